Context: an optimization exercise on an open-source flow, tuned for small area and a short achievable clock period. The choices shown serve that exercise and are no tape-out recipe.
Where RTL was checked, it was by simulation tests only, not by an equivalence proof against the original.
The runs stand in the order in which they began. Some may have run side by side, so a run need not build on the results above it, and the first need not be the original design.
The series may have gaps, and a smaller design here may also do less where the tests do not look.
The RTL of runs 2 to 8 and 24 to 29 was laid out without a check of its function.
In runs 9 to 39 the design's own scripts or RTL, not TritonCTS, make the clock network.
The flow treats the clock pin as an ideal source. Dropping or thinning the clock tree relies on that and would not hold on a real chip.

`config.mk`:
```
export PLATFORM = sky130hd
export DESIGN_NAME = fifo_top
export DESIGN_NICKNAME = fifo_top
export VERILOG_FILES = /design/flow/design.v
export SDC_FILE = /design/flow/constraint.sdc
export NUM_CORES = 4
export LEC_CHECK = 0
export CAP_MARGIN = 20
export CORE_MARGIN = 2
export CORE_UTILIZATION = 40
export SLEW_MARGIN = 20
```
`constraint.sdc`:
```
create_clock -name core_clock -period 4.5 [get_ports {clk}]
set_input_delay 0.9000 -clock core_clock [delete_from_list [all_inputs] [get_ports {clk}]]
set_output_delay 0.9000 -clock core_clock [all_outputs]
set_load 0.01 [all_outputs]
```
`design.v`:
```
module fifo_top (
    input         clk,
    input         rst,         
    input  [63:0] inputs,
    input         in_vld,
    output        fifo_rdy,
    output [63:0] outputs,
    output        fifo_vld,
    input         mac_rdy
  );
  fifo #(.WORD_L(8), .DEPTH(8), .PORT_L(8)) u_fifo (
    .clk      (clk),
    .rst      (rst),
    .inputs   (inputs),
    .in_vld   (in_vld),
    .fifo_rdy (fifo_rdy),
    .outputs  (outputs),
    .fifo_vld (fifo_vld),
    .mac_rdy  (mac_rdy)
  );
endmodule

module fifo #(parameter WORD_L= 8, DEPTH= 8, PORT_L= 8) (
    input                                   clk,
    input                                   rst,
    input [PORT_L - 1 : 0] [WORD_L -1 : 0]  inputs,
    input                                   in_vld,
    output                                  fifo_rdy,
    output [PORT_L - 1 : 0] [WORD_L -1 : 0] outputs,
    output                                  fifo_vld,
    input                                   mac_rdy
  ); 
  localparam ADR_L = $clog2(DEPTH);
  logic [DEPTH - 1 : 0] [PORT_L - 1 : 0] [WORD_L - 1 : 0] fifo_reg;
  logic [ADR_L : 0]                                       wr_adr;
  logic [ADR_L : 0]                                       rd_adr;
  logic                                                   full;
  logic                                                   empty;
  logic                                                   wr_en;
  logic                                                   rd_en;
  always_comb begin
    if ((wr_adr [ADR_L - 1 : 0] == rd_adr[ADR_L - 1 : 0]) && (wr_adr[ADR_L] != rd_adr[ADR_L])) begin
      full = 1;
    end else begin
      full = 0;
    end
    if (wr_adr == rd_adr) begin
      empty = 1;
    end else begin
      empty = 0;
    end
  end
  assign fifo_rdy = ~full;
  assign fifo_vld = ~empty;
  assign wr_en    = fifo_rdy && in_vld;
  assign rd_en    = fifo_vld && mac_rdy;
  always_ff @(posedge clk) begin
    if (rst== 0) begin
      wr_adr <= '0;
      rd_adr <= '0;
    end else begin
      if (wr_en) begin
        wr_adr <= wr_adr + 1;
      end
      if (rd_en) begin
        rd_adr <= rd_adr + 1;
      end      
    end
  end
  always_ff @(posedge clk) begin
    if (rst== 0) begin
      fifo_reg <= '0;
    end else begin
      if (wr_en) begin
        fifo_reg[wr_adr[ADR_L-1 : 0]] <= inputs;
      end
    end
  end
  assign outputs = fifo_reg[rd_adr[ADR_L-1 : 0]];
endmodule
```
`run.sh`:
```
#!/bin/bash
# synth_recipe.tcl (not shown) runs the flow's synth.tcl, then flattens the netlist and writes it again
# the make line also repeats each setting of config.mk as NAME=value (left out here)
make -C /OpenROAD-flow-scripts/flow DESIGN_CONFIG=/design/flow/config.mk WORK_HOME=/design/flow/orfs CLKGATE_MAP_FILE= SYNTH_SCRIPT=/design/flow/synth_recipe.tcl finish
```
==> results of run 1 <==
-- area by class of cell --
type | instances | share of cell area
repair buffers | 180 | 0.0805
multi-input cells | 899 | 0.401
clock buffers | 82 | 0.0615
well taps | 696 | 0.0349
flip-flops and latches | 520 | 0.417
inverters | 8 | 0.00120
clock inverters | 10 | 0.00431
-- per-stage QoR --
stage               utilization  instance area (µm²)  setup slack [ns]  instances
global route              0.462                25000             0.308       2395
finish                    0.462                25000             0.479       2395
detailed placement        0.430                23300              1.07       2300
floorplan                     -                21900              1.88       1696
global placement          0.430                23300              1.09       2300
CTS                       0.461                24900             0.405       2392
-- worst register-to-register path, cell delays in order, from the launching register on --
cell,delay (ns)
dfxtp_4,0.82
xnor2_2,0.21
nand4_2,0.33
buf_4,0.30
a41oi_4,0.79
buf_4,0.44
a32o_1,0.19
-- Yosys cell counts (5+ instances only) --
cell type / instances / area share
buf_6: 58 / 0.030
nand3b_1: 63 / 0.022
buf_1: 69 / 0.012
and3_1: 9 / 0.0026
nand3_1: 5 / 0.0011
ha_1: 6 / 0.0034
nand2_1: 70 / 0.012
mux4_2: 128 / 0.13
mux2_2: 64 / 0.033
inv_1: 8 / 0.0014
a22o_1: 64 / 0.026
clkbuf_1: 90 / 0.015
mux2i_1: 65 / 0.030
buf_2: 49 / 0.011
a32o_1: 384 / 0.18
dfxtp_1: 520 / 0.47
-- path summary, 6_finish.rpt --
kind	to	slack (ns)
min reg2reg	u_fifo.fifo_reg[50]	0.46
max reg2reg	u_fifo.fifo_reg[234]	1.33
max	outputs[22]	0.48
min	u_fifo.fifo_reg[50]	0.46
-- layer usage --
layer / part of all wire / vias up / global-route usage
met2: 0.48 / 556 / 0.368
li1: - / 6774 / -
met3: 0.068 / 104 / 0.0436
met4: 0.017 / 4 / 0.0489
met5: 0.00047 / - / 0
met1: 0.43 / 8216 / 0.296
-- layout by cell type (no fill, tap or decap), types with 3 or more instances in the layout --
cell / synthesis / layout
dfxtp_1: 520 / 517
mux2_2: 64 / 64
nand3_1: 5 / 5
a21oi_1: 3 / 3
clkbuf_1: 90 / 19
clkdlybuf4s50_1: 0 / 132
nand3b_1: 63 / 63
nand2_1: 70 / 70
a32o_1: 384 / 384
xnor2_2: 3 / 3
buf_12: 0 / 21
and3_2: 0 / 6
a41oi_4: 4 / 4
buf_16: 0 / 3
ha_1: 6 / 5
clkinv_2: 0 / 4
mux2i_1: 65 / 65
dfxtp_4: 0 / 3
inv_1: 8 / 8
mux4_2: 128 / 128
o21ai_0: 4 / 4
clkbuf_16: 0 / 53
clkbuf_8: 0 / 10
and3_1: 9 / 3
a22o_1: 64 / 64
a31oi_4: 3 / 3
buf_4: 2 / 23
-- cell families (layout without fill, tap and decap cells) --
kind of cell,Yosys count,in the layout,synth area share
buf+inv,277,280,0.0704
simple gates,164,164,0.0425
flops,520,520,0.474
fa+ha+maj,6,6,0.00342
mux,257,257,0.194
compound gates,466,466,0.212
xor+xnor,6,6,0.00342
==> results.json, run 1 <==
{
  "routed_via_density": 6.54,
  "outcome": "timing/DRC/antenna clean",
  "ys_ff_latch": 520,
  "cts_tree": "done",
  "port_buffers": 133,
  "relSlewSlack": 0.280,
  "multi_input_area_mm2": 0.0100,
  "drt-total-wl_um": 64100,
  "std_cell_rows": 85,
  "fillers": 4820,
  "cts_setup_buffers": 0,
  "rsz0062_at_grt": "no",
  "period_share": 0.894,
  "cp-start-kind": "register",
  "grt_max_degree": 224,
  "endpoint_kind": "primary output",
  "start_util": 0.406,
  "wire_per_inst_um": 26.7,
  "fp.coreArea_mm2": 0.0540,
  "yosysWarnings": 1,
  "synth_nets": 1770,
  "crit_buf_inv": 2,
  "syn_inst": 1696,
  "min_path_cells": 2,
  "synth.avg_cell_area_um2": 12.9,
  "die_y_um": 238,
  "regArea_mm2": 0.0104,
  "hp-class": "register to register",
  "cap_violations": 0,
  "rr_worst_depth": 6,
  "finalHoldViolCount": 0,
  "max_freq_mhz": 249,
  "grt_pass1_wl_um": 96800,
  "r2r-start": "u_fifo.rd_adr[1]",
  "maxSlewViolCount": 0,
  "skew_ns": 0.0252,
  "nNetsFinal": 1736,
  "cp_cell_sequence": "buf_4 > mux4_2 > mux2_2 > clkdlybuf4s50_1",
  "synth_cell_types": 39,
  "cp.depth": 4,
  "worst_ep_arrival_time_ns": 3.12,
  "die_w_um": 238,
  "setup_viol": 0,
  "drive_gt1_frac": 0.199,
  "setup.worst_path.start": "u_fifo.rd_adr[0]",
  "cts-root-buf": "clkbuf_16",
  "cts_sinks": 520,
  "cts_hold_buf": 0,
  "drtIter0Drc": 1471,
  "path_delay_family": "buffers and inverters",
  "path_class": "register to primary output",
  "cp_max_fo": 22,
  "synth_ff_type": "dfxtp_1",
  "cts_made_buffers": 53,
  "fin_hold_ws_ns": 0.457,
  "tns_ns": 0,
  "critPathSlowestCell": "dfxtp_4",
  "synth_edf_count": 0,
  "async_flop_share": 0,
  "num_vias": 15700,
  "diodes": 0,
  "drc_errors": 0,
  "post-route-min-period_ns": 4.02,
  "largest_reg_flops": 512,
  "gr-total-overflow": 0,
  "clk_pin_slew_ns": 0.06,
  "grt_pass1_vias": 15700,
  "dr.pass1.iters": 7,
  "grt.total_usage": 0.221,
  "yosysSeqAreaShare": 0.474,
  "hpwl_um": 33500,
  "io_pins": 134,
  "clkLatencyLatePin_ns": 0.61,
  "worstHoldStart": "u_fifo.fifo_reg[50]",
  "antenna_found_initial": 2,
  "synthToLayoutAreaGrowth_pct": 13.9,
  "h-tree-depth": 2,
  "netlist_area_mm2": 0.0219,
  "max_stage_delay_ns": 0.62,
  "die-area_mm2": 0.0567,
  "cts_buffer_depth": 3,
  "crit_required_ns": 3.60,
  "globalplace.congestion": 0.745,
  "worst_pin_slew_ns": 1.08,
  "cts_resized": 0,
  "final_antenna_net_count": 0
}
Power of run 1 is not shown: the default activity estimate is doubtful for this run.
==> run 2: changes to the inputs <==
==> design.v (replaced) <==
module fifo_top (
    input         clk,
    input         rst,         
    input  [63:0] inputs,
    input         in_vld,
    output        fifo_rdy,
    output [63:0] outputs,
    output        fifo_vld,
    input         mac_rdy
  );
  fifo #(.WORD_L(8), .DEPTH(8), .PORT_L(8)) u_fifo (
    .clk      (clk),
    .rst      (rst),
    .inputs   (inputs),
    .in_vld   (in_vld),
    .fifo_rdy (fifo_rdy),
    .outputs  (outputs),
    .fifo_vld (fifo_vld),
    .mac_rdy  (mac_rdy)
  );
endmodule

module fifo #(parameter WORD_L= 8, DEPTH= 8, PORT_L= 8) (
    input                                   clk,
    input                                   rst,
    input [PORT_L - 1 : 0] [WORD_L -1 : 0]  inputs,
    input                                   in_vld,
    output                                  fifo_rdy,
    output [PORT_L - 1 : 0] [WORD_L -1 : 0] outputs,
    output                                  fifo_vld,
    input                                   mac_rdy
  );
  localparam W   = PORT_L * WORD_L;
  localparam M   = DEPTH - 1;               
  localparam CNT = $clog2(DEPTH + 1);
  logic [M-1:0][W-1:0] mem;
  logic [W-1:0]        out_q;
  logic [M-1:0]        wr_oh;               
  logic [M-1:0]        rd_oh;               
  logic [M-1:0]        we_q;                
  logic [CNT-1:0]      count;
  logic                vld_q;               
  logic                rdy_q;               
  logic                two_q;               
  logic                wr_en, rd_en, load, to_mem, from_mem;
  logic [CNT-1:0]      count_n;
  logic [M-1:0]        wr_oh_n, rd_oh_n;
  logic [W-1:0]        head;
  assign fifo_rdy = rdy_q;
  assign fifo_vld = vld_q;
  assign outputs  = out_q;
  assign wr_en    = in_vld  & rdy_q;
  assign rd_en    = mac_rdy & vld_q;
  assign load     = mac_rdy | ~vld_q;
  assign from_mem = load & two_q;           
  assign to_mem   = wr_en & (two_q | (vld_q & ~mac_rdy));
  assign count_n  = count + CNT'(wr_en) - CNT'(rd_en);
  assign wr_oh_n  = to_mem   ? {wr_oh[M-2:0], wr_oh[M-1]} : wr_oh;
  assign rd_oh_n  = from_mem ? {rd_oh[M-2:0], rd_oh[M-1]} : rd_oh;
  always_ff @(posedge clk) begin
    if (!rst) begin
      count <= '0;
      vld_q <= 1'b0;
      rdy_q <= 1'b1;
      two_q <= 1'b0;
      wr_oh <= M'(1);
      rd_oh <= M'(1);
      we_q  <= M'(1);
    end else begin
      count <= count_n;
      vld_q <= count_n != 0;
      rdy_q <= count_n != CNT'(DEPTH);
      two_q <= count_n > 1;
      wr_oh <= wr_oh_n;
      rd_oh <= rd_oh_n;
      we_q  <= (count_n != CNT'(DEPTH)) ? wr_oh_n : '0;
    end
  end
  always_comb begin
    head = '0;
    for (int k = 0; k < M; k++)
      head = head | (mem[k] & {W{rd_oh[k]}});
  end
  always_ff @(posedge clk) begin
    for (int k = 0; k < M; k++)
      if (we_q[k]) mem[k] <= inputs;
    if (load) out_q <= two_q ? head : inputs;
  end
endmodule
==> results.json, run 2 <==
{
  "drtIter0Drc": 984,
  "design_area_mm2": 0.0230,
  "die_w_um": 223,
  "cts_hold_buf": 0,
  "grt_pass1_vias": 10400,
  "drive_gt1_frac": 0.0998,
  "clkLatencyLatePin_ns": 0.59,
  "pre_cts_slack_ns": 1.01,
  "hp-class": "register to register",
  "std_cell_rows": 80,
  "dpl_cell_area_mm2": 0.0211,
  "max_freq_mhz": 346,
  "cp_max_fo": 8,
  "grt_max_degree": 88,
  "routed_via_density": 5.67,
  "ys_top_cells_by_count": "edfxtp_1, a22oi_1, nor2_1",
  "die-area_mm2": 0.0497,
  "hpwl_um": 20800,
  "syn_inst": 1001,
  "synth_compound_area_frac": 0.117,
  "cts_tree": "done",
  "grt.total_usage": 0.177,
  "cts_resized": 0,
  "async_flop_share": 0,
  "fin_hold_ws_ns": 0.529,
  "crit_required_ns": 4.93,
  "drt-total-wl_um": 44000,
  "worst_pin_slew_ns": 1.08,
  "synthToLayoutAreaGrowth_pct": 20.0,
  "synth_edf_count": 512,
  "outcome": "timing/DRC/antenna clean",
  "final_cell_mix": "edfxtp_1, clkdlybuf4s50_1, a22oi_1",
  "cts_buffer_depth": 3,
  "tns_ns": 0,
  "synth_top_area_share": 0.801,
  "relSlewSlack": 0.278,
  "ys_ff_latch": 540,
  "start_util": 0.403,
  "h-tree-depth": 2,
  "synth-simple-area-share": 0.0264,
  "path_class": "input pin to register",
  "maxSlewViolCount": 0,
  "grt_pass1_wl_um": 66000,
  "endpoint_kind": "register",
  "io_pins": 134,
  "final_common_cell": "edfxtp_1",
  "post-route-min-period_ns": 2.89,
  "drc_errors": 0,
  "num_vias": 10200,
  "final_antenna_net_count": 0,
  "setup_viol": 0,
  "synth_fa_ha_area_frac": 0.00365,
  "synth_ff_type": "edfxtp_1",
  "netlist.top_cell.by_area": "edfxtp_1",
  "synth-xor-area-share": 0.000913,
  "finalHoldViolCount": 0,
  "antenna_found_initial": 6,
  "yosysSeqAreaShare": 0.831,
  "globalplace.congestion": 0.694,
  "synth_area_leaders": "edfxtp_1, a22oi_1, a222oi_1",
  "yosys.cell_count.top_type": "edfxtp_1",
  "cts_made_buffers": 54,
  "skew_ns": 0.0147,
  "die_y_um": 223,
  "synth.avg_cell_area_um2": 19.2,
  "port_buffers": 133,
  "cap_violations": 0,
  "yosysWarnings": 1,
  "cp-start-kind": "input pin",
  "fp.coreArea_mm2": 0.0475,
  "cts_setup_buffers": 0,
  "largest_reg_flops": 448,
  "worst_slack_ns": 1.61,
  "rsz0062_at_grt": "no",
  "worst_ep_arrival_time_ns": 3.32,
  "nNetsFinal": 1210,
  "synth_nets": 1074,
  "cts-root-buf": "clkbuf_16",
  "clk_pin_slew_ns": 0.06,
  "synth_cell_types": 32,
  "fillers": 3883,
  "gr-total-overflow": 0,
  "period_share": 0.642,
  "cts_sinks": 540,
  "netlist_area_mm2": 0.0192,
  "muxShareOfSynthArea": 0.00365,
  "synth_top_family_by_area": "compound AO/OA/AOI/OAI gates",
  "dr.pass1.iters": 5,
  "wire_per_inst_um": 24.4
}
==> run 2: changes by cell type after synthesis, moves of 68 or more <==
cell      before  now
buf_1         69    1
a22oi_1        0  128
dfxtp_1      520   28
clkbuf_1      90   16
a32o_1       384    0
mux4_2       128    0
edfxtp_1       0  512
==> run 2: final timing paths <==
path                                 startpoint               to  slack, ns  cells past startpoint
worst min register to register  u_fifo.wr_oh[6]  u_fifo.wr_oh[0]       0.53                      2
worst max register to register     u_fifo.vld_q   u_fifo.we_q[0]       2.11                      9
worst min-delay path            u_fifo.wr_oh[6]  u_fifo.wr_oh[0]       0.53                      2
worst max-delay path                    mac_rdy   u_fifo.we_q[0]       1.61                     10
==> run 2: layer usage <==
layer | track usage | share of wire | vias up | wire length (µm)
met5 | 0 | 0.0011 | - | 49
met4 | 0.0478 | 0.017 | 8 | 726
met2 | 0.280 | 0.46 | 439 | 20400
met1 | 0.252 | 0.43 | 5165 | 18800
met3 | 0.0356 | 0.089 | 55 | 3920
li1 | - | - | 4541 | -
==> run 2: worst max-delay path: stages <==
cell	delay [ns]
clkdlybuf4s50_1	0.46
and2_2	0.22
ha_1	0.28
inv_1	0.04
ha_1	0.20
fa_1	0.40
xor2_1	0.18
nor3_2	0.15
nor3b_4	0.39
o21ai_1	0.11
==> run 2: layout make-up <==
cell class / instances / area (µm²) / share of cell area
diodes: 2 / 5.00 / 0.000217
clock buffers: 68 / 1480 / 0.0642
inverters: 6 / 25.0 / 0.00109
well taps: 615 / 769 / 0.0334
multi-input cells: 389 / 2920 / 0.127
repair buffers: 146 / 1440 / 0.0626
flip-flops and latches: 540 / 16000 / 0.695
clock inverters: 33 / 389 / 0.0169
==> run 2: stage by stage <==
stage	instances	util
6_report	1799	0.484
5_1_grt	1797	0.484
4_1_cts	1796	0.484
3_5_place_dp	1695	0.444
3_3_place_gp	1695	0.444
2_1_floorplan	1001	-
==> run 2: kinds of logic after synthesis <==
kind of cell / count (synthesis)
flops: 540
compound gates: 268
simple gates: 107
buf+inv: 72
mux: 7
fa+ha+maj: 5
xor+xnor: 2
Power of run 2 is not shown: the default activity estimate is doubtful for this run.
==> run 3: changes to the inputs <==
==> design.v (replaced) <==
module fifo_top (
    input         clk,
    input         rst,         
    input  [63:0] inputs,
    input         in_vld,
    output        fifo_rdy,
    output [63:0] outputs,
    output        fifo_vld,
    input         mac_rdy
  );
  fifo #(.WORD_L(8), .DEPTH(8), .PORT_L(8)) u_fifo (
    .clk      (clk),
    .rst      (rst),
    .inputs   (inputs),
    .in_vld   (in_vld),
    .fifo_rdy (fifo_rdy),
    .outputs  (outputs),
    .fifo_vld (fifo_vld),
    .mac_rdy  (mac_rdy)
  );
endmodule

module fifo #(parameter WORD_L= 8, DEPTH= 8, PORT_L= 8) (
    input                                   clk,
    input                                   rst,
    input [PORT_L - 1 : 0] [WORD_L -1 : 0]  inputs,
    input                                   in_vld,
    output                                  fifo_rdy,
    output [PORT_L - 1 : 0] [WORD_L -1 : 0] outputs,
    output                                  fifo_vld,
    input                                   mac_rdy
  );
  localparam W = PORT_L * WORD_L;
  localparam M = DEPTH - 1;                 
  logic [M-1:0][W-1:0] mem;
  logic [W-1:0]        out_q;
  logic [M-1:0]        wr_oh;               
  logic [M-1:0]        rd_oh;               
  logic [DEPTH-1:0]    lvl;                 
  logic                rdy_q;               
  logic                wr_en, rd_en, inc, dec, load, to_mem, from_mem;
  logic [DEPTH-1:0]    lvl_n;
  logic [W-1:0]        head;
  assign fifo_rdy = rdy_q;
  assign fifo_vld = lvl[0];
  assign outputs  = out_q;
  assign wr_en    = in_vld  & rdy_q;
  assign rd_en    = mac_rdy & lvl[0];
  assign inc      = wr_en & ~rd_en;
  assign dec      = rd_en & ~wr_en;
  assign load     = mac_rdy | ~lvl[0];
  assign from_mem = mac_rdy & lvl[1];       
  assign to_mem   = wr_en & (lvl[1] | (lvl[0] & ~mac_rdy));
  always_comb begin
    for (int i = 0; i < DEPTH; i++) begin
      if (inc)      lvl_n[i] = (i == 0) ? 1'b1 : lvl[i-1];
      else if (dec) lvl_n[i] = (i == DEPTH-1) ? 1'b0 : lvl[i+1];
      else          lvl_n[i] = lvl[i];
    end
  end
  always_ff @(posedge clk) begin
    if (!rst) begin
      lvl   <= '0;
      rdy_q <= 1'b1;
      wr_oh <= M'(1);
      rd_oh <= M'(1);
    end else begin
      lvl   <= lvl_n;
      rdy_q <= ~lvl_n[DEPTH-1];
      if (to_mem)   wr_oh <= {wr_oh[M-2:0], wr_oh[M-1]};
      if (from_mem) rd_oh <= {rd_oh[M-2:0], rd_oh[M-1]};
    end
  end
  always_comb begin
    head = '0;
    for (int k = 0; k < M; k++)
      head = head | (mem[k] & {W{rd_oh[k]}});
  end
  always_ff @(posedge clk) begin
    for (int k = 0; k < M; k++)
      if (wr_oh[k] & rdy_q) mem[k] <= inputs;
    if (load) out_q <= lvl[1] ? head : inputs;
  end
endmodule
--- a/config.mk
+++ b/config.mk
@@ -7,5 +7,7 @@
 export LEC_CHECK = 0
 export CAP_MARGIN = 20
 export CORE_MARGIN = 2
-export CORE_UTILIZATION = 40
+export CORE_UTILIZATION = 60
+export CTS_BUF_LIST = sky130_fd_sc_hd__clkbuf_8
+export SETUP_SLACK_MARGIN = 2.8
 export SLEW_MARGIN = 20
==> results.json, run 3 <==
{
  "outcome": "timing/DRC/antenna clean",
  "antenna_found_initial": 2,
  "worst_ep_arrival_time_ns": 1.19,
  "num_vias": 11200,
  "cts_sinks": 535,
  "io_pins": 134,
  "grt_pass1_wl_um": 71900,
  "multi_input_area_mm2": 0.00332,
  "yosysWarnings": 1,
  "drt-total-wl_um": 51000,
  "cp_max_fo": 1,
  "fillers": 2027,
  "min_path_cells": 3,
  "regArea_mm2": 0.0159,
  "synth_area_leaders": "edfxtp_1, a222oi_1, a221oi_2",
  "drtIter0Drc": 1554,
  "clkLatencyLatePin_ns": 0.60,
  "h-tree-depth": 3,
  "worst_pin_slew_ns": 0.887,
  "setup_viol": 0,
  "worstReg2RegEnd": "u_fifo.mem[198]",
  "routed_via_density": 6.66,
  "cts_tree": "done",
  "path_delay_family": "flip-flops",
  "relSlewSlack": 0.409,
  "final_antenna_net_count": 0,
  "crit_required_ns": 3.60,
  "final_common_cell": "edfxtp_1",
  "netlist_area_mm2": 0.0194,
  "r2r_slack_ns": 2.70,
  "cp_cell_sequence": "buf_2",
  "die-area_mm2": 0.0338,
  "port_buffers": 133,
  "utilization": 0.717,
  "ys_top_cells_by_count": "edfxtp_1, a222oi_1, a22o_1, a31oi_1, nor2_1",
  "gr-total-overflow": 0,
  "fp.coreArea_mm2": 0.0317,
  "synth.avg_cell_area_um2": 19.2,
  "tns_ns": 0,
  "cap_violations": 0,
  "cts_buffer_depth": 3,
  "drive_gt1_frac": 0.224,
  "max_freq_mhz": 478,
  "largest_reg_flops": 448,
  "ys_ff_latch": 535,
  "grt_pass1_vias": 11100,
  "skew_ns": 0.0212,
  "diodes": 0,
  "std_cell_rows": 65,
  "synth_cell_types": 26,
  "finalHoldViolCount": 0,
  "yosysSeqAreaShare": 0.816,
  "start_util": 0.612,
  "synth_edf_count": 512,
  "die_w_um": 184,
  "worst_slack_ns": 2.41,
  "r2r-start": "u_fifo.rdy_q",
  "path_class": "register to primary output",
  "synth_nets": 1080,
  "die_y_um": 184,
  "max_stage_delay_ns": 0.43,
  "endpoint_kind": "primary output",
  "cts_hold_buf": 0,
  "synthToLayoutAreaGrowth_pct": 17.2,
  "final_cell_mix": "edfxtp_1, clkbuf_8",
  "syn_inst": 1010,
  "synth_ff_type": "edfxtp_1",
  "async_flop_share": 0,
  "dr.pass1.iters": 6,
  "worstHoldStart": "u_fifo.lvl[7]",
  "hp-class": "register to register",
  "yosys.cell_count.top_type": "edfxtp_1",
  "post-route-min-period_ns": 2.09,
  "crit_buf_inv": 1,
  "wire_per_inst_um": 30.4,
  "cts-root-buf": "clkbuf_8",
  "nNetsFinal": 1285,
  "hold_path_end": "u_fifo.rdy_q",
  "period_share": 0.465,
  "cp-start-kind": "register",
  "hpwl_um": 19500,
  "grt.total_usage": 0.298,
  "synth_top_area_share": 0.792,
  "cts_made_buffers": 83,
  "netlist.top_cell.by_area": "edfxtp_1",
  "clk_pin_slew_ns": 0.06,
  "pre_cts_slack_ns": 1.50,
  "drc_errors": 0,
  "maxSlewViolCount": 0,
  "globalplace.congestion": 0.699,
  "grt_max_degree": 43,
  "rsz0062_at_grt": "yes",
  "rr_worst_depth": 3,
  "critPathSlowestCell": "edfxtp_1"
}
-- run 3: cell count changes in the layout (fill, tap and decap cells not counted), moves of 14 or more --
cell / delta
a22oi_1: -128
inv_1: +33
a22o_1: +64
a221oi_2: +38
buf_2: +61
clkbuf_16: -56
clkbuf_8: +83
a41oi_1: -64
buf_6: +14
clkdlybuf4s50_1: -69
a221oi_1: +26
a31oi_1: +64
-- run 3: timing repair --
| item | CTS | global route |
|---|---|---|
| buffers inserted | 21 | 9 |
| setup endpoints to repair | 566 | 175 |
| gates cloned | 11 | 3 |
| gates resized for setup | 290 | 9 |
| pin swaps | 1 | 2 |
-- run 3: final cells by class --
cell class / count / area share
Sequential cell: 535 / 0.698
Multi-Input combinational cell: 416 / 0.146
Timing Repair Buffer: 176 / 0.0704
Clock buffer: 86 / 0.0520
Tap cell: 402 / 0.0221
Clock inverter: 62 / 0.0114
Inverter: 3 / 0.000495
-- run 3: worst max-delay path by stage --
stage                     cells after the start          endpoint  slack [ns]             from
after detailed placement                      3  u_fifo.out_q[53]        1.50          mac_rdy
after global routing                          1        outputs[2]        2.38  u_fifo.out_q[2]
after CTS                                     1        outputs[2]        2.38  u_fifo.out_q[2]
after floorplan                               5   u_fifo.wr_oh[4]        2.41          mac_rdy
final                                         1        outputs[2]        2.41  u_fifo.out_q[2]
after global placement                        3  u_fifo.out_q[52]        1.55          mac_rdy
-- run 3: kinds of logic (layout without fill, tap and decap cells) --
kind of cell,after synthesis,after routing,synth area share
flops,535,535,0.816
compound gates,271,271,0.129
simple gates,116,130,0.0258
buf+inv,73,327,0.0214
mux,13,13,0.00671
fa+ha+maj,2,2,0.00129
-- run 3: layer usage --
layer,part of all wire,track usage,vias to the layer above
met5,0.00051,0,-
met2,0.47,0.474,690
met3,0.11,0.0531,77
met4,0.019,0.0797,4
li1,-,-,4751
met1,0.40,0.436,5660
-- run 3: stage by stage --
step           hold slack [ns]  instance area (µm²)  std cells
2_1_floorplan            0.449                19500       1010
3_3_place_gp             0.463                21000       1488
3_5_place_dp             0.468                21000       1488
4_1_cts                  0.530                22600       1668
5_1_grt                  0.583                22800       1680
6_report                 0.532                22800       1680
Power of run 3 is not shown: the default activity estimate is doubtful for this run.
==> run 4: changes to the inputs <==
--- a/config.mk
+++ b/config.mk
@@ -7,7 +7,5 @@
 export LEC_CHECK = 0
 export CAP_MARGIN = 20
 export CORE_MARGIN = 2
-export CORE_UTILIZATION = 60
-export CTS_BUF_LIST = sky130_fd_sc_hd__clkbuf_8
-export SETUP_SLACK_MARGIN = 2.8
+export CORE_UTILIZATION = 40
 export SLEW_MARGIN = 20
==> results.json, run 4 <==
{
  "outcome": "timing/DRC/antenna clean",
  "crit_required_ns": 3.60,
  "cts_sinks": 535,
  "synth_cell_types": 26,
  "synth_ff_type": "edfxtp_1",
  "muxShareOfSynthArea": 0.00671,
  "rsz0062_at_grt": "no",
  "final_common_cell": "edfxtp_1",
  "cts_buffer_depth": 3,
  "synth.avg_cell_area_um2": 19.2,
  "io_pins": 134,
  "cts_hold_buf": 0,
  "cts_made_buffers": 52,
  "max_stage_delay_ns": 0.63,
  "diodes": 0,
  "relSlewSlack": 0.250,
  "std_cell_rows": 80,
  "cts_resized": 0,
  "period_share": 0.579,
  "final_antenna_net_count": 0,
  "die-area_mm2": 0.0503,
  "post-route-min-period_ns": 2.61,
  "worst_ep_arrival_time_ns": 1.71,
  "synth_edf_count": 512,
  "cts-root-buf": "clkbuf_16",
  "synth_fa_ha_area_frac": 0.00129,
  "ys_ff_latch": 535,
  "synth_area_leaders": "edfxtp_1, a222oi_1, a221oi_2",
  "drive_gt1_frac": 0.113,
  "port_buffers": 133,
  "h-tree-depth": 2,
  "synth_top_area_share": 0.792,
  "tns_ns": 0,
  "worst_pin_slew_ns": 1.12,
  "endpoint_kind": "primary output",
  "yosysWarnings": 1,
  "yosys.cell_count.top_type": "edfxtp_1",
  "cap_violations": 0,
  "nNetsFinal": 1208,
  "die_y_um": 224,
  "clkLatencyLatePin_ns": 0.57,
  "setup_viol": 0,
  "max_freq_mhz": 384,
  "synth-xor-area-share": 0,
  "start_util": 0.406,
  "antenna_found_initial": 7,
  "fp.coreArea_mm2": 0.0478,
  "cp_cell_sequence": "clkdlybuf4s50_1",
  "largest_reg_flops": 448,
  "yosysSeqAreaShare": 0.816,
  "path_class": "register to primary output",
  "grt_pass1_vias": 10300,
  "cts_tree": "done",
  "hpwl_um": 21300,
  "cp_max_fo": 9,
  "grt_pass1_wl_um": 64700,
  "die_w_um": 224,
  "netlist.top_cell.by_area": "edfxtp_1",
  "hp-class": "register to register",
  "cp-start-kind": "register",
  "critPathSlowestCell": "clkdlybuf4s50_1",
  "gr-total-overflow": 0,
  "path_delay_family": "buffers and inverters",
  "wire_per_inst_um": 24.5,
  "synthToLayoutAreaGrowth_pct": 17.7,
  "drc_errors": 0,
  "routed_via_density": 5.66,
  "netlist_area_mm2": 0.0194,
  "fillers": 3932,
  "maxSlewViolCount": 0,
  "crit_buf_inv": 1,
  "dr.pass1.iters": 6,
  "syn_inst": 1010,
  "ys_top_cells_by_count": "edfxtp_1, a222oi_1, a22o_1, a31oi_1, nor2_1",
  "num_vias": 10100,
  "synth_top_family_by_area": "compound AO/OA/AOI/OAI gates",
  "async_flop_share": 0,
  "synth_nets": 1080,
  "skew_ns": 0.0138,
  "synth-simple-area-share": 0.0258,
  "drtIter0Drc": 1064,
  "finalHoldViolCount": 0,
  "globalplace.congestion": 0.702,
  "grt.total_usage": 0.173,
  "clk_pin_slew_ns": 0.06,
  "final_cell_mix": "edfxtp_1, clkdlybuf4s50_1",
  "synth_compound_area_frac": 0.129,
  "drt-total-wl_um": 44000,
  "grt_max_degree": 75,
  "cts_setup_buffers": 0
}
==> run 4: layout make-up <==
| type | count | area (µm²) | share of cell area |
|---|---|---|---|
| well taps | 615 | 769 | 0.0337 |
| flip-flops and latches | 535 | 15900 | 0.694 |
| repair buffers | 144 | 1440 | 0.0630 |
| clock buffers | 68 | 1380 | 0.0605 |
| clock inverters | 26 | 208 | 0.00909 |
| inverters | 3 | 11.3 | 0.000493 |
| multi-input cells | 402 | 3170 | 0.139 |
==> run 4: per-layer routing <==
metal	vias to the layer above	track usage	part of all wire
met5	-	0	0.0023
met4	14	0.0442	0.018
met2	346	0.288	0.48
li1	4544	-	-
met1	5159	0.233	0.43
met3	79	0.0371	0.070
==> run 4: per-stage QoR <==
step / cell area [µm²] / utilization / hold slack [ns] / worst slack, ns / cells
detailed placement: 21300 / 0.444 / 0.469 / 1.75 / 1699
finish: 22800 / 0.477 / 0.476 / 1.89 / 1793
global route: 22800 / 0.477 / 0.512 / 1.82 / 1793
floorplan: 19400 / - / 0.444 / 2.08 / 1010
CTS: 22800 / 0.477 / 0.478 / 1.85 / 1793
global placement: 21300 / 0.444 / 0.460 / 1.81 / 1699
==> run 4: worst paths after layout <==
check | start | to | slack [ns] | cells past startpoint
worst max-delay path | u_fifo.rdy_q | fifo_rdy | 1.89 | 1
worst min-delay path | u_fifo.wr_oh[0] | u_fifo.wr_oh[1] | 0.48 | 2
worst max register to register | u_fifo.rdy_q | u_fifo.mem[105] | 2.36 | 2
worst min register to register | u_fifo.wr_oh[0] | u_fifo.wr_oh[1] | 0.48 | 2
==> run 4: logic make-up (layout without fill, tap and decap cells) <==
logic type,Yosys count,count (layout)
and+or+nand+nor,116,116
adders and majority gates,2,2
muxes,13,13
AOI/OAI and AO/OA,271,271
buffers and inverters,73,241
DFF,535,535
Power of run 4 is not shown: the default activity estimate is doubtful for this run.
==> run 5: changes to the inputs <==
==> flow/run.sh (new file) <==
#!/bin/bash
# Standard layout with two changes: port buffers are buf_2 cells (not the
# slow clkdlybuf4s50_1 buffer_ports picks by default) and the clock tree is
# built from fewer, larger sink clusters without dummy loads.
set -euo pipefail
bash standard.sh \
  "BUFFER_PORTS_ARGS=-buffer_cell sky130_fd_sc_hd__buf_2" \
  "CTS_ARGS=-sink_clustering_enable -repair_clock_nets -buf_list sky130_fd_sc_hd__clkbuf_16 -sink_clustering_size 20 -sink_clustering_max_diameter 50 -dont_use_dummy_load" \
  finish > standard.log 2>&1
==> standard.sh (new file) <==
#!/bin/bash
# synth_recipe.tcl (not shown) runs the flow's synth.tcl, then flattens the netlist and writes it again
# the make line also repeats each setting of config.mk as NAME=value (left out here)
make -C /OpenROAD-flow-scripts/flow DESIGN_CONFIG=/design/flow/config.mk WORK_HOME=/design/flow/orfs CLKGATE_MAP_FILE= SYNTH_SCRIPT=/design/flow/synth_recipe.tcl "${@:-finish}"
--- a/config.mk
+++ b/config.mk
@@ -7,5 +7,6 @@
 export LEC_CHECK = 0
 export CAP_MARGIN = 20
 export CORE_MARGIN = 2
-export CORE_UTILIZATION = 40
+export CORE_UTILIZATION = 60
+export SETUP_SLACK_MARGIN = 2.8
 export SLEW_MARGIN = 20
removed: run.sh
==> results.json, run 5 <==
{
  "max_freq_mhz": 480,
  "grt_pass1_wl_um": 68200,
  "r2r-start": "u_fifo.rdy_q",
  "cts_tree": "done",
  "final_cells": 1576,
  "grt_pass1_vias": 10200,
  "antenna_found_initial": 3,
  "cts_made_buffers": 41,
  "tns_ns": 0,
  "hpwl_um": 19100,
  "ys_top_cells_by_count": "edfxtp_1, a222oi_1, a22o_1, a31oi_1, nor2_1",
  "synth_area_leaders": "edfxtp_1, a222oi_1, a221oi_2",
  "port_buffers": 133,
  "synth.avg_cell_area_um2": 19.2,
  "cp-start-kind": "register",
  "grt_use_met1": 0.412,
  "dp.cells": 1486,
  "synthToLayoutAreaGrowth_pct": 13.4,
  "worstHoldStart": "u_fifo.wr_oh[6]",
  "async_flop_share": 0,
  "dr.pass1.iters": 7,
  "yosys.cell_count.top_type": "edfxtp_1",
  "r2r_slack_ns": 2.72,
  "synth_edf_count": 512,
  "period_share": 0.463,
  "setup_viol": 0,
  "yosysSeqAreaShare": 0.816,
  "cap_violations": 0,
  "synth_ff_type": "edfxtp_1",
  "final_antenna_net_count": 0,
  "h-tree-depth": 2,
  "synth_top_family_by_area": "compound AO/OA/AOI/OAI gates",
  "cts_hold_buf": 0,
  "globalplace.congestion": 0.700,
  "largest_reg_flops": 448,
  "setup.worst_path.start": "u_fifo.out_q[5]",
  "hp-class": "register to register",
  "netlist.top_cell.by_area": "edfxtp_1",
  "outcome": "timing/DRC/antenna clean",
  "cp_max_fo": 1,
  "crit_buf_inv": 1,
  "synth_cell_types": 26,
  "routed_via_density": 6.74,
  "utilization": 0.694,
  "finalHoldViolCount": 0,
  "ys_ff_latch": 535,
  "skew_ns": 0.0442,
  "path_class": "register to primary output",
  "cts_buffer_depth": 3,
  "synth-xor-area-share": 0,
  "worst_ep_arrival_time_ns": 1.18,
  "max_stage_delay_ns": 0.46,
  "drive_gt1_frac": 0.250,
  "cts_sinks": 535,
  "drt-total-wl_um": 48200,
  "post-route-min-period_ns": 2.08,
  "cp_cell_sequence": "buf_2",
  "drtIter0Drc": 1500,
  "num_vias": 10600,
  "die_w_um": 184,
  "die_y_um": 184,
  "synth_top_area_share": 0.792,
  "die-area_mm2": 0.0338,
  "relSlewSlack": 0.497,
  "worst_pin_slew_ns": 0.754,
  "fp.coreArea_mm2": 0.0317,
  "start_util": 0.612,
  "drc_errors": 0,
  "grt_max_degree": 93,
  "rsz0062_at_grt": "yes",
  "muxShareOfSynthArea": 0.00671,
  "critPathSlowestCell": "edfxtp_1",
  "yosysWarnings": 1,
  "endpoint_kind": "primary output",
  "syn_inst": 1010,
  "grt_busiest_layer": "met2",
  "clk_pin_slew_ns": 0.08,
  "synth_nets": 1080,
  "grt_use_met3": 0.0497,
  "use_met2": 0.450,
  "synth_fa_ha_area_frac": 0.00129,
  "gr-total-overflow": 0,
  "netlist_area_mm2": 0.0194,
  "wire_per_inst_um": 30.6,
  "synth_compound_area_frac": 0.129,
  "cts-root-buf": "clkbuf_16",
  "io_pins": 134,
  "maxSlewViolCount": 0,
  "path_delay_family": "flip-flops",
  "crit_required_ns": 3.60,
  "clkLatencyLatePin_ns": 0.54,
  "nNetsFinal": 1243,
  "final_common_cell": "edfxtp_1",
  "std_cell_rows": 65,
  "grt.total_usage": 0.282,
  "synth-simple-area-share": 0.0258,
  "final_cell_mix": "edfxtp_1, buf_2"
}
-- run 5: cell types whose count changed in the layout (fill, tap and decap cells not counted), moves of 12 or more --
cell | previous run | this run
clkdlybuf4s50_1 | 133 | 0
buf_2 | 0 | 127
clkbuf_1 | 15 | 0
buf_6 | 0 | 13
clkbuf_16 | 53 | 41
-- run 5: path summary, 6_finish.rpt --
check / cells after the start / endpoint
min reg2reg: 2 / u_fifo.wr_oh[6]
min: 2 / u_fifo.wr_oh[6]
max reg2reg: 3 / u_fifo.mem[205]
max: 1 / outputs[5]
-- run 5: layer usage --
| metal | share of wire | routed length, µm |
|---|---|---|
| met2 | 0.48 | 23200 |
| met3 | 0.093 | 4470 |
| met4 | 0.017 | 838 |
| met5 | 0.00023 | 11 |
| met1 | 0.41 | 19700 |
-- run 5: per-stage QoR --
stage	hold WS, ns	worst slack, ns	area [µm²]
after floorplan	0.449	2.41	19500
after global placement	0.462	1.84	20300
after detailed placement	0.466	1.81	20300
after CTS	0.541	2.42	21700
after global routing	0.583	2.39	22000
final	0.535	2.42	22000
-- run 5: kinds of logic (layout without fill, tap and decap cells) --
logic type / count (synthesis) / after routing
compound gates: 271 / 271
fa+ha+maj: 2 / 2
buf+inv: 73 / 221
flops: 535 / 535
mux: 13 / 13
other cells: 0 / 3
simple gates: 116 / 129
-- run 5: final cells by class --
| type | count | area (µm²) |
|---|---|---|
| fill | 2066 | 9720 |
| timing repair buffer | 177 | 1270 |
| tap | 402 | 503 |
| sequential | 535 | 15900 |
| clock buffer | 41 | 1030 |
| multi-input combinational | 415 | 3310 |
| antenna | 3 | 7.51 |
| inverter | 3 | 11.3 |
-- run 5: what timing repair did --
action                                 CTS  global route
pin swaps                                7             1
gates resized for setup                 16            13
gates cloned                            11             2
endpoints found under the hold margin    0             0
setup endpoints to repair              384           208
buffers inserted                        13            20
-- run 5: worst min-delay path: stages (launching register included) --
cell and delay [ns]:
dfxtp_1 0.35, nand2_1 0.07, mux2i_1 0.06
Power of run 5 is not shown: the default activity estimate is doubtful for this run.
==> run 6: changes to the inputs <==
==> flow/run.sh (replaced) <==
#!/bin/bash
# Standard layout with two changes: port buffers are buf_2 cells (not the
# slow clkdlybuf4s50_1 buffer_ports picks by default) and the clock tree is
# built from fewer, larger sink clusters without dummy loads.
set -euo pipefail
bash standard.sh \
  "BUFFER_PORTS_ARGS=-buffer_cell sky130_fd_sc_hd__buf_2" \
  "CTS_ARGS=-sink_clustering_enable -repair_clock_nets -buf_list {sky130_fd_sc_hd__clkbuf_8 sky130_fd_sc_hd__clkbuf_16} -sink_clustering_size 12 -sink_clustering_max_diameter 40 -dont_use_dummy_load" \
  finish > standard.log 2>&1
==> results.json, run 6 <==
{
  "cts-root-buf": "clkbuf_16",
  "endpoint_kind": "primary output",
  "outcome": "timing/DRC/antenna clean",
  "diodes": 0,
  "clk_pin_slew_ns": 0.05,
  "nNetsFinal": 1254,
  "netlist_area_mm2": 0.0194,
  "grt_max_degree": 93,
  "synth.avg_cell_area_um2": 19.2,
  "start_util": 0.612,
  "design_area_mm2": 0.0224,
  "die-area_mm2": 0.0338,
  "netlist.top_cell.by_area": "edfxtp_1",
  "wire_per_inst_um": 30.7,
  "num_vias": 10800,
  "largest_reg_flops": 448,
  "regArea_mm2": 0.0159,
  "cap_violations": 0,
  "fillers": 2020,
  "worst_ep_arrival_time_ns": 1.17,
  "multi_input_area_mm2": 0.00332,
  "tns_ns": 0,
  "utilization": 0.705,
  "max_stage_delay_ns": 0.45,
  "fp.coreArea_mm2": 0.0317,
  "clkLatencyLatePin_ns": 0.58,
  "path_class": "register to primary output",
  "rsz0062_at_grt": "yes",
  "path_delay_family": "flip-flops",
  "drive_gt1_frac": 0.257,
  "dr.pass1.iters": 7,
  "globalplace.congestion": 0.700,
  "synth_cell_types": 26,
  "fin_hold_ws_ns": 0.517,
  "yosys.cell_count.top_type": "edfxtp_1",
  "drc_errors": 0,
  "synthToLayoutAreaGrowth_pct": 15.3,
  "synth_ff_type": "edfxtp_1",
  "synth_nets": 1080,
  "h-tree-depth": 2,
  "critPathSlowestCell": "edfxtp_1",
  "gr-total-overflow": 0,
  "async_flop_share": 0,
  "grt.total_usage": 0.275,
  "final_antenna_net_count": 0,
  "dpl_cell_area_mm2": 0.0203,
  "post-route-min-period_ns": 2.07,
  "synth_edf_count": 512,
  "cp_cell_sequence": "buf_2",
  "synth_area_leaders": "edfxtp_1, a222oi_1, a221oi_2",
  "synth_top_area_share": 0.792,
  "ys_top_cells_by_count": "edfxtp_1, a222oi_1, a22o_1, a31oi_1, nor2_1",
  "cts_sinks": 535,
  "max_freq_mhz": 483,
  "cp_max_fo": 1,
  "yosysWarnings": 1,
  "routed_via_density": 6.80,
  "crit_required_ns": 3.60,
  "final_common_cell": "edfxtp_1",
  "worst_pin_slew_ns": 0.790,
  "cts_tree": "done",
  "die_y_um": 184,
  "drt-total-wl_um": 48600,
  "hpwl_um": 19100,
  "setup_viol": 0,
  "finalHoldViolCount": 0,
  "hp-class": "register to register",
  "std_cell_rows": 65,
  "crit_buf_inv": 1,
  "drtIter0Drc": 1374,
  "yosysSeqAreaShare": 0.816,
  "grt_pass1_vias": 10300,
  "port_buffers": 133,
  "skew_ns": 0.0503,
  "cts_buffer_depth": 3,
  "cts_made_buffers": 58,
  "cts_hold_buf": 0,
  "ys_ff_latch": 535,
  "maxSlewViolCount": 0,
  "antenna_found_initial": 2,
  "syn_inst": 1010,
  "die_w_um": 184,
  "relSlewSlack": 0.473,
  "grt_pass1_wl_um": 67200,
  "io_pins": 134,
  "final_cell_mix": "edfxtp_1, buf_2",
  "period_share": 0.460,
  "cp-start-kind": "register"
}
[run 6: cell counts after synthesis]
No cell type changed its count.
[run 6: stage by stage]
step	setup WS [ns]	std cells
after floorplan	2.41	1010
after global placement	1.84	1486
after detailed placement	1.81	1486
after CTS	2.42	1568
after global routing	2.38	1584
final	2.43	1584
[run 6: cell type report]
class	count	share of cell area
timing repair buffer	170	0.0545
clock buffer	58	0.0649
sequential	535	0.709
inverter	3	0.000503
tap	402	0.0225
multi-input combinational	416	0.148
[run 6: what timing repair did]
action / 4_1_cts / 5_1_grt
resized for setup: 16 / 20
pin swaps: 7 / 0
setup buffers: 12 / 14
cloned: 12 / 2
endpoints found under the setup margin: 406 / 278
[run 6: final timing paths]
| kind | start | depth (start not counted) | endpoint | slack (ns) |
|---|---|---|---|---|
| worst min register to register | u_fifo.wr_oh[3] | 2 | u_fifo.wr_oh[4] | 0.52 |
| worst max-delay path | u_fifo.out_q[5] | 1 | outputs[5] | 2.43 |
| worst max register to register | u_fifo.rdy_q | 3 | u_fifo.mem[220] | 2.73 |
| worst min-delay path | u_fifo.wr_oh[3] | 2 | u_fifo.wr_oh[4] | 0.52 |
[run 6: layer usage]
metal | track usage | vias to the layer above | wire (µm)
met3 | 0.0489 | 77 | 4600
met1 | 0.406 | 5469 | 20000
li1 | - | 4639 | -
met5 | 0 | - | 28
met2 | 0.437 | 586 | 23000
met4 | 0.0653 | 4 | 847
[run 6: cell families (layout without fill, tap and decap cells)]
group	after synthesis	after routing	synth area share
flip-flops	535	535	0.816
AND/OR/NAND/NOR	116	130	0.0258
multiplexers	13	13	0.00671
AO/OA/AOI/OAI	271	271	0.129
adder cells (fa/ha/maj)	2	2	0.00129
buffers and inverters	73	231	0.0214
Power of run 6 is not shown: the default activity estimate is doubtful for this run.
==> run 7: changes to the inputs <==
--- a/design.v
+++ b/design.v
@@ -74,11 +74,14 @@
   always_comb begin
     head = '0;
     for (int k = 0; k < M; k++)
-      head = head | (mem[k] & {W{rd_oh[k]}});
+      head = head | (mem[k] & {W{from_mem & rd_oh[k]}});
   end
   always_ff @(posedge clk) begin
     for (int k = 0; k < M; k++)
       if (wr_oh[k] & rdy_q) mem[k] <= inputs;
-    if (load) out_q <= lvl[1] ? head : inputs;
   end
+  always_ff @(posedge clk)
+    out_q <= (out_q  & {W{~load}})
+           | (inputs & {W{load & ~lvl[1]}})
+           | head;
 endmodule
==> flow/run.sh (replaced) <==
#!/bin/bash
# Standard layout with two changes: port buffers are buf_2 cells (not the
# slow clkdlybuf4s50_1 buffer_ports picks by default) and the clock tree is
# built from fewer, larger sink clusters without dummy loads.
set -euo pipefail
bash standard.sh \
  "BUFFER_PORTS_ARGS=-buffer_cell sky130_fd_sc_hd__buf_2" \
  "CTS_ARGS=-sink_clustering_enable -repair_clock_nets -buf_list sky130_fd_sc_hd__clkbuf_16 -sink_clustering_size 20 -sink_clustering_max_diameter 50 -dont_use_dummy_load" \
  finish > standard.log 2>&1
==> results.json, run 7 <==
{
  "period_share": 0.426,
  "synth_nets": 1218,
  "largest_reg_flops": 448,
  "netlist_area_mm2": 0.0197,
  "antenna_found_initial": 4,
  "synthToLayoutAreaGrowth_pct": 17.5,
  "syn_inst": 1148,
  "synth-simple-area-share": 0.0507,
  "skew_ns": 0.0338,
  "grt.total_usage": 0.272,
  "globalplace.congestion": 0.707,
  "synth.avg_cell_area_um2": 17.1,
  "synth_edf_count": 448,
  "async_flop_share": 0,
  "hold_path_end": "u_fifo.out_q[1]",
  "synth_area_leaders": "edfxtp_1, dfxtp_1, a22oi_1",
  "io_pins": 134,
  "hpwl_um": 22100,
  "cts_hold_buf": 0,
  "final_antenna_net_count": 0,
  "yosysSeqAreaShare": 0.773,
  "yosysWarnings": 1,
  "nNetsFinal": 1413,
  "min_path_cells": 2,
  "rr_worst_depth": 2,
  "ys_top_cells_by_count": "edfxtp_1, a22oi_1, dfxtp_1",
  "dr.pass1.iters": 5,
  "start_util": 0.608,
  "cts_tree": "done",
  "outcome": "timing/DRC/antenna clean",
  "die_y_um": 185,
  "setup_viol": 0,
  "hp-class": "register to register",
  "drt-total-wl_um": 48200,
  "crit_buf_inv": 1,
  "synth_compound_area_frac": 0.146,
  "synth_top_family_by_area": "compound AO/OA/AOI/OAI gates",
  "cp_max_fo": 2,
  "yosys.cell_count.top_type": "edfxtp_1",
  "synth_ff_type": "edfxtp_1",
  "routed_via_density": 6.39,
  "cp_cell_sequence": "buf_6",
  "crit_required_ns": 3.60,
  "netlist.top_cell.by_area": "edfxtp_1",
  "synth_fa_ha_area_frac": 0.00127,
  "final_common_cell": "edfxtp_1",
  "std_cell_rows": 66,
  "r2r-start": "u_fifo.wr_oh[4]",
  "wire_per_inst_um": 27.0,
  "die-area_mm2": 0.0342,
  "synth-xor-area-share": 0,
  "max_freq_mhz": 522,
  "grt_pass1_vias": 11200,
  "synth_top_area_share": 0.684,
  "worstReg2RegEnd": "u_fifo.mem[285]",
  "maxSlewViolCount": 0,
  "worstHoldStart": "u_fifo.mem[385]",
  "rsz0062_at_grt": "yes",
  "worst_pin_slew_ns": 0.689,
  "cts_buffer_depth": 3,
  "clkLatencyLatePin_ns": 0.53,
  "muxShareOfSynthArea": 0.00662,
  "h-tree-depth": 2,
  "cts_sinks": 535,
  "worst_ep_arrival_time_ns": 1.02,
  "port_buffers": 133,
  "grt_pass1_wl_um": 68300,
  "cap_violations": 0,
  "critPathSlowestCell": "dfxtp_4",
  "die_w_um": 185,
  "cts_made_buffers": 40,
  "drive_gt1_frac": 0.324,
  "relSlewSlack": 0.541,
  "drtIter0Drc": 1070,
  "path_class": "register to primary output",
  "tns_ns": 0,
  "num_vias": 11400,
  "cp-start-kind": "register",
  "fp.coreArea_mm2": 0.0324,
  "post-route-min-period_ns": 1.92,
  "r2r_slack_ns": 2.82,
  "gr-total-overflow": 0,
  "final_cell_mix": "edfxtp_1, a22oi_1, nand2_1",
  "finalHoldViolCount": 0,
  "path_delay_family": "flip-flops",
  "grt_max_degree": 47,
  "clk_pin_slew_ns": 0.07,
  "synth_cell_types": 27,
  "max_stage_delay_ns": 0.36,
  "endpoint_kind": "primary output",
  "ys_ff_latch": 535,
  "drc_errors": 0,
  "cts-root-buf": "clkbuf_16"
}
run 7: metrics by stage:
step | area (µm²) | setup WS [ns] | hold slack (ns) | std cells | util
after floorplan | 19800 | 2.71 | 0.453 | 1148 | -
after global placement | 20700 | 1.81 | 0.461 | 1661 | 0.641
after detailed placement | 20800 | 1.81 | 0.478 | 1662 | 0.642
after CTS | 22900 | 2.56 | 0.463 | 1770 | 0.707
after global routing | 23100 | 2.55 | 0.482 | 1784 | 0.714
final | 23100 | 2.58 | 0.470 | 1786 | 0.714
run 7: cell families (layout without fill, tap and decap cells):
| kind of cell | after synthesis | after routing |
|---|---|---|
| multiplexers | 13 | 13 |
| other | 0 | 3 |
| flip-flops | 535 | 535 |
| adder cells (fa/ha/maj) | 2 | 2 |
| AND/OR/NAND/NOR | 177 | 189 |
| AO/OA/AOI/OAI | 336 | 336 |
| buffers and inverters | 85 | 266 |
run 7: worst register-to-register path, cell delays in order (launching register included):
cell and delay (ns):
dfxtp_1 0.45, and2_4 0.49, buf_6 0.37
run 7: cell type report:
class                           count  area, µm²
Clock buffer                       40       1000
Tap cell                          442        553
Fill cell                        2183       9250
Inverter                            3       11.3
Antenna cell                        3       7.51
Sequential cell                   535      15300
Timing Repair Buffer              223       2000
Multi-Input combinational cell    540       4240
run 7: timing repair:
item	4_1_cts	5_1_grt
gates resized for setup	165	14
pin swaps	8	1
endpoints found under the setup margin	436	246
setup buffers	60	7
gates cloned	8	6
endpoints found under the hold margin	0	0
run 7: routing by layer:
metal | wire (µm) | part of all wire | GRT usage
met5 | 13 | 0.00027 | 0
met3 | 2880 | 0.060 | 0.0409
met2 | 24200 | 0.50 | 0.474
met1 | 19900 | 0.41 | 0.361
met4 | 1210 | 0.025 | 0.0695
run 7: worst max path at each step:
stage	to	slack [ns]	cells past startpoint	from
2_1_floorplan	u_fifo.lvl[1]	2.71	5	in_vld
3_3_place_gp	u_fifo.out_q[44]	1.81	6	mac_rdy
3_5_place_dp	u_fifo.out_q[44]	1.81	6	mac_rdy
4_1_cts	outputs[43]	2.56	1	u_fifo.out_q[43]
5_1_grt	outputs[43]	2.55	1	u_fifo.out_q[43]
6_report	outputs[43]	2.58	1	u_fifo.out_q[43]
Power of run 7 is not shown: the default activity estimate is doubtful for this run.
==> run 8: changes to the inputs <==
--- a/design.v
+++ b/design.v
@@ -74,14 +74,11 @@
   always_comb begin
     head = '0;
     for (int k = 0; k < M; k++)
-      head = head | (mem[k] & {W{from_mem & rd_oh[k]}});
+      head = head | (mem[k] & {W{rd_oh[k]}});
   end
   always_ff @(posedge clk) begin
     for (int k = 0; k < M; k++)
       if (wr_oh[k] & rdy_q) mem[k] <= inputs;
+    if (load) out_q <= lvl[1] ? head : inputs;
   end
-  always_ff @(posedge clk)
-    out_q <= (out_q  & {W{~load}})
-           | (inputs & {W{load & ~lvl[1]}})
-           | head;
 endmodule
==> flow/run.sh (replaced) <==
#!/bin/bash
# Standard layout with two changes: port buffers are buf_2 cells (not the
# slow clkdlybuf4s50_1 buffer_ports picks by default) and the clock tree is
# built from fewer, larger sink clusters without dummy loads.
set -euo pipefail
bash standard.sh \
  "BUFFER_PORTS_ARGS=-buffer_cell sky130_fd_sc_hd__buf_2" \
  "CTS_ARGS=-sink_clustering_enable -repair_clock_nets -buf_list sky130_fd_sc_hd__clkbuf_16 -sink_clustering_size 30 -sink_clustering_max_diameter 60 -dont_use_dummy_load" \
  finish > standard.log 2>&1
==> results.json, run 8 <==
{
  "hpwl_um": 19100,
  "synth_edf_count": 512,
  "gr-total-overflow": 0,
  "skew_ns": 0.0437,
  "antenna_found_initial": 4,
  "fp.coreArea_mm2": 0.0317,
  "crit_path_end": "outputs[5]",
  "r2r_slack_ns": 2.72,
  "cp.depth": 1,
  "drt-total-wl_um": 49200,
  "grt_pass1_vias": 10200,
  "clkLatencyLatePin_ns": 0.55,
  "path_delay_family": "flip-flops",
  "worst_pin_slew_ns": 0.781,
  "max_freq_mhz": 481,
  "drc_errors": 0,
  "cp-start-kind": "register",
  "grt.total_usage": 0.281,
  "num_vias": 10600,
  "finalHoldViolCount": 0,
  "yosysWarnings": 1,
  "grt_pass1_wl_um": 67600,
  "die_w_um": 184,
  "yosysSeqAreaShare": 0.816,
  "dr.pass1.iters": 6,
  "io_pins": 134,
  "worstHoldStart": "u_fifo.wr_oh[0]",
  "ys_top_cells_by_count": "edfxtp_1, a222oi_1, a22o_1, a31oi_1, nor2_1",
  "h-tree-depth": 2,
  "start_util": 0.612,
  "post-route-min-period_ns": 2.08,
  "synth.avg_cell_area_um2": 19.2,
  "yosys.cell_count.top_type": "edfxtp_1",
  "grt_max_degree": 93,
  "die-area_mm2": 0.0338,
  "critPathSlowestCell": "edfxtp_1",
  "pre_cts_slack_ns": 1.81,
  "synth_area_leaders": "edfxtp_1, a222oi_1, a221oi_2",
  "worst_slack_ns": 2.42,
  "syn_inst": 1010,
  "netlist_area_mm2": 0.0194,
  "drive_gt1_frac": 0.245,
  "max_stage_delay_ns": 0.48,
  "period_share": 0.462,
  "async_flop_share": 0,
  "wire_per_inst_um": 31.4,
  "synthToLayoutAreaGrowth_pct": 12.9,
  "nNetsFinal": 1237,
  "grt_busiest_layer": "met2",
  "tns_ns": 0,
  "cp_cell_sequence": "buf_2",
  "die_y_um": 184,
  "setup_viol": 0,
  "cts_buffer_depth": 3,
  "hp-class": "register to register",
  "r2r-start": "u_fifo.rdy_q",
  "grt_use_met3": 0.0440,
  "cts_sinks": 535,
  "largest_reg_flops": 448,
  "cts-root-buf": "clkbuf_16",
  "synth_ff_type": "edfxtp_1",
  "worstReg2RegEnd": "u_fifo.mem[200]",
  "use_met2": 0.442,
  "endpoint_kind": "primary output",
  "synth_cell_types": 26,
  "grt_use_met1": 0.419,
  "path_class": "register to primary output",
  "fin_hold_ws_ns": 0.486,
  "synth_nets": 1080,
  "maxSlewViolCount": 0,
  "synth_top_area_share": 0.792,
  "cp_max_fo": 1,
  "dp.cells": 1486,
  "final_antenna_net_count": 0,
  "setup.worst_path.start": "u_fifo.out_q[5]",
  "cap_violations": 0,
  "clk_pin_slew_ns": 0.08,
  "outcome": "timing/DRC/antenna clean",
  "final_common_cell": "edfxtp_1",
  "worst_ep_arrival_time_ns": 1.18,
  "port_buffers": 133,
  "cts_tree": "done",
  "final_cell_mix": "edfxtp_1, buf_2",
  "drtIter0Drc": 1498,
  "rr_worst_depth": 3,
  "relSlewSlack": 0.479,
  "cts_made_buffers": 36,
  "globalplace.congestion": 0.700,
  "crit_required_ns": 3.60,
  "std_cell_rows": 65,
  "crit_buf_inv": 1,
  "ys_ff_latch": 535,
  "netlist.top_cell.by_area": "edfxtp_1",
  "rsz0062_at_grt": "yes",
  "routed_via_density": 6.77,
  "final_cells": 1569
}
-- run 8: logic make-up (layout without fill, tap and decap cells) --
| logic type | Yosys count | after routing | share of synthesized area |
|---|---|---|---|
| AOI/OAI and AO/OA | 271 | 271 | 0.129 |
| adders and majority gates | 2 | 2 | 0.00129 |
| buffers and inverters | 73 | 215 | 0.0214 |
| DFF | 535 | 535 | 0.816 |
| muxes | 13 | 13 | 0.00671 |
| other | 0 | 2 | 0 |
| and+or+nand+nor | 116 | 129 | 0.0258 |
-- run 8: timing repair --
item                       CTS  global route
pin swaps                    7             0
setup buffers               14            18
gates resized for setup     15            12
cloned                      10             3
hold buffers                 0             0
setup endpoints to repair  411           259
-- run 8: worst min-delay path by stage --
stage / end / slack, ns / cells past startpoint
2_1_floorplan: u_fifo.wr_oh[1] / 0.45 / 2
3_3_place_gp: u_fifo.wr_oh[1] / 0.46 / 2
3_5_place_dp: u_fifo.wr_oh[1] / 0.47 / 2
4_1_cts: u_fifo.wr_oh[1] / 0.48 / 2
5_1_grt: u_fifo.wr_oh[1] / 0.50 / 2
6_report: u_fifo.wr_oh[1] / 0.49 / 2
-- run 8: metal layers --
metal	routed length, µm	part of all wire	vias up
met5	23	0.00047	-
li1	-	-	4589
met1	20700	0.42	5413
met2	23200	0.47	563
met4	818	0.017	4
met3	4390	0.089	60
-- run 8: area by class of cell --
type,instances,area (µm²)
fillers,2063,9810
clock buffers,36,901
multi-input cells,415,3310
repair buffers,176,1300
flip-flops and latches,535,15900
inverters,3,11.3
diodes,2,5.00
well taps,402,503
-- run 8: metrics by stage --
step,cell area (µm²),utilization
3_3_place_gp,20300,0.641
5_1_grt,21900,0.691
6_report,21900,0.691
2_1_floorplan,19500,-
4_1_cts,21600,0.681
3_5_place_dp,20300,0.641
Power of run 8 is not shown: the default activity estimate is doubtful for this run.
==> run 9: changes to the inputs <==
--- a/design.v
+++ b/design.v
@@ -38,8 +38,10 @@
   logic [M-1:0]        rd_oh;               
   logic [DEPTH-1:0]    lvl;                 
   logic                rdy_q;               
+  logic [M-1:0]        we_q;                
   logic                wr_en, rd_en, inc, dec, load, to_mem, from_mem;
   logic [DEPTH-1:0]    lvl_n;
+  logic [M-1:0]        wr_oh_n;
   logic [W-1:0]        head;
   assign fifo_rdy = rdy_q;
   assign fifo_vld = lvl[0];
@@ -58,27 +60,33 @@
       else          lvl_n[i] = lvl[i];
     end
   end
+  assign wr_oh_n = to_mem ? {wr_oh[M-2:0], wr_oh[M-1]} : wr_oh;
   always_ff @(posedge clk) begin
     if (!rst) begin
       lvl   <= '0;
       rdy_q <= 1'b1;
       wr_oh <= M'(1);
+      we_q  <= M'(1);
       rd_oh <= M'(1);
     end else begin
       lvl   <= lvl_n;
       rdy_q <= ~lvl_n[DEPTH-1];
-      if (to_mem)   wr_oh <= {wr_oh[M-2:0], wr_oh[M-1]};
+      wr_oh <= wr_oh_n;
+      we_q  <= lvl_n[DEPTH-1] ? '0 : wr_oh_n;
       if (from_mem) rd_oh <= {rd_oh[M-2:0], rd_oh[M-1]};
     end
   end
   always_comb begin
     head = '0;
     for (int k = 0; k < M; k++)
-      head = head | (mem[k] & {W{rd_oh[k]}});
+      head = head | (mem[k] & {W{from_mem & rd_oh[k]}});
   end
   always_ff @(posedge clk) begin
     for (int k = 0; k < M; k++)
-      if (wr_oh[k] & rdy_q) mem[k] <= inputs;
-    if (load) out_q <= lvl[1] ? head : inputs;
+      if (we_q[k]) mem[k] <= inputs;
   end
+  always_ff @(posedge clk)
+    out_q <= (out_q  & {W{~load}})
+           | (inputs & {W{load & ~lvl[1]}})
+           | head;
 endmodule
==> flow/run.sh (replaced) <==
#!/bin/bash
# Standard layout (standard.sh, standard synthesis unchanged) with two
# changes: port buffers are buf_2 cells instead of the slow clkdlybuf4s50_1
# that buffer_ports picks by default, and the clock tree is a balanced
# two-level tree built by flow/mycts.tcl in place of clock_tree_synthesis.
set -euo pipefail
export MYCTS_LEAF_SIZE=20
export MYCTS_MID=4
bash standard.sh \
  "BUFFER_PORTS_ARGS=-buffer_cell sky130_fd_sc_hd__buf_2" \
  "PRE_CTS_TCL=$PWD/flow/mycts.tcl" \
  finish > standard.log 2>&1
==> flow/mycts.tcl (new file) <==
# Two-level clock tree built by hand, used in place of clock_tree_synthesis.
# The clock port drives a few mid buffers; each drives leaf buffers placed at
# the centroids of k-means clusters of the flip-flops; every flip-flop is
# driven by a leaf buffer. All clock buffers are sky130_fd_sc_hd__clkbuf_16.

proc kmeans {pts k iters} {
  # pts: list of {x y}; returns list of cluster index per point
  set n [llength $pts]
  set cent {}
  # seed: points spread along sorted order
  set sorted [lsort -real -index 0 $pts]
  for {set i 0} {$i < $k} {incr i} {
    lappend cent [lindex $sorted [expr {int(($i + 0.5) * $n / $k)}]]
  }
  set asg [lrepeat $n 0]
  for {set it 0} {$it < $iters} {incr it} {
    set asg {}
    foreach p $pts {
      lassign $p x y
      set best 0; set bd 1e30
      set c 0
      foreach q $cent {
        lassign $q cx cy
        set d [expr {($x-$cx)*($x-$cx) + ($y-$cy)*($y-$cy)}]
        if {$d < $bd} { set bd $d; set best $c }
        incr c
      }
      lappend asg $best
    }
    set sx [lrepeat $k 0.0]; set sy [lrepeat $k 0.0]; set sn [lrepeat $k 0]
    foreach p $pts a $asg {
      lassign $p x y
      lset sx $a [expr {[lindex $sx $a] + $x}]
      lset sy $a [expr {[lindex $sy $a] + $y}]
      lset sn $a [expr {[lindex $sn $a] + 1}]
    }
    set new {}
    for {set c 0} {$c < $k} {incr c} {
      if {[lindex $sn $c] > 0} {
        lappend new [list [expr {[lindex $sx $c] / [lindex $sn $c]}] [expr {[lindex $sy $c] / [lindex $sn $c]}]]
      } else {
        lappend new [lindex $cent $c]
      }
    }
    set cent $new
  }
  return [list $asg $cent]
}

proc balance {pts cent cap} {
  # Assign each point to a cluster with room left, nearest pairs first.
  set pairs {}
  set i 0
  foreach p $pts {
    lassign $p x y
    set c 0
    foreach q $cent {
      lassign $q cx cy
      lappend pairs [list [expr {abs($x-$cx) + abs($y-$cy)}] $i $c]
      incr c
    }
    incr i
  }
  set asg [lrepeat [llength $pts] -1]
  set room [lrepeat [llength $cent] $cap]
  foreach pr [lsort -real -index 0 $pairs] {
    lassign $pr d i c
    if {[lindex $asg $i] >= 0 || [lindex $room $c] <= 0} continue
    lset asg $i $c
    lset room $c [expr {[lindex $room $c] - 1}]
  }
  return $asg
}

proc centroids {pts asg k} {
  set sx [lrepeat $k 0.0]; set sy [lrepeat $k 0.0]; set sn [lrepeat $k 0]
  foreach p $pts a $asg {
    lassign $p x y
    lset sx $a [expr {[lindex $sx $a] + $x}]
    lset sy $a [expr {[lindex $sy $a] + $y}]
    lset sn $a [expr {[lindex $sn $a] + 1}]
  }
  set cent {}
  for {set c 0} {$c < $k} {incr c} {
    set m [expr {max(1, [lindex $sn $c])}]
    lappend cent [list [expr {[lindex $sx $c] / $m}] [expr {[lindex $sy $c] / $m}]]
  }
  return $cent
}

proc inst_center {inst} {
  set b [$inst getBBox]
  return [list [expr {([$b xMin] + [$b xMax]) / 2.0}] [expr {([$b yMin] + [$b yMax]) / 2.0}]]
}

proc my_clock_tree {} {
  set leaf_size [expr {[info exists ::env(MYCTS_LEAF_SIZE)] ? $::env(MYCTS_LEAF_SIZE) : 32}]
  set nmid [expr {[info exists ::env(MYCTS_MID)] ? $::env(MYCTS_MID) : 4}]
  set bufname [expr {[info exists ::env(MYCTS_BUF)] ? $::env(MYCTS_BUF) : "sky130_fd_sc_hd__clkbuf_16"}]
  set block [ord::get_db_block]
  set master [[ord::get_db] findMaster $bufname]
  set clk [$block findNet clk]
  set sinks {}
  set pts {}
  foreach it [$clk getITerms] {
    lappend sinks $it
    lappend pts [inst_center [$it getInst]]
  }
  set n [llength $sinks]
  set k [expr {int(ceil(double($n) / $leaf_size))}]
  puts "mycts: $n sinks, $k leaf buffers, $nmid mid buffers"
  lassign [kmeans $pts $k 30] asg cent
  set cap [expr {int(ceil(double($n) / $k))}]
  for {set r 0} {$r < 8} {incr r} {
    set asg [balance $pts $cent $cap]
    set cent [centroids $pts $asg $k]
  }
  # leaves
  set leaves {}
  for {set c 0} {$c < $k} {incr c} {
    set inst [odb::dbInst_create $block $master "clkbuf_leaf_${c}_clk"]
    set net [odb::dbNet_create $block "clknet_leaf_${c}_clk"]
    $net setSigType CLOCK
    [$inst findITerm X] connect $net
    lassign [lindex $cent $c] x y
    $inst setLocation [expr {int($x)}] [expr {int($y)}]
    $inst setPlacementStatus PLACED
    lappend leaves $inst
  }
  foreach it $sinks a $asg {
    $it disconnect
    $it connect [$block findNet "clknet_leaf_${a}_clk"]
  }
  # mids
  lassign [kmeans $cent $nmid 30] masg mcent
  for {set m 0} {$m < $nmid} {incr m} {
    set inst [odb::dbInst_create $block $master "clkbuf_mid_${m}_clk"]
    set net [odb::dbNet_create $block "clknet_mid_${m}_clk"]
    $net setSigType CLOCK
    [$inst findITerm X] connect $net
    [$inst findITerm A] connect $clk
    lassign [lindex $mcent $m] x y
    $inst setLocation [expr {int($x)}] [expr {int($y)}]
    $inst setPlacementStatus PLACED
  }
  foreach leaf $leaves a $masg {
    [$leaf findITerm A] connect [$block findNet "clknet_mid_${a}_clk"]
  }
  $clk setSigType CLOCK
  catch {global_connect}
  set_propagated_clock [all_clocks]
  puts "mycts: done"
}

rename clock_tree_synthesis orig_clock_tree_synthesis
proc clock_tree_synthesis {args} { my_clock_tree }
==> results.json, run 9 <==
{
  "antenna_found_initial": 6,
  "synth_cell_types": 28,
  "setup_viol": 0,
  "die_y_um": 186,
  "final_antenna_net_count": 0,
  "yosys.cell_count.top_type": "edfxtp_1",
  "worst_ep_arrival_time_ns": 2.01,
  "grt.total_usage": 0.295,
  "fp.coreArea_mm2": 0.0325,
  "post-route-min-period_ns": 1.78,
  "regArea_mm2": 0.0155,
  "hpwl_um": 22400,
  "grt_max_degree": 72,
  "yosysWarnings": 1,
  "final_cell_mix": "edfxtp_1, a22oi_1, nand2_1",
  "finalHoldViolCount": 0,
  "fillers": 2075,
  "synth_edf_count": 448,
  "syn_inst": 1156,
  "outcome": "timing/DRC/antenna clean",
  "drc_errors": 0,
  "grt_pass1_vias": 11500,
  "synth_top_area_share": 0.680,
  "path_delay_family": "buffers and inverters",
  "path_class": "input pin to register",
  "rsz0062_at_grt": "yes",
  "routed_via_density": 6.53,
  "max_freq_mhz": 562,
  "dr.pass1.iters": 5,
  "cpMostUsedCell": "buf_12",
  "drtIter0Drc": 1451,
  "die_w_um": 186,
  "crit_required_ns": 4.73,
  "netlist_area_mm2": 0.0198,
  "hp-class": "register to register",
  "multi_input_area_mm2": 0.00441,
  "synth_nets": 1226,
  "relSlewSlack": 0.543,
  "gr-total-overflow": 0,
  "cts_hold_buf": 0,
  "ys_top_cells_by_count": "edfxtp_1, a22oi_1, dfxtp_1",
  "largest_reg_flops": 448,
  "clkLatencyLatePin_ns": 0.38,
  "worst_pin_slew_ns": 0.686,
  "synth.avg_cell_area_um2": 17.1,
  "cp_max_fo": 7,
  "die-area_mm2": 0.0344,
  "num_vias": 11800,
  "final_common_cell": "edfxtp_1",
  "critPathSlowestCell": "nor2b_4",
  "period_share": 0.396,
  "drive_gt1_frac": 0.354,
  "cp-start-kind": "input pin",
  "port_buffers": 133,
  "maxSlewViolCount": 0,
  "synthToLayoutAreaGrowth_pct": 20.8,
  "start_util": 0.608,
  "netlist.top_cell.by_area": "edfxtp_1",
  "dp.cells": 1672,
  "grt_pass1_wl_um": 73200,
  "utilization": 0.734,
  "crit_buf_inv": 5,
  "globalplace.congestion": 0.688,
  "clk_pin_slew_ns": 0.08,
  "async_flop_share": 0,
  "final_cells": 1812,
  "synth_ff_type": "edfxtp_1",
  "cp_cell_sequence": "buf_12 > nor2b_4 > buf_12 > buf_8 > buf_16 > buf_12 > nor3b_4 > a221oi_2 > o21ai_1",
  "wire_per_inst_um": 29.3,
  "drt-total-wl_um": 53100,
  "io_pins": 134,
  "synth_area_leaders": "edfxtp_1, dfxtp_1, a22oi_1",
  "cap_violations": 0,
  "yosysSeqAreaShare": 0.775,
  "nNetsFinal": 1438,
  "tns_ns": 0,
  "ys_ff_latch": 542,
  "endpoint_kind": "register",
  "skew_ns": 0.0596,
  "std_cell_rows": 66,
  "max_stage_delay_ns": 0.16
}
run 9: changes by cell type in the layout (fill, tap and decap cells not counted), sizes merged, moves of 64 or more:
cell,previous run,this run
a22oi,0,128
buf,175,252
dfxtp,23,94
o21ai,7,73
a221oi,64,128
a222oi,64,0
a22o,64,0
a31oi,64,0
edfxtp,512,448
nor3b,0,64
run 9: cells by family (layout without fill, tap and decap cells):
logic type,after synthesis,in the layout,share of synthesized area
flip-flops,542,542,0.775
AO/OA/AOI/OAI,338,338,0.145
AND/OR/NAND/NOR,176,181,0.0483
buffers and inverters,85,290,0.0231
multiplexers,13,13,0.00658
adder cells (fa/ha/maj),2,2,0.00127
other,0,4,0
run 9: worst paths after layout:
check | slack [ns] | endpoint | depth (start not counted) | start
setup / recovery | 2.72 | u_fifo.out_q[35] | 9 | mac_rdy
hold / removal | 0.48 | u_fifo.out_q[24] | 2 | u_fifo.mem[280]
setup reg to reg | 2.80 | u_fifo.we_q[0] | 8 | u_fifo.lvl[0]
hold reg to reg | 0.48 | u_fifo.out_q[24] | 2 | u_fifo.mem[280]
run 9: worst min-delay path: stages, from the launching register on:
cell and delay, ns:
edfxtp_1 0.35, a221oi_2 0.06, o21ai_1 0.07
run 9: repair_timing:
action | CTS | global route
setup buffers | 67 | 18
endpoints found under the setup margin | 293 | 154
gates resized for setup | 183 | 49
gates cloned | 14 | 5
pin swaps | 7 | 8
run 9: layout make-up:
type	instances	area share
diodes	4	0.000419
plain buffers	32	0.0335
inverters	3	0.000681
multi-input cells	534	0.185
flip-flops and latches	542	0.648
well taps	442	0.0231
repair buffers	255	0.110
run 9: routing by layer:
layer	share of wire	wire length, µm	track usage	up-vias
li1	-	-	-	5129
met1	0.40	21200	0.411	6085
met2	0.50	26400	0.498	542
met3	0.085	4500	0.0417	72
met4	0.018	968	0.0743	4
met5	0.00051	27	0	-
run 9: per-stage QoR:
step                hold slack (ns)  instance area, µm²  setup WS (ns)
floorplan                     0.453               20000           2.72
CTS                           0.480               23300           2.73
global route                  0.502               23900           2.69
detailed placement            0.474               21000           1.97
global placement              0.459               21000           1.99
finish                        0.483               23900           2.72
Power of run 9 is not shown: the default activity estimate is doubtful for this run.
==> run 10: changes to the inputs <==
--- a/design.v
+++ b/design.v
@@ -79,14 +79,12 @@
   always_comb begin
     head = '0;
     for (int k = 0; k < M; k++)
-      head = head | (mem[k] & {W{from_mem & rd_oh[k]}});
+      head = head | (mem[k] & {W{rd_oh[k]}});
   end
   always_ff @(posedge clk) begin
     for (int k = 0; k < M; k++)
       if (we_q[k]) mem[k] <= inputs;
   end
   always_ff @(posedge clk)
-    out_q <= (out_q  & {W{~load}})
-           | (inputs & {W{load & ~lvl[1]}})
-           | head;
+    if (load) out_q <= lvl[1] ? head : inputs;
 endmodule
--- a/config.mk
+++ b/config.mk
@@ -8,5 +8,5 @@
 export CAP_MARGIN = 20
 export CORE_MARGIN = 2
 export CORE_UTILIZATION = 60
-export SETUP_SLACK_MARGIN = 2.8
+export SETUP_SLACK_MARGIN = 2.65
 export SLEW_MARGIN = 20
==> results.json, run 10 <==
{
  "hpwl_um": 18800,
  "clk_pin_slew_ns": 0.08,
  "netlist.top_cell.by_area": "edfxtp_1",
  "cap_violations": 0,
  "tns_ns": 0,
  "crit_buf_inv": 1,
  "crit_required_ns": 3.60,
  "num_vias": 10400,
  "synth.avg_cell_area_um2": 19.0,
  "std_cell_rows": 65,
  "worst_slack_ns": 2.60,
  "synth_nets": 1086,
  "period_share": 0.421,
  "cp-start-kind": "register",
  "die_w_um": 183,
  "dp.cells": 1490,
  "synthToLayoutAreaGrowth_pct": 10.6,
  "endpoint_kind": "primary output",
  "relSlewSlack": 0.275,
  "cts_hold_buf": 0,
  "final_cell_mix": "edfxtp_1, buf_2, a22oi_1",
  "ys_top_cells_by_count": "edfxtp_1, a22oi_1, nor2_1",
  "yosysSeqAreaShare": 0.829,
  "synth_ff_type": "edfxtp_1",
  "max_freq_mhz": 528,
  "post-route-min-period_ns": 1.90,
  "fp.coreArea_mm2": 0.0316,
  "drc_errors": 0,
  "io_pins": 134,
  "critPathSlowestCell": "edfxtp_1",
  "synth_edf_count": 512,
  "synth_cell_types": 26,
  "syn_inst": 1016,
  "start_util": 0.611,
  "drt-total-wl_um": 44500,
  "rsz0062_at_grt": "yes",
  "cp_max_fo": 1,
  "final_antenna_net_count": 0,
  "yosysWarnings": 1,
  "async_flop_share": 0,
  "finalHoldViolCount": 0,
  "pre_cts_slack_ns": 1.99,
  "drive_gt1_frac": 0.182,
  "grt_pass1_vias": 10100,
  "grt.total_usage": 0.246,
  "ys_ff_latch": 542,
  "synth_area_leaders": "edfxtp_1, a22oi_1, a222oi_1",
  "gr-total-overflow": 0,
  "fillers": 2111,
  "nNetsFinal": 1203,
  "worst_ep_arrival_time_ns": 1.00,
  "path_class": "register to primary output",
  "yosys.cell_count.top_type": "edfxtp_1",
  "grt_pass1_wl_um": 61900,
  "setup_viol": 0,
  "drtIter0Drc": 1337,
  "outcome": "timing/DRC/antenna clean",
  "final_common_cell": "edfxtp_1",
  "path_delay_family": "flip-flops",
  "clkLatencyLatePin_ns": 0.36,
  "skew_ns": 0.0423,
  "final_cells": 1536,
  "largest_reg_flops": 448,
  "die-area_mm2": 0.0336,
  "port_buffers": 133,
  "wire_per_inst_um": 29.0,
  "netlist_area_mm2": 0.0193,
  "worst_pin_slew_ns": 1.09,
  "globalplace.congestion": 0.718,
  "max_stage_delay_ns": 0.46,
  "maxSlewViolCount": 0,
  "dr.pass1.iters": 8,
  "fin_hold_ws_ns": 0.518,
  "antenna_found_initial": 5,
  "synth_top_area_share": 0.798,
  "r2r_slack_ns": 2.71,
  "grt_max_degree": 80,
  "routed_via_density": 6.77,
  "cp_cell_sequence": "buf_2",
  "die_y_um": 183,
  "hp-class": "register to register"
}
-- run 10: path summary, 6_finish.rpt --
check / cells after the start / startpoint / to
worst min-delay path: 2 / u_fifo.wr_oh[0] / u_fifo.we_q[1]
worst max register to register: 1 / u_fifo.we_q[3] / u_fifo.mem[232]
worst min register to register: 2 / u_fifo.wr_oh[0] / u_fifo.we_q[1]
worst max-delay path: 1 / u_fifo.out_q[2] / outputs[2]
-- run 10: final cells by class --
cell class | instances | area [µm²] | share of cell area
inverter | 4 | 18.8 | 0.000881
antenna | 3 | 7.51 | 0.000352
sequential | 542 | 16000 | 0.753
buffer | 32 | 801 | 0.0376
tap | 402 | 503 | 0.0236
timing repair buffer | 153 | 1010 | 0.0476
multi-input combinational | 400 | 2930 | 0.137
-- run 10: cell families after synthesis --
kind of cell / Yosys count / share of synthesized area
buf+inv: 74 / 0.0197
mux: 13 / 0.00675
compound gates: 273 / 0.118
simple gates: 112 / 0.0247
fa+ha+maj: 2 / 0.00130
flops: 542 / 0.829
-- run 10: what timing repair did --
item,4_1_cts,5_1_grt
pin swaps,1,0
endpoints found under the setup margin,94,91
gates resized for setup,3,3
hold endpoints to repair,0,0
setup buffers,3,8
gates cloned,0,0
-- run 10: per-stage QoR --
stage          area [µm²]  utilization
5_1_grt             21300        0.675
4_1_cts             21100        0.668
6_report            21300        0.675
3_5_place_dp        20200        0.641
3_3_place_gp        20200        0.641
2_1_floorplan       19300            -
-- run 10: worst min-delay path: stages, from the launching register on --
cell and delay, ns:
dfxtp_1 0.33, mux2i_1 0.08, nor2_1 0.08
-- run 10: routing by layer --
layer / GRT usage / vias up / share of wire
li1: - / 4497 / -
met1: 0.357 / 5330 / 0.41
met2: 0.411 / 503 / 0.48
met3: 0.0316 / 58 / 0.092
met4: 0.0493 / 6 / 0.017
met5: 0 / - / 0.00085
Power of run 10 is not shown: the default activity estimate is doubtful for this run.
==> run 11: changes to the inputs <==
--- a/design.v
+++ b/design.v
@@ -79,12 +79,14 @@
   always_comb begin
     head = '0;
     for (int k = 0; k < M; k++)
-      head = head | (mem[k] & {W{rd_oh[k]}});
+      head = head | (mem[k] & {W{from_mem & rd_oh[k]}});
   end
   always_ff @(posedge clk) begin
     for (int k = 0; k < M; k++)
       if (we_q[k]) mem[k] <= inputs;
   end
   always_ff @(posedge clk)
-    if (load) out_q <= lvl[1] ? head : inputs;
+    out_q <= (out_q  & {W{~load}})
+           | (inputs & {W{load & ~lvl[1]}})
+           | head;
 endmodule
--- a/flow/run.sh
+++ b/flow/run.sh
@@ -4,7 +4,7 @@
 # that buffer_ports picks by default, and the clock tree is a balanced
 # two-level tree built by flow/mycts.tcl in place of clock_tree_synthesis.
 set -euo pipefail
-export MYCTS_LEAF_SIZE=20
+export MYCTS_LEAF_SIZE=24
 export MYCTS_MID=4
 bash standard.sh \
   "BUFFER_PORTS_ARGS=-buffer_cell sky130_fd_sc_hd__buf_2" \
--- a/config.mk
+++ b/config.mk
@@ -7,6 +7,6 @@
 export LEC_CHECK = 0
 export CAP_MARGIN = 20
 export CORE_MARGIN = 2
-export CORE_UTILIZATION = 60
+export CORE_UTILIZATION = 70
 export SETUP_SLACK_MARGIN = 2.65
 export SLEW_MARGIN = 20
==> results.json, run 11 <==
{
  "outcome": "timing/DRC/antenna clean",
  "die_y_um": 172,
  "netlist.top_cell.by_area": "edfxtp_1",
  "tns_ns": 0,
  "max_stage_delay_ns": 0.25,
  "synth_nets": 1226,
  "crit_required_ns": 4.71,
  "yosys.cell_count.top_type": "edfxtp_1",
  "cp-start-kind": "input pin",
  "grt_max_degree": 65,
  "cts_hold_buf": 0,
  "synth_edf_count": 448,
  "synth_area_leaders": "edfxtp_1, dfxtp_1, a22oi_1",
  "die-area_mm2": 0.0296,
  "drive_gt1_frac": 0.223,
  "fp.coreArea_mm2": 0.0278,
  "antenna_found_initial": 5,
  "endpoint_kind": "register",
  "io_pins": 134,
  "design_area_mm2": 0.0218,
  "drt-total-wl_um": 45400,
  "syn_inst": 1156,
  "num_vias": 11400,
  "synth_top_area_share": 0.680,
  "maxSlewViolCount": 0,
  "skew_ns": 0.0382,
  "cp_max_fo": 8,
  "yosysSeqAreaShare": 0.775,
  "netlist_area_mm2": 0.0198,
  "finalHoldViolCount": 0,
  "synth_ff_type": "edfxtp_1",
  "yosysWarnings": 1,
  "path_class": "input pin to register",
  "crit_buf_inv": 4,
  "drtIter0Drc": 1500,
  "start_util": 0.712,
  "critPathSlowestCell": "mux2i_1",
  "largest_reg_flops": 448,
  "cap_violations": 0,
  "path_delay_family": "buffers and inverters",
  "worst_pin_slew_ns": 1.11,
  "final_antenna_net_count": 0,
  "drc_errors": 0,
  "relSlewSlack": 0.260,
  "grt.total_usage": 0.301,
  "wire_per_inst_um": 27.5,
  "max_freq_mhz": 544,
  "nNetsFinal": 1343,
  "hp-class": "register to register",
  "dpl_cell_area_mm2": 0.0207,
  "synth.avg_cell_area_um2": 17.1,
  "grt_pass1_wl_um": 66100,
  "ys_ff_latch": 542,
  "clk_pin_slew_ns": 0.09,
  "rsz0062_at_grt": "yes",
  "ys_top_cells_by_count": "edfxtp_1, a22oi_1, dfxtp_1",
  "worst_ep_arrival_time_ns": 2.05,
  "async_flop_share": 0,
  "routed_via_density": 6.89,
  "dr.pass1.iters": 5,
  "gr-total-overflow": 0,
  "final_cell_mix": "edfxtp_1, buf_2, a22oi_1",
  "final_common_cell": "edfxtp_1",
  "die_w_um": 172,
  "hpwl_um": 22600,
  "std_cell_rows": 61,
  "synth_cell_types": 28,
  "cp_cell_sequence": "buf_12 > nor2b_4 > buf_12 > buf_16 > o21ai_4 > buf_6 > mux2i_1 > nor2b_1",
  "cpMostUsedCell": "buf_12",
  "synthToLayoutAreaGrowth_pct": 10.1,
  "period_share": 0.409,
  "setup_viol": 0,
  "port_buffers": 133,
  "grt_pass1_vias": 11100,
  "globalplace.congestion": 0.729,
  "post-route-min-period_ns": 1.84,
  "clkLatencyLatePin_ns": 0.36
}
[run 11: through the flow]
stage               utilization  worst slack, ns  hold WS, ns  instances
finish                    0.784             2.66        0.491       1651
global route              0.784             2.62        0.511       1649
CTS                       0.777             2.60        0.488       1641
detailed placement        0.745             1.80        0.477       1608
global placement          0.745             1.86        0.458       1608
floorplan                     -             2.67        0.453       1156
[run 11: timing repair]
action	4_1_cts	5_1_grt
buffers inserted	1	7
endpoints found under the setup margin	195	57
pin swaps	3	2
gates cloned	5	1
resized for setup	25	20
[run 11: final timing paths]
path	from	to	slack (ns)	depth (start not counted)
max	mac_rdy	u_fifo.wr_oh[6]	2.66	8
min	u_fifo.mem[398]	u_fifo.out_q[14]	0.49	2
max reg2reg	u_fifo.we_q[2]	u_fifo.mem[169]	2.74	1
min reg2reg	u_fifo.mem[398]	u_fifo.out_q[14]	0.49	2
[run 11: cell families (layout without fill, tap and decap cells)]
family / count (synthesis) / after routing / synth area share
fa+ha+maj: 2 / 2 / 0.00127
other cells: 0 / 2 / 0
buf+inv: 85 / 198 / 0.0231
flops: 542 / 542 / 0.775
compound gates: 338 / 338 / 0.145
simple gates: 176 / 178 / 0.0483
mux: 13 / 13 / 0.00658
[run 11: routing by layer]
layer / global-route usage / vias to the layer above / wire length [µm]
met3: 0.0426 / 71 / 4070
met5: 0 / - / 49
met2: 0.517 / 572 / 22200
met4: 0.0526 / 8 / 733
met1: 0.424 / 5802 / 18300
li1: - / 4921 / -
[run 11: layout make-up]
type	instances	area, µm²
inverter	3	11.3
sequential	542	15400
buffer	27	676
tap	378	473
multi-input combinational	531	4080
timing repair buffer	168	1150
antenna	2	5.00
fill	1615	6000
Power of run 11 is not shown: the default activity estimate is doubtful for this run.
==> run 12: changes to the inputs <==
--- a/flow/run.sh
+++ b/flow/run.sh
@@ -4,7 +4,7 @@
 # that buffer_ports picks by default, and the clock tree is a balanced
 # two-level tree built by flow/mycts.tcl in place of clock_tree_synthesis.
 set -euo pipefail
-export MYCTS_LEAF_SIZE=24
+export MYCTS_LEAF_SIZE=20
 export MYCTS_MID=4
 bash standard.sh \
   "BUFFER_PORTS_ARGS=-buffer_cell sky130_fd_sc_hd__buf_2" \
--- a/config.mk
+++ b/config.mk
@@ -7,6 +7,6 @@
 export LEC_CHECK = 0
 export CAP_MARGIN = 20
 export CORE_MARGIN = 2
-export CORE_UTILIZATION = 70
+export CORE_UTILIZATION = 60
 export SETUP_SLACK_MARGIN = 2.65
 export SLEW_MARGIN = 20
==> results.json, run 12 <==
{
  "gr-total-overflow": 0,
  "netlist_area_mm2": 0.0198,
  "num_vias": 11200,
  "antenna_found_initial": 5,
  "setup_viol": 0,
  "maxSlewViolCount": 0,
  "worst_ep_arrival_time_ns": 0.93,
  "grt.total_usage": 0.263,
  "finalHoldViolCount": 0,
  "worst_pin_slew_ns": 0.723,
  "final_cell_mix": "edfxtp_1, buf_2, a22oi_1",
  "yosys.cell_count.top_type": "edfxtp_1",
  "rsz0062_at_grt": "no",
  "rr_worst_depth": 3,
  "final_common_cell": "edfxtp_1",
  "routed_via_density": 6.50,
  "max_stage_delay_ns": 0.41,
  "die_y_um": 186,
  "post-route-min-period_ns": 1.83,
  "drt-total-wl_um": 46900,
  "crit_buf_inv": 1,
  "nNetsFinal": 1349,
  "globalplace.congestion": 0.718,
  "relSlewSlack": 0.518,
  "hpwl_um": 23300,
  "wire_per_inst_um": 27.2,
  "async_flop_share": 0,
  "crit_required_ns": 3.60,
  "io_pins": 134,
  "max_freq_mhz": 548,
  "synth_edf_count": 448,
  "path_class": "register to primary output",
  "std_cell_rows": 66,
  "largest_reg_flops": 448,
  "synth_top_area_share": 0.680,
  "grt_pass1_vias": 11000,
  "start_util": 0.608,
  "dr.pass1.iters": 5,
  "endpoint_kind": "primary output",
  "port_buffers": 133,
  "synthToLayoutAreaGrowth_pct": 11.0,
  "synth.avg_cell_area_um2": 17.1,
  "grt_max_degree": 72,
  "ys_top_cells_by_count": "edfxtp_1, a22oi_1, dfxtp_1",
  "synth_area_leaders": "edfxtp_1, dfxtp_1, a22oi_1",
  "cp.depth": 1,
  "final_antenna_net_count": 0,
  "yosysSeqAreaShare": 0.775,
  "path_delay_family": "flip-flops",
  "period_share": 0.406,
  "dp.cells": 1673,
  "clkLatencyLatePin_ns": 0.37,
  "final_cells": 1723,
  "fillers": 2282,
  "outcome": "timing/DRC/antenna clean",
  "die-area_mm2": 0.0344,
  "grt_pass1_wl_um": 68000,
  "cap_violations": 0,
  "dpl_cell_area_mm2": 0.0208,
  "syn_inst": 1156,
  "skew_ns": 0.0378,
  "drive_gt1_frac": 0.226,
  "tns_ns": 0,
  "die_w_um": 186,
  "utilization": 0.675,
  "synth_ff_type": "edfxtp_1",
  "drtIter0Drc": 1066,
  "synth_cell_types": 28,
  "design_area_mm2": 0.0220,
  "clk_pin_slew_ns": 0.08,
  "fp.coreArea_mm2": 0.0325,
  "cp_cell_sequence": "buf_2",
  "synth_nets": 1226,
  "netlist.top_cell.by_area": "edfxtp_1",
  "ys_ff_latch": 542,
  "cp-start-kind": "register",
  "cp_max_fo": 2,
  "cts_hold_buf": 0,
  "min_path_cells": 2,
  "drc_errors": 0,
  "critPathSlowestCell": "dfxtp_1",
  "yosysWarnings": 1,
  "hp-class": "register to register"
}
## run 12: logic make-up (layout without fill, tap and decap cells)
| logic type | Yosys count | in the layout | share of synthesized area |
|---|---|---|---|
| multiplexers | 13 | 13 | 0.00658 |
| AND/OR/NAND/NOR | 176 | 177 | 0.0483 |
| buffers and inverters | 85 | 205 | 0.0231 |
| AO/OA/AOI/OAI | 338 | 338 | 0.145 |
| adder cells (fa/ha/maj) | 2 | 2 | 0.00127 |
| flip-flops | 542 | 542 | 0.775 |
| other | 0 | 4 | 0 |
## run 12: stage by stage
| stage | hold WS [ns] | setup WS (ns) |
|---|---|---|
| after detailed placement | 0.472 | 1.84 |
| final | 0.468 | 2.67 |
| after global routing | 0.506 | 2.65 |
| after floorplan | 0.453 | 2.67 |
| after CTS | 0.472 | 2.62 |
| after global placement | 0.460 | 1.86 |
## run 12: worst paths after layout
kind                                  startpoint                to  slack, ns
worst max-delay path            u_fifo.out_q[60]       outputs[60]       2.67
worst min-delay path             u_fifo.mem[430]  u_fifo.out_q[46]       0.47
worst max register to register   u_fifo.rd_oh[3]  u_fifo.out_q[63]       2.73
worst min register to register   u_fifo.mem[430]  u_fifo.out_q[46]       0.47
## run 12: repair_timing
| action | 4_1_cts | 5_1_grt |
|---|---|---|
| hold endpoints to repair | 0 | 0 |
| cloned | 2 | 3 |
| setup buffers | 5 | 4 |
| pin swaps | 2 | 2 |
| endpoints found under the setup margin | 174 | 83 |
| gates resized for setup | 24 | 13 |
## run 12: area by class of cell
type,instances,area [µm²],area share
Antenna cell,4,10.0,0.000456
Tap cell,442,553,0.0252
Multi-Input combinational cell,530,4050,0.184
Buffer,32,801,0.0365
Inverter,3,11.3,0.000513
Sequential cell,542,15400,0.700
Timing Repair Buffer,170,1160,0.0526
## run 12: routing by layer
metal | GRT usage | part of all wire | up-vias
met5 | 0 | 0.00045 | -
met1 | 0.401 | 0.45 | 5852
li1 | - | - | 4930
met4 | 0.0435 | 0.014 | 4
met3 | 0.0303 | 0.067 | 47
met2 | 0.422 | 0.47 | 369
Power of run 12 is not shown: the default activity estimate is doubtful for this run.
==> run 13: changes to the inputs <==
--- a/design.v
+++ b/design.v
@@ -79,14 +79,12 @@
   always_comb begin
     head = '0;
     for (int k = 0; k < M; k++)
-      head = head | (mem[k] & {W{from_mem & rd_oh[k]}});
+      head = head | (mem[k] & {W{rd_oh[k]}});
   end
   always_ff @(posedge clk) begin
     for (int k = 0; k < M; k++)
       if (we_q[k]) mem[k] <= inputs;
   end
   always_ff @(posedge clk)
-    out_q <= (out_q  & {W{~load}})
-           | (inputs & {W{load & ~lvl[1]}})
-           | head;
+    if (load) out_q <= lvl[1] ? head : inputs;
 endmodule
==> flow/run.sh (replaced) <==
#!/bin/bash
# Standard layout (standard.sh, standard synthesis unchanged) with
# three changes:
#  - port buffers are buf_2 cells instead of the slow clkdlybuf4s50_1 that
#    buffer_ports picks by default;
#  - after global placement, flow/outff.tcl moves each flip-flop that drives
#    an output port buffer next to that buffer (detailed placement legalizes);
#  - the clock tree is a balanced two-level inverter tree built by
#    flow/mycts.tcl in place of clock_tree_synthesis.
set -euo pipefail
export MYCTS_LEAF_SIZE=20
export MYCTS_MID=4
export MYCTS_BUF=sky130_fd_sc_hd__clkinv_8
export MYCTS_MIDBUF=sky130_fd_sc_hd__clkinv_16
bash standard.sh \
  "BUFFER_PORTS_ARGS=-buffer_cell sky130_fd_sc_hd__buf_2" \
  "POST_GLOBAL_PLACE_TCL=$PWD/flow/outff.tcl" \
  "PRE_CTS_TCL=$PWD/flow/mycts.tcl" \
  finish > standard.log 2>&1
--- a/flow/mycts.tcl
+++ b/flow/mycts.tcl
@@ -99,6 +99,8 @@
   set bufname [expr {[info exists ::env(MYCTS_BUF)] ? $::env(MYCTS_BUF) : "sky130_fd_sc_hd__clkbuf_16"}]
   set block [ord::get_db_block]
   set master [[ord::get_db] findMaster $bufname]
+  set midname [expr {[info exists ::env(MYCTS_MIDBUF)] ? $::env(MYCTS_MIDBUF) : $bufname}]
+  set mmaster [[ord::get_db] findMaster $midname]
   set clk [$block findNet clk]
   set sinks {}
   set pts {}
@@ -121,7 +123,7 @@
     set inst [odb::dbInst_create $block $master "clkbuf_leaf_${c}_clk"]
     set net [odb::dbNet_create $block "clknet_leaf_${c}_clk"]
     $net setSigType CLOCK
-    [$inst findITerm X] connect $net
+    [$inst getFirstOutput] connect $net
     lassign [lindex $cent $c] x y
     $inst setLocation [expr {int($x)}] [expr {int($y)}]
     $inst setPlacementStatus PLACED
@@ -134,10 +136,10 @@
   # mids
   lassign [kmeans $cent $nmid 30] masg mcent
   for {set m 0} {$m < $nmid} {incr m} {
-    set inst [odb::dbInst_create $block $master "clkbuf_mid_${m}_clk"]
+    set inst [odb::dbInst_create $block $mmaster "clkbuf_mid_${m}_clk"]
     set net [odb::dbNet_create $block "clknet_mid_${m}_clk"]
     $net setSigType CLOCK
-    [$inst findITerm X] connect $net
+    [$inst getFirstOutput] connect $net
     [$inst findITerm A] connect $clk
     lassign [lindex $mcent $m] x y
     $inst setLocation [expr {int($x)}] [expr {int($y)}]
==> flow/outff.tcl (new file) <==
# After global placement: move each flip-flop that drives an output port's
# buffer next to that buffer, so the flop's output wire is short. Detailed
# placement legalizes the moved cells afterwards.
proc move_output_flops {} {
  set block [ord::get_db_block]
  set die [$block getDieArea]
  set cx [expr {([$die xMin] + [$die xMax]) / 2.0}]
  set cy [expr {([$die yMin] + [$die yMax]) / 2.0}]
  set step [expr {[info exists ::env(OUTFF_STEP_UM)] ? $::env(OUTFF_STEP_UM) : 6.0}]
  set step [expr {$step * [$block getDbUnitsPerMicron]}]
  set moved 0
  foreach bt [$block getBTerms] {
    if {[$bt getIoType] != "OUTPUT"} continue
    set net [$bt getNet]
    if {$net == "NULL"} continue
    set buf ""
    foreach it [$net getITerms] {
      if {[$it isOutputSignal]} { set buf [$it getInst] }
    }
    if {$buf == ""} continue
    set ff ""
    foreach it [$buf getITerms] {
      if {[$it isInputSignal]} {
        set n [$it getNet]
        if {$n == "NULL"} continue
        foreach j [$n getITerms] {
          if {[$j isOutputSignal] && [[[$j getInst] getMaster] isSequential]} { set ff [$j getInst] }
        }
      }
    }
    if {$ff == ""} continue
    lassign [$buf getLocation] bx by
    set dx [expr {$cx - $bx}]; set dy [expr {$cy - $by}]
    set d [expr {hypot($dx, $dy)}]
    if {$d < 1} continue
    set x [expr {int($bx + $step * $dx / $d)}]
    set y [expr {int($by + $step * $dy / $d)}]
    $ff setLocation $x $y
    incr moved
  }
  puts "outff: moved $moved output flip-flops next to their port buffers"
}
move_output_flops
--- a/config.mk
+++ b/config.mk
@@ -8,5 +8,5 @@
 export CAP_MARGIN = 20
 export CORE_MARGIN = 2
 export CORE_UTILIZATION = 60
-export SETUP_SLACK_MARGIN = 2.65
+export SETUP_SLACK_MARGIN = 2.8
 export SLEW_MARGIN = 20
==> results.json, run 13 <==
{
  "worst_slack_ns": 2.80,
  "yosysSeqAreaShare": 0.829,
  "rsz0062_at_grt": "yes",
  "async_flop_share": 0,
  "hpwl_um": 21000,
  "ys_top_cells_by_count": "edfxtp_1, a22oi_1, nor2_1",
  "clkLatencyLatePin_ns": 0.25,
  "grt.total_usage": 0.256,
  "synthToLayoutAreaGrowth_pct": 11.6,
  "max_stage_delay_ns": 0.41,
  "cp-start-kind": "register",
  "crit_buf_inv": 1,
  "wire_per_inst_um": 27.7,
  "crit_required_ns": 3.60,
  "netlist.top_cell.by_area": "edfxtp_1",
  "cap_violations": 0,
  "worstReg2RegEnd": "u_fifo.out_q[20]",
  "final_common_cell": "edfxtp_1",
  "pre_cts_slack_ns": 1.87,
  "outcome": "timing/DRC/antenna clean",
  "period_share": 0.379,
  "synth_compound_area_frac": 0.118,
  "die_y_um": 183,
  "cts_hold_buf": 0,
  "max_freq_mhz": 587,
  "dr.pass1.iters": 5,
  "worst_pin_slew_ns": 0.700,
  "drive_gt1_frac": 0.212,
  "fp.coreArea_mm2": 0.0316,
  "synth.avg_cell_area_um2": 19.0,
  "syn_inst": 1016,
  "final_cell_mix": "edfxtp_1, buf_2, a22oi_1",
  "drc_errors": 0,
  "synth_area_leaders": "edfxtp_1, a22oi_1, a222oi_1",
  "routed_via_density": 6.60,
  "r2r_slack_ns": 2.87,
  "finalHoldViolCount": 0,
  "path_class": "register to primary output",
  "cp.depth": 1,
  "die_w_um": 183,
  "synth_top_family_by_area": "compound AO/OA/AOI/OAI gates",
  "synth-simple-area-share": 0.0247,
  "maxSlewViolCount": 0,
  "final_antenna_net_count": 0,
  "r2r-start": "u_fifo.rd_oh[5]",
  "synth_cell_types": 26,
  "grt_pass1_wl_um": 63400,
  "hp-class": "register to register",
  "synth-xor-area-share": 0,
  "io_pins": 134,
  "gr-total-overflow": 0,
  "relSlewSlack": 0.533,
  "grt_pass1_vias": 10100,
  "worst_ep_arrival_time_ns": 0.80,
  "start_util": 0.611,
  "skew_ns": 0.0670,
  "synth_edf_count": 512,
  "port_buffers": 133,
  "ys_ff_latch": 542,
  "die-area_mm2": 0.0336,
  "worstHoldStart": "u_fifo.wr_oh[4]",
  "synth_top_area_share": 0.798,
  "std_cell_rows": 65,
  "antenna_found_initial": 5,
  "netlist_area_mm2": 0.0193,
  "setup_viol": 0,
  "path_delay_family": "flip-flops",
  "tns_ns": 0,
  "setup.worst_path.start": "u_fifo.out_q[1]",
  "min_path_cells": 2,
  "synth_fa_ha_area_frac": 0.00130,
  "largest_reg_flops": 448,
  "post-route-min-period_ns": 1.70,
  "synth_nets": 1086,
  "hold_path_end": "u_fifo.we_q[4]",
  "endpoint_kind": "primary output",
  "cp_cell_sequence": "buf_6",
  "drtIter0Drc": 1222,
  "muxShareOfSynthArea": 0.00675,
  "clk_pin_slew_ns": 0.08,
  "yosysWarnings": 1,
  "nNetsFinal": 1229,
  "num_vias": 10300,
  "drt-total-wl_um": 43200,
  "critPathSlowestCell": "edfxtp_1",
  "synth_ff_type": "edfxtp_1",
  "grt_max_degree": 67,
  "cp_max_fo": 1,
  "rr_worst_depth": 3,
  "yosys.cell_count.top_type": "edfxtp_1"
}
-- run 13: cell count changes after synthesis, moves of 12 or more --
cell,before,now
a221oi_1,72,0
nor2_1,6,70
a41oi_1,0,64
dfxtp_1,94,30
a222oi_1,0,64
o21ai_1,60,1
nor3b_1,64,0
a221oi_2,56,0
clkbuf_1,29,17
nand2_1,87,19
edfxtp_1,448,512
-- run 13: cell families (layout without fill, tap and decap cells) --
kind of cell / after synthesis / count (layout)
compound gates: 273 / 273
fa+ha+maj: 2 / 2
buf+inv: 74 / 215
flops: 542 / 542
mux: 13 / 13
other cells: 0 / 1
simple gates: 112 / 112
-- run 13: metrics by stage --
step | hold slack [ns] | utilization | instances | cell area (µm²)
after detailed placement | 0.485 | 0.643 | 1503 | 20300
after CTS | 0.491 | 0.677 | 1558 | 21400
after global placement | 0.475 | 0.643 | 1503 | 20300
after global routing | 0.511 | 0.681 | 1559 | 21500
final | 0.496 | 0.682 | 1560 | 21500
after floorplan | 0.454 | - | 1016 | 19300
-- run 13: worst max-delay path by stage --
stage,endpoint
6_report,outputs[1]
5_1_grt,u_fifo.we_q[6]
4_1_cts,fifo_vld
3_5_place_dp,u_fifo.out_q[25]
3_3_place_gp,u_fifo.out_q[30]
2_1_floorplan,u_fifo.out_q[0]
-- run 13: repair_timing --
action	in CTS	in global routing
buffers inserted	20	1
cloned	3	0
endpoints found under the setup margin	317	51
resized for setup	46	32
pin swaps	8	10
-- run 13: layout make-up --
type / count / area, µm²
Multi-Input combinational cell: 400 / 3010
Antenna cell: 1 / 2.50
Sequential cell: 542 / 16000
Inverter: 36 / 597
Tap cell: 402 / 503
Timing Repair Buffer: 179 / 1360
Fill cell: 2070 / 10000
-- run 13: per-layer routing --
layer,vias up,track usage,routed length [µm]
li1,4552,-,-
met1,5256,0.367,17800
met2,408,0.427,20900
met3,69,0.0423,3660
met4,8,0.0448,838
met5,-,0,46
Power of run 13 is not shown: the default activity estimate is doubtful for this run.
==> run 14: changes to the inputs <==
--- a/config.mk
+++ b/config.mk
@@ -8,5 +8,5 @@
 export CAP_MARGIN = 20
 export CORE_MARGIN = 2
 export CORE_UTILIZATION = 60
-export SETUP_SLACK_MARGIN = 2.8
+export SETUP_SLACK_MARGIN = 3.0
 export SLEW_MARGIN = 20
==> results.json, run 14 <==
{
  "gr-total-overflow": 0,
  "synth_compound_area_frac": 0.118,
  "worst_ep_arrival_time_ns": 1.79,
  "final_cells": 1635,
  "num_vias": 10900,
  "muxShareOfSynthArea": 0.00675,
  "yosysWarnings": 1,
  "std_cell_rows": 65,
  "async_flop_share": 0,
  "clk_pin_slew_ns": 0.08,
  "worst_pin_slew_ns": 0.511,
  "start_util": 0.611,
  "setup.worst_path.start": "mac_rdy",
  "synth_top_family_by_area": "compound AO/OA/AOI/OAI gates",
  "synth_cell_types": 26,
  "crit_required_ns": 4.53,
  "setup_viol": 0,
  "dp.cells": 1503,
  "synth_edf_count": 512,
  "hpwl_um": 21000,
  "skew_ns": 0.0685,
  "yosys.cell_count.top_type": "edfxtp_1",
  "wire_per_inst_um": 30.0,
  "maxSlewViolCount": 0,
  "synth-simple-area-share": 0.0247,
  "endpoint_kind": "register",
  "synth_nets": 1086,
  "relSlewSlack": 0.659,
  "post-route-min-period_ns": 1.76,
  "synth-xor-area-share": 0,
  "drc_errors": 0,
  "die_y_um": 183,
  "cp_max_fo": 9,
  "die-area_mm2": 0.0336,
  "drive_gt1_frac": 0.284,
  "rsz0062_at_grt": "yes",
  "ys_ff_latch": 542,
  "worstHoldStart": "u_fifo.rd_oh[3]",
  "drt-total-wl_um": 49100,
  "tns_ns": 0,
  "synth_fa_ha_area_frac": 0.00130,
  "grt_max_degree": 67,
  "die_w_um": 183,
  "port_buffers": 133,
  "drtIter0Drc": 1481,
  "nNetsFinal": 1304,
  "hp-class": "register to register",
  "path_class": "input pin to register",
  "outcome": "timing/DRC/antenna clean",
  "grt_pass1_vias": 10400,
  "io_pins": 134,
  "synth_area_leaders": "edfxtp_1, a22oi_1, a222oi_1",
  "grt.total_usage": 0.271,
  "largest_reg_flops": 448,
  "dr.pass1.iters": 6,
  "netlist.top_cell.by_area": "edfxtp_1",
  "synthToLayoutAreaGrowth_pct": 19.1,
  "routed_via_density": 6.66,
  "synth.avg_cell_area_um2": 19.0,
  "cp-start-kind": "input pin",
  "synth_ff_type": "edfxtp_1",
  "yosysSeqAreaShare": 0.829,
  "grt_pass1_wl_um": 66800,
  "antenna_found_initial": 4,
  "max_freq_mhz": 567,
  "final_antenna_net_count": 0,
  "synth_top_area_share": 0.798,
  "r2r-start": "u_fifo.rd_oh[0]",
  "fp.coreArea_mm2": 0.0316,
  "syn_inst": 1016,
  "cap_violations": 0,
  "ys_top_cells_by_count": "edfxtp_1, a22oi_1, nor2_1",
  "period_share": 0.392,
  "finalHoldViolCount": 0,
  "final_common_cell": "edfxtp_1",
  "final_cell_mix": "edfxtp_1, buf_2, a22oi_1",
  "netlist_area_mm2": 0.0193,
  "clkLatencyLatePin_ns": 0.25
}
## run 14: cell counts after synthesis
No cell type changed its count.
## run 14: final timing paths
check	to	slack, ns	cells past startpoint
worst max register to register	u_fifo.out_q[52]	2.89	4
worst max-delay path	u_fifo.out_q[60]	2.74	5
worst min register to register	u_fifo.rd_oh[4]	0.55	2
worst min-delay path	u_fifo.rd_oh[4]	0.55	2
## run 14: logic make-up (layout without fill, tap and decap cells)
family	after synthesis	count (layout)
other	0	1
AO/OA/AOI/OAI	273	273
flip-flops	542	542
AND/OR/NAND/NOR	112	112
multiplexers	13	13
buffers and inverters	74	290
adder cells (fa/ha/maj)	2	2
## run 14: per-stage QoR
stage	setup slack, ns	hold WS [ns]	utilization	instance area (µm²)
6_report	2.74	0.553	0.727	22900
5_1_grt	2.71	0.578	0.727	22900
4_1_cts	2.78	0.503	0.702	22200
3_5_place_dp	1.87	0.485	0.643	20300
3_3_place_gp	1.82	0.475	0.643	20300
2_1_floorplan	2.00	0.454	-	19300
## run 14: final cells by class
| type | instances | area, µm² |
|---|---|---|
| Timing Repair Buffer | 254 | 2600 |
| Antenna cell | 1 | 2.50 |
| Tap cell | 402 | 503 |
| Multi-Input combinational cell | 400 | 3210 |
| Inverter | 36 | 597 |
| Fill cell | 1888 | 8610 |
| Sequential cell | 542 | 16000 |
## run 14: worst max-delay path: stages
cell and delay [ns]:
buf_12 0.11, nor2b_4 0.15, clkinvlp_4 0.14, buf_12 0.20, bufbuf_16 0.29
## run 14: what timing repair did
item,in CTS,in global routing
pin swaps,41,70
cloned,12,10
hold buffers,0,0
buffers inserted,51,26
gates resized for setup,118,69
setup endpoints to repair,420,247
## run 14: per-layer routing
| layer | GRT usage | vias up | wire length (µm) |
|---|---|---|---|
| met3 | 0.0439 | 63 | 4420 |
| met2 | 0.463 | 502 | 24400 |
| met4 | 0.0397 | 6 | 784 |
| met1 | 0.384 | 5598 | 19400 |
| met5 | 0 | - | 41 |
| li1 | - | 4727 | - |
Power of run 14 is not shown: the default activity estimate is doubtful for this run.
==> run 15: changes to the inputs <==
--- a/design.v
+++ b/design.v
@@ -79,12 +79,14 @@
   always_comb begin
     head = '0;
     for (int k = 0; k < M; k++)
-      head = head | (mem[k] & {W{rd_oh[k]}});
+      head = head | (mem[k] & {W{from_mem & rd_oh[k]}});
   end
   always_ff @(posedge clk) begin
     for (int k = 0; k < M; k++)
       if (we_q[k]) mem[k] <= inputs;
   end
   always_ff @(posedge clk)
-    if (load) out_q <= lvl[1] ? head : inputs;
+    out_q <= (out_q  & {W{~load}})
+           | (inputs & {W{load & ~lvl[1]}})
+           | head;
 endmodule
--- a/config.mk
+++ b/config.mk
@@ -8,5 +8,5 @@
 export CAP_MARGIN = 20
 export CORE_MARGIN = 2
 export CORE_UTILIZATION = 60
-export SETUP_SLACK_MARGIN = 3.0
+export SETUP_SLACK_MARGIN = 2.8
 export SLEW_MARGIN = 20
==> results.json, run 15 <==
{
  "synth_area_leaders": "edfxtp_1, dfxtp_1, a22oi_1",
  "grt_pass1_wl_um": 71000,
  "utilization": 0.688,
  "outcome": "timing/DRC/antenna clean",
  "crit_buf_inv": 6,
  "hpwl_um": 22700,
  "cpMostUsedCell": "buf_12",
  "nNetsFinal": 1367,
  "drt-total-wl_um": 50200,
  "netlist.top_cell.by_area": "edfxtp_1",
  "cp-start-kind": "input pin",
  "dpl_cell_area_mm2": 0.0210,
  "drive_gt1_frac": 0.268,
  "num_vias": 11300,
  "ys_top_cells_by_count": "edfxtp_1, a22oi_1, dfxtp_1",
  "dr.pass1.iters": 5,
  "cp_max_fo": 5,
  "fin_hold_ws_ns": 0.483,
  "post-route-min-period_ns": 1.94,
  "gr-total-overflow": 0,
  "max_stage_delay_ns": 0.20,
  "grt.total_usage": 0.285,
  "yosys.cell_count.top_type": "edfxtp_1",
  "final_cell_mix": "edfxtp_1, buf_2, a22oi_1",
  "fp.coreArea_mm2": 0.0325,
  "fillers": 2229,
  "maxSlewViolCount": 0,
  "critPathSlowestCell": "a221oi_2",
  "tns_ns": 0,
  "synth_ff_type": "edfxtp_1",
  "ys_ff_latch": 542,
  "rsz0062_at_grt": "yes",
  "synth_top_area_share": 0.680,
  "endpoint_kind": "register",
  "grt_max_degree": 72,
  "synth_edf_count": 448,
  "cp_cell_sequence": "buf_12 > nor2b_4 > buf_12 > clkbuf_16 > buf_12 > buf_16 > buf_4 > a221oi_2 > o21ai_1",
  "syn_inst": 1156,
  "period_share": 0.432,
  "yosysSeqAreaShare": 0.775,
  "clk_pin_slew_ns": 0.09,
  "max_freq_mhz": 515,
  "port_buffers": 133,
  "final_common_cell": "edfxtp_1",
  "std_cell_rows": 66,
  "path_class": "input pin to register",
  "drtIter0Drc": 1014,
  "final_antenna_net_count": 0,
  "worst_ep_arrival_time_ns": 2.02,
  "async_flop_share": 0,
  "design_area_mm2": 0.0224,
  "setup_viol": 0,
  "largest_reg_flops": 448,
  "path_delay_family": "buffers and inverters",
  "cap_violations": 0,
  "relSlewSlack": 0.545,
  "wire_per_inst_um": 28.9,
  "crit_required_ns": 4.58,
  "die_w_um": 186,
  "yosysWarnings": 1,
  "die_y_um": 186,
  "synth_cell_types": 28,
  "start_util": 0.608,
  "io_pins": 134,
  "skew_ns": 0.0516,
  "antenna_found_initial": 6,
  "die-area_mm2": 0.0344,
  "synthToLayoutAreaGrowth_pct": 13.3,
  "routed_via_density": 6.52,
  "worst_pin_slew_ns": 0.683,
  "regArea_mm2": 0.0154,
  "cts_hold_buf": 0,
  "synth_nets": 1226,
  "multi_input_area_mm2": 0.00432,
  "hp-class": "register to register",
  "drc_errors": 0,
  "clkLatencyLatePin_ns": 0.24,
  "finalHoldViolCount": 0,
  "netlist_area_mm2": 0.0198,
  "synth.avg_cell_area_um2": 17.1,
  "grt_pass1_vias": 11000
}
run 15: changes by cell type after synthesis, moves of 59 or more:
cell	change
a221oi_1	+72
a222oi_1	-64
a41oi_1	-64
dfxtp_1	+64
edfxtp_1	-64
nand2_1	+68
nor2_1	-64
nor3b_1	+64
o21ai_1	+59
run 15: per-layer routing:
layer  wire (µm)  track usage  vias to the layer above
li1            -            -                     4974
met1       21600        0.407                     5840
met2       24300        0.472                      454
met3        3370       0.0423                       67
met4         975       0.0592                        6
met5          39            0                        -
run 15: worst paths after layout:
path	endpoint	from	cells past startpoint	slack, ns
max reg2reg	u_fifo.out_q[4]	u_fifo.rd_oh[0]	5	2.72
min	u_fifo.out_q[0]	u_fifo.mem[256]	2	0.48
max	u_fifo.out_q[16]	mac_rdy	9	2.56
min reg2reg	u_fifo.out_q[0]	u_fifo.mem[256]	2	0.48
run 15: final cells by class:
type / instances / area share
Antenna cell: 3 / 0.000335
Inverter: 35 / 0.0264
Multi-Input combinational cell: 531 / 0.193
Sequential cell: 542 / 0.687
Tap cell: 442 / 0.0247
Timing Repair Buffer: 187 / 0.0687
run 15: metrics by stage:
step           cells  setup slack, ns
6_report        1740             2.56
5_1_grt         1739             2.52
4_1_cts         1726             2.60
3_5_place_dp    1672             1.85
3_3_place_gp    1672             1.99
2_1_floorplan   1156             2.72
run 15: logic make-up (layout without fill, tap and decap cells):
group / count (synthesis) / after routing / synth area share
buffers and inverters: 85 / 222 / 0.0231
muxes: 13 / 13 / 0.00658
adders and majority gates: 2 / 2 / 0.00127
DFF: 542 / 542 / 0.775
other: 0 / 3 / 0
AOI/OAI and AO/OA: 338 / 338 / 0.145
and+or+nand+nor: 176 / 178 / 0.0483
run 15: repair_timing:
action,CTS,global route
hold endpoints to repair,0,0
endpoints found under the setup margin,235,86
cloned,10,4
pin swaps,6,6
buffers inserted,12,7
resized for setup,50,18
run 15: worst register-to-register path, stage by stage (launching register included):
cell and delay [ns]:
dfxtp_4 0.67, buf_6 0.41, a22oi_1 0.17, nand2_1 0.10
a221oi_1 0.05, o21ai_1 0.28
Power of run 15 is not shown: the default activity estimate is doubtful for this run.
==> run 16: changes to the inputs <==
--- a/design.v
+++ b/design.v
@@ -79,14 +79,12 @@
   always_comb begin
     head = '0;
     for (int k = 0; k < M; k++)
-      head = head | (mem[k] & {W{from_mem & rd_oh[k]}});
+      head = head | (mem[k] & {W{rd_oh[k]}});
   end
   always_ff @(posedge clk) begin
     for (int k = 0; k < M; k++)
       if (we_q[k]) mem[k] <= inputs;
   end
   always_ff @(posedge clk)
-    out_q <= (out_q  & {W{~load}})
-           | (inputs & {W{load & ~lvl[1]}})
-           | head;
+    if (load) out_q <= lvl[1] ? head : inputs;
 endmodule
--- a/config.mk
+++ b/config.mk
@@ -7,6 +7,6 @@
 export LEC_CHECK = 0
 export CAP_MARGIN = 20
 export CORE_MARGIN = 2
-export CORE_UTILIZATION = 60
+export CORE_UTILIZATION = 70
 export SETUP_SLACK_MARGIN = 2.8
 export SLEW_MARGIN = 20
==> results.json, run 16 <==
{
  "finalHoldViolCount": 0,
  "die_y_um": 170,
  "antenna_found_initial": 8,
  "nNetsFinal": 1221,
  "post-route-min-period_ns": 1.74,
  "final_cell_mix": "edfxtp_1, buf_2, a22oi_1",
  "path_class": "input pin to register",
  "die-area_mm2": 0.0289,
  "skew_ns": 0.0463,
  "synth_top_area_share": 0.798,
  "yosys.cell_count.top_type": "edfxtp_1",
  "period_share": 0.387,
  "yosysWarnings": 1,
  "largest_reg_flops": 448,
  "clk_pin_slew_ns": 0.08,
  "syn_inst": 1016,
  "fp.coreArea_mm2": 0.0270,
  "cp_cell_sequence": "buf_8 > nand2_4 > inv_4 > buf_12 > o21ai_4 > buf_12 > mux2i_1 > nor2b_1",
  "synth_cell_types": 26,
  "critPathSlowestCell": "mux2i_1",
  "max_stage_delay_ns": 0.30,
  "worst_pin_slew_ns": 1.10,
  "synth_top_family_by_area": "compound AO/OA/AOI/OAI gates",
  "setup_viol": 0,
  "dr.pass1.iters": 7,
  "hp-class": "register to register",
  "io_pins": 134,
  "synth.avg_cell_area_um2": 19.0,
  "cts_hold_buf": 0,
  "ys_ff_latch": 542,
  "synth_area_leaders": "edfxtp_1, a22oi_1, a222oi_1",
  "maxSlewViolCount": 0,
  "drtIter0Drc": 1606,
  "drt-total-wl_um": 42700,
  "worst_ep_arrival_time_ns": 1.83,
  "ys_top_cells_by_count": "edfxtp_1, a22oi_1, nor2_1",
  "outcome": "timing/DRC/antenna clean",
  "max_freq_mhz": 575,
  "die_w_um": 170,
  "muxShareOfSynthArea": 0.00675,
  "endpoint_kind": "register",
  "routed_via_density": 6.97,
  "synth_nets": 1086,
  "synth_compound_area_frac": 0.118,
  "crit_required_ns": 4.59,
  "synth_edf_count": 512,
  "wire_per_inst_um": 28.6,
  "crit_buf_inv": 4,
  "path_delay_family": "buffers and inverters",
  "tns_ns": 0,
  "netlist_area_mm2": 0.0193,
  "synth-simple-area-share": 0.0247,
  "synthToLayoutAreaGrowth_pct": 10.5,
  "start_util": 0.713,
  "rsz0062_at_grt": "yes",
  "cpMostUsedCell": "buf_12",
  "synth_fa_ha_area_frac": 0.00130,
  "netlist.top_cell.by_area": "edfxtp_1",
  "yosysSeqAreaShare": 0.829,
  "final_antenna_net_count": 0,
  "hpwl_um": 20500,
  "synth-xor-area-share": 0,
  "cap_violations": 0,
  "gr-total-overflow": 0,
  "clkLatencyLatePin_ns": 0.24,
  "async_flop_share": 0,
  "grt_pass1_vias": 10500,
  "cp-start-kind": "input pin",
  "drive_gt1_frac": 0.209,
  "synth_ff_type": "edfxtp_1",
  "port_buffers": 133,
  "cp_max_fo": 7,
  "drc_errors": 0,
  "grt_pass1_wl_um": 63400,
  "grt_max_degree": 65,
  "final_common_cell": "edfxtp_1",
  "relSlewSlack": 0.266,
  "num_vias": 10400,
  "grt.total_usage": 0.298,
  "std_cell_rows": 60
}
## run 16: cells by family after synthesis
| family | after synthesis |
|---|---|
| AOI/OAI and AO/OA | 273 |
| and+or+nand+nor | 112 |
| buffers and inverters | 74 |
| DFF | 542 |
| muxes | 13 |
| adders and majority gates | 2 |
## run 16: area by class of cell
class / count / area [µm²]
sequential: 542 / 16000
tap: 341 / 427
antenna: 4 / 10.0
inverter: 36 / 597
fill: 1440 / 5730
multi-input combinational: 400 / 3020
timing repair buffer: 171 / 1210
## run 16: repair_timing
item / 4_1_cts / 5_1_grt
setup buffers: 16 / 5
gates resized for setup: 43 / 23
gates cloned: 0 / 0
pin swaps: 4 / 10
endpoints found under the setup margin: 235 / 54
## run 16: worst paths after layout
| kind | from | endpoint | slack (ns) | cells after the start |
|---|---|---|---|---|
| min reg2reg | u_fifo.wr_oh[0] | u_fifo.wr_oh[0] | 0.53 | 2 |
| max | in_vld | u_fifo.wr_oh[1] | 2.76 | 8 |
| min | u_fifo.wr_oh[0] | u_fifo.wr_oh[0] | 0.53 | 2 |
| max reg2reg | u_fifo.rd_oh[2] | u_fifo.out_q[55] | 2.86 | 3 |
## run 16: metal layers
metal  part of all wire  wire length (µm)  GRT usage  vias up
met4              0.024              1030     0.0780        6
met5            0.00096                41          0        -
met3              0.098              4200     0.0414       78
li1                   -                 -          -     4549
met2               0.48             20600      0.481      579
met1               0.39             16800      0.443     5195
## run 16: through the flow
stage | cells | util | hold slack (ns) | setup slack, ns | cell area [µm²]
3_5_place_dp | 1437 | 0.747 | 0.476 | 2.16 | 20200
3_3_place_gp | 1437 | 0.747 | 0.472 | 2.30 | 20200
6_report | 1494 | 0.788 | 0.533 | 2.76 | 21300
5_1_grt | 1492 | 0.788 | 0.557 | 2.73 | 21300
2_1_floorplan | 1016 | - | 0.454 | 2.00 | 19300
4_1_cts | 1485 | 0.782 | 0.494 | 2.79 | 21100
## run 16: worst register-to-register path: stages (launching register included)
cell	delay (ns)
dfxtp_4	0.61
buf_12	0.32
a222oi_1	0.16
a41oi_1	0.34
Power of run 16 is not shown: the default activity estimate is doubtful for this run.
==> run 17: changes to the inputs <==
--- a/flow/run.sh
+++ b/flow/run.sh
@@ -16,4 +16,5 @@
   "BUFFER_PORTS_ARGS=-buffer_cell sky130_fd_sc_hd__buf_2" \
   "POST_GLOBAL_PLACE_TCL=$PWD/flow/outff.tcl" \
   "PRE_CTS_TCL=$PWD/flow/mycts.tcl" \
+  "IO_CONSTRAINTS=$PWD/flow/io.tcl" \
   finish > standard.log 2>&1
==> flow/io.tcl (new file) <==
# Pin sides: the producer side (data in, in_vld, rst) on the left edge and the
# consumer side (data out, fifo_vld, fifo_rdy, mac_rdy) on the right edge, so
# each bit's storage sits in a row between its input and output pins.
set_io_pin_constraint -pin_names {inputs[*] in_vld rst} -region left:*
set_io_pin_constraint -pin_names {outputs[*] fifo_vld fifo_rdy mac_rdy} -region right:*
--- a/config.mk
+++ b/config.mk
@@ -7,6 +7,6 @@
 export LEC_CHECK = 0
 export CAP_MARGIN = 20
 export CORE_MARGIN = 2
-export CORE_UTILIZATION = 70
+export CORE_UTILIZATION = 60
 export SETUP_SLACK_MARGIN = 2.8
 export SLEW_MARGIN = 20
==> results.json, run 17 <==
{
  "synth_edf_count": 512,
  "max_stage_delay_ns": 0.36,
  "grt.total_usage": 0.308,
  "hpwl_um": 29500,
  "grt_pass1_wl_um": 72900,
  "wire_per_inst_um": 33.5,
  "period_share": 0.393,
  "endpoint_kind": "register",
  "largest_reg_flops": 448,
  "synth_area_leaders": "edfxtp_1, a22oi_1, a222oi_1",
  "final_cell_mix": "edfxtp_1, a22oi_1, buf_2",
  "synth_nets": 1086,
  "cp.depth": 8,
  "num_vias": 11100,
  "setup_viol": 0,
  "fin_hold_ws_ns": 0.549,
  "fillers": 1990,
  "crit_required_ns": 4.64,
  "synth_cell_types": 26,
  "worst_pin_slew_ns": 0.565,
  "cp_cell_sequence": "buf_12 > nand2_4 > inv_4 > buf_4 > o21ai_4 > buf_12 > mux2i_1 > nor2b_1",
  "start_util": 0.611,
  "dr.pass1.iters": 6,
  "std_cell_rows": 65,
  "path_class": "input pin to register",
  "nNetsFinal": 1261,
  "antenna_found_initial": 45,
  "netlist.top_cell.by_area": "edfxtp_1",
  "ys_top_cells_by_count": "edfxtp_1, a22oi_1, nor2_1",
  "drt-total-wl_um": 53600,
  "relSlewSlack": 0.623,
  "tns_ns": 0,
  "grt_max_degree": 59,
  "drtIter0Drc": 1790,
  "worst_ep_arrival_time_ns": 1.90,
  "die_w_um": 183,
  "yosysWarnings": 1,
  "drive_gt1_frac": 0.254,
  "rsz0062_at_grt": "yes",
  "hp-class": "register to register",
  "post-route-min-period_ns": 1.77,
  "cp-start-kind": "input pin",
  "path_delay_family": "buffers and inverters",
  "netlist_area_mm2": 0.0193,
  "die_y_um": 183,
  "clk_pin_slew_ns": 0.09,
  "ys_ff_latch": 542,
  "final_common_cell": "edfxtp_1",
  "synth_ff_type": "edfxtp_1",
  "synthToLayoutAreaGrowth_pct": 14.5,
  "crit_buf_inv": 4,
  "grt_pass1_vias": 10100,
  "cp_max_fo": 7,
  "gr-total-overflow": 0,
  "async_flop_share": 0,
  "synth.avg_cell_area_um2": 19.0,
  "die-area_mm2": 0.0336,
  "drc_errors": 0,
  "cpMostUsedCell": "buf_12",
  "clkLatencyLatePin_ns": 0.25,
  "finalHoldViolCount": 0,
  "rr_worst_depth": 3,
  "maxSlewViolCount": 0,
  "max_freq_mhz": 566,
  "critPathSlowestCell": "mux2i_1",
  "port_buffers": 133,
  "io_pins": 134,
  "min_path_cells": 2,
  "final_antenna_net_count": 0,
  "syn_inst": 1016,
  "skew_ns": 0.0509,
  "yosys.cell_count.top_type": "edfxtp_1",
  "utilization": 0.699,
  "outcome": "timing/DRC/antenna clean",
  "fp.coreArea_mm2": 0.0316,
  "routed_via_density": 6.95,
  "synth_top_area_share": 0.798,
  "yosysSeqAreaShare": 0.829,
  "cap_violations": 0
}
==> run 17: cell counts after synthesis <==
No cell type changed its count.
==> run 17: logic make-up (layout without fill, tap and decap cells) <==
logic type | Yosys count | in the layout | synth area share
other | 0 | 10 | 0
muxes | 13 | 13 | 0.00675
DFF | 542 | 542 | 0.829
and+or+nand+nor | 112 | 112 | 0.0247
adders and majority gates | 2 | 2 | 0.00130
buffers and inverters | 74 | 247 | 0.0197
AOI/OAI and AO/OA | 273 | 273 | 0.118
==> run 17: path summary, 6_finish.rpt <==
kind,slack [ns],end,start
min reg2reg,0.55,u_fifo.wr_oh[0],u_fifo.wr_oh[6]
max,2.73,u_fifo.wr_oh[5],in_vld
max reg2reg,2.77,u_fifo.out_q[29],u_fifo.rd_oh[4]
min,0.55,u_fifo.wr_oh[0],u_fifo.wr_oh[6]
==> run 17: cell type report <==
cell class	instances	area (µm²)	area share
sequential	542	16000	0.727
multi-input combinational	400	3210	0.146
timing repair buffer	211	1680	0.0764
inverter	36	597	0.0271
tap	402	503	0.0228
antenna	10	25.0	0.00113
==> run 17: routing by layer <==
layer	GRT usage	vias up	wire length, µm
met5	0	-	349
met4	0.0451	56	869
met3	0.161	113	8850
met2	0.408	739	21600
met1	0.466	5602	21900
li1	-	4624	-
==> run 17: timing repair <==
item / 4_1_cts / 5_1_grt
setup endpoints to repair: 352 / 50
resized for setup: 71 / 28
pin swaps: 12 / 32
endpoints found under the hold margin: 0 / 0
hold buffers: 0 / 0
buffers inserted: 23 / 26
cloned: 0 / 3
==> run 17: worst register-to-register path: stages, from the launching register on <==
cell      delay (ns)
dfxtp_4         0.46
buf_8           0.24
a222oi_1        0.38
a41oi_2         0.30
==> run 17: stage by stage <==
| stage | cells | area [µm²] | worst slack (ns) |
|---|---|---|---|
| floorplan | 1016 | 19300 | 2.00 |
| global placement | 1507 | 20400 | 2.23 |
| detailed placement | 1507 | 20400 | 2.03 |
| CTS | 1562 | 21600 | 2.73 |
| global route | 1591 | 22000 | 2.72 |
| finish | 1601 | 22100 | 2.73 |
Power of run 17 is not shown: the default activity estimate is doubtful for this run.
==> run 18: changes to the inputs <==
--- a/flow/run.sh
+++ b/flow/run.sh
@@ -16,5 +16,4 @@
   "BUFFER_PORTS_ARGS=-buffer_cell sky130_fd_sc_hd__buf_2" \
   "POST_GLOBAL_PLACE_TCL=$PWD/flow/outff.tcl" \
   "PRE_CTS_TCL=$PWD/flow/mycts.tcl" \
-  "IO_CONSTRAINTS=$PWD/flow/io.tcl" \
   finish > standard.log 2>&1
--- a/config.mk
+++ b/config.mk
@@ -8,5 +8,5 @@
 export CAP_MARGIN = 20
 export CORE_MARGIN = 2
 export CORE_UTILIZATION = 60
-export SETUP_SLACK_MARGIN = 2.8
+export SETUP_SLACK_MARGIN = 2.9
 export SLEW_MARGIN = 20
removed: flow/io.tcl
==> results.json, run 18 <==
{
  "finalHoldViolCount": 0,
  "nNetsFinal": 1260,
  "critPathSlowestCell": "buf_12",
  "fp.coreArea_mm2": 0.0316,
  "path_class": "input pin to register",
  "io_pins": 134,
  "cpMostUsedCell": "buf_12",
  "cp-start-kind": "input pin",
  "largest_reg_flops": 448,
  "die-area_mm2": 0.0336,
  "rr_worst_depth": 3,
  "gr-total-overflow": 0,
  "routed_via_density": 6.61,
  "synth.avg_cell_area_um2": 19.0,
  "path_delay_family": "buffers and inverters",
  "clkLatencyLatePin_ns": 0.25,
  "multi_input_area_mm2": 0.00309,
  "grt_use_met1": 0.377,
  "grt_use_met3": 0.0437,
  "min_path_cells": 2,
  "synth_area_leaders": "edfxtp_1, a22oi_1, a222oi_1",
  "setup.worst_path.start": "mac_rdy",
  "worst_ep_arrival_time_ns": 1.77,
  "cp_max_fo": 9,
  "r2r_slack_ns": 2.92,
  "worstHoldStart": "u_fifo.rd_oh[4]",
  "worst_pin_slew_ns": 0.541,
  "outcome": "timing/DRC/antenna clean",
  "yosysWarnings": 1,
  "relSlewSlack": 0.639,
  "period_share": 0.400,
  "netlist.top_cell.by_area": "edfxtp_1",
  "endpoint_kind": "register",
  "hpwl_um": 21000,
  "r2r-start": "u_fifo.rd_oh[5]",
  "skew_ns": 0.0657,
  "port_buffers": 133,
  "yosysSeqAreaShare": 0.829,
  "std_cell_rows": 65,
  "hold_path_end": "u_fifo.rd_oh[5]",
  "drtIter0Drc": 1319,
  "ys_top_cells_by_count": "edfxtp_1, a22oi_1, nor2_1",
  "synth_cell_types": 26,
  "drive_gt1_frac": 0.242,
  "netlist_area_mm2": 0.0193,
  "max_freq_mhz": 556,
  "synth_ff_type": "edfxtp_1",
  "synthToLayoutAreaGrowth_pct": 14.7,
  "yosys.cell_count.top_type": "edfxtp_1",
  "wire_per_inst_um": 28.3,
  "setup_viol": 0,
  "grt_pass1_wl_um": 65100,
  "use_met2": 0.443,
  "regArea_mm2": 0.0160,
  "rsz0062_at_grt": "yes",
  "grt_busiest_layer": "met2",
  "die_w_um": 183,
  "cap_violations": 0,
  "clk_pin_slew_ns": 0.08,
  "grt_max_degree": 67,
  "cts_hold_buf": 0,
  "synth_nets": 1086,
  "crit_buf_inv": 5,
  "antenna_found_initial": 5,
  "hp-class": "register to register",
  "fillers": 2000,
  "maxSlewViolCount": 0,
  "grt.total_usage": 0.264,
  "final_antenna_net_count": 0,
  "final_common_cell": "edfxtp_1",
  "num_vias": 10500,
  "grt_pass1_vias": 10300,
  "ys_ff_latch": 542,
  "async_flop_share": 0,
  "synth_edf_count": 512,
  "cp_cell_sequence": "buf_12 > nor2b_4 > clkinvlp_4 > buf_12 > buf_4 > buf_16",
  "tns_ns": 0,
  "post-route-min-period_ns": 1.80,
  "final_cell_mix": "edfxtp_1, a22oi_1, buf_2",
  "syn_inst": 1016,
  "drc_errors": 0,
  "crit_required_ns": 4.47,
  "die_y_um": 183,
  "start_util": 0.611,
  "synth_top_area_share": 0.798,
  "drt-total-wl_um": 45000,
  "dr.pass1.iters": 7,
  "max_stage_delay_ns": 0.18,
  "worstReg2RegEnd": "u_fifo.out_q[23]"
}
==> run 18: cell types whose count changed in the layout (fill, tap and decap cells not counted), sizes merged <==
cell / previous run / this run
clkbuf: 6 / 2
buf: 205 / 206
diode: 10 / 1
bufbuf: 0 / 2
==> run 18: worst register-to-register path: stages, from the launching register on <==
cell and delay (ns):
dfxtp_4 0.42, buf_12 0.21, a222oi_1 0.44, a41oi_2 0.19
==> run 18: metrics by stage <==
step	setup WS, ns	hold slack [ns]	cells	utilization	cell area [µm²]
6_report	2.70	0.501	1591	0.700	22100
5_1_grt	2.68	0.520	1590	0.700	22100
4_1_cts	2.73	0.496	1577	0.689	21700
3_5_place_dp	1.87	0.485	1503	0.643	20300
3_3_place_gp	1.82	0.475	1503	0.643	20300
2_1_floorplan	2.00	0.454	1016	-	19300
==> run 18: cell families after synthesis <==
family	count (synthesis)	synth area share
DFF	542	0.829
buffers and inverters	74	0.0197
adders and majority gates	2	0.00130
muxes	13	0.00675
AOI/OAI and AO/OA	273	0.118
and+or+nand+nor	112	0.0247
==> run 18: worst max-delay path by stage <==
stage,slack (ns),to,cells past startpoint
3_5_place_dp,1.87,u_fifo.out_q[25],5
4_1_cts,2.73,u_fifo.out_q[31],6
2_1_floorplan,2.00,u_fifo.out_q[0],3
3_3_place_gp,1.82,u_fifo.out_q[30],5
6_report,2.70,u_fifo.out_q[31],6
5_1_grt,2.68,u_fifo.out_q[31],6
==> run 18: what timing repair did <==
action / 4_1_cts / 5_1_grt
endpoints found under the setup margin: 413 / 196
resized for setup: 82 / 41
cloned: 7 / 2
setup buffers: 35 / 11
pin swaps: 20 / 16
==> run 18: layout make-up <==
| cell class | count | share of cell area |
|---|---|---|
| Timing Repair Buffer | 210 | 0.0847 |
| Tap cell | 402 | 0.0228 |
| Sequential cell | 542 | 0.726 |
| Antenna cell | 1 | 0.000113 |
| Multi-Input combinational cell | 400 | 0.140 |
| Inverter | 36 | 0.0270 |
==> run 18: metal layers <==
metal | vias to the layer above | part of all wire | wire length (µm)
li1 | 4626 | - | -
met1 | 5348 | 0.40 | 18000
met2 | 479 | 0.49 | 22100
met3 | 61 | 0.092 | 4130
met4 | 8 | 0.016 | 711
met5 | - | 0.0011 | 48
Power of run 18 is not shown: the default activity estimate is doubtful for this run.
==> run 19: changes to the inputs <==
--- a/config.mk
+++ b/config.mk
@@ -8,5 +8,5 @@
 export CAP_MARGIN = 20
 export CORE_MARGIN = 2
 export CORE_UTILIZATION = 60
-export SETUP_SLACK_MARGIN = 2.9
+export SETUP_SLACK_MARGIN = 2.75
 export SLEW_MARGIN = 20
==> results.json, run 19 <==
{
  "fp.coreArea_mm2": 0.0316,
  "yosysWarnings": 1,
  "cap_violations": 0,
  "synth_edf_count": 512,
  "die_w_um": 183,
  "start_util": 0.611,
  "final_common_cell": "edfxtp_1",
  "synthToLayoutAreaGrowth_pct": 10.6,
  "relSlewSlack": 0.561,
  "utilization": 0.675,
  "gr-total-overflow": 0,
  "max_freq_mhz": 556,
  "worst_pin_slew_ns": 0.658,
  "dp.cells": 1503,
  "std_cell_rows": 65,
  "netlist.top_cell.by_area": "edfxtp_1",
  "netlist_area_mm2": 0.0193,
  "largest_reg_flops": 448,
  "clkLatencyLatePin_ns": 0.25,
  "grt.total_usage": 0.259,
  "hp-class": "register to register",
  "dr.pass1.iters": 7,
  "endpoint_kind": "register",
  "io_pins": 134,
  "grt_pass1_vias": 10200,
  "period_share": 0.400,
  "fillers": 2076,
  "rsz0062_at_grt": "yes",
  "grt_pass1_wl_um": 64000,
  "drive_gt1_frac": 0.198,
  "cts_hold_buf": 0,
  "synth_cell_types": 26,
  "final_antenna_net_count": 0,
  "async_flop_share": 0,
  "crit_required_ns": 4.46,
  "routed_via_density": 6.68,
  "drc_errors": 0,
  "die-area_mm2": 0.0336,
  "nNetsFinal": 1221,
  "pre_cts_slack_ns": 2.04,
  "ys_top_cells_by_count": "edfxtp_1, a22oi_1, nor2_1",
  "synth_area_leaders": "edfxtp_1, a22oi_1, a222oi_1",
  "worst_slack_ns": 2.70,
  "die_y_um": 183,
  "synth.avg_cell_area_um2": 19.0,
  "outcome": "timing/DRC/antenna clean",
  "finalHoldViolCount": 0,
  "grt_use_met1": 0.372,
  "drtIter0Drc": 1227,
  "post-route-min-period_ns": 1.80,
  "final_cell_mix": "edfxtp_1, buf_2, a22oi_1",
  "grt_busiest_layer": "met2",
  "tns_ns": 0,
  "clk_pin_slew_ns": 0.09,
  "setup_viol": 0,
  "worst_ep_arrival_time_ns": 1.76,
  "antenna_found_initial": 6,
  "skew_ns": 0.0599,
  "use_met2": 0.423,
  "grt_use_met3": 0.0439,
  "yosys.cell_count.top_type": "edfxtp_1",
  "synth_top_area_share": 0.798,
  "num_vias": 10400,
  "path_class": "input pin to register",
  "cp-start-kind": "input pin",
  "ys_ff_latch": 542,
  "synth_nets": 1086,
  "final_cells": 1554,
  "cp_max_fo": 8,
  "syn_inst": 1016,
  "wire_per_inst_um": 28.0,
  "synth_ff_type": "edfxtp_1",
  "maxSlewViolCount": 0,
  "drt-total-wl_um": 43500,
  "port_buffers": 133,
  "hpwl_um": 21200,
  "yosysSeqAreaShare": 0.829,
  "grt_max_degree": 57
}
[run 19: cell counts after synthesis]
Identical to the previous run, type by type.
[run 19: logic make-up (layout without fill, tap and decap cells)]
group,after synthesis,after routing,share of synthesized area
AO/OA/AOI/OAI,273,273,0.118
adder cells (fa/ha/maj),2,2,0.00130
buffers and inverters,74,207,0.0197
flip-flops,542,542,0.829
multiplexers,13,13,0.00675
other,0,3,0
AND/OR/NAND/NOR,112,112,0.0247
[run 19: worst paths after layout]
path | depth (start not counted) | from | endpoint | slack [ns]
worst min-delay path | 2 | u_fifo.wr_oh[6] | u_fifo.wr_oh[0] | 0.52
worst max-delay path | 6 | mac_rdy | u_fifo.out_q[16] | 2.70
worst max register to register | 3 | u_fifo.rd_oh[4] | u_fifo.out_q[50] | 2.79
worst min register to register | 2 | u_fifo.wr_oh[6] | u_fifo.wr_oh[0] | 0.52
[run 19: worst max-delay path, stage by stage]
cell and delay (ns):
buf_12 0.11, nor2b_4 0.13, clkinvlp_4 0.16, buf_12 0.18, buf_8 0.12, buf_16 0.15
[run 19: stage by stage]
| step | hold slack, ns | cell area, µm² |
|---|---|---|
| floorplan | 0.463 | 19300 |
| global placement | 0.499 | 20300 |
| detailed placement | 0.503 | 20300 |
| CTS | 0.530 | 21200 |
| global route | 0.564 | 21300 |
| finish | 0.523 | 21300 |
[run 19: cell type report]
cell class / count / area [µm²] / area share
well taps: 402 / 503 / 0.0236
diodes: 3 / 7.51 / 0.000352
repair buffers: 171 / 1230 / 0.0580
flip-flops and latches: 542 / 16000 / 0.752
multi-input cells: 400 / 2940 / 0.138
inverters: 36 / 597 / 0.0280
[run 19: layer usage]
metal  wire (µm)  vias up
met3        3790       78
li1            -     4539
met4        1170        6
met1       17700     5294
met5          41        -
met2       20800      460
[run 19: timing repair]
action / in CTS / in global routing
setup buffers: 10 / 3
endpoints found under the setup margin: 291 / 77
resized for setup: 30 / 20
gates cloned: 3 / 0
pin swaps: 1 / 4
Power of run 19 is not shown: the default activity estimate is doubtful for this run.
==> run 20: changes to the inputs <==
--- a/flow/run.sh
+++ b/flow/run.sh
@@ -12,6 +12,7 @@
 export MYCTS_MID=4
 export MYCTS_BUF=sky130_fd_sc_hd__clkinv_8
 export MYCTS_MIDBUF=sky130_fd_sc_hd__clkinv_16
+export OUTFF_MOVE_BUF=1
 bash standard.sh \
   "BUFFER_PORTS_ARGS=-buffer_cell sky130_fd_sc_hd__buf_2" \
   "POST_GLOBAL_PLACE_TCL=$PWD/flow/outff.tcl" \
--- a/flow/outff.tcl
+++ b/flow/outff.tcl
@@ -29,6 +29,13 @@
       }
     }
     if {$ff == ""} continue
+    if {[info exists ::env(OUTFF_MOVE_BUF)] && $::env(OUTFF_MOVE_BUF)} {
+      # keep the flip-flop, bring the port buffer to it
+      lassign [$ff getLocation] fx fy
+      $buf setLocation [expr {int($fx + $step)}] $fy
+      incr moved
+      continue
+    }
     lassign [$buf getLocation] bx by
     set dx [expr {$cx - $bx}]; set dy [expr {$cy - $by}]
     set d [expr {hypot($dx, $dy)}]
--- a/config.mk
+++ b/config.mk
@@ -8,5 +8,5 @@
 export CAP_MARGIN = 20
 export CORE_MARGIN = 2
 export CORE_UTILIZATION = 60
-export SETUP_SLACK_MARGIN = 2.75
+export SETUP_SLACK_MARGIN = 2.8
 export SLEW_MARGIN = 20
==> results.json, run 20 <==
{
  "synth_ff_type": "edfxtp_1",
  "synth_edf_count": 512,
  "netlist.top_cell.by_area": "edfxtp_1",
  "outcome": "timing/DRC/antenna clean",
  "grt_pass1_vias": 10300,
  "tns_ns": 0,
  "nNetsFinal": 1238,
  "drive_gt1_frac": 0.215,
  "worst_ep_arrival_time_ns": 1.73,
  "synth_nets": 1086,
  "critPathSlowestCell": "clkbuf_16",
  "cp-start-kind": "input pin",
  "final_common_cell": "edfxtp_1",
  "path_class": "input pin to register",
  "drtIter0Drc": 1204,
  "netlist_area_mm2": 0.0193,
  "rr_worst_depth": 1,
  "path_delay_family": "buffers and inverters",
  "synth_top_area_share": 0.798,
  "async_flop_share": 0,
  "num_vias": 10400,
  "relSlewSlack": 0.530,
  "period_share": 0.390,
  "fin_hold_ws_ns": 0.502,
  "skew_ns": 0.0446,
  "largest_reg_flops": 448,
  "grt_pass1_wl_um": 64100,
  "grt.total_usage": 0.257,
  "clk_pin_slew_ns": 0.07,
  "dr.pass1.iters": 6,
  "synthToLayoutAreaGrowth_pct": 12.3,
  "start_util": 0.611,
  "hp-class": "register to register",
  "min_path_cells": 2,
  "cp_max_fo": 5,
  "yosysSeqAreaShare": 0.829,
  "yosysWarnings": 1,
  "dp.cells": 1503,
  "synth.avg_cell_area_um2": 19.0,
  "syn_inst": 1016,
  "max_stage_delay_ns": 0.16,
  "die_y_um": 183,
  "crit_required_ns": 4.47,
  "max_freq_mhz": 570,
  "r2r_slack_ns": 2.85,
  "final_antenna_net_count": 0,
  "antenna_found_initial": 3,
  "maxSlewViolCount": 0,
  "regArea_mm2": 0.0160,
  "wire_per_inst_um": 28.1,
  "final_cell_mix": "edfxtp_1, buf_2, a22oi_1",
  "worstReg2RegEnd": "u_fifo.mem[421]",
  "endpoint_kind": "register",
  "rsz0062_at_grt": "yes",
  "hpwl_um": 21100,
  "gr-total-overflow": 0,
  "final_cells": 1569,
  "finalHoldViolCount": 0,
  "synth_area_leaders": "edfxtp_1, a22oi_1, a222oi_1",
  "fp.coreArea_mm2": 0.0316,
  "cap_violations": 0,
  "cp.depth": 6,
  "yosys.cell_count.top_type": "edfxtp_1",
  "r2r-start": "u_fifo.we_q[6]",
  "worst_pin_slew_ns": 0.705,
  "die_w_um": 183,
  "drt-total-wl_um": 44100,
  "cp_cell_sequence": "buf_12 > nor2b_4 > clkinvlp_4 > buf_12 > buf_12 > clkbuf_16",
  "worst_slack_ns": 2.74,
  "drc_errors": 0,
  "multi_input_area_mm2": 0.00299,
  "fillers": 2090,
  "grt_max_degree": 67,
  "crit_buf_inv": 5,
  "ys_top_cells_by_count": "edfxtp_1, a22oi_1, nor2_1",
  "port_buffers": 133,
  "hold_path_end": "u_fifo.rd_oh[3]",
  "die-area_mm2": 0.0336,
  "post-route-min-period_ns": 1.76,
  "cts_hold_buf": 0,
  "clkLatencyLatePin_ns": 0.24,
  "setup_viol": 0,
  "synth_cell_types": 26,
  "std_cell_rows": 65,
  "ys_ff_latch": 542,
  "worstHoldStart": "u_fifo.rd_oh[3]",
  "pre_cts_slack_ns": 1.81,
  "cpMostUsedCell": "buf_12",
  "io_pins": 134,
  "routed_via_density": 6.61
}
run 20: per-layer routing:
layer / vias up / wire length, µm / track usage
met1: 5353 / 17900 / 0.359
met4: 4 / 578 / 0.0362
li1: 4578 / - / -
met3: 48 / 3520 / 0.0455
met5: - / 24 / 0
met2: 387 / 22100 / 0.442
run 20: what timing repair did:
action / CTS / global route
pin swaps: 6 / 5
endpoints found under the hold margin: 0 / 0
gates cloned: 5 / 3
setup endpoints to repair: 329 / 133
resized for setup: 43 / 21
buffers inserted: 19 / 6
run 20: stage by stage:
stage          cell area (µm²)   util
6_report                 21600  0.686
5_1_grt                  21600  0.686
4_1_cts                  21400  0.679
3_5_place_dp             20300  0.643
3_3_place_gp             20300  0.643
2_1_floorplan            19300      -
run 20: final cells by class:
type                            count  share of cell area
Sequential cell                   542               0.741
Multi-Input combinational cell    400               0.138
Timing Repair Buffer              188              0.0699
Inverter                           36              0.0276
Tap cell                          402              0.0232
Antenna cell                        1            0.000116
run 20: kinds of logic (layout without fill, tap and decap cells):
family | count (synthesis) | after routing | share of synthesized area
adder cells (fa/ha/maj) | 2 | 2 | 0.00130
AO/OA/AOI/OAI | 273 | 273 | 0.118
other | 0 | 1 | 0
flip-flops | 542 | 542 | 0.829
AND/OR/NAND/NOR | 112 | 112 | 0.0247
buffers and inverters | 74 | 224 | 0.0197
multiplexers | 13 | 13 | 0.00675
run 20: how the worst max path moves through the flow:
stage,to,slack [ns],from
4_1_cts,fifo_vld,2.74,u_fifo.lvl[0]
3_5_place_dp,u_fifo.out_q[46],1.81,mac_rdy
6_report,u_fifo.out_q[37],2.74,mac_rdy
2_1_floorplan,u_fifo.out_q[0],2.00,mac_rdy
5_1_grt,u_fifo.out_q[37],2.72,mac_rdy
3_3_place_gp,u_fifo.out_q[30],1.82,mac_rdy
Power of run 20 is not shown: the default activity estimate is doubtful for this run.
==> run 21: changes to the inputs <==
--- a/design.v
+++ b/design.v
@@ -35,13 +35,13 @@
   logic [M-1:0][W-1:0] mem;
   logic [W-1:0]        out_q;
   logic [M-1:0]        wr_oh;               
-  logic [M-1:0]        rd_oh;               
+  logic [M-1:0]        rsel;                
   logic [DEPTH-1:0]    lvl;                 
   logic                rdy_q;               
   logic [M-1:0]        we_q;                
   logic                wr_en, rd_en, inc, dec, load, to_mem, from_mem;
   logic [DEPTH-1:0]    lvl_n;
-  logic [M-1:0]        wr_oh_n;
+  logic [M-1:0]        wr_oh_n, rd_oh, rd_oh_n;
   logic [W-1:0]        head;
   assign fifo_rdy = rdy_q;
   assign fifo_vld = lvl[0];
@@ -60,31 +60,33 @@
       else          lvl_n[i] = lvl[i];
     end
   end
-  assign wr_oh_n = to_mem ? {wr_oh[M-2:0], wr_oh[M-1]} : wr_oh;
+  assign rd_oh   = lvl[1] ? rsel : wr_oh;
+  assign wr_oh_n = to_mem   ? {wr_oh[M-2:0], wr_oh[M-1]} : wr_oh;
+  assign rd_oh_n = from_mem ? {rd_oh[M-2:0], rd_oh[M-1]} : rd_oh;
   always_ff @(posedge clk) begin
     if (!rst) begin
       lvl   <= '0;
       rdy_q <= 1'b1;
       wr_oh <= M'(1);
       we_q  <= M'(1);
-      rd_oh <= M'(1);
+      rsel  <= '0;
     end else begin
       lvl   <= lvl_n;
       rdy_q <= ~lvl_n[DEPTH-1];
       wr_oh <= wr_oh_n;
       we_q  <= lvl_n[DEPTH-1] ? '0 : wr_oh_n;
-      if (from_mem) rd_oh <= {rd_oh[M-2:0], rd_oh[M-1]};
+      rsel  <= lvl_n[1] ? rd_oh_n : '0;
     end
   end
   always_comb begin
-    head = '0;
+    head = inputs & {W{~lvl[1]}};
     for (int k = 0; k < M; k++)
-      head = head | (mem[k] & {W{rd_oh[k]}});
+      head = head | (mem[k] & {W{rsel[k]}});
   end
   always_ff @(posedge clk) begin
     for (int k = 0; k < M; k++)
       if (we_q[k]) mem[k] <= inputs;
   end
   always_ff @(posedge clk)
-    if (load) out_q <= lvl[1] ? head : inputs;
+    if (load) out_q <= head;
 endmodule
--- a/flow/run.sh
+++ b/flow/run.sh
@@ -12,7 +12,6 @@
 export MYCTS_MID=4
 export MYCTS_BUF=sky130_fd_sc_hd__clkinv_8
 export MYCTS_MIDBUF=sky130_fd_sc_hd__clkinv_16
-export OUTFF_MOVE_BUF=1
 bash standard.sh \
   "BUFFER_PORTS_ARGS=-buffer_cell sky130_fd_sc_hd__buf_2" \
   "POST_GLOBAL_PLACE_TCL=$PWD/flow/outff.tcl" \
--- a/flow/outff.tcl
+++ b/flow/outff.tcl
@@ -29,13 +29,6 @@
       }
     }
     if {$ff == ""} continue
-    if {[info exists ::env(OUTFF_MOVE_BUF)] && $::env(OUTFF_MOVE_BUF)} {
-      # keep the flip-flop, bring the port buffer to it
-      lassign [$ff getLocation] fx fy
-      $buf setLocation [expr {int($fx + $step)}] $fy
-      incr moved
-      continue
-    }
     lassign [$buf getLocation] bx by
     set dx [expr {$cx - $bx}]; set dy [expr {$cy - $by}]
     set d [expr {hypot($dx, $dy)}]
==> results.json, run 21 <==
{
  "netlist.top_cell.by_area": "edfxtp_1",
  "synth_area_leaders": "edfxtp_1, a22oi_1, dfxtp_1",
  "worstHoldStart": "u_fifo.mem[319]",
  "r2r_slack_ns": 2.87,
  "largest_reg_flops": 448,
  "cap_violations": 0,
  "skew_ns": 0.0436,
  "grt_pass1_vias": 10200,
  "wire_per_inst_um": 29.2,
  "grt_max_degree": 67,
  "path_class": "input pin to register",
  "drc_errors": 0,
  "die_w_um": 183,
  "yosysSeqAreaShare": 0.836,
  "synth_ff_type": "edfxtp_1",
  "finalHoldViolCount": 0,
  "die_y_um": 183,
  "regArea_mm2": 0.0160,
  "grt_busiest_layer": "met2",
  "io_pins": 134,
  "hp-class": "register to register",
  "netlist_area_mm2": 0.0191,
  "max_freq_mhz": 573,
  "worst_pin_slew_ns": 1.12,
  "synth_top_area_share": 0.804,
  "fillers": 2104,
  "post-route-min-period_ns": 1.74,
  "drtIter0Drc": 1009,
  "synth_nets": 1079,
  "utilization": 0.676,
  "grt_use_met3": 0.0281,
  "antenna_found_initial": 4,
  "crit_required_ns": 4.65,
  "dr.pass1.iters": 5,
  "final_cell_mix": "edfxtp_1, a22oi_1, buf_2",
  "ys_top_cells_by_count": "edfxtp_1, a22oi_1, nand4_1",
  "worstReg2RegEnd": "u_fifo.out_q[22]",
  "relSlewSlack": 0.254,
  "final_common_cell": "edfxtp_1",
  "cp_max_fo": 8,
  "synthToLayoutAreaGrowth_pct": 11.3,
  "syn_inst": 1009,
  "die-area_mm2": 0.0333,
  "num_vias": 10300,
  "yosysWarnings": 1,
  "routed_via_density": 6.70,
  "grt_pass1_wl_um": 64400,
  "clkLatencyLatePin_ns": 0.24,
  "min_path_cells": 2,
  "drt-total-wl_um": 45100,
  "std_cell_rows": 65,
  "hold_path_end": "u_fifo.out_q[63]",
  "endpoint_kind": "register",
  "maxSlewViolCount": 0,
  "synth_cell_types": 23,
  "port_buffers": 133,
  "grt_use_met1": 0.390,
  "multi_input_area_mm2": 0.00299,
  "setup_viol": 0,
  "clk_pin_slew_ns": 0.08,
  "grt.total_usage": 0.262,
  "ys_ff_latch": 542,
  "rsz0062_at_grt": "yes",
  "outcome": "timing/DRC/antenna clean",
  "cp-start-kind": "input pin",
  "synth_edf_count": 512,
  "start_util": 0.607,
  "tns_ns": 0,
  "gr-total-overflow": 0,
  "drive_gt1_frac": 0.204,
  "rr_worst_depth": 2,
  "nNetsFinal": 1212,
  "async_flop_share": 0,
  "synth.avg_cell_area_um2": 18.9,
  "fp.coreArea_mm2": 0.0315,
  "worst_ep_arrival_time_ns": 1.89,
  "use_met2": 0.425,
  "yosys.cell_count.top_type": "edfxtp_1",
  "period_share": 0.387,
  "r2r-start": "u_fifo.rsel[6]",
  "hpwl_um": 19100,
  "final_antenna_net_count": 0
}
-- run 21: cell types whose count changed in the layout (fill, tap and decap cells not counted), moves of 6 or more --
cell,delta
buf_4,-8
nor2_1,-60
a41oi_1,-64
nand2_1,-7
a222oi_1,-64
a21boi_0,-6
a22oi_1,+128
nand3_1,-8
a211oi_2,+7
buf_6,-9
nand4_1,+64
mux2i_1,+11
-- run 21: how the worst max path moves through the flow --
stage / end / slack, ns / depth (start not counted) / start
final: u_fifo.rsel[2] / 2.76 / 8 / in_vld
after global placement: u_fifo.out_q[55] / 1.78 / 3 / mac_rdy
after floorplan: u_fifo.we_q[0] / 2.22 / 6 / mac_rdy
after detailed placement: u_fifo.out_q[58] / 1.82 / 3 / mac_rdy
after global routing: u_fifo.we_q[2] / 2.71 / 8 / in_vld
after CTS: u_fifo.rsel[2] / 2.73 / 8 / mac_rdy
-- run 21: worst max-delay path, stage by stage --
cell and delay (ns):
buf_6 0.09, nand2_4 0.09, inv_4 0.04, ha_4 0.17, buf_6 0.13, o21ai_2 0.16, nand2_4 0.12, a211oi_2 0.18
-- run 21: logic make-up (layout without fill, tap and decap cells) --
kind of cell	after synthesis	count (layout)	synth area share
DFF	542	542	0.836
AOI/OAI and AO/OA	274	274	0.107
and+or+nand+nor	103	104	0.0308
buffers and inverters	68	198	0.0152
muxes	20	20	0.0105
adders and majority gates	2	2	0.00131
other	0	2	0
-- run 21: final cells by class --
class                   count  share of cell area
flip-flops and latches    542               0.753
inverters                  37              0.0284
diodes                      2            0.000235
repair buffers            161              0.0541
well taps                 402              0.0236
multi-input cells         400               0.140
-- run 21: through the flow --
step	hold WS (ns)	cells	instance area, µm²	setup slack, ns
floorplan	0.487	1009	19200	2.22
global placement	0.522	1489	20200	1.78
CTS	0.522	1535	21100	2.73
detailed placement	0.532	1489	20200	1.82
global route	0.568	1543	21300	2.71
finish	0.530	1544	21300	2.76
-- run 21: routing by layer --
metal	share of wire	wire length, µm
met1	0.42	19000
met2	0.48	21800
met3	0.073	3310
met4	0.023	1030
met5	0.00047	21
-- run 21: timing repair --
item / 4_1_cts / 5_1_grt
buffers inserted: 13 / 6
hold buffers: 0 / 0
pin swaps: 3 / 7
resized for setup: 20 / 28
setup endpoints to repair: 293 / 61
cloned: 1 / 1
Power of run 21 is not shown: the default activity estimate is doubtful for this run.
==> run 22: changes to the inputs <==
--- a/flow/run.sh
+++ b/flow/run.sh
@@ -12,6 +12,7 @@
 export MYCTS_MID=4
 export MYCTS_BUF=sky130_fd_sc_hd__clkinv_8
 export MYCTS_MIDBUF=sky130_fd_sc_hd__clkinv_16
+export OUTFF_MOVE_BUF=1
 bash standard.sh \
   "BUFFER_PORTS_ARGS=-buffer_cell sky130_fd_sc_hd__buf_2" \
   "POST_GLOBAL_PLACE_TCL=$PWD/flow/outff.tcl" \
--- a/flow/outff.tcl
+++ b/flow/outff.tcl
@@ -29,6 +29,13 @@
       }
     }
     if {$ff == ""} continue
+    if {[info exists ::env(OUTFF_MOVE_BUF)] && $::env(OUTFF_MOVE_BUF)} {
+      # keep the flip-flop, bring the port buffer to it
+      lassign [$ff getLocation] fx fy
+      $buf setLocation [expr {int($fx + $step)}] $fy
+      incr moved
+      continue
+    }
     lassign [$buf getLocation] bx by
     set dx [expr {$cx - $bx}]; set dy [expr {$cy - $by}]
     set d [expr {hypot($dx, $dy)}]
==> results.json, run 22 <==
{
  "antenna_found_initial": 6,
  "grt_pass1_vias": 10100,
  "skew_ns": 0.0650,
  "drive_gt1_frac": 0.211,
  "met3_length_um": 3170,
  "largest_reg_flops": 448,
  "finalHoldViolCount": 0,
  "crit_required_ns": 4.62,
  "routed_via_density": 6.59,
  "final_common_cell": "edfxtp_1",
  "ys_ff_latch": 542,
  "hpwl_um": 19000,
  "dr.max_layer_used": "met5",
  "dr.pass1.iters": 5,
  "yosysSeqAreaShare": 0.836,
  "relSlewSlack": 0.245,
  "grt_pass1_wl_um": 63100,
  "final_antenna_net_count": 0,
  "synth_top_area_share": 0.804,
  "hp-class": "register to register",
  "synth_cell_types": 23,
  "io_pins": 134,
  "worstHoldStart": "u_fifo.mem[383]",
  "outcome": "timing/DRC/antenna clean",
  "worst_ep_arrival_time_ns": 1.90,
  "endpoint_kind": "register",
  "gr-total-overflow": 0,
  "drt-met1-wl_um": 18400,
  "syn_inst": 1009,
  "post-route-min-period_ns": 1.78,
  "yosysWarnings": 1,
  "num_vias": 10200,
  "cp_max_fo": 8,
  "synth_area_leaders": "edfxtp_1, a22oi_1, dfxtp_1",
  "clkLatencyLatePin_ns": 0.25,
  "clk_pin_slew_ns": 0.08,
  "wl_met2_um": 21000,
  "cp_cell_sequence": "buf_12 > nand2_8 > inv_4 > ha_4 > mux2i_2 > o21ai_4 > nand2_4 > a211oi_2",
  "worstReg2RegEnd": "u_fifo.out_q[14]",
  "die-area_mm2": 0.0333,
  "synth_ff_type": "edfxtp_1",
  "die_w_um": 183,
  "netlist.top_cell.by_area": "edfxtp_1",
  "grt.total_usage": 0.255,
  "tns_ns": 0,
  "std_cell_rows": 65,
  "worst_pin_slew_ns": 1.13,
  "synth_edf_count": 512,
  "port_buffers": 133,
  "max_freq_mhz": 561,
  "cap_violations": 0,
  "grt_max_degree": 67,
  "drt-total-wl_um": 43300,
  "rr_worst_depth": 2,
  "min_path_cells": 2,
  "hold_path_end": "u_fifo.out_q[63]",
  "critPathSlowestCell": "a211oi_2",
  "yosys.cell_count.top_type": "edfxtp_1",
  "ys_top_cells_by_count": "edfxtp_1, a22oi_1, nand4_1",
  "final_cell_mix": "edfxtp_1, a22oi_1, buf_2",
  "die_y_um": 183,
  "synth.avg_cell_area_um2": 18.9,
  "async_flop_share": 0,
  "maxSlewViolCount": 0,
  "netlist_area_mm2": 0.0191,
  "start_util": 0.607,
  "synth_nets": 1079,
  "fp.coreArea_mm2": 0.0315,
  "synthToLayoutAreaGrowth_pct": 10.9,
  "path_class": "input pin to register",
  "drtIter0Drc": 986,
  "drc_errors": 0,
  "period_share": 0.396,
  "nNetsFinal": 1212,
  "max_stage_delay_ns": 0.21,
  "cp-start-kind": "input pin",
  "r2r-start": "u_fifo.rsel[3]",
  "wire_per_inst_um": 28.0,
  "setup_viol": 0,
  "rsz0062_at_grt": "yes",
  "r2r_slack_ns": 2.84
}
==> run 22: cell type report <==
| type | count | area [µm²] |
|---|---|---|
| multi-input cells | 400 | 3050 |
| repair buffers | 161 | 1020 |
| fillers | 2127 | 10300 |
| well taps | 402 | 503 |
| flip-flops and latches | 542 | 16000 |
| inverters | 37 | 604 |
| diodes | 3 | 7.51 |
==> run 22: timing repair <==
action / CTS / global route
resized for setup: 30 / 22
endpoints found under the setup margin: 271 / 45
pin swaps: 8 / 11
hold buffers: 0 / 0
buffers inserted: 17 / 3
cloned: 1 / 0
==> run 22: per-stage QoR <==
| stage | instances | setup slack [ns] | hold slack, ns | utilization | instance area (µm²) |
|---|---|---|---|---|---|
| 2_1_floorplan | 1009 | 2.22 | 0.487 | - | 19200 |
| 3_3_place_gp | 1489 | 1.78 | 0.522 | 0.642 | 20200 |
| 3_5_place_dp | 1489 | 1.75 | 0.530 | 0.642 | 20200 |
| 4_1_cts | 1539 | 2.71 | 0.528 | 0.670 | 21100 |
| 5_1_grt | 1543 | 2.66 | 0.555 | 0.674 | 21200 |
| 6_report | 1545 | 2.72 | 0.521 | 0.674 | 21200 |
==> run 22: kinds of logic after synthesis <==
family          after synthesis  synth area share
compound gates              274             0.107
fa+ha+maj                     2           0.00131
simple gates                103            0.0308
buf+inv                      68            0.0152
flops                       542             0.836
mux                          20            0.0105
==> run 22: worst max-delay path by stage <==
stage | startpoint | endpoint | cells after the start
after floorplan | mac_rdy | u_fifo.we_q[0] | 6
after global placement | mac_rdy | u_fifo.out_q[55] | 3
after detailed placement | mac_rdy | u_fifo.out_q[58] | 3
after CTS | mac_rdy | u_fifo.rsel[4] | 8
after global routing | mac_rdy | u_fifo.rsel[5] | 8
final | mac_rdy | u_fifo.rsel[2] | 8
==> run 22: critical path: cells and delay by family <==
kind | cells | cell delay (ns)
adder cells (fa/ha/maj) | 1 | 0.15
AO/OA/AOI/OAI | 2 | 0.36
AND/OR/NAND/NOR | 2 | 0.18
buffers and inverters | 2 | 0.15
multiplexers | 1 | 0.15
==> run 22: per-layer routing <==
| layer | GRT usage | vias up |
|---|---|---|
| met5 | 0 | - |
| met4 | 0.0448 | 6 |
| met3 | 0.0347 | 56 |
| met2 | 0.418 | 394 |
| met1 | 0.378 | 5265 |
| li1 | - | 4468 |
Power of run 22 is not shown: the default activity estimate is doubtful for this run.
==> run 23: changes to the inputs <==
--- a/flow/run.sh
+++ b/flow/run.sh
@@ -12,7 +12,6 @@
 export MYCTS_MID=4
 export MYCTS_BUF=sky130_fd_sc_hd__clkinv_8
 export MYCTS_MIDBUF=sky130_fd_sc_hd__clkinv_16
-export OUTFF_MOVE_BUF=1
 bash standard.sh \
   "BUFFER_PORTS_ARGS=-buffer_cell sky130_fd_sc_hd__buf_2" \
   "POST_GLOBAL_PLACE_TCL=$PWD/flow/outff.tcl" \
--- a/flow/mycts.tcl
+++ b/flow/mycts.tcl
@@ -1,7 +1,7 @@
 # Two-level clock tree built by hand, used in place of clock_tree_synthesis.
 # The clock port drives a few mid buffers; each drives leaf buffers placed at
 # the centroids of k-means clusters of the flip-flops; every flip-flop is
-# driven by a leaf buffer. All clock buffers are sky130_fd_sc_hd__clkbuf_16.
+# driven by a leaf buffer. Cells and cluster sizes come from MYCTS_* variables.
 
 proc kmeans {pts k iters} {
   # pts: list of {x y}; returns list of cluster index per point
@@ -154,5 +154,7 @@
   puts "mycts: done"
 }
 
-rename clock_tree_synthesis orig_clock_tree_synthesis
-proc clock_tree_synthesis {args} { my_clock_tree }
+if {[info commands orig_clock_tree_synthesis] == ""} {
+  rename clock_tree_synthesis orig_clock_tree_synthesis
+  proc clock_tree_synthesis {args} { my_clock_tree }
+}
--- a/flow/outff.tcl
+++ b/flow/outff.tcl
@@ -29,13 +29,6 @@
       }
     }
     if {$ff == ""} continue
-    if {[info exists ::env(OUTFF_MOVE_BUF)] && $::env(OUTFF_MOVE_BUF)} {
-      # keep the flip-flop, bring the port buffer to it
-      lassign [$ff getLocation] fx fy
-      $buf setLocation [expr {int($fx + $step)}] $fy
-      incr moved
-      continue
-    }
     lassign [$buf getLocation] bx by
     set dx [expr {$cx - $bx}]; set dy [expr {$cy - $by}]
     set d [expr {hypot($dx, $dy)}]
--- a/config.mk
+++ b/config.mk
@@ -8,5 +8,6 @@
 export CAP_MARGIN = 20
 export CORE_MARGIN = 2
 export CORE_UTILIZATION = 60
+export PLACE_DENSITY = 0.75
 export SETUP_SLACK_MARGIN = 2.8
 export SLEW_MARGIN = 20
==> results.json, run 23 <==
{
  "path_class": "input pin to register",
  "cp_max_fo": 8,
  "regArea_mm2": 0.0160,
  "rsz0062_at_grt": "yes",
  "grt_pass1_vias": 10100,
  "start_util": 0.607,
  "clkLatencyLatePin_ns": 0.24,
  "dr.pass1.iters": 5,
  "min_path_cells": 2,
  "setup_viol": 0,
  "rr_worst_depth": 8,
  "clk_pin_slew_ns": 0.08,
  "yosysWarnings": 1,
  "grt_pass1_wl_um": 61200,
  "final_cell_mix": "edfxtp_1, a22oi_1, buf_2",
  "synth_cell_types": 23,
  "hpwl_um": 19300,
  "post-route-min-period_ns": 1.76,
  "synth_nets": 1079,
  "synth_ff_type": "edfxtp_1",
  "synth_edf_count": 512,
  "endpoint_kind": "register",
  "yosysSeqAreaShare": 0.836,
  "async_flop_share": 0,
  "cp-start-kind": "input pin",
  "netlist_area_mm2": 0.0191,
  "outcome": "timing/DRC/antenna clean",
  "final_cells": 1549,
  "grt.total_usage": 0.244,
  "antenna_found_initial": 7,
  "port_buffers": 133,
  "ys_ff_latch": 542,
  "max_freq_mhz": 570,
  "wire_per_inst_um": 27.7,
  "drtIter0Drc": 1316,
  "dp.cells": 1487,
  "maxSlewViolCount": 0,
  "cts_hold_buf": 0,
  "gr-total-overflow": 0,
  "period_share": 0.390,
  "relSlewSlack": 0.246,
  "drt-total-wl_um": 42900,
  "synth_area_leaders": "edfxtp_1, a22oi_1, dfxtp_1",
  "num_vias": 10300,
  "cap_violations": 0,
  "synth.avg_cell_area_um2": 18.9,
  "routed_via_density": 6.67,
  "syn_inst": 1009,
  "final_antenna_net_count": 0,
  "io_pins": 134,
  "die-area_mm2": 0.0333,
  "final_common_cell": "edfxtp_1",
  "synth_top_area_share": 0.804,
  "hp-class": "register to register",
  "std_cell_rows": 65,
  "multi_input_area_mm2": 0.00302,
  "worst_pin_slew_ns": 1.13,
  "synthToLayoutAreaGrowth_pct": 11.2,
  "tns_ns": 0,
  "drive_gt1_frac": 0.208,
  "skew_ns": 0.0605,
  "nNetsFinal": 1216,
  "crit_required_ns": 4.65,
  "die_y_um": 183,
  "fp.coreArea_mm2": 0.0315,
  "netlist.top_cell.by_area": "edfxtp_1",
  "design_area_mm2": 0.0213,
  "die_w_um": 183,
  "largest_reg_flops": 448,
  "drc_errors": 0,
  "dpl_cell_area_mm2": 0.0202,
  "ys_top_cells_by_count": "edfxtp_1, a22oi_1, nand4_1",
  "finalHoldViolCount": 0,
  "fillers": 2047,
  "yosys.cell_count.top_type": "edfxtp_1",
  "worst_ep_arrival_time_ns": 1.91,
  "grt_max_degree": 67
}
==> run 23: cell counts after synthesis <==
Identical to the previous run, type by type.
==> run 23: area by class of cell <==
| type | instances | area share |
|---|---|---|
| Sequential cell | 542 | 0.754 |
| Inverter | 37 | 0.0282 |
| Timing Repair Buffer | 164 | 0.0518 |
| Tap cell | 402 | 0.0236 |
| Multi-Input combinational cell | 401 | 0.142 |
| Antenna cell | 3 | 0.000353 |
==> run 23: stage by stage <==
| stage | hold WS, ns | worst slack (ns) | util |
|---|---|---|---|
| after floorplan | 0.487 | 2.22 | - |
| after global placement | 0.520 | 1.78 | 0.641 |
| after detailed placement | 0.528 | 1.74 | 0.641 |
| after CTS | 0.524 | 2.76 | 0.666 |
| after global routing | 0.561 | 2.71 | 0.676 |
| final | 0.527 | 2.74 | 0.676 |
==> run 23: final timing paths <==
check	start	end	slack [ns]
worst min register to register	u_fifo.mem[301]	u_fifo.out_q[45]	0.53
worst min-delay path	u_fifo.mem[301]	u_fifo.out_q[45]	0.53
worst max-delay path	mac_rdy	u_fifo.rsel[5]	2.74
worst max register to register	u_fifo.lvl[0]	u_fifo.rsel[5]	2.87
==> run 23: cells by family after synthesis <==
logic type                 Yosys count  share of synthesized area
DFF                                542                      0.836
AOI/OAI and AO/OA                  274                      0.107
and+or+nand+nor                    103                     0.0308
buffers and inverters               68                     0.0152
muxes                               20                     0.0105
adders and majority gates            2                    0.00131
==> run 23: critical path, stage by stage <==
cell	delay (ns)
buf_16	0.08
nand2_4	0.04
buf_6	0.12
ha_4	0.18
buf_6	0.14
o21ai_4	0.16
nand2_4	0.11
a211oi_2	0.17
==> run 23: timing repair <==
item                       CTS  global route
resized for setup           26            19
setup endpoints to repair  248            65
pin swaps                    4             7
buffers inserted             9            16
gates cloned                 2             0
==> run 23: metal layers <==
metal / up-vias / GRT usage / share of wire
met5: - / 0 / 0.0012
met4: 8 / 0.0542 / 0.028
met1: 5284 / 0.360 / 0.40
li1: 4472 / - / -
met2: 484 / 0.395 / 0.48
met3: 84 / 0.0367 / 0.085
Power of run 23 is not shown: the default activity estimate is doubtful for this run.
==> run 24: changes to the inputs <==
--- a/design.v
+++ b/design.v
@@ -38,7 +38,6 @@
   logic [M-1:0]        rsel;                
   logic [DEPTH-1:0]    lvl;                 
   logic                rdy_q;               
-  logic [M-1:0]        we_q;                
   logic                wr_en, rd_en, inc, dec, load, to_mem, from_mem;
   logic [DEPTH-1:0]    lvl_n;
   logic [M-1:0]        wr_oh_n, rd_oh, rd_oh_n;
@@ -68,13 +67,11 @@
       lvl   <= '0;
       rdy_q <= 1'b1;
       wr_oh <= M'(1);
-      we_q  <= M'(1);
       rsel  <= '0;
     end else begin
       lvl   <= lvl_n;
       rdy_q <= ~lvl_n[DEPTH-1];
       wr_oh <= wr_oh_n;
-      we_q  <= lvl_n[DEPTH-1] ? '0 : wr_oh_n;
       rsel  <= lvl_n[1] ? rd_oh_n : '0;
     end
   end
@@ -85,7 +82,7 @@
   end
   always_ff @(posedge clk) begin
     for (int k = 0; k < M; k++)
-      if (we_q[k]) mem[k] <= inputs;
+      if (wr_oh[k] & rdy_q) mem[k] <= inputs;
   end
   always_ff @(posedge clk)
     if (load) out_q <= head;
--- a/config.mk
+++ b/config.mk
@@ -8,6 +8,5 @@
 export CAP_MARGIN = 20
 export CORE_MARGIN = 2
 export CORE_UTILIZATION = 60
-export PLACE_DENSITY = 0.75
-export SETUP_SLACK_MARGIN = 2.8
+export SETUP_SLACK_MARGIN = 2.9
 export SLEW_MARGIN = 20
==> results.json, run 24 <==
{
  "worstHoldStart": "u_fifo.mem[335]",
  "r2r-start": "u_fifo.rdy_q",
  "grt.total_usage": 0.268,
  "period_share": 0.409,
  "synth_area_leaders": "edfxtp_1, a22oi_1, dfxtp_1",
  "synth_edf_count": 512,
  "design_area_mm2": 0.0213,
  "relSlewSlack": 0.570,
  "fillers": 2070,
  "ys_top_cells_by_count": "edfxtp_1, a22oi_1, nand4_1",
  "worstReg2RegEnd": "u_fifo.rsel[4]",
  "finalHoldViolCount": 0,
  "netlist.top_cell.by_area": "edfxtp_1",
  "synthToLayoutAreaGrowth_pct": 11.6,
  "rr_worst_depth": 8,
  "hpwl_um": 20900,
  "worst_ep_arrival_time_ns": 1.93,
  "antenna_found_initial": 5,
  "die-area_mm2": 0.0332,
  "synth.avg_cell_area_um2": 19.0,
  "final_cell_mix": "edfxtp_1, a22oi_1, buf_2",
  "drtIter0Drc": 1114,
  "worst_pin_slew_ns": 0.646,
  "routed_via_density": 6.64,
  "maxSlewViolCount": 0,
  "wire_per_inst_um": 28.8,
  "cp_max_fo": 8,
  "yosys.cell_count.top_type": "edfxtp_1",
  "multi_input_area_mm2": 0.00311,
  "setup_viol": 0,
  "min_path_cells": 2,
  "num_vias": 10400,
  "cts_hold_buf": 0,
  "dr.pass1.iters": 5,
  "rsz0062_at_grt": "yes",
  "die_w_um": 182,
  "netlist_area_mm2": 0.0191,
  "cp-start-kind": "input pin",
  "async_flop_share": 0,
  "post-route-min-period_ns": 1.84,
  "grt_pass1_vias": 10300,
  "synth_ff_type": "edfxtp_1",
  "crit_required_ns": 4.59,
  "hp-class": "register to register",
  "synth_cell_types": 25,
  "port_buffers": 133,
  "nNetsFinal": 1231,
  "drc_errors": 0,
  "yosysWarnings": 1,
  "fp.coreArea_mm2": 0.0314,
  "tns_ns": 0,
  "start_util": 0.608,
  "dpl_cell_area_mm2": 0.0201,
  "clk_pin_slew_ns": 0.08,
  "synth_nets": 1072,
  "final_antenna_net_count": 0,
  "path_class": "input pin to register",
  "outcome": "timing/DRC/antenna clean",
  "grt_max_degree": 53,
  "yosysSeqAreaShare": 0.830,
  "final_common_cell": "edfxtp_1",
  "std_cell_rows": 65,
  "max_freq_mhz": 544,
  "drive_gt1_frac": 0.224,
  "gr-total-overflow": 0,
  "synth_top_area_share": 0.806,
  "clkLatencyLatePin_ns": 0.27,
  "cap_violations": 0,
  "syn_inst": 1002,
  "r2r_slack_ns": 2.82,
  "ys_ff_latch": 535,
  "drt-total-wl_um": 45100,
  "skew_ns": 0.0775,
  "grt_pass1_wl_um": 65700,
  "endpoint_kind": "register",
  "io_pins": 134,
  "hold_path_end": "u_fifo.out_q[15]",
  "regArea_mm2": 0.0159,
  "die_y_um": 182,
  "largest_reg_flops": 448
}
-- run 24: routing by layer --
metal | wire, µm | part of all wire | GRT usage | up-vias
met5 | 14 | 0.00031 | 0 | -
met3 | 3580 | 0.079 | 0.0305 | 68
li1 | - | - | - | 4512
met1 | 19300 | 0.43 | 0.405 | 5322
met4 | 997 | 0.022 | 0.0539 | 2
met2 | 21300 | 0.47 | 0.435 | 494
-- run 24: metrics by stage --
step           utilization  std cells  setup WS, ns  hold WS [ns]
3_5_place_dp         0.641       1491          1.80         0.495
2_1_floorplan            -       1002          2.39         0.461
5_1_grt              0.678       1564          2.63         0.554
4_1_cts              0.675       1558          2.68         0.510
6_report             0.678       1565          2.66         0.513
3_3_place_gp         0.641       1491          1.95         0.494
-- run 24: timing repair --
item	in CTS	in global routing
endpoints found under the setup margin	656	120
resized for setup	57	18
pin swaps	10	4
cloned	14	0
buffers inserted	22	3
-- run 24: logic make-up (layout without fill, tap and decap cells) --
family                   Yosys count  in the layout  synth area share
AO/OA/AOI/OAI                    272            272             0.109
other                              0              4                 0
multiplexers                      20             20            0.0106
flip-flops                       535            535             0.830
buffers and inverters             68            211            0.0171
adder cells (fa/ha/maj)            2              2           0.00131
AND/OR/NAND/NOR                  105            119            0.0318
-- run 24: worst max-delay path by stage --
| stage | cells after the start | slack (ns) | to | from |
|---|---|---|---|---|
| after floorplan | 5 | 2.39 | u_fifo.wr_oh[0] | mac_rdy |
| after global placement | 3 | 1.95 | u_fifo.out_q[36] | mac_rdy |
| after detailed placement | 4 | 1.80 | u_fifo.out_q[22] | u_fifo.lvl[1] |
| after CTS | 8 | 2.68 | u_fifo.rsel[2] | mac_rdy |
| after global routing | 8 | 2.63 | u_fifo.rsel[2] | mac_rdy |
| final | 8 | 2.66 | u_fifo.rsel[4] | mac_rdy |
-- run 24: critical path: stages --
cell and delay, ns:
buf_12 0.10, nand2_4 0.06, inv_2 0.04, ha_4 0.15, mux2_4 0.30, o211ai_4 0.18
buf_12 0.15, a211oi_2 0.04
-- run 24: layout make-up --
cell class,count,area share
Sequential cell,535,0.745
Timing Repair Buffer,176,0.0569
Antenna cell,4,0.000470
Inverter,35,0.0276
Tap cell,402,0.0236
Multi-Input combinational cell,413,0.146
Power of run 24 is not shown: the default activity estimate is doubtful for this run.
==> run 25: changes to the inputs <==
--- a/config.mk
+++ b/config.mk
@@ -8,5 +8,5 @@
 export CAP_MARGIN = 20
 export CORE_MARGIN = 2
 export CORE_UTILIZATION = 60
-export SETUP_SLACK_MARGIN = 2.9
+export SETUP_SLACK_MARGIN = 2.85
 export SLEW_MARGIN = 20
==> results.json, run 25 <==
{
  "outcome": "timing/DRC/antenna clean",
  "die-area_mm2": 0.0332,
  "netlist.top_cell.by_area": "edfxtp_1",
  "worst_pin_slew_ns": 0.722,
  "cts_hold_buf": 0,
  "fp.coreArea_mm2": 0.0314,
  "design_area_mm2": 0.0212,
  "final_cell_mix": "edfxtp_1, a22oi_1, buf_2",
  "cp-start-kind": "input pin",
  "synth_top_area_share": 0.806,
  "io_pins": 134,
  "utilization": 0.676,
  "wire_per_inst_um": 28.6,
  "tns_ns": 0,
  "grt_pass1_vias": 10300,
  "critPathSlowestCell": "mux2_4",
  "ys_top_cells_by_count": "edfxtp_1, a22oi_1, nand4_1",
  "clkLatencyLatePin_ns": 0.27,
  "synth_fa_ha_area_frac": 0.00131,
  "routed_via_density": 6.63,
  "dr.pass1.iters": 5,
  "endpoint_kind": "register",
  "grt_pass1_wl_um": 65300,
  "num_vias": 10400,
  "crit_required_ns": 4.59,
  "drive_gt1_frac": 0.224,
  "antenna_found_initial": 5,
  "path_class": "input pin to register",
  "synth_compound_area_frac": 0.109,
  "synthToLayoutAreaGrowth_pct": 11.3,
  "yosysWarnings": 1,
  "synth_ff_type": "edfxtp_1",
  "post-route-min-period_ns": 1.84,
  "max_freq_mhz": 543,
  "period_share": 0.410,
  "yosys.cell_count.top_type": "edfxtp_1",
  "synth_area_leaders": "edfxtp_1, a22oi_1, dfxtp_1",
  "gr-total-overflow": 0,
  "drc_errors": 0,
  "cp_cell_sequence": "buf_12 > nand2_4 > inv_2 > ha_4 > mux2_4 > o211ai_4 > buf_12 > a211oi_2",
  "synth-simple-area-share": 0.0318,
  "nNetsFinal": 1230,
  "dpl_cell_area_mm2": 0.0201,
  "die_w_um": 182,
  "syn_inst": 1002,
  "crit_buf_inv": 3,
  "max_stage_delay_ns": 0.30,
  "clk_pin_slew_ns": 0.08,
  "hp-class": "register to register",
  "cpMostUsedCell": "buf_12",
  "cap_violations": 0,
  "netlist_area_mm2": 0.0191,
  "final_common_cell": "edfxtp_1",
  "ys_ff_latch": 535,
  "hpwl_um": 20900,
  "std_cell_rows": 65,
  "largest_reg_flops": 448,
  "drt-total-wl_um": 44800,
  "synth_nets": 1072,
  "skew_ns": 0.0810,
  "final_antenna_net_count": 0,
  "die_y_um": 182,
  "finalHoldViolCount": 0,
  "async_flop_share": 0,
  "synth.avg_cell_area_um2": 19.0,
  "cp_max_fo": 8,
  "path_delay_family": "multiplexers",
  "maxSlewViolCount": 0,
  "fillers": 2080,
  "grt.total_usage": 0.266,
  "synth-xor-area-share": 0,
  "rsz0062_at_grt": "yes",
  "worst_ep_arrival_time_ns": 1.93,
  "synth_top_family_by_area": "compound AO/OA/AOI/OAI gates",
  "port_buffers": 133,
  "start_util": 0.608,
  "muxShareOfSynthArea": 0.0106,
  "synth_cell_types": 25,
  "setup_viol": 0,
  "fin_hold_ws_ns": 0.506,
  "synth_edf_count": 512,
  "drtIter0Drc": 1068,
  "yosysSeqAreaShare": 0.830,
  "grt_max_degree": 53,
  "relSlewSlack": 0.518
}
run 25: cell counts after synthesis:
No cell type changed its count.
run 25: cells by family after synthesis:
| logic type | after synthesis |
|---|---|
| fa+ha+maj | 2 |
| mux | 20 |
| buf+inv | 68 |
| compound gates | 272 |
| simple gates | 105 |
| flops | 535 |
run 25: metrics by stage:
step	instances	worst slack, ns
finish	1565	2.66
global route	1563	2.63
CTS	1553	2.68
detailed placement	1491	1.80
global placement	1491	1.95
floorplan	1002	2.39
run 25: tightest hold or removal path, cell delays in order, from the launching register on:
cell	delay (ns)
edfxtp_1	0.33
a22oi_1	0.06
nand4_1	0.07
run 25: per-layer routing:
| metal | wire length, µm | up-vias | track usage |
|---|---|---|---|
| li1 | - | 4510 | - |
| met1 | 19100 | 5339 | 0.397 |
| met2 | 21400 | 456 | 0.433 |
| met3 | 3410 | 67 | 0.0325 |
| met4 | 909 | 2 | 0.0529 |
| met5 | 14 | - | 0 |
run 25: layout make-up:
type | instances | area, µm² | share of cell area
flip-flops and latches | 535 | 15900 | 0.748
well taps | 402 | 503 | 0.0237
diodes | 5 | 12.5 | 0.000590
inverters | 35 | 587 | 0.0276
repair buffers | 175 | 1150 | 0.0542
multi-input cells | 413 | 3100 | 0.146
run 25: timing repair:
item                       4_1_cts  5_1_grt
setup endpoints to repair      597       83
buffers inserted                17        7
pin swaps                       10        4
resized for setup               44       16
cloned                          14        0
run 25: final timing paths:
check	startpoint	end	slack, ns	depth (start not counted)
max	mac_rdy	u_fifo.rsel[4]	2.66	8
min	u_fifo.mem[335]	u_fifo.out_q[15]	0.51	2
max reg2reg	u_fifo.rdy_q	u_fifo.rsel[4]	2.82	8
min reg2reg	u_fifo.mem[335]	u_fifo.out_q[15]	0.51	2
Power of run 25 is not shown: the default activity estimate is doubtful for this run.
==> run 26: changes to the inputs <==
==> design.v (replaced) <==
module fifo_top (
    input         clk,
    input         rst,         
    input  [63:0] inputs,
    input         in_vld,
    output        fifo_rdy,
    output [63:0] outputs,
    output        fifo_vld,
    input         mac_rdy
  );
  fifo #(.WORD_L(8), .DEPTH(8), .PORT_L(8)) u_fifo (
    .clk      (clk),
    .rst      (rst),
    .inputs   (inputs),
    .in_vld   (in_vld),
    .fifo_rdy (fifo_rdy),
    .outputs  (outputs),
    .fifo_vld (fifo_vld),
    .mac_rdy  (mac_rdy)
  );
endmodule

module fifo #(parameter WORD_L= 8, DEPTH= 8, PORT_L= 8) (
    input                                   clk,
    input                                   rst,
    input [PORT_L - 1 : 0] [WORD_L -1 : 0]  inputs,
    input                                   in_vld,
    output                                  fifo_rdy,
    output [PORT_L - 1 : 0] [WORD_L -1 : 0] outputs,
    output                                  fifo_vld,
    input                                   mac_rdy
  );
  localparam W = PORT_L * WORD_L;
  localparam M = DEPTH - 1;                 
  localparam S = DEPTH + 1 + 2 * M;         
  logic [M-1:0][W-1:0] mem;
  logic [W-1:0]        out_q;
  logic [M-1:0]        wr_oh;               
  logic [M-1:0]        rsel;                
  logic [DEPTH-1:0]    lvl;                 
  logic                rdy_q;               
  logic [W-1:0]        head;
  function automatic logic [S-1:0] next_ctrl(
      input logic iv, input logic mr, input logic [DEPTH-1:0] lvl,
      input logic rdy_q, input logic [M-1:0] wr_oh, input logic [M-1:0] rsel);
    logic             wr_en, rd_en, inc, dec, to_mem, from_mem;
    logic [DEPTH-1:0] l_n;
    logic [M-1:0]     w_n, r, r_n;
    wr_en    = iv & rdy_q;
    rd_en    = mr & lvl[0];
    inc      = wr_en & ~rd_en;
    dec      = rd_en & ~wr_en;
    to_mem   = wr_en & (lvl[1] | (lvl[0] & ~mr));
    from_mem = mr & lvl[1];
    for (int i = 0; i < DEPTH; i++) begin
      if (inc)      l_n[i] = (i == 0) ? 1'b1 : lvl[i-1];
      else if (dec) l_n[i] = (i == DEPTH-1) ? 1'b0 : lvl[i+1];
      else          l_n[i] = lvl[i];
    end
    r   = lvl[1] ? rsel : wr_oh;
    w_n = to_mem   ? {wr_oh[M-2:0], wr_oh[M-1]} : wr_oh;
    r_n = from_mem ? {r[M-2:0], r[M-1]} : r;
    next_ctrl = {l_n, ~l_n[DEPTH-1], w_n, (l_n[1] ? r_n : {M{1'b0}})};
  endfunction
  logic [S-1:0] n00, n01, n10, n11;
  assign n00 = next_ctrl(1'b0, 1'b0, lvl, rdy_q, wr_oh, rsel);
  assign n01 = next_ctrl(1'b0, 1'b1, lvl, rdy_q, wr_oh, rsel);
  assign n10 = next_ctrl(1'b1, 1'b0, lvl, rdy_q, wr_oh, rsel);
  assign n11 = next_ctrl(1'b1, 1'b1, lvl, rdy_q, wr_oh, rsel);
  assign fifo_rdy = rdy_q;
  assign fifo_vld = lvl[0];
  assign outputs  = out_q;
  always_ff @(posedge clk) begin
    if (!rst)
      {lvl, rdy_q, wr_oh, rsel} <= {{DEPTH{1'b0}}, 1'b1, M'(1), {M{1'b0}}};
    else
      {lvl, rdy_q, wr_oh, rsel} <= mac_rdy ? (in_vld ? n11 : n01)
                                           : (in_vld ? n10 : n00);
  end
  always_comb begin
    head = inputs & {W{~lvl[1]}};
    for (int k = 0; k < M; k++)
      head = head | (mem[k] & {W{rsel[k]}});
  end
  always_ff @(posedge clk) begin
    for (int k = 0; k < M; k++)
      if (wr_oh[k] & rdy_q) mem[k] <= inputs;
  end
  always_ff @(posedge clk)
    if (mac_rdy | ~lvl[0]) out_q <= head;
endmodule
==> results.json, run 26 <==
{
  "outcome": "timing/DRC/antenna clean",
  "maxSlewViolCount": 0,
  "start_util": 0.611,
  "io_pins": 134,
  "drt-total-wl_um": 48700,
  "max_freq_mhz": 592,
  "wire_per_inst_um": 30.1,
  "ys_ff_latch": 535,
  "path_class": "register to primary output",
  "drtIter0Drc": 1147,
  "cp.depth": 1,
  "relSlewSlack": 0.438,
  "tns_ns": 0,
  "std_cell_rows": 65,
  "netlist.top_cell.by_area": "edfxtp_1",
  "final_common_cell": "edfxtp_1",
  "async_flop_share": 0,
  "period_share": 0.375,
  "num_vias": 11100,
  "synth_cell_types": 42,
  "finalHoldViolCount": 0,
  "cp-start-kind": "register",
  "worst_slack_ns": 2.81,
  "crit_required_ns": 3.60,
  "max_stage_delay_ns": 0.40,
  "worst_pin_slew_ns": 0.843,
  "synth_top_area_share": 0.793,
  "synth_nets": 1115,
  "path_delay_family": "flip-flops",
  "netlist_area_mm2": 0.0194,
  "final_antenna_net_count": 0,
  "dpl_cell_area_mm2": 0.0204,
  "grt_max_degree": 68,
  "synth_edf_count": 512,
  "hpwl_um": 21600,
  "ys_top_cells_by_count": "edfxtp_1, a22oi_1, nand4_1",
  "rr_worst_depth": 2,
  "rsz0062_at_grt": "yes",
  "final_cell_mix": "edfxtp_1, a22oi_1, buf_2",
  "largest_reg_flops": 448,
  "antenna_found_initial": 4,
  "cp_cell_sequence": "buf_2",
  "grt.total_usage": 0.285,
  "hp-class": "register to register",
  "pre_cts_slack_ns": 1.63,
  "fp.coreArea_mm2": 0.0317,
  "endpoint_kind": "primary output",
  "port_buffers": 133,
  "crit_buf_inv": 1,
  "design_area_mm2": 0.0218,
  "post-route-min-period_ns": 1.69,
  "grt_pass1_wl_um": 69900,
  "clkLatencyLatePin_ns": 0.24,
  "yosysSeqAreaShare": 0.817,
  "worst_ep_arrival_time_ns": 0.79,
  "grt_pass1_vias": 10400,
  "syn_inst": 1045,
  "utilization": 0.689,
  "critPathSlowestCell": "edfxtp_1",
  "synth_ff_type": "edfxtp_1",
  "min_path_cells": 2,
  "fillers": 2126,
  "drive_gt1_frac": 0.240,
  "routed_via_density": 6.86,
  "skew_ns": 0.0742,
  "die_w_um": 184,
  "synthToLayoutAreaGrowth_pct": 12.7,
  "synth.avg_cell_area_um2": 18.5,
  "yosysWarnings": 1,
  "clk_pin_slew_ns": 0.08,
  "cap_violations": 0,
  "synth_area_leaders": "edfxtp_1, a22oi_1, dfxtp_1",
  "setup_viol": 0,
  "nNetsFinal": 1281,
  "cts_hold_buf": 0,
  "cp_max_fo": 1,
  "drc_errors": 0,
  "yosys.cell_count.top_type": "edfxtp_1",
  "gr-total-overflow": 0,
  "dr.pass1.iters": 6,
  "die_y_um": 184,
  "die-area_mm2": 0.0338
}
[run 26: cell families after synthesis]
| family | count (synthesis) | share of synthesized area |
|---|---|---|
| DFF | 535 | 0.817 |
| and+or+nand+nor | 102 | 0.0312 |
| buffers and inverters | 72 | 0.0172 |
| AOI/OAI and AO/OA | 311 | 0.120 |
| muxes | 23 | 0.0128 |
| adders and majority gates | 2 | 0.00129 |
[run 26: layout make-up]
type | count | area, µm² | share of cell area
multi-input cells | 456 | 3540 | 0.162
well taps | 402 | 503 | 0.0230
flip-flops and latches | 535 | 15900 | 0.726
repair buffers | 182 | 1330 | 0.0606
inverters | 36 | 594 | 0.0272
diodes | 5 | 12.5 | 0.000573
[run 26: what timing repair did]
action | CTS | global route
endpoints found under the hold margin | 0 | 0
pin swaps | 24 | 8
setup buffers | 16 | 11
cloned | 17 | 4
resized for setup | 58 | 26
endpoints found under the setup margin | 620 | 193
[run 26: worst paths after layout]
path,end,start,slack (ns)
hold / removal,u_fifo.out_q[31],u_fifo.mem[31],0.53
hold reg to reg,u_fifo.out_q[31],u_fifo.mem[31],0.53
setup / recovery,outputs[28],u_fifo.out_q[28],2.81
setup reg to reg,u_fifo.mem[254],u_fifo.rdy_q,2.88
[run 26: metal layers]
layer	global-route usage	wire length, µm	vias up
li1	-	-	4743
met1	0.433	20400	5717
met2	0.446	23100	546
met3	0.0386	3890	75
met4	0.0662	1260	2
met5	0	13	-
[run 26: metrics by stage]
| stage | cells | hold WS, ns |
|---|---|---|
| global route | 1613 | 0.555 |
| floorplan | 1045 | 0.458 |
| detailed placement | 1532 | 0.532 |
| CTS | 1596 | 0.526 |
| finish | 1616 | 0.529 |
| global placement | 1532 | 0.491 |
Power of run 26 is not shown: the default activity estimate is doubtful for this run.
==> run 27: changes to the inputs <==
--- a/config.mk
+++ b/config.mk
@@ -8,5 +8,5 @@
 export CAP_MARGIN = 20
 export CORE_MARGIN = 2
 export CORE_UTILIZATION = 60
-export SETUP_SLACK_MARGIN = 2.85
+export SETUP_SLACK_MARGIN = 2.95
 export SLEW_MARGIN = 20
==> results.json, run 27 <==
{
  "final_cell_mix": "edfxtp_1, a22oi_1, buf_2",
  "synth_cell_types": 42,
  "drtIter0Drc": 1233,
  "hp-class": "register to register",
  "drive_gt1_frac": 0.270,
  "start_util": 0.611,
  "crit_required_ns": 3.60,
  "die-area_mm2": 0.0338,
  "ys_ff_latch": 535,
  "cts_hold_buf": 0,
  "rsz0062_at_grt": "yes",
  "rr_worst_depth": 8,
  "r2r-start": "u_fifo.rdy_q",
  "maxSlewViolCount": 0,
  "relSlewSlack": 0.619,
  "path_class": "register to primary output",
  "synth_ff_type": "edfxtp_1",
  "routed_via_density": 6.78,
  "drc_errors": 0,
  "final_antenna_net_count": 0,
  "grt.total_usage": 0.289,
  "clk_pin_slew_ns": 0.08,
  "worstHoldStart": "u_fifo.mem[240]",
  "grt_pass1_wl_um": 70600,
  "post-route-min-period_ns": 1.71,
  "dr.pass1.iters": 5,
  "netlist_area_mm2": 0.0194,
  "setup_viol": 0,
  "synth_top_area_share": 0.793,
  "std_cell_rows": 65,
  "num_vias": 11200,
  "grt_max_degree": 68,
  "worst_slack_ns": 2.79,
  "netlist.top_cell.by_area": "edfxtp_1",
  "wire_per_inst_um": 29.7,
  "antenna_found_initial": 5,
  "syn_inst": 1045,
  "worst_pin_slew_ns": 0.571,
  "hold_path_end": "u_fifo.out_q[48]",
  "period_share": 0.380,
  "skew_ns": 0.0422,
  "hpwl_um": 21200,
  "cp_max_fo": 4,
  "ys_top_cells_by_count": "edfxtp_1, a22oi_1, nand4_1",
  "fp.coreArea_mm2": 0.0317,
  "synth_edf_count": 512,
  "tns_ns": 0,
  "drt-total-wl_um": 48900,
  "synthToLayoutAreaGrowth_pct": 15.8,
  "cap_violations": 0,
  "grt_pass1_vias": 11000,
  "clkLatencyLatePin_ns": 0.23,
  "max_freq_mhz": 585,
  "worstReg2RegEnd": "u_fifo.rsel[6]",
  "die_w_um": 184,
  "nNetsFinal": 1315,
  "async_flop_share": 0,
  "yosysSeqAreaShare": 0.817,
  "synth.avg_cell_area_um2": 18.5,
  "gr-total-overflow": 0,
  "worst_ep_arrival_time_ns": 0.81,
  "synth_area_leaders": "edfxtp_1, a22oi_1, dfxtp_1",
  "r2r_slack_ns": 2.86,
  "endpoint_kind": "primary output",
  "io_pins": 134,
  "die_y_um": 184,
  "finalHoldViolCount": 0,
  "min_path_cells": 2,
  "final_common_cell": "edfxtp_1",
  "yosys.cell_count.top_type": "edfxtp_1",
  "cp-start-kind": "register",
  "outcome": "timing/DRC/antenna clean",
  "port_buffers": 133,
  "yosysWarnings": 1,
  "largest_reg_flops": 448,
  "synth_nets": 1115,
  "pre_cts_slack_ns": 1.67,
  "setup.worst_path.start": "u_fifo.rdy_q"
}
run 27: logic make-up (layout without fill, tap and decap cells):
family                   count (synthesis)  count (layout)  share of synthesized area
AO/OA/AOI/OAI                          311             312                      0.120
adder cells (fa/ha/maj)                  2               2                    0.00129
buffers and inverters                   72             252                     0.0172
flip-flops                             535             535                      0.817
multiplexers                            23              23                     0.0128
other                                    0               2                          0
AND/OR/NAND/NOR                        102             119                     0.0312
run 27: how the worst max path moves through the flow:
stage / end / slack, ns / depth (start not counted)
after floorplan: u_fifo.wr_oh[0] / 2.39 / 5
after global placement: u_fifo.out_q[44] / 1.61 / 3
after detailed placement: u_fifo.out_q[39] / 1.67 / 3
after CTS: u_fifo.mem[185] / 2.76 / 2
after global routing: u_fifo.rsel[2] / 2.77 / 6
final: fifo_rdy / 2.79 / 2
run 27: final cells by class:
cell class	instances	area, µm²
inverter	36	594
sequential	535	15900
timing repair buffer	216	1840
multi-input combinational	456	3620
fill	2049	9280
tap	402	503
antenna	2	5.00
run 27: metrics by stage:
stage	utilization	hold slack [ns]	area [µm²]	instances
global placement	0.644	0.501	20400	1529
global route	0.707	0.574	22400	1646
detailed placement	0.644	0.534	20400	1529
CTS	0.694	0.549	22000	1614
finish	0.707	0.552	22400	1647
floorplan	-	0.458	19500	1045
run 27: critical path, cell delays in order, from the launching register on:
cell and delay, ns:
dfxtp_4 0.37, buf_6 0.12, buf_6 0.11
run 27: timing repair:
action                                  CTS  global route
endpoints found under the setup margin  665           222
resized for setup                       108            31
cloned                                   24             1
buffers inserted                         30            30
pin swaps                                22            14
run 27: layer usage:
metal  routed length, µm  part of all wire  track usage
met5                  27           0.00055            0
met2               23800              0.49        0.475
met4                1180             0.024       0.0784
met3                3880             0.079       0.0497
met1               20100              0.41        0.406
Power of run 27 is not shown: the default activity estimate is doubtful for this run.
==> run 28: changes to the inputs <==
==> design.v (replaced) <==
module fifo_top (
    input         clk,
    input         rst,         
    input  [63:0] inputs,
    input         in_vld,
    output        fifo_rdy,
    output [63:0] outputs,
    output        fifo_vld,
    input         mac_rdy
  );
  fifo #(.WORD_L(8), .DEPTH(8), .PORT_L(8)) u_fifo (
    .clk      (clk),
    .rst      (rst),
    .inputs   (inputs),
    .in_vld   (in_vld),
    .fifo_rdy (fifo_rdy),
    .outputs  (outputs),
    .fifo_vld (fifo_vld),
    .mac_rdy  (mac_rdy)
  );
endmodule

module fifo #(parameter WORD_L= 8, DEPTH= 8, PORT_L= 8) (
    input                                   clk,
    input                                   rst,
    input [PORT_L - 1 : 0] [WORD_L -1 : 0]  inputs,
    input                                   in_vld,
    output                                  fifo_rdy,
    output [PORT_L - 1 : 0] [WORD_L -1 : 0] outputs,
    output                                  fifo_vld,
    input                                   mac_rdy
  );
  localparam W = PORT_L * WORD_L;
  localparam M = DEPTH - 1;                 
  logic [M-1:0][W-1:0] mem;
  logic [W-1:0]        out_q;
  logic [M-1:0]        wr_oh;               
  logic [M-1:0]        rsel;                
  logic [DEPTH-1:0]    lvl;                 
  logic                rdy_q;               
  logic [M-1:0]        we_q;                
  logic                wr_en, rd_en, inc, dec, load, to_mem, from_mem;
  logic [DEPTH-1:0]    lvl_n;
  logic [M-1:0]        wr_oh_n, rd_oh, rd_oh_n;
  logic [W-1:0]        head;
  assign fifo_rdy = rdy_q;
  assign fifo_vld = lvl[0];
  assign outputs  = out_q;
  assign wr_en    = in_vld  & rdy_q;
  assign rd_en    = mac_rdy & lvl[0];
  assign inc      = wr_en & ~rd_en;
  assign dec      = rd_en & ~wr_en;
  assign load     = mac_rdy | ~lvl[0];
  assign from_mem = mac_rdy & lvl[1];       
  assign to_mem   = wr_en & (lvl[1] | (lvl[0] & ~mac_rdy));
  always_comb begin
    for (int i = 0; i < DEPTH; i++) begin
      if (inc)      lvl_n[i] = (i == 0) ? 1'b1 : lvl[i-1];
      else if (dec) lvl_n[i] = (i == DEPTH-1) ? 1'b0 : lvl[i+1];
      else          lvl_n[i] = lvl[i];
    end
  end
  assign rd_oh   = lvl[1] ? rsel : wr_oh;
  assign wr_oh_n = to_mem   ? {wr_oh[M-2:0], wr_oh[M-1]} : wr_oh;
  assign rd_oh_n = from_mem ? {rd_oh[M-2:0], rd_oh[M-1]} : rd_oh;
  always_ff @(posedge clk) begin
    if (!rst) begin
      lvl   <= '0;
      rdy_q <= 1'b1;
      wr_oh <= M'(1);
      we_q  <= M'(1);
      rsel  <= '0;
    end else begin
      lvl   <= lvl_n;
      rdy_q <= ~lvl_n[DEPTH-1];
      wr_oh <= wr_oh_n;
      we_q  <= lvl_n[DEPTH-1] ? '0 : wr_oh_n;
      rsel  <= lvl_n[1] ? rd_oh_n : '0;
    end
  end
  always_comb begin
    head = '0;
    for (int k = 0; k < M; k++)
      head = head | (mem[k] & {W{rsel[k]}});
  end
  always_ff @(posedge clk) begin
    for (int k = 0; k < M; k++)
      if (we_q[k]) mem[k] <= inputs;
  end
  always_ff @(posedge clk)
    out_q <= (out_q  & {W{~mac_rdy & lvl[0]}})
           | (inputs & {W{load & ~lvl[1]}})
           | (head   & {W{mac_rdy}});
endmodule
==> results.json, run 28 <==
{
  "outcome": "timing/DRC/antenna clean",
  "synth_edf_count": 448,
  "dr.max_layer_used": "met5",
  "fp.coreArea_mm2": 0.0316,
  "synth_nets": 1162,
  "worst_ep_arrival_time_ns": 1.94,
  "ys_top_cells_by_count": "edfxtp_1, a22oi_1, dfxtp_1",
  "skew_ns": 0.0887,
  "max_stage_delay_ns": 0.31,
  "relSlewSlack": 0.561,
  "max_freq_mhz": 530,
  "cts_hold_buf": 0,
  "std_cell_rows": 65,
  "drt-met1-wl_um": 19400,
  "r2r_slack_ns": 2.75,
  "yosysWarnings": 1,
  "die_y_um": 184,
  "routed_via_density": 6.85,
  "die-area_mm2": 0.0337,
  "cpMostUsedCell": "buf_12",
  "grt_pass1_wl_um": 72800,
  "min_path_cells": 1,
  "rsz0062_at_grt": "yes",
  "rr_worst_depth": 4,
  "async_flop_share": 0,
  "final_cell_mix": "edfxtp_1, a22oi_1, buf_6",
  "hpwl_um": 21800,
  "period_share": 0.419,
  "netlist.top_cell.by_area": "edfxtp_1",
  "drtIter0Drc": 1388,
  "yosysSeqAreaShare": 0.793,
  "crit_buf_inv": 4,
  "path_delay_family": "buffers and inverters",
  "num_vias": 11500,
  "drive_gt1_frac": 0.342,
  "clkLatencyLatePin_ns": 0.26,
  "final_common_cell": "edfxtp_1",
  "drt-total-wl_um": 49900,
  "final_antenna_net_count": 0,
  "gr-total-overflow": 0,
  "nNetsFinal": 1341,
  "start_util": 0.612,
  "synth_cell_types": 27,
  "cp-start-kind": "input pin",
  "wl_met2_um": 24300,
  "ys_ff_latch": 542,
  "synth_area_leaders": "edfxtp_1, dfxtp_1, a22oi_1",
  "worstHoldStart": "u_fifo.out_q[26]",
  "cp_cell_sequence": "buf_12 > nor2b_4 > buf_12 > buf_12 > buf_16 > nor3b_2 > a221o_1",
  "tns_ns": 0,
  "grt_pass1_vias": 11400,
  "r2r-start": "u_fifo.rsel[5]",
  "antenna_found_initial": 5,
  "hp-class": "register to register",
  "final_cells": 1674,
  "port_buffers": 133,
  "cap_violations": 0,
  "synthToLayoutAreaGrowth_pct": 20.0,
  "worstReg2RegEnd": "u_fifo.out_q[22]",
  "grt_max_degree": 71,
  "syn_inst": 1092,
  "critPathSlowestCell": "a221o_1",
  "met3_length_um": 4380,
  "yosys.cell_count.top_type": "edfxtp_1",
  "finalHoldViolCount": 0,
  "synth_top_area_share": 0.695,
  "wire_per_inst_um": 29.8,
  "drc_errors": 0,
  "crit_required_ns": 4.56,
  "synth_ff_type": "edfxtp_1",
  "die_w_um": 184,
  "post-route-min-period_ns": 1.89,
  "netlist_area_mm2": 0.0193,
  "io_pins": 134,
  "setup_viol": 0,
  "dr.pass1.iters": 8,
  "largest_reg_flops": 448,
  "path_class": "input pin to register",
  "grt.total_usage": 0.294,
  "worst_pin_slew_ns": 0.659,
  "synth.avg_cell_area_um2": 17.7,
  "maxSlewViolCount": 0,
  "cp_max_fo": 8,
  "hold_path_end": "u_fifo.out_q[26]",
  "dp.cells": 1563,
  "clk_pin_slew_ns": 0.08,
  "endpoint_kind": "register"
}
run 28: changes by cell type in the layout (fill, tap and decap cells not counted), sizes merged, moves of 8 or more:
cell    before  now
a22oi      256  128
dfxtp       23   94
a221o        0   64
a222oi       0   64
edfxtp     512  448
nand4       64    0
nand3        1   64
nor3b        1   64
and2        21    5
buf        214  226
a21oi       11    0
mux2         8    0
run 28: metrics by stage:
step                hold WS (ns)  cell area (µm²)  worst slack (ns)  utilization
finish                     0.480            23200              2.61        0.734
global route               0.494            23200              2.60        0.734
CTS                        0.476            22900              2.65        0.724
detailed placement         0.465            20700              1.99        0.653
global placement           0.464            20700              2.04        0.653
floorplan                  0.467            19800              2.40            -
run 28: layer usage:
metal  global-route usage  vias to the layer above
li1                     -                     4927
met1                0.405                     5838
met2                0.490                      597
met3               0.0420                      101
met4               0.0954                        4
met5                    0                        -
run 28: final cells by class:
cell class,count,area [µm²]
antenna,3,7.51
fill,1914,8420
inverter,36,593
multi-input combinational,463,4110
sequential,542,15500
tap,402,503
timing repair buffer,228,2520
run 28: cell families (layout without fill, tap and decap cells):
logic type | Yosys count | count (layout) | synth area share
compound gates | 274 | 274 | 0.122
fa+ha+maj | 2 | 2 | 0.00129
buf+inv | 87 | 264 | 0.0222
flops | 542 | 542 | 0.793
mux | 20 | 20 | 0.0103
other cells | 0 | 3 | 0
simple gates | 167 | 167 | 0.0512
run 28: timing repair:
action	CTS	global route
pin swaps	35	14
buffers inserted	57	7
resized for setup	191	47
endpoints found under the setup margin	364	172
cloned	12	0
endpoints found under the hold margin	0	0
run 28: how the worst max path moves through the flow:
stage,from,to,slack (ns),cells after the start
6_report,mac_rdy,u_fifo.out_q[21],2.61,7
5_1_grt,mac_rdy,u_fifo.out_q[21],2.60,7
4_1_cts,mac_rdy,u_fifo.out_q[21],2.65,7
3_5_place_dp,mac_rdy,u_fifo.rsel[1],1.99,4
3_3_place_gp,mac_rdy,u_fifo.rsel[1],2.04,4
2_1_floorplan,u_fifo.we_q[1],u_fifo.mem[100],2.40,0
Power of run 28 is not shown: the default activity estimate is doubtful for this run.
==> run 29: changes to the inputs <==
--- a/config.mk
+++ b/config.mk
@@ -8,5 +8,5 @@
 export CAP_MARGIN = 20
 export CORE_MARGIN = 2
 export CORE_UTILIZATION = 60
-export SETUP_SLACK_MARGIN = 2.95
+export SETUP_SLACK_MARGIN = 2.85
 export SLEW_MARGIN = 20
==> results.json, run 29 <==
{
  "final_common_cell": "edfxtp_1",
  "grt_pass1_vias": 11100,
  "multi_input_area_mm2": 0.00409,
  "drc_errors": 0,
  "final_cell_mix": "edfxtp_1, a22oi_1, buf_2",
  "largest_reg_flops": 448,
  "dpl_cell_area_mm2": 0.0207,
  "yosysWarnings": 1,
  "fillers": 1983,
  "drtIter0Drc": 1308,
  "synth_cell_types": 27,
  "die_w_um": 184,
  "max_freq_mhz": 534,
  "grt_max_degree": 71,
  "dp.cells": 1563,
  "rsz0062_at_grt": "yes",
  "drive_gt1_frac": 0.303,
  "grt_pass1_wl_um": 71400,
  "path_class": "input pin to register",
  "worst_slack_ns": 2.63,
  "cp-start-kind": "input pin",
  "skew_ns": 0.0861,
  "synth_nets": 1162,
  "final_cells": 1651,
  "ys_top_cells_by_count": "edfxtp_1, a22oi_1, dfxtp_1",
  "cap_violations": 0,
  "synth.avg_cell_area_um2": 17.7,
  "synth_top_area_share": 0.695,
  "drt-total-wl_um": 49200,
  "synthToLayoutAreaGrowth_pct": 16.9,
  "hp-class": "register to register",
  "dr.pass1.iters": 6,
  "final_antenna_net_count": 0,
  "netlist.top_cell.by_area": "edfxtp_1",
  "cp_max_fo": 4,
  "outcome": "timing/DRC/antenna clean",
  "ys_ff_latch": 542,
  "setup_viol": 0,
  "relSlewSlack": 0.562,
  "clkLatencyLatePin_ns": 0.26,
  "clk_pin_slew_ns": 0.08,
  "wire_per_inst_um": 29.8,
  "synth_edf_count": 448,
  "async_flop_share": 0,
  "worst_ep_arrival_time_ns": 2.01,
  "die-area_mm2": 0.0337,
  "worst_pin_slew_ns": 0.656,
  "routed_via_density": 6.85,
  "num_vias": 11300,
  "nNetsFinal": 1318,
  "fp.coreArea_mm2": 0.0316,
  "die_y_um": 184,
  "syn_inst": 1092,
  "pre_cts_slack_ns": 1.99,
  "crit_required_ns": 4.64,
  "port_buffers": 133,
  "regArea_mm2": 0.0154,
  "std_cell_rows": 65,
  "synth_ff_type": "edfxtp_1",
  "start_util": 0.612,
  "finalHoldViolCount": 0,
  "design_area_mm2": 0.0226,
  "maxSlewViolCount": 0,
  "gr-total-overflow": 0,
  "hpwl_um": 21800,
  "tns_ns": 0,
  "antenna_found_initial": 5,
  "endpoint_kind": "register",
  "yosysSeqAreaShare": 0.793,
  "period_share": 0.416,
  "io_pins": 134,
  "synth_area_leaders": "edfxtp_1, dfxtp_1, a22oi_1",
  "yosys.cell_count.top_type": "edfxtp_1",
  "netlist_area_mm2": 0.0193,
  "grt.total_usage": 0.288,
  "post-route-min-period_ns": 1.87
}
run 29: cells by family after synthesis:
logic type	share of synthesized area
muxes	0.0103
adders and majority gates	0.00129
buffers and inverters	0.0222
DFF	0.793
and+or+nand+nor	0.0512
AOI/OAI and AO/OA	0.122
run 29: timing repair:
| action | 4_1_cts | 5_1_grt |
|---|---|---|
| hold buffers | 0 | 0 |
| gates cloned | 12 | 0 |
| resized for setup | 97 | 51 |
| pin swaps | 35 | 21 |
| buffers inserted | 33 | 8 |
| setup endpoints to repair | 320 | 146 |
run 29: path summary, 6_finish.rpt:
path / start / end / slack (ns) / cells past startpoint
worst max-delay path: mac_rdy / u_fifo.out_q[45] / 2.63 / 7
worst min-delay path: u_fifo.out_q[15] / u_fifo.out_q[15] / 0.48 / 1
worst max register to register: u_fifo.lvl[1] / u_fifo.out_q[21] / 2.76 / 3
worst min register to register: u_fifo.out_q[15] / u_fifo.out_q[15] / 0.48 / 1
run 29: metrics by stage:
stage | hold slack (ns) | utilization
floorplan | 0.467 | -
global placement | 0.464 | 0.653
detailed placement | 0.465 | 0.653
CTS | 0.489 | 0.706
global route | 0.487 | 0.715
finish | 0.477 | 0.715
run 29: final cells by class:
cell class / instances / share of cell area
Timing Repair Buffer: 205 / 0.0881
Multi-Input combinational cell: 463 / 0.181
Inverter: 36 / 0.0262
Antenna cell: 3 / 0.000332
Tap cell: 402 / 0.0222
Sequential cell: 542 / 0.682
run 29: layer usage:
metal  track usage  share of wire  vias to the layer above
li1              -              -                     4891
met1         0.402           0.40                     5786
met2         0.476           0.48                      531
met3        0.0372          0.081                      103
met4        0.0928          0.038                        4
met5             0        0.00055                        -
run 29: critical path, stage by stage:
cell	delay, ns
buf_12	0.11
nor2b_4	0.13
buf_4	0.15
buf_12	0.14
bufbuf_16	0.26
nor3b_2	0.04
a221o_1	0.27
Power of run 29 is not shown: the default activity estimate is doubtful for this run.
==> run 30: changes to the inputs <==
--- a/design.v
+++ b/design.v
@@ -79,7 +79,7 @@
     end
   end
   always_comb begin
-    head = '0;
+    head = inputs & {W{~lvl[1]}};
     for (int k = 0; k < M; k++)
       head = head | (mem[k] & {W{rsel[k]}});
   end
@@ -88,7 +88,5 @@
       if (we_q[k]) mem[k] <= inputs;
   end
   always_ff @(posedge clk)
-    out_q <= (out_q  & {W{~mac_rdy & lvl[0]}})
-           | (inputs & {W{load & ~lvl[1]}})
-           | (head   & {W{mac_rdy}});
+    if (load) out_q <= head;
 endmodule
--- a/config.mk
+++ b/config.mk
@@ -7,6 +7,6 @@
 export LEC_CHECK = 0
 export CAP_MARGIN = 20
 export CORE_MARGIN = 2
-export CORE_UTILIZATION = 60
+export CORE_UTILIZATION = 55
 export SETUP_SLACK_MARGIN = 2.85
 export SLEW_MARGIN = 20
==> results.json, run 30 <==
{
  "synthToLayoutAreaGrowth_pct": 12.3,
  "antenna_found_initial": 3,
  "io_pins": 134,
  "largest_reg_flops": 448,
  "final_common_cell": "edfxtp_1",
  "max_freq_mhz": 578,
  "yosysSeqAreaShare": 0.836,
  "async_flop_share": 0,
  "yosysWarnings": 1,
  "dr.pass1.iters": 5,
  "cpMostUsedCell": "buf_4",
  "final_antenna_net_count": 0,
  "routed_via_density": 6.50,
  "worstHoldStart": "u_fifo.mem[229]",
  "final_cell_mix": "edfxtp_1, a22oi_1, buf_2",
  "post-route-min-period_ns": 1.73,
  "num_vias": 10400,
  "relSlewSlack": 0.553,
  "die-area_mm2": 0.0363,
  "r2r-start": "u_fifo.we_q[4]",
  "synth_area_leaders": "edfxtp_1, a22oi_1, dfxtp_1",
  "netlist.top_cell.by_area": "edfxtp_1",
  "clk_pin_slew_ns": 0.08,
  "ys_top_cells_by_count": "edfxtp_1, a22oi_1, nand4_1",
  "drc_errors": 0,
  "critPathSlowestCell": "buf_4",
  "synth_ff_type": "edfxtp_1",
  "std_cell_rows": 68,
  "nNetsFinal": 1221,
  "port_buffers": 133,
  "die_y_um": 190,
  "wire_per_inst_um": 29.0,
  "fp.coreArea_mm2": 0.0344,
  "syn_inst": 1009,
  "cts_hold_buf": 0,
  "synth_nets": 1079,
  "cp.depth": 8,
  "setup_viol": 0,
  "fillers": 2512,
  "hpwl_um": 20000,
  "cp-start-kind": "input pin",
  "worst_ep_arrival_time_ns": 1.87,
  "hp-class": "register to register",
  "max_stage_delay_ns": 0.19,
  "yosys.cell_count.top_type": "edfxtp_1",
  "crit_required_ns": 4.63,
  "netlist_area_mm2": 0.0191,
  "start_util": 0.556,
  "setup.worst_path.start": "in_vld",
  "min_path_cells": 2,
  "crit_buf_inv": 4,
  "drt-total-wl_um": 46700,
  "grt.total_usage": 0.254,
  "cp_cell_sequence": "buf_4 > nand2_4 > inv_4 > ha_4 > buf_4 > o211ai_1 > buf_4 > nor2_2",
  "drtIter0Drc": 982,
  "rr_worst_depth": 1,
  "rsz0062_at_grt": "yes",
  "gr-total-overflow": 0,
  "maxSlewViolCount": 0,
  "drive_gt1_frac": 0.215,
  "period_share": 0.385,
  "synth_edf_count": 512,
  "synth_cell_types": 23,
  "grt_max_degree": 53,
  "cap_violations": 0,
  "skew_ns": 0.0427,
  "synth.avg_cell_area_um2": 18.9,
  "outcome": "timing/DRC/antenna clean",
  "endpoint_kind": "register",
  "grt_pass1_vias": 10200,
  "cp_max_fo": 6,
  "path_class": "input pin to register",
  "synth_top_area_share": 0.804,
  "clkLatencyLatePin_ns": 0.24,
  "grt_pass1_wl_um": 67400,
  "finalHoldViolCount": 0,
  "path_delay_family": "buffers and inverters",
  "worst_pin_slew_ns": 0.670,
  "tns_ns": 0,
  "die_w_um": 190,
  "ys_ff_latch": 542
}
==> run 30: repair_timing <==
| item | in CTS | in global routing |
|---|---|---|
| gates cloned | 1 | 0 |
| setup buffers | 23 | 5 |
| pin swaps | 9 | 7 |
| resized for setup | 37 | 15 |
| setup endpoints to repair | 387 | 114 |
==> run 30: final cells by class <==
type / instances / area, µm² / share of cell area
flip-flops and latches: 542 / 16000 / 0.747
well taps: 455 / 569 / 0.0265
inverters: 37 / 609 / 0.0284
diodes: 3 / 7.51 / 0.000350
multi-input cells: 400 / 3000 / 0.140
repair buffers: 170 / 1250 / 0.0582
==> run 30: through the flow <==
stage               utilization  area [µm²]  hold WS, ns  cells  worst slack [ns]
finish                    0.625       21500        0.547   1607              2.77
global placement          0.590       20300        0.525   1543              1.78
floorplan                     -       19200        0.487   1009              2.22
detailed placement        0.590       20300        0.531   1543              1.79
global route              0.625       21500        0.578   1605              2.72
CTS                       0.621       21300        0.546   1599              2.77
==> run 30: per-layer routing <==
layer,track usage,vias to the layer above,share of wire
met2,0.420,400,0.49
met1,0.376,5488,0.42
met4,0.0376,4,0.016
li1,-,4495,-
met5,0,-,0.00056
met3,0.0304,51,0.069
==> run 30: kinds of logic (layout without fill, tap and decap cells) <==
kind of cell	after synthesis	in the layout	synth area share
and+or+nand+nor	103	104	0.0308
AOI/OAI and AO/OA	274	274	0.107
buffers and inverters	68	207	0.0152
adders and majority gates	2	2	0.00131
muxes	20	20	0.0105
other	0	3	0
DFF	542	542	0.836
==> run 30: path summary, 6_finish.rpt <==
kind	endpoint	slack [ns]
setup / recovery	u_fifo.we_q[5]	2.77
hold / removal	u_fifo.out_q[37]	0.55
setup reg to reg	u_fifo.mem[318]	2.90
hold reg to reg	u_fifo.out_q[37]	0.55
Power of run 30 is not shown: the default activity estimate is doubtful for this run.
==> run 31: changes to the inputs <==
--- a/flow/run.sh
+++ b/flow/run.sh
@@ -8,7 +8,7 @@
 #  - the clock tree is a balanced two-level inverter tree built by
 #    flow/mycts.tcl in place of clock_tree_synthesis.
 set -euo pipefail
-export MYCTS_LEAF_SIZE=20
+export MYCTS_LEAF_SIZE=16
 export MYCTS_MID=4
 export MYCTS_BUF=sky130_fd_sc_hd__clkinv_8
 export MYCTS_MIDBUF=sky130_fd_sc_hd__clkinv_16
--- a/config.mk
+++ b/config.mk
@@ -7,6 +7,6 @@
 export LEC_CHECK = 0
 export CAP_MARGIN = 20
 export CORE_MARGIN = 2
-export CORE_UTILIZATION = 55
+export CORE_UTILIZATION = 60
 export SETUP_SLACK_MARGIN = 2.85
 export SLEW_MARGIN = 20
==> results.json, run 31 <==
{
  "outcome": "timing/DRC/antenna clean",
  "dr.pass1.iters": 5,
  "syn_inst": 1009,
  "regArea_mm2": 0.0160,
  "worst_pin_slew_ns": 1.14,
  "path_class": "input pin to register",
  "synth_area_leaders": "edfxtp_1, a22oi_1, dfxtp_1",
  "clk_pin_slew_ns": 0.08,
  "start_util": 0.607,
  "grt_pass1_vias": 10200,
  "crit_required_ns": 4.55,
  "synthToLayoutAreaGrowth_pct": 13.8,
  "cap_violations": 0,
  "min_path_cells": 2,
  "drt-total-wl_um": 46300,
  "netlist.top_cell.by_area": "edfxtp_1",
  "netlist_area_mm2": 0.0191,
  "relSlewSlack": 0.237,
  "cts_hold_buf": 0,
  "tns_ns": 0,
  "yosysSeqAreaShare": 0.836,
  "final_cell_mix": "edfxtp_1, a22oi_1, buf_2",
  "io_pins": 134,
  "fillers": 2041,
  "std_cell_rows": 65,
  "finalHoldViolCount": 0,
  "final_antenna_net_count": 0,
  "grt.total_usage": 0.263,
  "rsz0062_at_grt": "yes",
  "wire_per_inst_um": 29.5,
  "async_flop_share": 0,
  "drc_errors": 0,
  "rr_worst_depth": 2,
  "die_w_um": 183,
  "grt_pass1_wl_um": 64400,
  "ys_top_cells_by_count": "edfxtp_1, a22oi_1, nand4_1",
  "die-area_mm2": 0.0333,
  "largest_reg_flops": 448,
  "nNetsFinal": 1238,
  "maxSlewViolCount": 0,
  "multi_input_area_mm2": 0.00310,
  "drtIter0Drc": 1068,
  "cp_max_fo": 7,
  "port_buffers": 133,
  "yosys.cell_count.top_type": "edfxtp_1",
  "setup_viol": 0,
  "yosysWarnings": 1,
  "final_common_cell": "edfxtp_1",
  "synth_top_area_share": 0.804,
  "routed_via_density": 6.70,
  "num_vias": 10500,
  "gr-total-overflow": 0,
  "hpwl_um": 19100,
  "skew_ns": 0.132,
  "synth_nets": 1079,
  "fp.coreArea_mm2": 0.0315,
  "post-route-min-period_ns": 1.86,
  "max_freq_mhz": 537,
  "cp-start-kind": "input pin",
  "endpoint_kind": "register",
  "synth.avg_cell_area_um2": 18.9,
  "die_y_um": 183,
  "hp-class": "register to register",
  "synth_ff_type": "edfxtp_1",
  "worst_ep_arrival_time_ns": 1.91,
  "synth_edf_count": 512,
  "period_share": 0.414,
  "antenna_found_initial": 4,
  "grt_max_degree": 67,
  "clkLatencyLatePin_ns": 0.30,
  "synth_cell_types": 23,
  "ys_ff_latch": 542,
  "drive_gt1_frac": 0.234
}
run 31: cell counts after synthesis:
Identical to the previous run, type by type.
run 31: kinds of logic (layout without fill, tap and decap cells):
| logic type | after synthesis | after routing | share of synthesized area |
|---|---|---|---|
| fa+ha+maj | 2 | 2 | 0.00131 |
| compound gates | 274 | 274 | 0.107 |
| buf+inv | 68 | 224 | 0.0152 |
| other cells | 0 | 2 | 0 |
| simple gates | 103 | 104 | 0.0308 |
| flops | 542 | 542 | 0.836 |
| mux | 20 | 20 | 0.0105 |
run 31: final timing paths:
path / endpoint / startpoint / slack [ns]
min: u_fifo.out_q[5] / u_fifo.mem[389] / 0.43
min reg2reg: u_fifo.out_q[5] / u_fifo.mem[389] / 0.43
max reg2reg: u_fifo.out_q[22] / u_fifo.rsel[6] / 2.91
max: u_fifo.we_q[0] / mac_rdy / 2.64
run 31: stage by stage:
stage,worst slack (ns),instance area (µm²),utilization,hold slack [ns],std cells
2_1_floorplan,2.22,19200,-,0.487,1009
3_5_place_dp,1.82,20200,0.642,0.532,1489
3_3_place_gp,1.78,20200,0.642,0.522,1489
6_report,2.64,21800,0.691,0.434,1570
4_1_cts,2.68,21300,0.676,0.425,1552
5_1_grt,2.58,21800,0.691,0.450,1569
run 31: metal layers:
| metal | GRT usage | vias to the layer above | part of all wire |
|---|---|---|---|
| met3 | 0.0265 | 64 | 0.073 |
| li1 | - | 4513 | - |
| met2 | 0.432 | 460 | 0.49 |
| met1 | 0.392 | 5472 | 0.42 |
| met5 | 0 | - | 0.00039 |
| met4 | 0.0510 | 4 | 0.020 |
run 31: repair_timing:
item | 4_1_cts | 5_1_grt
cloned | 1 | 4
setup endpoints to repair | 308 | 126
pin swaps | 8 | 10
gates resized for setup | 34 | 43
setup buffers | 24 | 12
run 31: critical path, stage by stage:
cell,delay [ns]
buf_12,0.10
buf_4,0.13
nand2b_4,0.15
a21o_4,0.29
mux2i_2,0.25
o21ai_1,0.08
run 31: area by class of cell:
| type | count | area share |
|---|---|---|
| multi-input combinational | 400 | 0.142 |
| tap | 402 | 0.0231 |
| inverter | 43 | 0.0321 |
| timing repair buffer | 181 | 0.0652 |
| antenna | 2 | 0.000230 |
| sequential | 542 | 0.737 |
Power of run 31 is not shown: the default activity estimate is doubtful for this run.
==> run 32: changes to the inputs <==
--- a/flow/run.sh
+++ b/flow/run.sh
@@ -8,7 +8,7 @@
 #  - the clock tree is a balanced two-level inverter tree built by
 #    flow/mycts.tcl in place of clock_tree_synthesis.
 set -euo pipefail
-export MYCTS_LEAF_SIZE=16
+export MYCTS_LEAF_SIZE=20
 export MYCTS_MID=4
 export MYCTS_BUF=sky130_fd_sc_hd__clkinv_8
 export MYCTS_MIDBUF=sky130_fd_sc_hd__clkinv_16
==> results.json, run 32 <==
{
  "design_area_mm2": 0.0214,
  "antenna_found_initial": 4,
  "routed_via_density": 6.68,
  "synth_nets": 1079,
  "cts_hold_buf": 0,
  "port_buffers": 133,
  "cp-start-kind": "input pin",
  "crit_required_ns": 4.62,
  "drtIter0Drc": 1048,
  "yosysSeqAreaShare": 0.836,
  "die-area_mm2": 0.0333,
  "grt_pass1_wl_um": 65400,
  "synthToLayoutAreaGrowth_pct": 11.9,
  "synth.avg_cell_area_um2": 18.9,
  "grt_max_degree": 67,
  "synth_area_leaders": "edfxtp_1, a22oi_1, dfxtp_1",
  "dp.cells": 1489,
  "post-route-min-period_ns": 1.70,
  "fillers": 2077,
  "hp-class": "register to register",
  "gr-total-overflow": 0,
  "path_class": "input pin to register",
  "syn_inst": 1009,
  "async_flop_share": 0,
  "synth_top_area_share": 0.804,
  "final_antenna_net_count": 0,
  "drt-total-wl_um": 45300,
  "std_cell_rows": 65,
  "rsz0062_at_grt": "yes",
  "yosysWarnings": 1,
  "final_common_cell": "edfxtp_1",
  "grt.total_usage": 0.267,
  "worst_ep_arrival_time_ns": 1.82,
  "synth_edf_count": 512,
  "io_pins": 134,
  "ys_ff_latch": 542,
  "synth_ff_type": "edfxtp_1",
  "die_w_um": 183,
  "final_cells": 1550,
  "worst_pin_slew_ns": 1.12,
  "skew_ns": 0.0462,
  "drc_errors": 0,
  "ys_top_cells_by_count": "edfxtp_1, a22oi_1, nand4_1",
  "tns_ns": 0,
  "max_freq_mhz": 590,
  "pre_cts_slack_ns": 1.82,
  "clk_pin_slew_ns": 0.08,
  "outcome": "timing/DRC/antenna clean",
  "fp.coreArea_mm2": 0.0315,
  "period_share": 0.377,
  "setup_viol": 0,
  "wire_per_inst_um": 29.2,
  "netlist.top_cell.by_area": "edfxtp_1",
  "drive_gt1_frac": 0.210,
  "relSlewSlack": 0.252,
  "largest_reg_flops": 448,
  "die_y_um": 183,
  "final_cell_mix": "edfxtp_1, a22oi_1, buf_2",
  "clkLatencyLatePin_ns": 0.24,
  "yosys.cell_count.top_type": "edfxtp_1",
  "synth_cell_types": 23,
  "dpl_cell_area_mm2": 0.0202,
  "finalHoldViolCount": 0,
  "maxSlewViolCount": 0,
  "dr.pass1.iters": 5,
  "nNetsFinal": 1217,
  "cp_max_fo": 6,
  "endpoint_kind": "register",
  "hpwl_um": 19100,
  "grt_pass1_vias": 10200,
  "num_vias": 10400,
  "cap_violations": 0,
  "netlist_area_mm2": 0.0191,
  "start_util": 0.607,
  "worst_slack_ns": 2.80
}
==> run 32: routing by layer <==
metal / share of wire / vias up / GRT usage
li1: - / 4482 / -
met1: 0.41 / 5335 / 0.401
met2: 0.48 / 456 / 0.438
met3: 0.077 / 75 / 0.0249
met4: 0.024 / 2 / 0.0539
met5: 0.00020 / - / 0
==> run 32: metrics by stage <==
step,hold slack (ns),utilization
2_1_floorplan,0.487,-
3_3_place_gp,0.522,0.642
3_5_place_dp,0.532,0.642
4_1_cts,0.522,0.674
5_1_grt,0.568,0.680
6_report,0.530,0.680
==> run 32: cell type report <==
type	instances	area (µm²)	area share
Sequential cell	542	16000	0.749
Multi-Input combinational cell	400	3010	0.141
Antenna cell	3	7.51	0.000351
Timing Repair Buffer	166	1240	0.0580
Inverter	37	604	0.0282
Tap cell	402	503	0.0235
==> run 32: what timing repair did <==
item                                    CTS  global route
pin swaps                                 6             6
hold endpoints to repair                  0             0
endpoints found under the setup margin  327           122
setup buffers                            20             5
cloned                                    1             0
resized for setup                        33            27
==> run 32: critical path: stages <==
cell,delay (ns)
buf_12,0.11
nand2_8,0.05
inv_2,0.04
ha_4,0.15
nand2b_4,0.14
o211ai_1,0.16
buf_4,0.20
nor2_2,0.06
==> run 32: final timing paths <==
kind                            slack [ns]  depth (start not counted)             from          endpoint
worst max-delay path                  2.80                          8          mac_rdy    u_fifo.we_q[5]
worst max register to register        2.90                          1   u_fifo.we_q[5]   u_fifo.mem[326]
worst min register to register        0.53                          2  u_fifo.mem[319]  u_fifo.out_q[63]
worst min-delay path                  0.53                          2  u_fifo.mem[319]  u_fifo.out_q[63]
==> run 32: kinds of logic (layout without fill, tap and decap cells) <==
family,count (synthesis),after routing,share of synthesized area
flops,542,542,0.836
compound gates,274,274,0.107
simple gates,103,104,0.0308
buf+inv,68,203,0.0152
mux,20,20,0.0105
fa+ha+maj,2,2,0.00131
other cells,0,3,0
Power of run 32 is not shown: the default activity estimate is doubtful for this run.
==> run 33: changes to the inputs <==
--- a/flow/run.sh
+++ b/flow/run.sh
@@ -13,7 +13,7 @@
 export MYCTS_BUF=sky130_fd_sc_hd__clkinv_8
 export MYCTS_MIDBUF=sky130_fd_sc_hd__clkinv_16
 bash standard.sh \
-  "BUFFER_PORTS_ARGS=-buffer_cell sky130_fd_sc_hd__buf_2" \
-  "POST_GLOBAL_PLACE_TCL=$PWD/flow/outff.tcl" \
+  "BUFFER_PORTS_ARGS=-inputs -buffer_cell sky130_fd_sc_hd__buf_1" \
+  "POST_GLOBAL_PLACE_TCL=$PWD/flow/postgp.tcl" \
   "PRE_CTS_TCL=$PWD/flow/mycts.tcl" \
   finish > standard.log 2>&1
==> flow/postgp.tcl (new file) <==
# After global placement: buffer the output ports with buf_2 (the inputs were
# buffered with buf_1 by buffer_ports before global placement), then move the
# flip-flops that drive output buffers next to them.
buffer_ports -outputs -buffer_cell sky130_fd_sc_hd__buf_2
source [file join [file dirname [info script]] outff.tcl]
==> results.json, run 33 <==
{
  "cap_violations": 0,
  "die_y_um": 183,
  "async_flop_share": 0,
  "wire_per_inst_um": 29.0,
  "yosysWarnings": 1,
  "grt_pass1_vias": 10300,
  "cp-start-kind": "input pin",
  "clk_pin_slew_ns": 0.08,
  "yosysSeqAreaShare": 0.836,
  "outcome": "timing/DRC/antenna clean",
  "syn_inst": 1009,
  "yosys.cell_count.top_type": "edfxtp_1",
  "netlist_area_mm2": 0.0191,
  "ys_top_cells_by_count": "edfxtp_1, a22oi_1, nand4_1",
  "io_pins": 134,
  "die_w_um": 183,
  "final_common_cell": "edfxtp_1",
  "endpoint_kind": "register",
  "antenna_found_initial": 4,
  "grt.total_usage": 0.268,
  "port_buffers": 133,
  "finalHoldViolCount": 0,
  "synth_nets": 1079,
  "ys_ff_latch": 542,
  "path_class": "input pin to register",
  "period_share": 0.421,
  "synthToLayoutAreaGrowth_pct": 11.4,
  "max_freq_mhz": 528,
  "std_cell_rows": 65,
  "nNetsFinal": 1221,
  "gr-total-overflow": 0,
  "worst_ep_arrival_time_ns": 1.99,
  "skew_ns": 0.0573,
  "synth_top_area_share": 0.804,
  "largest_reg_flops": 448,
  "die-area_mm2": 0.0333,
  "setup_viol": 0,
  "drtIter0Drc": 1141,
  "final_antenna_net_count": 0,
  "synth.avg_cell_area_um2": 18.9,
  "fp.coreArea_mm2": 0.0315,
  "synth_cell_types": 23,
  "hpwl_um": 19300,
  "clkLatencyLatePin_ns": 0.24,
  "crit_required_ns": 4.59,
  "drive_gt1_frac": 0.157,
  "maxSlewViolCount": 0,
  "start_util": 0.607,
  "hp-class": "register to register",
  "netlist.top_cell.by_area": "edfxtp_1",
  "synth_ff_type": "edfxtp_1",
  "synth_edf_count": 512,
  "grt_max_degree": 67,
  "post-route-min-period_ns": 1.89,
  "tns_ns": 0,
  "rsz0062_at_grt": "yes",
  "cp_max_fo": 8,
  "drc_errors": 0,
  "final_cell_mix": "edfxtp_1, a22oi_1, buf_2",
  "relSlewSlack": 0.235,
  "drt-total-wl_um": 45200,
  "routed_via_density": 6.61,
  "num_vias": 10300,
  "worst_pin_slew_ns": 1.15,
  "synth_area_leaders": "edfxtp_1, a22oi_1, dfxtp_1",
  "dr.pass1.iters": 5,
  "grt_pass1_wl_um": 65500
}
## run 33: cell counts after synthesis
Identical to the previous run, type by type.
## run 33: kinds of logic after synthesis
kind of cell               after synthesis  share of synthesized area
DFF                                    542                      0.836
AOI/OAI and AO/OA                      274                      0.107
and+or+nand+nor                        103                     0.0308
buffers and inverters                   68                     0.0152
muxes                                   20                     0.0105
adders and majority gates                2                    0.00131
## run 33: worst max-delay path, cell delays in order
cell	delay (ns)
buf_1	0.08
nand2_2	0.09
buf_12	0.11
ha_4	0.12
mux2i_1	0.31
o21ai_4	0.09
nand2_4	0.14
buf_6	0.11
inv_1	0.03
## run 33: layout make-up
cell class | count | area [µm²]
Inverter | 37 | 597
Antenna cell | 4 | 10.0
Tap cell | 402 | 503
Fill cell | 2043 | 10200
Timing Repair Buffer | 170 | 1140
Multi-Input combinational cell | 400 | 3020
Sequential cell | 542 | 16000
## run 33: path summary, 6_finish.rpt
check                                      from                to  slack [ns]  cells past startpoint
worst max register to register    u_fifo.lvl[0]    u_fifo.we_q[5]        2.83                      8
worst min-delay path            u_fifo.mem[316]  u_fifo.out_q[60]        0.54                      2
worst min register to register  u_fifo.mem[316]  u_fifo.out_q[60]        0.54                      2
worst max-delay path                     in_vld     u_fifo.lvl[1]        2.61                      9
## run 33: per-stage QoR
| stage | hold WS, ns | utilization | instances | worst slack, ns | cell area, µm² |
|---|---|---|---|---|---|
| detailed placement | 0.530 | 0.639 | 1490 | 1.56 | 20100 |
| finish | 0.541 | 0.677 | 1555 | 2.61 | 21300 |
| floorplan | 0.487 | - | 1009 | 2.22 | 19200 |
| global placement | 0.528 | 0.629 | 1424 | 1.58 | 19800 |
| global route | 0.575 | 0.677 | 1553 | 2.56 | 21300 |
| CTS | 0.544 | 0.671 | 1541 | 2.69 | 21100 |
## run 33: routing by layer
layer,GRT usage,share of wire,up-vias
met1,0.381,0.41,5299
met4,0.0555,0.028,0
met2,0.452,0.49,407
met3,0.0365,0.073,84
li1,-,-,4487
met5,0,0,-
## run 33: what timing repair did
item,CTS,global route
cloned,1,0
resized for setup,27,20
hold buffers,0,0
setup buffers,18,10
setup endpoints to repair,330,107
pin swaps,5,10
Power of run 33 is not shown: the default activity estimate is doubtful for this run.
==> run 34: changes to the inputs <==
--- a/flow/run.sh
+++ b/flow/run.sh
@@ -13,7 +13,7 @@
 export MYCTS_BUF=sky130_fd_sc_hd__clkinv_8
 export MYCTS_MIDBUF=sky130_fd_sc_hd__clkinv_16
 bash standard.sh \
-  "BUFFER_PORTS_ARGS=-inputs -buffer_cell sky130_fd_sc_hd__buf_1" \
-  "POST_GLOBAL_PLACE_TCL=$PWD/flow/postgp.tcl" \
+  "BUFFER_PORTS_ARGS=-buffer_cell sky130_fd_sc_hd__buf_2" \
+  "POST_GLOBAL_PLACE_TCL=$PWD/flow/outff.tcl" \
   "PRE_CTS_TCL=$PWD/flow/mycts.tcl" \
   finish > standard.log 2>&1
--- a/config.mk
+++ b/config.mk
@@ -8,5 +8,6 @@
 export CAP_MARGIN = 20
 export CORE_MARGIN = 2
 export CORE_UTILIZATION = 60
+export GPL_ROUTABILITY_DRIVEN = 0
 export SETUP_SLACK_MARGIN = 2.85
 export SLEW_MARGIN = 20
removed: flow/postgp.tcl
==> results.json, run 34 <==
{
  "cap_violations": 0,
  "drtIter0Drc": 1048,
  "r2r_slack_ns": 2.90,
  "max_stage_delay_ns": 0.20,
  "clk_pin_slew_ns": 0.08,
  "std_cell_rows": 65,
  "synth_top_family_by_area": "compound AO/OA/AOI/OAI gates",
  "path_class": "input pin to register",
  "maxSlewViolCount": 0,
  "hpwl_um": 19100,
  "die-area_mm2": 0.0333,
  "fillers": 2077,
  "synth_cell_types": 23,
  "r2r-start": "u_fifo.we_q[5]",
  "period_share": 0.377,
  "drt-total-wl_um": 45300,
  "synth-simple-area-share": 0.0308,
  "ys_top_cells_by_count": "edfxtp_1, a22oi_1, nand4_1",
  "cp-start-kind": "input pin",
  "synth_top_area_share": 0.804,
  "worstHoldStart": "u_fifo.mem[319]",
  "min_path_cells": 2,
  "num_vias": 10400,
  "synth.avg_cell_area_um2": 18.9,
  "nNetsFinal": 1217,
  "tns_ns": 0,
  "yosysWarnings": 1,
  "muxShareOfSynthArea": 0.0105,
  "routed_via_density": 6.68,
  "syn_inst": 1009,
  "final_cell_mix": "edfxtp_1, a22oi_1, buf_2",
  "critPathSlowestCell": "buf_4",
  "antenna_found_initial": 4,
  "relSlewSlack": 0.252,
  "async_flop_share": 0,
  "gr-total-overflow": 0,
  "clkLatencyLatePin_ns": 0.24,
  "post-route-min-period_ns": 1.70,
  "outcome": "timing/DRC/antenna clean",
  "drive_gt1_frac": 0.210,
  "synth_area_leaders": "edfxtp_1, a22oi_1, dfxtp_1",
  "drc_errors": 0,
  "synth_nets": 1079,
  "grt.total_usage": 0.267,
  "cp_max_fo": 6,
  "crit_buf_inv": 3,
  "grt_max_degree": 67,
  "die_y_um": 183,
  "io_pins": 134,
  "ys_ff_latch": 542,
  "synth_ff_type": "edfxtp_1",
  "yosys.cell_count.top_type": "edfxtp_1",
  "synth-xor-area-share": 0,
  "finalHoldViolCount": 0,
  "grt_pass1_vias": 10200,
  "dr.pass1.iters": 5,
  "synth_compound_area_frac": 0.107,
  "fp.coreArea_mm2": 0.0315,
  "die_w_um": 183,
  "rsz0062_at_grt": "yes",
  "cp_cell_sequence": "buf_12 > nand2_8 > inv_2 > ha_4 > nand2b_4 > o211ai_1 > buf_4 > nor2_2",
  "synthToLayoutAreaGrowth_pct": 11.9,
  "cts_hold_buf": 0,
  "final_antenna_net_count": 0,
  "yosysSeqAreaShare": 0.836,
  "wire_per_inst_um": 29.2,
  "netlist.top_cell.by_area": "edfxtp_1",
  "path_delay_family": "buffers and inverters",
  "max_freq_mhz": 590,
  "rr_worst_depth": 1,
  "synth_fa_ha_area_frac": 0.00131,
  "endpoint_kind": "register",
  "hp-class": "register to register",
  "grt_pass1_wl_um": 65400,
  "worstReg2RegEnd": "u_fifo.mem[326]",
  "skew_ns": 0.0462,
  "setup_viol": 0,
  "worst_ep_arrival_time_ns": 1.82,
  "crit_required_ns": 4.62,
  "hold_path_end": "u_fifo.out_q[63]",
  "largest_reg_flops": 448,
  "port_buffers": 133,
  "start_util": 0.607,
  "synth_edf_count": 512,
  "worst_pin_slew_ns": 1.12,
  "netlist_area_mm2": 0.0191,
  "final_common_cell": "edfxtp_1"
}
## run 34: cell counts after synthesis
No cell type changed its count.
## run 34: stage by stage
stage          setup WS (ns)  utilization  hold WS (ns)  instances  cell area, µm²
6_report                2.80        0.680         0.530       1550           21400
5_1_grt                 2.76        0.680         0.568       1548           21400
4_1_cts                 2.76        0.674         0.522       1542           21200
3_5_place_dp            1.82        0.642         0.532       1489           20200
3_3_place_gp            1.78        0.642         0.522       1489           20200
2_1_floorplan           2.22            -         0.487       1009           19200
## run 34: how the worst max path moves through the flow
| stage | start | end | cells past startpoint | slack [ns] |
|---|---|---|---|---|
| 6_report | mac_rdy | u_fifo.we_q[5] | 8 | 2.80 |
| 5_1_grt | mac_rdy | u_fifo.rsel[2] | 8 | 2.76 |
| 4_1_cts | in_vld | u_fifo.rsel[2] | 8 | 2.76 |
| 3_5_place_dp | mac_rdy | u_fifo.out_q[58] | 3 | 1.82 |
| 3_3_place_gp | mac_rdy | u_fifo.out_q[55] | 3 | 1.78 |
| 2_1_floorplan | mac_rdy | u_fifo.we_q[0] | 6 | 2.22 |
## run 34: logic make-up after synthesis
family,Yosys count
flip-flops,542
AO/OA/AOI/OAI,274
buffers and inverters,68
AND/OR/NAND/NOR,103
multiplexers,20
adder cells (fa/ha/maj),2
## run 34: final cells by class
type                       instances  area (µm²)  share of cell area
sequential                       542       16000               0.749
multi-input combinational        400        3010               0.141
timing repair buffer             166        1240              0.0580
inverter                          37         604              0.0282
tap                              402         503              0.0235
antenna                            3        7.51            0.000351
## run 34: what timing repair did
| action | in CTS | in global routing |
|---|---|---|
| pin swaps | 6 | 6 |
| buffers inserted | 20 | 5 |
| setup endpoints to repair | 327 | 122 |
| endpoints found under the hold margin | 0 | 0 |
| resized for setup | 33 | 27 |
| gates cloned | 1 | 0 |
## run 34: worst min-delay path, stage by stage, from the launching register on
cell	delay (ns)
edfxtp_1	0.32
a22oi_1	0.06
nand4_1	0.09
## run 34: per-layer routing
layer  track usage  share of wire
met4        0.0539          0.024
met1         0.401           0.41
met3        0.0249          0.077
met5             0        0.00020
met2         0.438           0.48
Power of run 34 is not shown: the default activity estimate is doubtful for this run.
==> run 35: changes to the inputs <==
--- a/config.mk
+++ b/config.mk
@@ -7,7 +7,6 @@
 export LEC_CHECK = 0
 export CAP_MARGIN = 20
 export CORE_MARGIN = 2
-export CORE_UTILIZATION = 60
-export GPL_ROUTABILITY_DRIVEN = 0
+export CORE_UTILIZATION = 65
 export SETUP_SLACK_MARGIN = 2.85
 export SLEW_MARGIN = 20
==> results.json, run 35 <==
{
  "drtIter0Drc": 1253,
  "ys_ff_latch": 542,
  "grt.total_usage": 0.273,
  "clk_pin_slew_ns": 0.08,
  "largest_reg_flops": 448,
  "worst_pin_slew_ns": 1.12,
  "maxSlewViolCount": 0,
  "fillers": 1744,
  "grt_pass1_wl_um": 62800,
  "synth_top_area_share": 0.804,
  "relSlewSlack": 0.250,
  "syn_inst": 1009,
  "synth-simple-area-share": 0.0308,
  "post-route-min-period_ns": 1.78,
  "async_flop_share": 0,
  "port_buffers": 133,
  "finalHoldViolCount": 0,
  "cts_hold_buf": 0,
  "start_util": 0.663,
  "ys_top_cells_by_count": "edfxtp_1, a22oi_1, nand4_1",
  "synth_nets": 1079,
  "drt-total-wl_um": 42800,
  "yosysWarnings": 1,
  "tns_ns": 0,
  "final_cell_mix": "edfxtp_1, a22oi_1, buf_2",
  "setup.worst_path.start": "mac_rdy",
  "endpoint_kind": "register",
  "netlist_area_mm2": 0.0191,
  "synth_top_family_by_area": "compound AO/OA/AOI/OAI gates",
  "grt_pass1_vias": 10300,
  "muxShareOfSynthArea": 0.0105,
  "final_antenna_net_count": 0,
  "design_area_mm2": 0.0213,
  "max_freq_mhz": 560,
  "crit_required_ns": 4.61,
  "setup_viol": 0,
  "io_pins": 134,
  "synth_area_leaders": "edfxtp_1, a22oi_1, dfxtp_1",
  "synth_compound_area_frac": 0.107,
  "final_common_cell": "edfxtp_1",
  "synth-xor-area-share": 0,
  "synth_ff_type": "edfxtp_1",
  "synth_fa_ha_area_frac": 0.00131,
  "nNetsFinal": 1230,
  "hpwl_um": 20700,
  "drive_gt1_frac": 0.220,
  "die_w_um": 176,
  "path_class": "input pin to register",
  "skew_ns": 0.0146,
  "outcome": "timing/DRC/antenna clean",
  "gr-total-overflow": 0,
  "cp_cell_sequence": "buf_16 > nand2_4 > buf_6 > ha_4 > buf_6 > buf_6 > mux2i_1 > o21ai_1 > and2_1",
  "cpMostUsedCell": "buf_6",
  "fin_hold_ws_ns": 0.534,
  "num_vias": 10400,
  "grt_max_degree": 65,
  "antenna_found_initial": 6,
  "worstHoldStart": "u_fifo.lvl[1]",
  "fp.coreArea_mm2": 0.0289,
  "die_y_um": 176,
  "drc_errors": 0,
  "yosys.cell_count.top_type": "edfxtp_1",
  "hp-class": "register to register",
  "max_stage_delay_ns": 0.17,
  "period_share": 0.397,
  "worst_ep_arrival_time_ns": 1.90,
  "synth.avg_cell_area_um2": 18.9,
  "netlist.top_cell.by_area": "edfxtp_1",
  "cap_violations": 0,
  "yosysSeqAreaShare": 0.836,
  "dr.pass1.iters": 5,
  "cp_max_fo": 5,
  "clkLatencyLatePin_ns": 0.21,
  "synth_edf_count": 512,
  "die-area_mm2": 0.0308,
  "r2r-start": "u_fifo.rsel[2]",
  "dpl_cell_area_mm2": 0.0202,
  "std_cell_rows": 62,
  "wire_per_inst_um": 27.7,
  "rsz0062_at_grt": "yes",
  "synthToLayoutAreaGrowth_pct": 11.6,
  "routed_via_density": 6.71,
  "critPathSlowestCell": "mux2i_1",
  "cp-start-kind": "input pin",
  "synth_cell_types": 23
}
## run 35: final cells by class
class	instances	area (µm²)	share of cell area
Multi-Input combinational cell	402	3020	0.141
Antenna cell	2	5.00	0.000235
Timing Repair Buffer	177	1200	0.0564
Tap cell	384	480	0.0225
Inverter	37	596	0.0279
Sequential cell	542	16000	0.751
## run 35: per-layer routing
layer	vias to the layer above	wire (µm)	global-route usage	part of all wire
met5	-	48	0	0.0011
met4	8	792	0.0530	0.019
li1	4505	-	-	-
met3	78	3720	0.0372	0.087
met2	540	20800	0.444	0.49
met1	5231	17400	0.409	0.41
## run 35: final timing paths
| path | endpoint | slack [ns] | cells past startpoint |
|---|---|---|---|
| worst max-delay path | u_fifo.lvl[5] | 2.72 | 9 |
| worst min-delay path | u_fifo.rsel[6] | 0.53 | 1 |
| worst min register to register | u_fifo.rsel[6] | 0.53 | 1 |
| worst max register to register | u_fifo.out_q[47] | 2.91 | 3 |
## run 35: kinds of logic (layout without fill, tap and decap cells)
kind of cell	count (synthesis)	in the layout
compound gates	274	274
fa+ha+maj	2	2
buf+inv	68	214
flops	542	542
mux	20	20
other cells	0	2
simple gates	103	106
## run 35: worst max-delay path, delay by kind of cell
kind / cells / cell delay [ns]
AO/OA/AOI/OAI: 1 / 0.07
adder cells (fa/ha/maj): 1 / 0.14
AND/OR/NAND/NOR: 2 / 0.20
buffers and inverters: 4 / 0.42
multiplexers: 1 / 0.17
## run 35: per-stage QoR
step | cells | utilization | worst slack [ns]
floorplan | 1009 | - | 2.22
global placement | 1479 | 0.700 | 1.77
detailed placement | 1479 | 0.700 | 1.81
CTS | 1528 | 0.731 | 2.70
global route | 1544 | 0.739 | 2.67
finish | 1544 | 0.739 | 2.72
## run 35: timing repair
| action | in CTS | in global routing |
|---|---|---|
| gates cloned | 2 | 1 |
| pin swaps | 5 | 10 |
| setup endpoints to repair | 359 | 156 |
| hold endpoints to repair | 0 | 0 |
| gates resized for setup | 44 | 24 |
| buffers inserted | 15 | 13 |
Power of run 35 is not shown: the default activity estimate is doubtful for this run.
==> run 36: changes to the inputs <==
--- a/flow/run.sh
+++ b/flow/run.sh
@@ -12,6 +12,7 @@
 export MYCTS_MID=4
 export MYCTS_BUF=sky130_fd_sc_hd__clkinv_8
 export MYCTS_MIDBUF=sky130_fd_sc_hd__clkinv_16
+export OUTFF_AT_PIN=1
 bash standard.sh \
   "BUFFER_PORTS_ARGS=-buffer_cell sky130_fd_sc_hd__buf_2" \
   "POST_GLOBAL_PLACE_TCL=$PWD/flow/outff.tcl" \
--- a/flow/outff.tcl
+++ b/flow/outff.tcl
@@ -30,6 +30,16 @@
     }
     if {$ff == ""} continue
     lassign [$buf getLocation] bx by
+    if {[info exists ::env(OUTFF_AT_PIN)] && $::env(OUTFF_AT_PIN)} {
+      # put the port buffer just inside the core next to its pin
+      set core [$block getCoreArea]
+      set pb [$bt getBBox]
+      set px [expr {([$pb xMin] + [$pb xMax]) / 2}]
+      set py [expr {([$pb yMin] + [$pb yMax]) / 2}]
+      set bx [expr {min(max($px, [$core xMin]), [$core xMax] - 3000)}]
+      set by [expr {min(max($py, [$core yMin]), [$core yMax] - 3000)}]
+      $buf setLocation $bx $by
+    }
     set dx [expr {$cx - $bx}]; set dy [expr {$cy - $by}]
     set d [expr {hypot($dx, $dy)}]
     if {$d < 1} continue
--- a/config.mk
+++ b/config.mk
@@ -7,6 +7,6 @@
 export LEC_CHECK = 0
 export CAP_MARGIN = 20
 export CORE_MARGIN = 2
-export CORE_UTILIZATION = 65
+export CORE_UTILIZATION = 60
 export SETUP_SLACK_MARGIN = 2.85
 export SLEW_MARGIN = 20
==> results.json, run 36 <==
{
  "outcome": "timing/DRC/antenna clean",
  "endpoint_kind": "register",
  "cts_hold_buf": 0,
  "post-route-min-period_ns": 1.69,
  "clkLatencyLatePin_ns": 0.24,
  "synth_top_area_share": 0.804,
  "gr-total-overflow": 0,
  "antenna_found_initial": 6,
  "drtIter0Drc": 1078,
  "fillers": 2082,
  "design_area_mm2": 0.0214,
  "cp_cell_sequence": "buf_12 > nand2_8 > inv_4 > ha_4 > mux2i_2 > o21ai_2 > nand2_4 > a211oi_2",
  "final_common_cell": "edfxtp_1",
  "grt_max_degree": 65,
  "yosysSeqAreaShare": 0.836,
  "synthToLayoutAreaGrowth_pct": 12.2,
  "max_freq_mhz": 591,
  "netlist.top_cell.by_area": "edfxtp_1",
  "critPathSlowestCell": "a211oi_2",
  "synth_ff_type": "edfxtp_1",
  "final_antenna_net_count": 0,
  "nNetsFinal": 1221,
  "synth.avg_cell_area_um2": 18.9,
  "hpwl_um": 19400,
  "yosysWarnings": 1,
  "final_cell_mix": "edfxtp_1, a22oi_1, buf_2",
  "fp.coreArea_mm2": 0.0315,
  "skew_ns": 0.0549,
  "synth-xor-area-share": 0,
  "regArea_mm2": 0.0160,
  "die_w_um": 183,
  "port_buffers": 133,
  "std_cell_rows": 65,
  "cp-start-kind": "input pin",
  "netlist_area_mm2": 0.0191,
  "wire_per_inst_um": 29.5,
  "drive_gt1_frac": 0.216,
  "io_pins": 134,
  "synth_compound_area_frac": 0.107,
  "largest_reg_flops": 448,
  "cap_violations": 0,
  "routed_via_density": 6.74,
  "grt.total_usage": 0.271,
  "rsz0062_at_grt": "yes",
  "clk_pin_slew_ns": 0.08,
  "async_flop_share": 0,
  "num_vias": 10500,
  "grt_pass1_vias": 10300,
  "synth-simple-area-share": 0.0308,
  "dpl_cell_area_mm2": 0.0202,
  "period_share": 0.376,
  "grt_pass1_wl_um": 65900,
  "worst_pin_slew_ns": 1.13,
  "synth_fa_ha_area_frac": 0.00131,
  "die-area_mm2": 0.0333,
  "synth_top_family_by_area": "compound AO/OA/AOI/OAI gates",
  "drc_errors": 0,
  "cp_max_fo": 8,
  "path_delay_family": "compound AO/OA/AOI/OAI gates",
  "crit_buf_inv": 2,
  "tns_ns": 0,
  "synth_cell_types": 23,
  "muxShareOfSynthArea": 0.0105,
  "yosys.cell_count.top_type": "edfxtp_1",
  "die_y_um": 183,
  "finalHoldViolCount": 0,
  "synth_area_leaders": "edfxtp_1, a22oi_1, dfxtp_1",
  "setup_viol": 0,
  "drt-total-wl_um": 45800,
  "ys_ff_latch": 542,
  "worst_ep_arrival_time_ns": 1.85,
  "maxSlewViolCount": 0,
  "synth_nets": 1079,
  "multi_input_area_mm2": 0.00302,
  "relSlewSlack": 0.248,
  "dr.pass1.iters": 5,
  "syn_inst": 1009,
  "hp-class": "register to register",
  "ys_top_cells_by_count": "edfxtp_1, a22oi_1, nand4_1",
  "synth_edf_count": 512,
  "path_class": "input pin to register",
  "start_util": 0.607,
  "max_stage_delay_ns": 0.17,
  "crit_required_ns": 4.65
}
## run 36: cell counts after synthesis
Identical to the previous run, type by type.
## run 36: kinds of logic (layout without fill, tap and decap cells)
logic type                 Yosys count  after routing
buffers and inverters               68            207
and+or+nand+nor                    103            104
other                                0              3
DFF                                542            542
muxes                               20             20
adders and majority gates            2              2
AOI/OAI and AO/OA                  274            274
## run 36: layer usage
layer / vias to the layer above / share of wire / global-route usage
li1: 4494 / - / -
met3: 78 / 0.079 / 0.0375
met2: 465 / 0.48 / 0.449
met5: - / 0.00074 / 0
met4: 6 / 0.021 / 0.0519
met1: 5438 / 0.42 / 0.394
## run 36: area by class of cell
cell class                 count  share of cell area
multi-input combinational    400               0.141
inverter                      37              0.0284
antenna                        3            0.000350
tap                          402              0.0235
timing repair buffer         170              0.0593
sequential                   542               0.748
## run 36: timing repair
action,4_1_cts,5_1_grt
pin swaps,10,9
cloned,2,0
resized for setup,37,19
setup endpoints to repair,323,102
buffers inserted,21,7
## run 36: stage by stage
stage                util  cells  hold slack, ns  setup WS [ns]
floorplan               -   1009           0.487           2.22
global placement    0.642   1489           0.522           1.78
detailed placement  0.642   1489           0.535           1.82
CTS                 0.676   1544           0.539           2.68
global route        0.681   1552           0.568           2.75
finish              0.681   1554           0.552           2.81
## run 36: final timing paths
kind                        start          endpoint  slack, ns  cells past startpoint
setup / recovery          mac_rdy    u_fifo.rsel[2]       2.81                      8
hold / removal    u_fifo.mem[283]  u_fifo.out_q[27]       0.55                      2
setup reg to reg    u_fifo.lvl[1]   u_fifo.out_q[9]       2.86                      5
hold reg to reg   u_fifo.mem[283]  u_fifo.out_q[27]       0.55                      2
## run 36: worst reg2reg max path, stage by stage (launching register included)
cell and delay, ns:
dfxtp_1 0.36, buf_12 0.18, inv_12 0.11, buf_16 0.22
a22oi_1 0.18, nand4_1 0.23
Power of run 36 is not shown: the default activity estimate is doubtful for this run.
==> run 37: changes to the inputs <==
--- a/config.mk
+++ b/config.mk
@@ -8,5 +8,5 @@
 export CAP_MARGIN = 20
 export CORE_MARGIN = 2
 export CORE_UTILIZATION = 60
-export SETUP_SLACK_MARGIN = 2.85
+export SETUP_SLACK_MARGIN = 2.92
 export SLEW_MARGIN = 20
==> results.json, run 37 <==
{
  "synth_ff_type": "edfxtp_1",
  "die_w_um": 183,
  "drtIter0Drc": 1157,
  "outcome": "timing/DRC/antenna clean",
  "io_pins": 134,
  "yosys.cell_count.top_type": "edfxtp_1",
  "grt_max_degree": 65,
  "antenna_found_initial": 7,
  "cp_cell_sequence": "buf_8 > nand2_8 > inv_4 > ha_4 > buf_6 > o211ai_1 > buf_4 > nor2_2",
  "cp_max_fo": 6,
  "final_common_cell": "edfxtp_1",
  "hpwl_um": 19400,
  "path_class": "input pin to register",
  "wire_per_inst_um": 30.5,
  "maxSlewViolCount": 0,
  "netlist_area_mm2": 0.0191,
  "port_buffers": 133,
  "dr.pass1.iters": 6,
  "drive_gt1_frac": 0.233,
  "rsz0062_at_grt": "yes",
  "endpoint_kind": "register",
  "yosysSeqAreaShare": 0.836,
  "synth_top_area_share": 0.804,
  "cts_hold_buf": 0,
  "post-route-min-period_ns": 1.77,
  "worst_pin_slew_ns": 0.683,
  "die-area_mm2": 0.0333,
  "drc_errors": 0,
  "clkLatencyLatePin_ns": 0.24,
  "max_freq_mhz": 566,
  "fp.coreArea_mm2": 0.0315,
  "finalHoldViolCount": 0,
  "largest_reg_flops": 448,
  "ys_ff_latch": 542,
  "std_cell_rows": 65,
  "max_stage_delay_ns": 0.22,
  "worst_ep_arrival_time_ns": 1.91,
  "ys_top_cells_by_count": "edfxtp_1, a22oi_1, nand4_1",
  "synth_area_leaders": "edfxtp_1, a22oi_1, dfxtp_1",
  "period_share": 0.393,
  "synth.avg_cell_area_um2": 18.9,
  "setup_viol": 0,
  "grt.total_usage": 0.278,
  "routed_via_density": 6.80,
  "final_antenna_net_count": 0,
  "synth_nets": 1079,
  "cap_violations": 0,
  "final_cell_mix": "edfxtp_1, a22oi_1, buf_2",
  "syn_inst": 1009,
  "critPathSlowestCell": "o211ai_1",
  "grt_pass1_vias": 10400,
  "netlist.top_cell.by_area": "edfxtp_1",
  "hp-class": "register to register",
  "async_flop_share": 0,
  "gr-total-overflow": 0,
  "tns_ns": 0,
  "start_util": 0.607,
  "die_y_um": 183,
  "path_delay_family": "buffers and inverters",
  "yosysWarnings": 1,
  "cp-start-kind": "input pin",
  "crit_required_ns": 4.64,
  "nNetsFinal": 1236,
  "clk_pin_slew_ns": 0.09,
  "skew_ns": 0.0576,
  "grt_pass1_wl_um": 67300,
  "synthToLayoutAreaGrowth_pct": 14.4,
  "synth_edf_count": 512,
  "relSlewSlack": 0.544,
  "num_vias": 10700,
  "crit_buf_inv": 4,
  "synth_cell_types": 23,
  "drt-total-wl_um": 47800
}
-- run 37: area by class of cell --
| type | instances | area (µm²) |
|---|---|---|
| Tap cell | 402 | 503 |
| Timing Repair Buffer | 185 | 1620 |
| Antenna cell | 3 | 7.51 |
| Multi-Input combinational cell | 400 | 3090 |
| Fill cell | 2014 | 9610 |
| Inverter | 37 | 612 |
| Sequential cell | 542 | 16000 |
-- run 37: worst paths after layout --
path / start / endpoint / slack [ns] / cells after the start
worst max-delay path: in_vld / u_fifo.we_q[6] / 2.73 / 8
worst min-delay path: u_fifo.mem[283] / u_fifo.out_q[27] / 0.56 / 2
worst max register to register: u_fifo.lvl[0] / u_fifo.we_q[6] / 2.93 / 8
worst min register to register: u_fifo.mem[283] / u_fifo.out_q[27] / 0.56 / 2
-- run 37: tightest hold or removal path: cells and delay by family, from the launching register on --
family             cells  cell delay, ns
DFF                    1            0.32
AOI/OAI and AO/OA      1            0.06
and+or+nand+nor        1            0.08
-- run 37: per-stage QoR --
step                      cell area [µm²]  utilization  setup slack, ns  hold WS [ns]  cells
after floorplan                     19200            -             2.22         0.487   1009
after global routing                21900        0.695             2.71         0.568   1567
after detailed placement            20200        0.642             1.82         0.535   1489
after global placement              20200        0.642             1.78         0.522   1489
final                               21900        0.695             2.73         0.555   1569
after CTS                           21500        0.683             2.73         0.539   1552
-- run 37: per-layer routing --
layer / vias up / global-route usage / share of wire
li1: 4520 / - / -
met4: 6 / 0.0655 / 0.024
met1: 5528 / 0.405 / 0.41
met2: 525 / 0.451 / 0.48
met3: 85 / 0.0433 / 0.088
met5: - / 0 / 0.00071
-- run 37: cell families (layout without fill, tap and decap cells) --
family	after synthesis	after routing	synth area share
multiplexers	20	20	0.0105
other	0	3	0
adder cells (fa/ha/maj)	2	2	0.00131
AO/OA/AOI/OAI	274	274	0.107
AND/OR/NAND/NOR	103	104	0.0308
flip-flops	542	542	0.836
buffers and inverters	68	222	0.0152
-- run 37: timing repair --
| action | 4_1_cts | 5_1_grt |
|---|---|---|
| cloned | 5 | 3 |
| endpoints found under the hold margin | 0 | 0 |
| setup buffers | 26 | 11 |
| resized for setup | 49 | 33 |
| pin swaps | 7 | 7 |
| endpoints found under the setup margin | 369 | 193 |
Power of run 37 is not shown: the default activity estimate is doubtful for this run.
==> run 38: changes to the inputs <==
--- a/flow/run.sh
+++ b/flow/run.sh
@@ -12,9 +12,9 @@
 export MYCTS_MID=4
 export MYCTS_BUF=sky130_fd_sc_hd__clkinv_8
 export MYCTS_MIDBUF=sky130_fd_sc_hd__clkinv_16
-export OUTFF_AT_PIN=1
 bash standard.sh \
   "BUFFER_PORTS_ARGS=-buffer_cell sky130_fd_sc_hd__buf_2" \
   "POST_GLOBAL_PLACE_TCL=$PWD/flow/outff.tcl" \
   "PRE_CTS_TCL=$PWD/flow/mycts.tcl" \
+  "RECOVER_POWER=60" \
   finish > standard.log 2>&1
--- a/flow/outff.tcl
+++ b/flow/outff.tcl
@@ -30,16 +30,6 @@
     }
     if {$ff == ""} continue
     lassign [$buf getLocation] bx by
-    if {[info exists ::env(OUTFF_AT_PIN)] && $::env(OUTFF_AT_PIN)} {
-      # put the port buffer just inside the core next to its pin
-      set core [$block getCoreArea]
-      set pb [$bt getBBox]
-      set px [expr {([$pb xMin] + [$pb xMax]) / 2}]
-      set py [expr {([$pb yMin] + [$pb yMax]) / 2}]
-      set bx [expr {min(max($px, [$core xMin]), [$core xMax] - 3000)}]
-      set by [expr {min(max($py, [$core yMin]), [$core yMax] - 3000)}]
-      $buf setLocation $bx $by
-    }
     set dx [expr {$cx - $bx}]; set dy [expr {$cy - $by}]
     set d [expr {hypot($dx, $dy)}]
     if {$d < 1} continue
--- a/config.mk
+++ b/config.mk
@@ -8,5 +8,5 @@
 export CAP_MARGIN = 20
 export CORE_MARGIN = 2
 export CORE_UTILIZATION = 60
-export SETUP_SLACK_MARGIN = 2.92
+export SETUP_SLACK_MARGIN = 2.85
 export SLEW_MARGIN = 20
==> results.json, run 38 <==
{
  "outcome": "complete, but fails checks",
  "check.faults": "max-capacitance violations, max-slew violations",
  "min_path_cells": 2,
  "synth_top_family_by_area": "compound AO/OA/AOI/OAI gates",
  "netlist_area_mm2": 0.0191,
  "tns_ns": 0,
  "r2r-start": "u_fifo.we_q[5]",
  "drtIter0Drc": 970,
  "period_share": 0.679,
  "cp_cell_sequence": "clkbuf_1",
  "rsz0062_at_grt": "yes",
  "synth_top_area_share": 0.804,
  "max_freq_mhz": 327,
  "synth.avg_cell_area_um2": 18.9,
  "io_pins": 134,
  "worstHoldStart": "u_fifo.mem[319]",
  "routed_via_density": 6.70,
  "grt_pass1_vias": 10200,
  "cap_violations": 4,
  "crit_required_ns": 4.31,
  "worst_slack_ns": 1.44,
  "crit_buf_inv": 1,
  "synth_edf_count": 512,
  "post-route-min-period_ns": 3.06,
  "dr.pass1.iters": 5,
  "die_y_um": 183,
  "critPathSlowestCell": "dfxtp_1",
  "hold_path_end": "u_fifo.out_q[63]",
  "synth_nets": 1079,
  "relSlewSlack": -0.115,
  "num_vias": 10400,
  "skew_ns": 0.0461,
  "path_delay_family": "flip-flops",
  "yosys.cell_count.top_type": "edfxtp_1",
  "synth_fa_ha_area_frac": 0.00131,
  "maxSlewViolCount": 59,
  "regArea_mm2": 0.0160,
  "largest_reg_flops": 448,
  "r2r_slack_ns": 1.44,
  "multi_input_area_mm2": 0.00301,
  "synth_compound_area_frac": 0.107,
  "die-area_mm2": 0.0333,
  "async_flop_share": 0,
  "worst_ep_arrival_time_ns": 2.86,
  "antenna_found_initial": 2,
  "endpoint_kind": "register",
  "drc_errors": 0,
  "finalHoldViolCount": 0,
  "path_class": "register to register",
  "wire_per_inst_um": 29.3,
  "design_area_mm2": 0.0212,
  "pre_cts_slack_ns": 1.82,
  "synth_ff_type": "edfxtp_1",
  "fillers": 2108,
  "synth_cell_types": 23,
  "synthToLayoutAreaGrowth_pct": 10.9,
  "muxShareOfSynthArea": 0.0105,
  "synth-xor-area-share": 0,
  "dpl_cell_area_mm2": 0.0202,
  "synth_area_leaders": "edfxtp_1, a22oi_1, dfxtp_1",
  "cp_max_fo": 19,
  "final_cell_mix": "edfxtp_1, a22oi_1, clkbuf_1",
  "clkLatencyLatePin_ns": 0.24,
  "netlist.top_cell.by_area": "edfxtp_1",
  "cp-start-kind": "register",
  "ys_ff_latch": 542,
  "ys_top_cells_by_count": "edfxtp_1, a22oi_1, nand4_1",
  "gr-total-overflow": 0,
  "hp-class": "register to register",
  "final_antenna_net_count": 0,
  "rr_worst_depth": 1,
  "std_cell_rows": 65,
  "final_common_cell": "edfxtp_1",
  "hpwl_um": 19100,
  "setup_viol": 0,
  "dp.cells": 1489,
  "start_util": 0.607,
  "port_buffers": 133,
  "die_w_um": 183,
  "clk_pin_slew_ns": 0.08,
  "drive_gt1_frac": 0.146,
  "grt_max_degree": 67,
  "yosysWarnings": 1,
  "yosysSeqAreaShare": 0.836,
  "final_cells": 1549,
  "syn_inst": 1009,
  "grt_pass1_wl_um": 65400,
  "synth-simple-area-share": 0.0308,
  "worst_pin_slew_ns": 1.67,
  "nNetsFinal": 1217,
  "grt.total_usage": 0.267,
  "drt-total-wl_um": 45300,
  "max_stage_delay_ns": 1.33,
  "worstReg2RegEnd": "u_fifo.mem[374]",
  "fp.coreArea_mm2": 0.0315
}
## run 38: final cells by class
class / instances / area share
Inverter: 37 / 0.0285
Tap cell: 402 / 0.0237
Timing Repair Buffer: 166 / 0.0506
Sequential cell: 542 / 0.755
Antenna cell: 2 / 0.000236
Multi-Input combinational cell: 400 / 0.142
## run 38: cell families (layout without fill, tap and decap cells)
group                    Yosys count  after routing
other                              0              2
adder cells (fa/ha/maj)            2              2
buffers and inverters             68            203
AO/OA/AOI/OAI                    274            274
AND/OR/NAND/NOR                  103            104
multiplexers                      20             20
flip-flops                       542            542
## run 38: tightest hold or removal path, stage by stage (launching register included)
cell      delay [ns]
edfxtp_1        0.32
a22oi_1         0.06
nand4_1         0.09
## run 38: stage by stage
stage | utilization | hold slack (ns)
after floorplan | - | 0.487
after global placement | 0.642 | 0.522
after detailed placement | 0.642 | 0.532
after CTS | 0.674 | 0.522
after global routing | 0.674 | 0.568
final | 0.674 | 0.529
## run 38: how the worst max path moves through the flow
stage / start / end / slack (ns) / depth (start not counted)
finish: u_fifo.we_q[5] / u_fifo.mem[374] / 1.44 / 1
global route: u_fifo.we_q[5] / u_fifo.mem[358] / 1.42 / 1
CTS: in_vld / u_fifo.rsel[2] / 2.76 / 8
detailed placement: mac_rdy / u_fifo.out_q[58] / 1.82 / 3
global placement: mac_rdy / u_fifo.out_q[55] / 1.78 / 3
floorplan: mac_rdy / u_fifo.we_q[0] / 2.22 / 6
## run 38: metal layers
layer / routed length, µm / track usage / share of wire / vias up
li1: - / - / - / 4484
met4: 1040 / 0.0539 / 0.023 / 0
met1: 19200 / 0.401 / 0.42 / 5400
met3: 3250 / 0.0249 / 0.072 / 66
met2: 21800 / 0.438 / 0.48 / 429
met5: 0 / 0 / 0 / -
## run 38: timing repair
action	CTS	global route
hold buffers	0	0
gates cloned	1	0
buffers inserted	20	5
pin swaps	6	6
resized for setup	33	27
setup endpoints to repair	327	122
Power of run 38 is not shown: the default activity estimate is doubtful for this run.
==> run 39: changes to the inputs <==
--- a/flow/run.sh
+++ b/flow/run.sh
@@ -16,5 +16,5 @@
   "BUFFER_PORTS_ARGS=-buffer_cell sky130_fd_sc_hd__buf_2" \
   "POST_GLOBAL_PLACE_TCL=$PWD/flow/outff.tcl" \
   "PRE_CTS_TCL=$PWD/flow/mycts.tcl" \
-  "RECOVER_POWER=60" \
+  "RECOVER_POWER=30" \
   finish > standard.log 2>&1
==> results.json, run 39 <==
{
  "final_antenna_net_count": 0,
  "synth_area_leaders": "edfxtp_1, a22oi_1, dfxtp_1",
  "nNetsFinal": 1217,
  "cp_cell_sequence": "buf_4",
  "wire_per_inst_um": 29.3,
  "synth_cell_types": 23,
  "yosys.cell_count.top_type": "edfxtp_1",
  "maxSlewViolCount": 40,
  "drc_errors": 0,
  "num_vias": 10300,
  "worstHoldStart": "u_fifo.mem[319]",
  "yosysSeqAreaShare": 0.836,
  "dp.cells": 1489,
  "setup_viol": 0,
  "finalHoldViolCount": 0,
  "period_share": 0.529,
  "routed_via_density": 6.68,
  "min_path_cells": 2,
  "synth_top_family_by_area": "compound AO/OA/AOI/OAI gates",
  "synth-simple-area-share": 0.0308,
  "max_freq_mhz": 420,
  "synth_ff_type": "edfxtp_1",
  "final_cells": 1548,
  "yosysWarnings": 1,
  "syn_inst": 1009,
  "relSlewSlack": -0.0278,
  "die_w_um": 183,
  "drt-total-wl_um": 45400,
  "outcome": "complete, but fails checks",
  "skew_ns": 0.0469,
  "gr-total-overflow": 0,
  "rr_worst_depth": 1,
  "grt.total_usage": 0.267,
  "dr.pass1.iters": 5,
  "clkLatencyLatePin_ns": 0.24,
  "post-route-min-period_ns": 2.38,
  "synth_compound_area_frac": 0.107,
  "largest_reg_flops": 448,
  "hpwl_um": 19100,
  "ys_ff_latch": 542,
  "final_common_cell": "edfxtp_1",
  "clk_pin_slew_ns": 0.08,
  "grt_pass1_vias": 10200,
  "synthToLayoutAreaGrowth_pct": 11.5,
  "grt_pass1_wl_um": 65400,
  "final_cell_mix": "edfxtp_1, a22oi_1, buf_2",
  "cp.depth": 1,
  "path_class": "register to register",
  "std_cell_rows": 65,
  "cp_max_fo": 29,
  "path_delay_family": "flip-flops",
  "r2r-start": "u_fifo.we_q[5]",
  "cts_hold_buf": 0,
  "fp.coreArea_mm2": 0.0315,
  "synth_nets": 1079,
  "tns_ns": 0,
  "start_util": 0.607,
  "synth_fa_ha_area_frac": 0.00131,
  "ys_top_cells_by_count": "edfxtp_1, a22oi_1, nand4_1",
  "setup.worst_path.start": "u_fifo.we_q[5]",
  "async_flop_share": 0,
  "worst_pin_slew_ns": 1.54,
  "max_stage_delay_ns": 1.34,
  "antenna_found_initial": 2,
  "crit_required_ns": 4.35,
  "io_pins": 134,
  "grt_max_degree": 67,
  "synth_edf_count": 512,
  "netlist_area_mm2": 0.0191,
  "crit_buf_inv": 1,
  "r2r_slack_ns": 2.12,
  "critPathSlowestCell": "dfxtp_1",
  "hold_path_end": "u_fifo.out_q[63]",
  "die_y_um": 183,
  "cap_violations": 2,
  "hp-class": "register to register",
  "muxShareOfSynthArea": 0.0105,
  "netlist.top_cell.by_area": "edfxtp_1",
  "endpoint_kind": "register",
  "synth_top_area_share": 0.804,
  "rsz0062_at_grt": "yes",
  "synth.avg_cell_area_um2": 18.9,
  "drive_gt1_frac": 0.167,
  "cp-start-kind": "register",
  "check.faults": "max-capacitance violations, max-slew violations",
  "drtIter0Drc": 1053,
  "worst_ep_arrival_time_ns": 2.22,
  "die-area_mm2": 0.0333,
  "worstReg2RegEnd": "u_fifo.mem[333]",
  "synth-xor-area-share": 0,
  "port_buffers": 133
}
run 39: area by class of cell:
type / count / area (µm²)
antenna: 1 / 2.50
fill: 2097 / 10200
inverter: 37 / 604
multi-input combinational: 400 / 3010
sequential: 542 / 16000
tap: 402 / 503
timing repair buffer: 166 / 1180
run 39: kinds of logic after synthesis:
group,Yosys count
flops,542
compound gates,274
simple gates,103
buf+inv,68
mux,20
fa+ha+maj,2
run 39: how the worst max path moves through the flow:
stage	to
after global routing	u_fifo.mem[326]
final	u_fifo.mem[333]
after global placement	u_fifo.out_q[55]
after floorplan	u_fifo.we_q[0]
after detailed placement	u_fifo.out_q[58]
after CTS	u_fifo.rsel[2]
run 39: through the flow:
step                hold WS [ns]  utilization  setup slack (ns)  area (µm²)
finish                     0.532        0.677              2.12       21300
global route               0.568        0.677              2.08       21300
detailed placement         0.532        0.642              1.82       20200
global placement           0.522        0.642              1.78       20200
CTS                        0.522        0.674              2.76       21200
floorplan                  0.487            -              2.22       19200
run 39: what timing repair did:
action,CTS,global route
gates cloned,1,0
buffers inserted,20,5
pin swaps,6,6
setup endpoints to repair,327,122
resized for setup,33,27
run 39: routing by layer:
metal	global-route usage	wire, µm	vias up	share of wire
met5	0	14	-	0.00031
li1	-	-	4472	-
met1	0.401	19100	5357	0.42
met4	0.0539	1090	2	0.024
met2	0.438	22000	438	0.48
met3	0.0249	3230	73	0.071
Power of run 39 is not shown: the default activity estimate is doubtful for this run.

[re-timing with driven ports]
How much do the figures lean on ideal ports? The routed layouts below were timed once more, with nothing changed but the port constraints. Step 1 assumes that a clkbuf_16 drives the clock port and a buf_2 every other input. Step 2 moves the port delays by t, midway between the first and last clock arrival at a register: inputs arrive t later, outputs are due t later. That takes back most of the time a late clock gives input paths. Slacks: ideal ports / drivers / drivers and shift; pairs: ideal ports / drivers.
run	t (ns)	setup WS [ns]	pins driven straight from the clock port
run 1	0.657	0.479 / 0.424 / 1.082	1
run 2	0.638	1.610 / 1.646 / 1.008	1
run 3	0.643	2.406 / 2.356 / 2.248	1
run 4	0.624	1.895 / 1.839 / 1.731	1
run 5	0.573	2.418 / 2.368 / 2.262	1
run 6	0.605	2.431 / 2.379 / 2.267	1
run 7	0.575	2.583 / 2.529 / 2.330	1
run 8	0.571	2.421 / 2.370 / 2.276	1
run 9	0.462	2.719 / 2.623 / 2.325	4
run 10	0.453	2.604 / 2.493 / 2.395	4
run 11	0.453	2.661 / 2.571 / 2.260	4
run 12	0.466	2.674 / 2.560 / 2.317	4
run 13	0.469	2.796 / 2.545 / 2.518	4
run 14	0.472	2.737 / 2.538 / 2.460	4
run 15	0.467	2.557 / 2.525 / 2.276	4
run 16	0.456	2.761 / 2.558 / 2.503	4
run 17	0.476	2.732 / 2.526 / 2.463	4
run 18	0.469	2.701 / 2.548 / 2.430	4
run 19	0.456	2.701 / 2.571 / 2.428	4
run 20	0.459	2.745 / 2.590 / 2.468	4
run 21	0.454	2.756 / 2.568 / 2.508	4
run 22	0.458	2.718 / 2.580 / 2.447	4
run 23	0.450	2.745 / 2.583 / 2.449	4
run 24	0.466	2.661 / 2.550 / 2.390	4
run 25	0.468	2.657 / 2.561 / 2.380	4
run 26	0.439	2.811 / 2.571 / 2.522	4
run 27	0.462	2.791 / 2.541 / 2.438	4
run 28	0.460	2.615 / 2.631 / 2.352	4
run 29	0.459	2.627 / 2.616 / 2.352	4
run 30	0.459	2.769 / 2.558 / 2.502	4
run 31	0.490	2.637 / 2.495 / 2.358	4
run 32	0.452	2.804 / 2.573 / 2.544	4
run 33	0.458	2.606 / 2.582 / 2.341	4
run 34	0.452	2.804 / 2.573 / 2.544	4
run 35	0.446	2.715 / 2.593 / 2.421	4
run 36	0.458	2.809 / 2.584 / 2.549	4
run 37	0.460	2.734 / 2.575 / 2.477	4
run 38	0.453	1.444 / 1.445 / 1.445	4
run 39	0.454	2.121 / 2.122 / 2.122	4
The setup slack of run 2, which loses most, moves by +0.036 ns with the drivers and by -0.602 ns with both steps.
